What follows belongs to an exercise in optimizing a design on an open flow for small area, a short achievable clock period and few clock cycles; a production flow would make more cautious choices. Where RTL was checked, it was by simulation tests only, not by an equivalence proof against the original. Runs are listed by start time; runs that overlapped did not see each other's results, and the first one shown may already differ from the original design. Some runs may be left out. An edit can pass the tests and still lose a function that they never use. For runs 5 to 8, 11, 14, 16, 21, 24, 25, 34 and 35, only the layout was checked, not whether the RTL still works. Power and IR drop assume default switching activity.

==> design/flow/design.v <==
module axi_stream_insert_header #(
	parameter DATA_WD 		= 32,
	parameter DATA_BYTE_WD 	= DATA_WD / 8,
	parameter BYTE_CNT_WD 	= $clog2(DATA_BYTE_WD)
) (
	input clk,
	input rst_n,
	input 							valid_in,
	input 	[DATA_WD-1 : 0] 		data_in,
	input 	[DATA_BYTE_WD-1 : 0] 	keep_in,
	input 							last_in,
	output 							ready_in,
	output 							valid_out,
	output reg	[DATA_WD-1 : 0] 	data_out,
	output reg	[DATA_BYTE_WD-1:0] 	keep_out,
	output reg						last_out,
	input 							ready_out,
	input 							valid_insert,
	input 	[DATA_WD-1 : 0] 		header_insert,
	input 	[DATA_BYTE_WD-1 : 0] 	keep_insert,
	input 	[BYTE_CNT_WD : 0] 		byte_insert_cnt,
	output 							ready_insert
);
	reg			e;			 
	reg			pend;		 
	reg			fl;			 
	reg	[1:0]	s_reg;
	reg	[31:0]	rem;
	wire		h4		= keep_insert[3];
	wire [1:0]	s_hdr	= {keep_insert[1] & ~keep_insert[3],
						   ~keep_insert[1] | (keep_insert[2] & ~keep_insert[3])};
	wire		ovf		= (s_reg == 2'd1) ? keep_in[0] : (s_reg == 2'd2) ? keep_in[1] : (s_reg == 2'd3) ? keep_in[2] : 1'b0;
	wire [1:0]	llen	= {keep_in[2] & ~keep_in[0], ~keep_in[2] | (keep_in[1] & ~keep_in[0])};
	wire [1:0]	r		= s_reg + llen;
	wire		strm	= ~e & ~pend & ~fl;
	wire		done	= fl | (strm & valid_in & last_in & ~ovf);	 
	assign valid_out	= ~e & (pend | fl | valid_in);
	assign ready_in		= ready_out & strm;
	assign ready_insert	= e | (ready_out & done);
	reg [31:0]	rot;
	always @(*) begin
		case (s_reg)
			2'd0: rot = data_in;
			2'd1: rot = {data_in[7:0], data_in[31:8]};
			2'd2: rot = {data_in[15:0], data_in[31:16]};
			default: rot = {data_in[23:0], data_in[31:24]};
		endcase
	end
	reg [31:0]	hrot;
	always @(*) begin
		case (s_hdr)
			2'd0: hrot = header_insert;
			2'd1: hrot = {header_insert[7:0], header_insert[31:8]};
			2'd2: hrot = {header_insert[15:0], header_insert[31:16]};
			default: hrot = {header_insert[23:0], header_insert[31:24]};
		endcase
	end
	wire [3:0]	therm	= {s_reg != 2'd0, s_reg[1], s_reg == 2'd3, 1'b0};
	wire [3:0]	mask	= pend ? 4'b1111 : therm;
	integer j;
	always @(*) begin
		for (j = 0; j < 4; j = j + 1)
			data_out[8*j +: 8] = mask[j] ? rem[8*j +: 8] : rot[8*j +: 8];
		if (fl) begin
			keep_out = therm;
			last_out = 1'b1;
		end else if (pend | ~last_in | ovf) begin
			keep_out = 4'b1111;
			last_out = 1'b0;
		end else begin
			keep_out = therm | (keep_in >> s_reg);
			last_out = 1'b1;
		end
	end
	wire		hs		= valid_out & ready_out;
	wire		take_h	= valid_insert & ready_insert;
	wire		take_d	= valid_in & ready_in;
	always @(posedge clk or negedge rst_n) begin
		if (!rst_n) begin
			e		<= 1'b1;
			pend	<= 1'b0;
			fl		<= 1'b0;
			s_reg	<= 2'd0;
		end else if (take_h) begin
			e		<= 1'b0;
			pend	<= h4;
			fl		<= 1'b0;
			s_reg	<= s_hdr;
		end else if (hs) begin
			if (done) begin
				e		<= 1'b1;
				fl		<= 1'b0;
			end else if (pend) begin
				pend	<= 1'b0;
			end else if (last_in & ovf) begin
				fl		<= 1'b1;
				s_reg	<= r;
			end
		end
	end
	always @(posedge clk) begin
		if (take_h)
			rem <= hrot;
		else if (take_d)
			rem[31:8] <= rot[31:8];
	end
endmodule
==> design/flow/run.sh <==
#!/bin/bash
# synth_recipe.tcl (not shown) runs the flow's synth.tcl, then flattens the netlist and writes it again
# the make line also repeats each setting of config.mk as NAME=value (left out here)
make -C /OpenROAD-flow-scripts/flow DESIGN_CONFIG=/design/flow/config.mk WORK_HOME=/design/flow/orfs CLKGATE_MAP_FILE= SYNTH_SCRIPT=/design/flow/synth_recipe.tcl finish
==> design/flow/config.mk <==
export PLATFORM = sky130hd
export DESIGN_NAME = axi_stream_insert_header
export DESIGN_NICKNAME = axi_stream_insert_header
export VERILOG_FILES = /design/flow/design.v
export SDC_FILE = /design/flow/constraint.sdc
export NUM_CORES = 4
export LEC_CHECK = 0
export CAP_MARGIN = 20
export CORE_MARGIN = 2
export CORE_UTILIZATION = 30
export SLEW_MARGIN = 20
==> design/flow/constraint.sdc <==
create_clock -name core_clock -period 5.0 [get_ports {clk}]
set_input_delay 1.0000 -clock core_clock [delete_from_list [all_inputs] [get_ports {clk}]]
set_output_delay 1.0000 -clock core_clock [all_outputs]
set_load 0.01 [all_outputs]
==> results of run 1 <==
==> Yosys cell counts, types with 2 or more instances <==
library cell and instances:
mux2_4 8, o22ai_1 49, buf_1 5, a32o_1 8, a21oi_1 21, nor2_1 37
nand2_1 64, mux2i_1 42, nand3b_1 2, a21o_1 17, inv_1 14, clkinv_1 2
edfxtp_1 32, dfrtp_1 4, buf_6 2, clkbuf_1 27, o21ai_0 44, mux2_2 36
or2_2 2, buf_2 4
==> per-layer routing <==
metal | track usage | wire [um] | vias to the layer above | share of wire
li1 | - | - | 1816 | -
met1 | 0.275 | 5940 | 1771 | 0.46
met2 | 0.304 | 5880 | 154 | 0.46
met3 | 0.0201 | 735 | 11 | 0.058
met4 | 0.0553 | 221 | 0 | 0.017
met5 | 0 | 0 | - | 0
==> through the flow <==
step / instance area, um^2 / worst slack (ps) / cells / total power [mW]
after floorplan: 3670 / 2020 / 442 / 1.50
after global placement: 4890 / 980 / 672 / 2.18
after detailed placement: 4890 / 922 / 672 / 2.19
after CTS: 5030 / 915 / 680 / 2.50
after global routing: 5030 / 815 / 680 / 2.65
final: 5030 / 900 / 680 / 2.49
==> final cells by class <==
| class | count | area [um^2] | area share |
|---|---|---|---|
| multi-input cells | 350 | 2360 | 0.469 |
| repair buffers | 121 | 1190 | 0.237 |
| flip-flops and latches | 37 | 1090 | 0.217 |
| well taps | 147 | 184 | 0.0366 |
| clock buffers | 6 | 129 | 0.0256 |
| inverters | 17 | 65.1 | 0.0129 |
| clock inverters | 2 | 10.0 | 0.00199 |
==> worst paths after layout <==
kind,startpoint,to,slack (ps)
max reg2reg,s_reg[1],s_reg[0],1820
min in group asynchronous,rst_n,pend,950
max,keep_in[2],keep_out[1],900
min,e,e,520
max in group asynchronous,rst_n,e,3780
min reg2reg,e,e,520
==> kinds of logic after synthesis <==
| group | synth area share |
|---|---|
| XOR/XNOR | 0.00239 |
| AND/OR/NAND/NOR | 0.127 |
| multiplexers | 0.258 |
| AO/OA/AOI/OAI | 0.251 |
| adder cells (fa/ha/maj) | 0.00341 |
| flip-flops | 0.296 |
| buffers and inverters | 0.0620 |
==> power by group through the flow <==
| stage | Combinational (mW) | Clock, mW | Sequential, mW |
|---|---|---|---|
| final | 1.61 | 0.305 | 0.579 |
| after global routing | 1.74 | 0.321 | 0.593 |
| after CTS | 1.62 | 0.307 | 0.577 |
| after detailed placement | 1.61 | 0 | 0.583 |
| after global placement | 1.60 | 0 | 0.579 |
| after floorplan | 1.01 | 0 | 0.487 |
==> worst max-delay path, cell delays in order <==
cell	delay, ps
clkdlybuf4s50_1	470
mux2_4	310
a21oi_1	390
a31o_2	280
o221ai_1	120
clkdlybuf4s50_1	520
==> summary.txt, run 1 <==
Critical path
  – Crit end category: output pin
  – Critical Path Source Type: input pin
  – Required time worst endpoint: 4000 ps
  – CP Max Fanout: 5
  – Crit path DAT: 3100 ps
  – WS Path Type: in -> out
  – R2R cell count: 5

STA
  – Max Slew Vio Count: 0
  – Tmin final: 4100 ps
  – Final Hold Viols: 0
  – Setup tns final: 0 ps
  – Worst-margin pin slew: 922 ps
  – Max Freq: approximately 240 MHz
  – Fin crit share: 0.820
  – Unrepaired setup endpoints after global routing: false
  – Fin Hold WS: between 500 and 600 ps
  – Final setup fails: 0
  – Rel. slew slack: 0.383
  – Clock skew: 3.76 ps

Power and ir drop
  – Clock power share: 0.122
  – Max VDD drop: between 0.15 and 0.2 mV
  – Leakage: 1.96 nW
  – Net Sw Power: 1.03 mW
  – Switching power share of the total: 0.412
  – Seq pwr share: 0.232
  – Gate power share: 0.646
  – Pwr dens: 496 nW/um^2
  – Internal power: 1.47 mW

Placed design
  – Count of input and output buffers: 116
  – GP Congestion: 0.884
  – Detailed Place HPWL: 9.50 mm

Die
  – # IOs: 121
  – Initial core utilization: 0.307
  – Die X-Extent: ~110 um
  – Core area: approximately 12000 um^2
  – Site row count: 40
  – Die area: 13100 um^2
  – Die height: 115 um

Yosys
  – Post-synth ARST share: 0.135
  – Syn. warnings: 1
  – Seq/Total Area, Yosys: 0.296
  – Synth Flop Type: edfxtp_1
  – Synth area leader: edfxtp_1
  – Mapped cell area: 3670 um^2
  – Post-synthesis area per instance: 8.31 um^2
  – Top cell type's share of synthesized area: 0.262
  – Cells after synthesis: 442
  – Yosys reg bits: 37
  – Area contributors post-synth: edfxtp_1 (26%), mux2i_1 (11%), mux2_2 (11%)
  – Number of synthesized flops with an enable pin: 32
  – Synth cell types: 42

Clock network
  – Post-CTS sizing: 0
  – Worst-Skew Late Latency: 280 ps
  – H-tree depth: 2
  – CTS root buf: clkbuf_16
  – CTS Buffer Depth: 2
  – CTS buffer count: 5
  – Post-CTS Setup Repair Bufs: 0
  – Clock transition at path regs: 60 ps
  – Sink Count: 37
  – # hold bufs at CTS: 0
  – CTS tree: done

GRT
  – Largest net degree at the start of global routing: 59
  – GRT Resource Usage Total: 0.192
  – First-pass GRT wire length: 19.4 mm
  – Initial antenna violation count: 0
  – Overflow after GRT: 0
  – Vias in the first global route: 3501

Layout
  – Most frequent cells in the layout: clkdlybuf4s50_1 (115), nand2_1 (64), o22ai_1 (49)
  – Net count, final: roughly 610
  – Max FFs per register: 32
  – Fillers: 1166
  – Layout area overhead: 37.0%
  – Utilization after layout: 0.420
  – Ant diodes: 0
  – Most common cell after layout, fill and taps aside: clkdlybuf4s50_1
  – Share of layout cells above drive strength 1: 0.122

Routing
  – Via count: 3752
  – Post-DR wirelength/cell: approximately 19 um
  – Initial DRT Pass Iterations: 5
  – Final wirelength: 12.8 mm
  – Detailed router's first-iteration violation count: 340
  – Final ANT Viol Nets: 0
  – DR vias/cell: 5.52
  – # DRC: 0

Flow run
  – Max-cap violations: 0

Hold path
  – Hold/Removal Path Class: reg -> reg
  – Hold Crit Depth: 2

Run status
  – Status: finished clean
Testbench counts, summed over its fixed seeds: cycles 1,652.
==> run 2, diff against run 1 <==
==> design/flow/design.v (replaced) <==
module axi_stream_insert_header #(
	parameter DATA_WD 		= 32,
	parameter DATA_BYTE_WD 	= DATA_WD / 8,
	parameter BYTE_CNT_WD 	= $clog2(DATA_BYTE_WD)
) (
	input clk,
	input rst_n,
	input 							valid_in,
	input 	[DATA_WD-1 : 0] 		data_in,
	input 	[DATA_BYTE_WD-1 : 0] 	keep_in,
	input 							last_in,
	output 							ready_in,
	output 							valid_out,
	output reg	[DATA_WD-1 : 0] 	data_out,
	output reg	[DATA_BYTE_WD-1:0] 	keep_out,
	output reg						last_out,
	input 							ready_out,
	input 							valid_insert,
	input 	[DATA_WD-1 : 0] 		header_insert,
	input 	[DATA_BYTE_WD-1 : 0] 	keep_insert,
	input 	[BYTE_CNT_WD : 0] 		byte_insert_cnt,
	output 							ready_insert
);
	reg			e;			 
	reg			fl;			 
	reg	[2:0]	sh;			 
	reg	[2:1]	fk;			 
	reg	[31:0]	rem;
	wire		pend	= sh[2];
	wire [4:0]	sel		= {sh == 3'd4, sh == 3'd3, sh == 3'd2, sh == 3'd1, sh == 3'd0};
	wire		ovf		= sel[1] & keep_in[0] | sel[2] & keep_in[1] | sel[3] & keep_in[2];
	wire		strm	= ~e & ~fl & ~pend;
	wire		done	= fl | (strm & valid_in & last_in & ~ovf);	 
	assign valid_out	= ~e & (pend | fl | valid_in);
	assign ready_in		= ready_out & strm;
	assign ready_insert	= e | (ready_out & done);
	wire [63:0]	win		= {rem, data_in};
	wire [3:0]	therm	= {~sel[0], sh[1], sel[3], 1'b0};
	integer j, k;
	always @(*) begin
		data_out = 32'd0;
		for (j = 0; j < 4; j = j + 1)
			for (k = 0; k < 5; k = k + 1)
				data_out[8*j +: 8] = data_out[8*j +: 8] | ({8{sel[k]}} & win[8*(j+k) +: 8]);
		if (fl) begin
			keep_out = {1'b1, fk, 1'b0};
			last_out = 1'b1;
		end else if (pend | ~last_in | ovf) begin
			keep_out = 4'b1111;
			last_out = 1'b0;
		end else begin
			keep_out = therm | (keep_in >> sh[1:0]);
			last_out = 1'b1;
		end
	end
	wire		hs		= valid_out & ready_out;
	wire		take_h	= valid_insert & ready_insert;
	wire		take_d	= valid_in & ready_in;
	always @(posedge clk or negedge rst_n) begin
		if (!rst_n) begin
			e		<= 1'b1;
			fl		<= 1'b0;
			sh		<= 3'd0;
		end else if (take_h) begin
			e		<= 1'b0;
			fl		<= 1'b0;
			sh		<= {keep_insert[3], keep_insert[1] & ~keep_insert[3],
						~keep_insert[1] | (keep_insert[2] & ~keep_insert[3])};
		end else if (hs) begin
			if (done) begin
				e		<= 1'b1;
				fl		<= 1'b0;
			end else if (pend) begin
				sh		<= 3'd0;
			end else if (last_in & ovf) begin
				fl		<= 1'b1;
			end
		end
	end
	always @(posedge clk) begin
		if (take_d)
			fk <= {sel[2] & keep_in[0] | sel[3] & keep_in[1], sel[3] & keep_in[0]};
	end
	always @(posedge clk) begin
		if (take_h)
			rem <= header_insert;
		else if (take_d)
			rem[23:0] <= data_in[23:0];
	end
endmodule
==> run 2 against run 1 <==
Net effect:
- total power shrank 17%
- setup slack better by 210 ps
- register-to-register slack about the same
- sequential power decreased by 3%
- combinational power is 19% lower
- clock-buffer cell count fell by 1
- die area is 19% lower
- largest power group unchanged
==> summary.txt, run 2 <==
Routing
  – DR vias/cell: 4.71
  – Post-DR wirelength/cell: 14.9 um
  – Detailed router's first-iteration violation count: 80
  – Final ANT Viol Nets: 0
  – # DRC: 0
  – Initial DRT Pass Iterations: 4
  – Via count: about 2600
  – Final wirelength: 8.32 mm

Placed design
  – Detailed Place HPWL: 6.07 mm
  – GP Congestion: 0.756
  – Post-placement cell area: 4220 um^2
  – Count of input and output buffers: 116

Layout
  – Ant diodes: 0
  – Share of layout cells above drive strength 1: 0.136
  – Most common cell after layout, fill and taps aside: clkdlybuf4s50_1
  – Max FFs per register: 32
  – Net count, final: approximately 510
  – Most frequent cells in the layout: clkdlybuf4s50_1 (116), nand2_1 (59), o21ai_0 (50)
  – Largest Register: rem
  – Utilization after layout: 0.447
  – Layout area overhead: 46.5%
  – Fin area: 4310 um^2

STA
  – Rel. slew slack: 0.506
  – Tmin final: 3890 ps
  – Fin crit share: 0.778
  – Worst-margin pin slew: 741 ps
  – Fin Hold WS: 712 ps
  – Setup tns final: 0 ps
  – Max Slew Vio Count: 0
  – Clock skew: 11.4 ps
  – Max Freq: 257 MHz
  – Final setup fails: 0
  – Final Hold Viols: 0
  – Unrepaired setup endpoints after global routing: false

Yosys
  – Commonest cells in the netlist: nand2_1 (59), o21ai_0 (50), mux2i_1 (36), mux2_2 (35), edfxtp_1 (34)
  – Post-synth ARST share: 0.128
  – Synth Area in XOR/XNOR: 0
  – Yosys reg bits: 39
  – Adder-cell share of the synthesized area: 0
  – Area contributors post-synth: edfxtp_1 (35%), mux2_2 (13%), mux2i_1 (12%)
  – Simple-Gate Fraction of Synth Area: 0.138
  – Compound-cell area share of the yosys netlist: 0.142
  – Synth cell types: 35
  – Number of synthesized flops with an enable pin: 34
  – Cells after synthesis: 321
  – Main combinational cell family by area after synthesis: multiplexers
  – Synth area leader: edfxtp_1
  – Synth Flop Type: edfxtp_1
  – Post-synthesis area per instance: 9.17 um^2
  – Seq/Total Area, Yosys: 0.390
  – Mapped cell area: 2940 um^2
  – Top cell type's share of synthesized area: 0.347
  – Syn. warnings: 1
  – Mux share of post-synthesis cell area: 0.283
  – Top-count cell post-synth: nand2_1

Flow run
  – Max-cap violations: 0

Run status
  – Status: finished clean

Clock network
  – CTS root buf: clkbuf_8
  – Post-CTS Setup Repair Bufs: 0
  – CTS Buffer Depth: 2
  – H-tree depth: 2
  – Post-CTS sizing: 0
  – Clock transition at path regs: around 80 ps
  – # hold bufs at CTS: 0
  – Sink Count: 39
  – CTS tree: done
  – Worst-Skew Late Latency: 300 ps
  – CTS buffer count: 5

Die
  – Site row count: 36
  – Die area: approximately 11000 um^2
  – # IOs: 121
  – Initial core utilization: 0.305
  – Die height: 103 um
  – Die X-Extent: a little over 100 um
  – Core area: 9640 um^2

Power and ir drop
  – Pwr dens: 481 nW/um^2
  – Max VDD drop: 0.188 mV
  – Total power: 2.08 mW
  – Leakage: 1.54 nW

GRT
  – Largest net degree at the start of global routing: between 40 and 50
  – Vias in the first global route: 2553
  – Initial antenna violation count: 0
  – GRT Resource Usage Total: 0.153
  – First-pass GRT wire length: ~13 mm
  – Overflow after GRT: 0

Critical path
  – Critical Path Source Type: register
  – Crit path DAT: between 2000 and 3000 ps
  – CP Max Fanout: 32
  – R2R cell count: 7
  – Crit-path max cell delay: 850 ps
  – Delay-heaviest family, CP: flip-flops
  – WS Path Type: reg -> out
  – Crit end category: output pin
  – CP Cell Sequence: buf_12 -> mux2_2 -> o21ai_0 -> o21ai_0 -> clkdlybuf4s50_1
  – Most frequent CP cell: o21ai_0
  – Crit. path cell count: 5
  – Crit-path slowest cell: dfrtp_2
  – Required time worst endpoint: roughly 4000 ps
  – Worst path bufs/invs: 2

Hold path
  – Hold Crit Depth: 2
  – Hold/Removal Path Class: reg -> reg
==> run 2: worst register-to-register path: cells and delay by family, from the launching register on <==
family / cells / cell delay (ps)
compound gates: 2 / 350
buf+inv: 3 / 970
flops: 1 / 850
mux: 2 / 750
==> run 2: final cells by class <==
| class | count | area (um^2) |
|---|---|---|
| Tap cell | 133 | 166 |
| Multi-Input combinational cell | 252 | 1660 |
| Sequential cell | 39 | 1150 |
| Inverter | 5 | 18.8 |
| Clock inverter | 3 | 20.0 |
| Fill cell | 973 | 5330 |
| Timing Repair Buffer | 123 | 1230 |
| Clock buffer | 5 | 68.8 |
==> run 2: path summary, 6_finish.rpt <==
check	from	endpoint	slack [ps]
worst max-delay path	sh[0]	data_out[24]	1110
min in group asynchronous	rst_n	sh[2]	940
max in group asynchronous	rst_n	e	3790
worst min register to register	e	fl	710
worst min-delay path	e	fl	710
worst max register to register	sh[0]	rem[23]	1830
==> run 2: kinds of logic (layout without fill, tap and decap cells) <==
kind of cell           after synthesis  after routing
buffers and inverters               30            136
and+or+nand+nor                     97             97
DFF                                 39             39
AOI/OAI and AO/OA                   77             77
muxes                               78             78
==> run 2: metal layers <==
| layer | GRT usage | up-vias | wire [um] |
|---|---|---|---|
| li1 | - | 1361 | - |
| met1 | 0.215 | 1197 | 3970 |
| met2 | 0.247 | 75 | 3860 |
| met3 | 0.0251 | 5 | 414 |
| met4 | 0.0334 | 0 | 75 |
| met5 | 0 | - | 0 |
==> run 2: metrics by stage <==
stage / std cells / setup WS [ps]
2_1_floorplan: 321 / 2250
3_3_place_gp: 552 / 1300
3_5_place_dp: 552 / 1270
4_1_cts: 560 / 1120
5_1_grt: 560 / 982
6_report: 560 / 1110
==> run 2: where the power goes <==
part	total, mW	switching (mW)	internal, mW
Clock	0.218	0.120	0.0972
Combinational	1.30	0.585	0.710
Sequential	0.562	0.132	0.430
Testbench counts for the RTL of run 2, summed over its fixed seeds: cycles 1,652.
==> run 3, diff against run 2 <==
==> design/flow/flow/run.sh (new file) <==
#!/bin/bash
# The standard layout, with the port buffers made of buf_1 cells
# (every input and output port still gets its own buffer).
set -euo pipefail
bash standard.sh "BUFFER_PORTS_ARGS=-buffer_cell sky130_fd_sc_hd__buf_1" finish > standard_flow.log 2>&1
==> design/flow/standard.sh (new file) <==
#!/bin/bash
# synth_recipe.tcl (not shown) runs the flow's synth.tcl, then flattens the netlist and writes it again
# the make line also repeats each setting of config.mk as NAME=value (left out here)
make -C /OpenROAD-flow-scripts/flow DESIGN_CONFIG=/design/flow/config.mk WORK_HOME=/design/flow/orfs CLKGATE_MAP_FILE= SYNTH_SCRIPT=/design/flow/synth_recipe.tcl "${@:-finish}"
--- a/design/flow/config.mk
+++ b/design/flow/config.mk
@@ -8,4 +8,5 @@
 export CAP_MARGIN = 20
 export CORE_MARGIN = 2
 export CORE_UTILIZATION = 30
+export SETUP_SLACK_MARGIN = 2.5
 export SLEW_MARGIN = 20
removed: design/flow/run.sh
==> run 3 against run 2 <==
Net effect:
- still clean on timing, DRC and antenna
- worst hold slack got worse by 150 ps
- total power up 7.8%
- clock-buffer cell count is 2 higher
- clock power up 4%
- synthesized area unchanged
- design area fell by 4.1%
- sequential share of layout area grew 1.3 points
- critical path type is now in -> out
- largest cell class unchanged
==> summary.txt, run 3 <==
Run status
  – Status: finished clean

Placed design
  – Detailed Place HPWL: 5.84 mm
  – GP Congestion: just under 0.8
  – Setup Slack @ Placement: 1720 ps
  – Count of input and output buffers: 116

STA
  – Final setup fails: 0
  – Clock skew: 11.4 ps
  – Worst setup margin: 2160 ps
  – Final Hold Viols: 0
  – Worst-margin pin slew: around 560 ps
  – Max Slew Vio Count: 0
  – Setup tns final: 0 ps
  – Max Freq: around 350 MHz
  – Unrepaired setup endpoints after global routing: true
  – Rel. slew slack: 0.624
  – Tmin final: 2840 ps
  – Fin crit share: 0.567

Layout
  – Most frequent cells in the layout: buf_1 (72), nand2_1 (58), o21ai_1 (40)
  – Layout area overhead: 40.5%
  – Ant diodes: 0
  – Most common cell after layout, fill and taps aside: buf_1
  – Net count, final: 530
  – Max FFs per register: 32
  – Share of layout cells above drive strength 1: 0.309
  – Fillers: 996
  – Largest Register: rem

Clock network
  – CTS buffer count: 5
  – CTS Buffer Depth: 2
  – H-tree depth: 2
  – Sink Count: 39
  – CTS root buf: clkbuf_8
  – CTS tree: done
  – Clock transition at path regs: 70 ps
  – # hold bufs at CTS: 0
  – Worst-Skew Late Latency: 290 ps

GRT
  – Largest net degree at the start of global routing: 42
  – GRT Resource Usage Total: 0.166
  – Vias in the first global route: between 2000 and 3000
  – First-pass GRT wire length: 13.5 mm
  – Initial antenna violation count: 0
  – Overflow after GRT: 0

Yosys
  – Post-synthesis area per instance: 9.17 um^2
  – Mapped cell area: 2940 um^2
  – Synth Flop Type: edfxtp_1
  – Synth cell types: 35
  – Number of synthesized flops with an enable pin: 34
  – Synth area leader: edfxtp_1
  – Area contributors post-synth: edfxtp_1 (35%), mux2_2 (13%), mux2i_1 (12%)
  – Top-count cell post-synth: nand2_1
  – Top cell type's share of synthesized area: 0.347
  – Post-synth ARST share: 0.128
  – Commonest cells in the netlist: nand2_1 (59), o21ai_0 (50), mux2i_1 (36), mux2_2 (35), edfxtp_1 (34)
  – Cells after synthesis: roughly 320
  – Syn. warnings: 1
  – Seq/Total Area, Yosys: 0.390
  – Yosys reg bits: 39

Power and ir drop
  – Internal power: between 1 and 1.5 mW
  – Total power: 2.24 mW
  – Switching power share of the total: 0.426
  – Seq pwr share: 0.225
  – Max VDD drop: 0.204 mV
  – Leakage: 1.57 nW
  – Gate power share: 0.673
  – Pwr dens: 541 nW/um^2
  – Clock power share: 0.101
  – Net Sw Power: between 0.9 and 1 mW

Critical path
  – Required time worst endpoint: 4000 ps
  – Crit end category: output pin
  – WS Path Type: in -> out
  – Critical Path Source Type: input pin
  – Crit path DAT: 1840 ps
  – CP Max Fanout: 3

Die
  – Site row count: 36
  – Core area: 9640 um^2
  – Die X-Extent: about 100 um
  – Initial core utilization: 0.305
  – # IOs: 121
  – Die height: 103 um
  – Die area: 10600 um^2

Routing
  – # DRC: 0
  – Highest Signal Layer: met4
  – Post-DR wirelength/cell: roughly 15 um
  – Metal2 WL: about 4.2 mm
  – Final wirelength: 8.97 mm
  – Detailed router's first-iteration violation count: 106
  – Initial DRT Pass Iterations: 4
  – DR vias/cell: 4.99
  – Final ANT Viol Nets: 0
  – Post-Route M1 WL: 4.17 mm
  – Via count: 2908
  – Metal3 WL: 475 um

Hold path
  – Hold/Removal Path Class: in -> async

Flow run
  – Max-cap violations: 0
run 3: cell counts after synthesis:
Identical to the previous run, type by type.
run 3: final cells by class:
cell class,count,area [um^2],area share
Clock buffer,7,86.3,0.0209
Multi-Input combinational cell,252,1780,0.431
Timing Repair Buffer,146,907,0.219
Inverter,5,31.3,0.00757
Sequential cell,39,1150,0.279
Tap cell,133,166,0.0403
Clock inverter,1,5.00,0.00121
run 3: cells by family (layout without fill, tap and decap cells):
group           count (synthesis)  in the layout  share of synthesized area
simple gates                   97             97                      0.138
mux                            78             78                      0.283
compound gates                 77             77                      0.142
flops                          39             39                      0.390
buf+inv                        30            159                     0.0472
run 3: final timing paths:
path / startpoint / endpoint / slack, ps / cells past startpoint
max: keep_in[3] / keep_out[1] / 2160 / 5
max in group asynchronous: rst_n / e / 4170 / 1
min: rst_n / sh[0] / 560 / 1
min reg2reg: e / fl / 710 / 2
min in group core_clock: e / fl / 710 / 2
max reg2reg: sh[0] / rem[20] / 2630 / 8
run 3: layer usage:
metal / GRT usage / up-vias
met1: 0.231 / 1378
met2: 0.266 / 105
met3: 0.0278 / 8
met4: 0.0435 / 0
met5: 0 / -
li1: - / 1417
run 3: worst max-delay path, cell delays in order:
cell and delay [ps]:
buf_1 110, o211ai_1 200, nand4_1 110, mux2_4 290, buf_6 120
run 3: per-stage QoR:
step | hold slack, ps | cells | utilization | cell area [um^2]
6_report | 560 | 583 | 0.429 | 4130
5_1_grt | 568 | 583 | 0.429 | 4130
4_1_cts | 555 | 579 | 0.417 | 4020
3_5_place_dp | 698 | 551 | 0.363 | 3500
3_3_place_gp | 682 | 551 | 0.363 | 3500
2_1_floorplan | 581 | 321 | - | 2960
run 3: power by group through the flow:
stage          sequential, mW  clock, mW  combinational (mW)
2_1_floorplan           0.464          0               0.832
3_3_place_gp            0.551          0                1.05
3_5_place_dp            0.555          0                1.06
4_1_cts                 0.512      0.236                1.43
5_1_grt                 0.513      0.247                1.65
6_report                0.504      0.227                1.51
run 3: what timing repair did:
action,in CTS,in global routing
setup buffers,18,4
resized for setup,89,21
hold endpoints to repair,0,0
cloned,2,0
pin swaps,7,8
setup endpoints to repair,93,64
==> run 4, diff against run 3 <==
--- a/design/flow/config.mk
+++ b/design/flow/config.mk
@@ -8,5 +8,4 @@
 export CAP_MARGIN = 20
 export CORE_MARGIN = 2
 export CORE_UTILIZATION = 30
-export SETUP_SLACK_MARGIN = 2.5
 export SLEW_MARGIN = 20
==> run 4 against run 3 <==
Net effect:
- still clean on timing, DRC and antenna
- global-route usage shrank 1.2 points
- clock skew is 7.9 ps lower
- worst hold slack got worse by 22 ps
- total power fell by 20%
- final cell count decreased by 3.8%
- critical path depth unchanged
- routed wire length down 8.7%
- synthesized cell count stayed put
- register-to-register slack got worse by 740 ps
- flip-flop and latch count is the same
- sequential power is 14% higher
- first-iteration DRC count shrank 51%
- critical path type is now reg -> out
==> summary.txt, run 4 <==
Run status
  – Status: finished clean

Die
  – # IOs: about 120
  – Die area: around 11000 um^2
  – Die height: a little over 100 um
  – Initial core utilization: 0.305
  – Site row count: 36
  – Die X-Extent: 103 um
  – Core area: 9640 um^2

Yosys
  – Yosys reg bits: 39
  – Mapped cell area: 2940 um^2
  – Area contributors post-synth: edfxtp_1 (35%), mux2_2 (13%), mux2i_1 (12%)
  – Post-synth ARST share: 0.128
  – Synth cell types: 35
  – Cells after synthesis: 321
  – Top-count cell post-synth: nand2_1
  – Post-synthesis area per instance: just over 9 um^2
  – Syn. warnings: 1
  – Commonest cells in the netlist: nand2_1 (59), o21ai_0 (50), mux2i_1 (36), mux2_2 (35), edfxtp_1 (34)
  – Synth area leader: edfxtp_1
  – Top cell type's share of synthesized area: 0.347
  – Synth Flop Type: edfxtp_1
  – Number of synthesized flops with an enable pin: 34
  – Seq/Total Area, Yosys: 0.390

GRT
  – First-pass GRT wire length: 12.5 mm
  – Initial antenna violation count: 0
  – GRT Resource Usage Total: 0.153
  – Vias in the first global route: 2426
  – Overflow after GRT: 0
  – Largest net degree at the start of global routing: 43

Critical path
  – Crit end category: output pin
  – WS Path Type: reg -> out
  – Critical Path Source Type: register
  – Required time worst endpoint: approximately 4000 ps
  – CP Cell Sequence: buf_4 -> mux2_2 -> o21ai_0 -> o21ai_0 -> buf_1
  – Most frequent CP cell: o21ai_0
  – R2R cell count: 5
  – Crit-path slowest cell: dfrtp_2
  – Crit-path max cell delay: around 1000 ps
  – Crit path DAT: 2680 ps
  – CP Max Fanout: 38

STA
  – Max Slew Vio Count: 0
  – Clock skew: 3.46 ps
  – Final setup fails: 0
  – Worst-margin pin slew: 1040 ps
  – Max Freq: around 270 MHz
  – Rel. slew slack: 0.308
  – Tmin final: 3680 ps
  – Unrepaired setup endpoints after global routing: false
  – Setup tns final: 0 ps
  – Final Hold Viols: 0
  – Fin crit share: 0.735

Clock network
  – CTS root buf: clkbuf_8
  – Worst-Skew Late Latency: 300 ps
  – CTS buffer count: 5
  – CTS tree: done
  – Post-CTS Setup Repair Bufs: 0
  – H-tree depth: 2
  – Sink Count: 39
  – CTS Buffer Depth: 2
  – # hold bufs at CTS: 0
  – Post-CTS sizing: 0
  – Clock transition at path regs: 80 ps

Placed design
  – Count of input and output buffers: 116
  – GP Congestion: 0.757
  – Detailed Place HPWL: 5.88 mm

Layout
  – Utilization after layout: 0.371
  – Most frequent cells in the layout: buf_1 (116), nand2_1 (59), o21ai_0 (50)
  – Net count, final: around 500
  – Largest Register: rem
  – Most common cell after layout, fill and taps aside: buf_1
  – Layout area overhead: 21.4%
  – Ant diodes: 0
  – Share of layout cells above drive strength 1: 0.133
  – Fillers: between 1000 and 1500
  – Max FFs per register: 32

Routing
  – Detailed router's first-iteration violation count: 52
  – # DRC: 0
  – Final wirelength: 8.19 mm
  – Initial DRT Pass Iterations: 4
  – Via count: roughly 2700
  – DR vias/cell: roughly 4.9
  – Final ANT Viol Nets: 0
  – Post-DR wirelength/cell: 14.6 um

Power and ir drop
  – Max VDD drop: ~0.19 mV
  – Pwr dens: ~500 nW/um^2
  – Leakage: 1.22 nW

Flow run
  – Max-cap violations: 0

Hold path
  – Hold/Removal Path Class: in -> async
[run 4: power breakdown]
| group | leakage (nW) | internal, mW | total (mW) | switching, mW |
|---|---|---|---|---|
| registers | 0.379 | 0.430 | 0.576 | 0.147 |
| clock network | 0.0422 | 0.0983 | 0.222 | 0.124 |
| logic | 0.803 | 0.420 | 0.984 | 0.564 |
| total | 1.22 | 0.948 | 1.78 | 0.834 |
[run 4: metal layers]
layer / track usage / up-vias / share of wire
met5: 0 / - / 0
met4: 0.0466 / 0 / 0.011
met3: 0.0298 / 9 / 0.048
met2: 0.248 / 90 / 0.47
met1: 0.207 / 1281 / 0.47
li1: - / 1368 / -
[run 4: area by class of cell]
class | instances | area (um^2) | share of cell area
Inverter | 5 | 18.8 | 0.00525
Multi-Input combinational cell | 252 | 1660 | 0.465
Timing Repair Buffer | 124 | 495 | 0.139
Clock buffer | 7 | 76.3 | 0.0214
Sequential cell | 39 | 1150 | 0.322
Clock inverter | 1 | 5.00 | 0.00140
Tap cell | 133 | 166 | 0.0466
[run 4: per-stage QoR]
stage          cells  hold slack (ps)  power (mW)  worst slack, ps  instance area, um^2
4_1_cts          561              535        1.81             1300                 3570
3_5_place_dp     553              684        1.58             1650                 3490
3_3_place_gp     553              686        1.56             1660                 3490
6_report         561              538        1.78             1320                 3570
2_1_floorplan    321              581        1.25             2250                 2940
5_1_grt          561              564        1.94             1120                 3570
[run 4: critical path, delay by kind of cell (launching register included)]
family / cells / cell delay [ps]
DFF: 1 / 1040
buffers and inverters: 2 / 510
AOI/OAI and AO/OA: 2 / 430
muxes: 1 / 370
[run 4: worst paths after layout]
path / start / endpoint / slack [ps]
worst max-delay path: sh[0] / data_out[27] / 1320
worst min-delay path: rst_n / sh[2] / 540
worst max register to register: sh[0] / rem[4] / 1890
worst min register to register: e / fl / 690
max in group asynchronous: rst_n / e / 4190
min in group core_clock: e / fl / 690
[run 4: cells by family after synthesis]
logic type	share of synthesized area
compound gates	0.142
flops	0.390
mux	0.283
buf+inv	0.0472
simple gates	0.138
==> run 5, diff against run 4 <==
--- a/design/flow/design.v
+++ b/design/flow/design.v
@@ -49,7 +49,7 @@
 			keep_out = 4'b1111;
 			last_out = 1'b0;
 		end else begin
-			keep_out = therm | (keep_in >> sh[1:0]);
+			keep_out = therm | ({1'b1, keep_in[2:0]} >> sh[1:0]);	 
 			last_out = 1'b1;
 		end
 	end
--- a/design/flow/config.mk
+++ b/design/flow/config.mk
@@ -7,5 +7,7 @@
 export LEC_CHECK = 0
 export CAP_MARGIN = 20
 export CORE_MARGIN = 2
-export CORE_UTILIZATION = 30
+export CORE_UTILIZATION = 55
+export SETUP_SLACK_MARGIN = 2.5
 export SLEW_MARGIN = 20
+export TNS_END_PERCENT = 0
==> run 5 against run 4 <==
Net effect:
- setup slack gained 650 ps
- final cell count shrank 11%
- global-route usage grew 10 points
- sequential power fell by 12%
- critical path depth is the same
- design area up 1.8%
- die area decreased by 43%
- utilization rose by 33 points
- critical path type is now in -> out
- largest cell class unchanged
==> summary.txt, run 5 <==
Routing
  – Final wirelength: 7.66 mm
  – # DRC: 0
  – Final ANT Viol Nets: 0
  – DR vias/cell: 5.55
  – Initial DRT Pass Iterations: 4
  – Detailed router's first-iteration violation count: 194
  – Post-DR wirelength/cell: 15.4 um
  – Via count: between 2000 and 3000

Critical path
  – Critical Path Source Type: input pin
  – Worst path bufs/invs: 2
  – Crit. path cell count: 5
  – Crit-path max cell delay: about 380 ps
  – Crit path DAT: ~2000 ps
  – Worst Setup SP: keep_in[0]
  – Delay-heaviest family, CP: simple AND/OR/NAND/NOR gates
  – Crit-path slowest cell: a2111oi_4
  – CP Max Fanout: 4
  – RR Endpoint: rem[23]
  – R2R cell count: 7
  – CP Cell Sequence: buf_1 -> and3b_4 -> a2111oi_4 -> or2_4 -> buf_6
  – R2R setup slack: approximately 2500 ps
  – Setup crit end: last_out
  – WS Path Type: in -> out
  – Required time worst endpoint: 4000 ps
  – Crit end category: output pin
  – RR Startpoint: sh[0]

Clock network
  – Sink Count: 39
  – CTS tree: done
  – CTS root buf: clkbuf_8
  – H-tree depth: 2
  – CTS buffer count: 5
  – # hold bufs at CTS: 0
  – Worst-Skew Late Latency: 290 ps
  – CTS Buffer Depth: 2
  – Clock transition at path regs: around 70 ps

STA
  – Final setup fails: 0
  – Setup tns final: 0 ps
  – Unrepaired setup endpoints after global routing: true
  – Max Freq: 331 MHz
  – Clock skew: 6.03 ps
  – Max Slew Vio Count: 0
  – Fin crit share: 0.605
  – Worst setup margin: roughly 2000 ps
  – Final Hold Viols: 0
  – Tmin final: 3020 ps

Hold path
  – Hold/Removal Path Class: in -> async

Yosys
  – Yosys reg bits: 39
  – Top cell type's share of synthesized area: 0.341
  – Number of synthesized flops with an enable pin: 34
  – Seq/Total Area, Yosys: 0.384
  – Post-synth ARST share: 0.128
  – Synth area leader: edfxtp_1
  – Commonest cells in the netlist: nand2_1 (54), o21ai_0 (49), mux2i_1 (35), edfxtp_1 (34), mux2_2 (25)
  – Syn. warnings: 1
  – Cells after synthesis: 318
  – Synth Flop Type: edfxtp_1
  – Post-synthesis area per instance: between 9 and 10 um^2
  – Area contributors post-synth: edfxtp_1 (34%), mux2i_1 (12%), mux2_2 (9.4%)
  – Mapped cell area: ~3000 um^2
  – Synth cell types: 36
  – Top-count cell post-synth: nand2_1

Die
  – Die area: 6040 um^2
  – Initial core utilization: 0.578
  – Die X-Extent: slightly below 80 um
  – Core area: 5170 um^2
  – # IOs: 121
  – Site row count: 26
  – Die height: roughly 78 um

Placed design
  – Count of input and output buffers: 114
  – Setup Slack @ Placement: 1450 ps
  – Detailed Place HPWL: about 5.1 mm
  – Placed insts: 479
  – GP Congestion: between 0.8 and 0.9
  – Post-placement cell area: about 3400 um^2

GRT
  – Initial antenna violation count: 0
  – GRT Resource Usage Total: 0.255
  – Largest net degree at the start of global routing: 52
  – Vias in the first global route: 2526
  – First-pass GRT wire length: 12.2 mm
  – Overflow after GRT: 0

Layout
  – Layout area overhead: 21.6%
  – Largest Register: rem
  – Fin area: 3640 um^2
  – Most frequent cells in the layout: buf_1 (110), nand2_1 (54), o21ai_0 (49)
  – Max FFs per register: 32
  – Most common cell after layout, fill and taps aside: buf_1
  – Ant diodes: 0
  – Net count, final: 507
  – Share of layout cells above drive strength 1: 0.157
  – Non-Filler Instances: slightly below 500

Power and ir drop
  – Pwr dens: 505 nW/um^2
  – Max VDD drop: between 0.2 and 0.3 mV
  – Leakage: 1.32 nW

Run status
  – Status: finished clean

Flow run
  – Max-cap violations: 0
run 5: cell count changes in the layout (fill, tap and decap cells not counted), sizes merged, moves of 2 or more:
cell   previous run  this run
a21oi            17        20
and2              0         2
buf             124       126
nand2            59        54
nand4             2         0
nor2             21        23
nor3              1         3
nor4              3         0
o21ai            51        49
run 5: cell families after synthesis:
logic type,Yosys count,share of synthesized area
buffers and inverters,30,0.0469
DFF,39,0.384
AOI/OAI and AO/OA,77,0.150
other,1,0.00125
and+or+nand+nor,95,0.135
muxes,76,0.283
run 5: area by class of cell:
class | instances | area (um^2)
repair buffers | 127 | 577
multi-input cells | 249 | 1720
flip-flops and latches | 39 | 1150
clock inverters | 2 | 7.51
clock buffers | 6 | 72.6
well taps | 70 | 87.6
inverters | 4 | 22.5
fillers | 443 | 1540
run 5: worst min-delay path by stage:
stage	slack, ps	from	to
after floorplan	660	e	fl
after global placement	700	e	fl
after detailed placement	690	e	fl
after CTS	560	rst_n	sh[2]
after global routing	550	rst_n	sh[2]
final	550	rst_n	sh[2]
run 5: worst reg2reg max path, stage by stage, from the launching register on:
cell	delay (ps)
dfrtp_4	530
buf_4	160
and3b_4	180
a2111oi_4	380
buf_4	190
a41oi_4	200
inv_8	240
mux2_2	360
run 5: through the flow:
step                hold WS (ps)  utilization  total power [mW]
global placement             699        0.659              1.52
finish                       554        0.703              1.84
CTS                          556        0.700              1.82
global route                 554        0.703              1.97
floorplan                    655            -              1.25
detailed placement           688        0.659              1.53
run 5: where the power goes:
| part | internal [mW] | total, mW | switching (mW) |
|---|---|---|---|
| clock network | 0.0954 | 0.211 | 0.115 |
| logic | 0.472 | 1.12 | 0.645 |
| registers | 0.436 | 0.507 | 0.0715 |
| total | 1.00 | 1.84 | 0.832 |
run 5: what timing repair did:
item | 4_1_cts | 5_1_grt
buffers inserted | 9 | 1
resized for setup | 14 | 3
endpoints found under the setup margin | 98 | 88
pin swaps | 3 | 2
run 5: per-layer routing:
metal	up-vias	global-route usage	part of all wire
met4	0	0.0732	0.0064
met3	4	0.0465	0.091
met5	-	0	0
met2	143	0.385	0.44
li1	1357	-	-
met1	1255	0.372	0.46
==> run 6, diff against run 5 <==
--- a/design/flow/config.mk
+++ b/design/flow/config.mk
@@ -7,7 +7,7 @@
 export LEC_CHECK = 0
 export CAP_MARGIN = 20
 export CORE_MARGIN = 2
-export CORE_UTILIZATION = 55
+export CORE_UTILIZATION = 30
 export SETUP_SLACK_MARGIN = 2.5
 export SLEW_MARGIN = 20
 export TNS_END_PERCENT = 0
==> run 6 against run 5 <==
Net effect:
- still clean
- synthesized area unchanged
- total power increased by 1.6%
- setup slack improved by 35 ps
- final cell count increased by 13%
- first-iteration DRC count decreased by 47%
- critical endpoint unchanged
==> summary.txt, run 6 <==
Run status
  – Status: finished clean

Yosys
  – Commonest cells in the netlist: nand2_1 (54), o21ai_0 (49), mux2i_1 (35), edfxtp_1 (34), mux2_2 (25)
  – Mapped cell area: 2990 um^2
  – Post-synthesis area per instance: 9.40 um^2
  – Syn. warnings: 1
  – Synth Flop Type: edfxtp_1
  – Yosys reg bits: 39
  – Post-synth ARST share: 0.128
  – Top-count cell post-synth: nand2_1
  – Cells after synthesis: 318
  – Number of synthesized flops with an enable pin: 34
  – Top cell type's share of synthesized area: 0.341
  – Synth area leader: edfxtp_1
  – Area contributors post-synth: edfxtp_1 (34%), mux2i_1 (12%), mux2_2 (9.4%)
  – Synth cell types: 36
  – Seq/Total Area, Yosys: 0.384

STA
  – Setup tns final: 0 ps
  – Unrepaired setup endpoints after global routing: true
  – Final setup fails: 0
  – Max Slew Vio Count: 0
  – Worst setup margin: 2010 ps
  – Clock skew: 9.74 ps
  – Fin crit share: 0.598
  – Tmin final: ~3000 ps
  – Final Hold Viols: 0
  – Max Freq: ~330 MHz

Die
  – Site row count: 36
  – Die X-Extent: 104 um
  – Die area: 10800 um^2
  – Core area: 9730 um^2
  – # IOs: about 120
  – Initial core utilization: 0.307
  – Die height: 104 um

Routing
  – Post-DR wirelength/cell: 15.5 um
  – Detailed router's first-iteration violation count: around 100
  – DR vias/cell: 4.85
  – Via count: approximately 2700
  – # DRC: 0
  – Final wirelength: 8.69 mm
  – Initial DRT Pass Iterations: 4
  – Final ANT Viol Nets: 0

Placed design
  – Count of input and output buffers: 114
  – Setup Slack @ Placement: 1370 ps
  – Detailed Place HPWL: 6.03 mm
  – GP Congestion: 0.815

Clock network
  – CTS Buffer Depth: 2
  – # hold bufs at CTS: 0
  – CTS buffer count: 5
  – Worst-Skew Late Latency: 300 ps
  – H-tree depth: 2
  – Sink Count: 39
  – Clock transition at path regs: 90 ps
  – CTS root buf: clkbuf_8
  – CTS tree: done

Critical path
  – WS Path Type: in -> out
  – RR Startpoint: sh[0]
  – Crit end category: output pin
  – CP Cell Sequence: buf_6 -> mux2_4 -> a2111oi_4 -> or2_4 -> buf_6
  – Critical Path Source Type: input pin
  – Crit-path max cell delay: 340 ps
  – Most frequent CP cell: buf_6
  – Required time worst endpoint: roughly 4000 ps
  – CP Max Fanout: 3
  – Crit-path slowest cell: a2111oi_4
  – Worst Setup SP: keep_in[1]
  – Crit path DAT: 1990 ps

GRT
  – Largest net degree at the start of global routing: 67
  – Vias in the first global route: 2757
  – Initial antenna violation count: 0
  – GRT Resource Usage Total: 0.162
  – First-pass GRT wire length: approximately 14 mm
  – Overflow after GRT: 0

Layout
  – Most common cell after layout, fill and taps aside: buf_1
  – Layout area overhead: 24.8%
  – Net count, final: 508
  – Ant diodes: 0
  – Largest Register: rem
  – Share of layout cells above drive strength 1: 0.173
  – Max FFs per register: 32
  – Most frequent cells in the layout: buf_1 (109), nand2_1 (54), o21ai_0 (43)

Power and ir drop
  – Max VDD drop: 0.169 mV
  – Leakage: 1.33 nW
  – Pwr dens: 500 nW/um^2

Hold path
  – Hold/Removal Path Class: in -> async

Flow run
  – Max-cap violations: 0
## run 6: changes by cell type in the layout (fill, tap and decap cells not counted), moves of 2 or more
cell	change
clkinv_2	+3
o21ai_0	-6
o21ai_1	+5
clkinv_1	-2
## run 6: final timing paths
kind,end,slack (ps),cells past startpoint
max reg2reg,rem[13],2430,7
max in group asynchronous,e,4180,1
max,last_out,2010,5
min reg2reg,fl,720,2
min,fl,550,1
min in group core_clock,fl,720,2
## run 6: report_power, final
group / switching [mW] / internal [mW]
clock: 0.122 / 0.0958
sequential: 0.0608 / 0.435
combinational: 0.677 / 0.475
## run 6: critical path, delay by kind of cell
| family | cells | cell delay (ps) |
|---|---|---|
| AND/OR/NAND/NOR | 1 | 180 |
| buffers and inverters | 2 | 180 |
| multiplexers | 1 | 280 |
| AO/OA/AOI/OAI | 1 | 340 |
## run 6: kinds of logic after synthesis
logic type	share of synthesized area
other cells	0.00125
flops	0.384
simple gates	0.135
compound gates	0.150
buf+inv	0.0469
mux	0.283
## run 6: layout make-up
cell class / instances / area, um^2
Tap cell: 133 / 166
Timing Repair Buffer: 128 / 586
Clock buffer: 5 / 68.8
Multi-Input combinational cell: 249 / 1720
Fill cell: 1024 / 6000
Clock inverter: 3 / 15.0
Inverter: 4 / 20.0
Sequential cell: 39 / 1160
## run 6: timing repair
item / CTS / global route
resized for setup: 18 / 12
buffers inserted: 6 / 4
pin swaps: 2 / 4
endpoints found under the setup margin: 98 / 98
## run 6: metrics by stage
step                cells  hold WS, ps  total power, mW  utilization  instance area, um^2
floorplan             318          655             1.25            -                 2990
global placement      543          678             1.56        0.359                 3490
detailed placement    543          694             1.58        0.359                 3490
CTS                   557          545             1.87        0.378                 3680
global route          561          549             2.02        0.383                 3730
finish                561          546             1.87        0.383                 3730
## run 6: metal layers
layer / routed length [um] / vias to the layer above / global-route usage
met5: 0 / - / 0
met4: 114 / 0 / 0.0454
met3: 394 / 9 / 0.0296
met2: 4250 / 80 / 0.276
met1: 3940 / 1284 / 0.209
li1: - / 1347 / -
==> run 7, diff against run 6 <==
==> design/flow/design.v (replaced) <==
module axi_stream_insert_header #(
	parameter DATA_WD 		= 32,
	parameter DATA_BYTE_WD 	= DATA_WD / 8,
	parameter BYTE_CNT_WD 	= $clog2(DATA_BYTE_WD)
) (
	input clk,
	input rst_n,
	input 							valid_in,
	input 	[DATA_WD-1 : 0] 		data_in,
	input 	[DATA_BYTE_WD-1 : 0] 	keep_in,
	input 							last_in,
	output 							ready_in,
	output 							valid_out,
	output reg	[DATA_WD-1 : 0] 	data_out,
	output reg	[DATA_BYTE_WD-1:0] 	keep_out,
	output reg						last_out,
	input 							ready_out,
	input 							valid_insert,
	input 	[DATA_WD-1 : 0] 		header_insert,
	input 	[DATA_BYTE_WD-1 : 0] 	keep_insert,
	input 	[BYTE_CNT_WD : 0] 		byte_insert_cnt,
	output 							ready_insert
);
	reg			e;			 
	reg			fl;			 
	reg			pend;		 
	reg	[3:0]	m;			 
	reg	[2:1]	fk;			 
	reg	[31:0]	rem;
	wire		strm	= ~e & ~fl & ~pend;
	wire		fit		= m[0] | m[1] & ~keep_in[0] | m[2] & ~keep_in[1] | m[3] & ~keep_in[2];
	wire		ovf		= m[1] & keep_in[0] | m[2] & keep_in[1] | m[3] & keep_in[2];
	assign valid_out	= pend | fl | ~e & valid_in;
	assign ready_in		= ready_out & strm;
	assign ready_insert	= e | ready_out & (fl | valid_in & last_in & fit);
	wire [63:0]	win		= {rem, data_in};
	wire [4:0]	sel		= {pend, m};
	integer j, k;
	always @(*) begin
		data_out = 32'd0;
		for (j = 0; j < 4; j = j + 1)
			for (k = 0; k < 5; k = k + 1)
				data_out[8*j +: 8] = data_out[8*j +: 8] | ({8{sel[k]}} & win[8*(j+k) +: 8]);
		keep_out[3] = 1'b1;
		keep_out[2] = fl ? fk[2] : ~(last_in & m[0] & ~keep_in[2]);
		keep_out[1] = fl ? fk[1] : ~(last_in & (m[0] & ~keep_in[1] | m[1] & ~keep_in[2]));
		keep_out[0] = ~fl & ~(last_in & (m[0] & ~keep_in[0] | m[1] & ~keep_in[1] | m[2] & ~keep_in[2]));
		last_out	= fl | last_in & fit;
	end
	wire		take_h	= valid_insert & ready_insert;
	wire		take_d	= valid_in & ready_in;
	wire		hs		= valid_out & ready_out;
	always @(posedge clk or negedge rst_n) begin
		if (!rst_n) begin
			e		<= 1'b1;
			fl		<= 1'b0;
			pend	<= 1'b0;
			m		<= 4'd0;
		end else if (take_h) begin
			e		<= 1'b0;
			fl		<= 1'b0;
			pend	<= keep_insert[3];
			m		<= {keep_insert[2] & ~keep_insert[3], keep_insert[1] & ~keep_insert[2],
						~keep_insert[1], 1'b0};
		end else if (hs) begin
			if (fl | strm & last_in & fit) begin
				e		<= 1'b1;
				fl		<= 1'b0;
			end else if (pend) begin
				pend	<= 1'b0;
				m		<= 4'b0001;
			end else if (last_in) begin
				fl		<= 1'b1;
			end
		end
	end
	always @(posedge clk) begin
		if (take_d)
			fk <= {m[2] & keep_in[0] | m[3] & keep_in[1], m[3] & keep_in[0]};
	end
	wire		hsel	= e | fl | last_in & fit;
	always @(posedge clk) begin
		if (take_h | take_d)
			rem[23:0] <= hsel ? header_insert[23:0] : data_in[23:0];
		if (take_h)
			rem[31:24] <= header_insert[31:24];
	end
endmodule
==> run 7 against run 6 <==
Net effect:
- setup slack got worse by 84 ps
- critical path depth increased by 1
- still clean
- largest power group unchanged
- design area is 5.3% lower
- highest routed layer unchanged
- sequential share of layout area is 3.0 points higher
- flip-flop and latch count rose by 2
- via count shrank 3.8%
- register-to-register slack lost 360 ps
- clock skew is essentially flat
- combinational power decreased by 4%
==> summary.txt, run 7 <==
Layout
  – Most common cell after layout, fill and taps aside: buf_1
  – Layout area overhead: 29.4%
  – Most frequent cells in the layout: buf_1 (110), nand2_1 (38), edfxtp_1 (34)
  – Register area: between 1000 and 1500 um^2
  – Net count, final: ~440
  – Ant diodes: 0
  – Share of layout cells above drive strength 1: 0.199
  – Non-Filler Instances: 470
  – Fillers: 899
  – Max FFs per register: 32
  – Largest Register: rem
  – Multi-input gate area: 1420 um^2

Yosys
  – Synth Flop Type: edfxtp_1
  – Yosys reg bits: 41
  – Area contributors post-synth: edfxtp_1 (37%), a222oi_1 (12%), mux2_4 (11%)
  – Number of synthesized flops with an enable pin: 34
  – Synth area leader: edfxtp_1
  – Post-synthesis area per instance: 11.3 um^2
  – Syn. warnings: 1
  – Top cell type's share of synthesized area: 0.374
  – Seq/Total Area, Yosys: 0.439
  – Top-count cell post-synth: nand2_1
  – Cells after synthesis: 242
  – Mapped cell area: 2730 um^2
  – Post-synth ARST share: 0.171
  – Commonest cells in the netlist: nand2_1 (38), edfxtp_1 (34), a222oi_1 (32), a22oi_1 (32), mux2_4 (20)
  – Synth cell types: between 40 and 50

Clock network
  – CTS tree: done
  – H-tree depth: 2
  – CTS root buf: clkbuf_8
  – CTS Buffer Depth: 2
  – CTS buffer count: 5
  – # hold bufs at CTS: 0
  – Worst-Skew Late Latency: 290 ps
  – Clock transition at path regs: 90 ps
  – Sink Count: 41

Critical path
  – Critical Path Source Type: input pin
  – Crit path DAT: 2070 ps
  – CP Max Fanout: 4
  – Crit-path max cell delay: between 300 and 400 ps
  – R2R cell count: 15
  – WS Path Type: in -> out
  – Crit end category: output pin
  – Delay-heaviest family, CP: simple AND/OR/NAND/NOR gates
  – Crit-path slowest cell: nor4_4
  – Required time worst endpoint: 4000 ps
  – CP Cell Sequence: buf_8 -> and2b_2 -> nor4_4 -> nor2_1 -> or2_4 -> buf_6
  – Worst path bufs/invs: 2
  – Crit. path cell count: 6

Routing
  – Initial DRT Pass Iterations: 9
  – Via count: 2617
  – Final wirelength: 7.99 mm
  – # DRC: 0
  – Post-DR wirelength/cell: 17.0 um
  – DR vias/cell: 5.57
  – Detailed router's first-iteration violation count: 216
  – Final ANT Viol Nets: 0

Placed design
  – Detailed Place HPWL: 5.50 mm
  – GP Congestion: about 0.78
  – Count of input and output buffers: 114
  – Placed insts: 445

Hold path
  – Hold/Removal Path Class: in -> async

STA
  – Tmin final: 3070 ps
  – Fin crit share: 0.615
  – Max Slew Vio Count: 0
  – Unrepaired setup endpoints after global routing: true
  – Final setup fails: 0
  – Worst-margin pin slew: about 650 ps
  – Rel. slew slack: 0.568
  – Clock skew: 9.40 ps
  – Final Hold Viols: 0
  – Setup tns final: 0 ps
  – Max Freq: 325 MHz

GRT
  – First-pass GRT wire length: 12.4 mm
  – Vias in the first global route: 2536
  – Largest net degree at the start of global routing: 38
  – Initial antenna violation count: 0
  – Overflow after GRT: 0
  – GRT Resource Usage Total: 0.156

Die
  – Die X-Extent: ~99 um
  – Die area: 9880 um^2
  – Die height: between 90 and 100 um
  – # IOs: between 100 and 150
  – Site row count: 34
  – Initial core utilization: 0.312
  – Core area: 8760 um^2

Power and ir drop
  – Leakage: between 1 and 1.5 nW
  – Total power: 1.96 mW
  – Pwr dens: 555 nW/um^2
  – Max VDD drop: between 0.2 and 0.25 mV

Flow run
  – Max-cap violations: 0

Run status
  – Status: finished clean
==> run 7: path summary, 6_finish.rpt <==
path / to / start / slack, ps
min reg2reg: pend / e / 760
min: pend / rst_n / 590
max: last_out / keep_in[0] / 1930
min in group core_clock: pend / e / 760
max reg2reg: fl / m[1] / 2070
max in group asynchronous: e / rst_n / 4090
==> run 7: where the power goes <==
part	leakage [nW]	total (mW)	switching (mW)	internal, mW
combinational	0.863	1.10	0.592	0.511
sequential	0.404	0.593	0.111	0.483
clock	0.0556	0.264	0.122	0.142
==> run 7: per-layer routing <==
metal | vias up | track usage | share of wire
li1 | 1228 | - | -
met4 | 0 | 0.0453 | 0.011
met3 | 7 | 0.0232 | 0.066
met2 | 124 | 0.281 | 0.50
met5 | - | 0 | 0
met1 | 1258 | 0.194 | 0.42
==> run 7: cells by family (layout without fill, tap and decap cells) <==
family	count (synthesis)	in the layout	synth area share
AO/OA/AOI/OAI	82	82	0.259
AND/OR/NAND/NOR	61	61	0.111
flip-flops	41	41	0.439
buffers and inverters	29	149	0.0481
multiplexers	28	28	0.142
other	1	1	0.00137
==> run 7: cell type report <==
class | count | area share
Clock buffer | 7 | 0.0305
Clock inverter | 1 | 0.00212
Tap cell | 108 | 0.0382
Multi-Input combinational cell | 172 | 0.401
Inverter | 5 | 0.00531
Sequential cell | 41 | 0.340
Timing Repair Buffer | 136 | 0.182
==> run 7: per-stage QoR <==
step	util	hold WS [ps]	worst slack (ps)	cell area (um^2)
6_report	0.403	594	1930	3530
3_3_place_gp	0.369	733	1810	3230
4_1_cts	0.398	603	1940	3490
5_1_grt	0.403	606	1910	3530
3_5_place_dp	0.369	750	1760	3230
2_1_floorplan	-	630	2220	2730
==> run 7: repair_timing <==
action / in CTS / in global routing
endpoints found under the setup margin: 86 / 78
resized for setup: 11 / 3
buffers inserted: 15 / 1
pin swaps: 3 / 3
==> run 8, diff against run 7 <==
--- a/design/flow/config.mk
+++ b/design/flow/config.mk
@@ -8,6 +8,6 @@
 export CAP_MARGIN = 20
 export CORE_MARGIN = 2
 export CORE_UTILIZATION = 30
-export SETUP_SLACK_MARGIN = 2.5
+export SETUP_SLACK_MARGIN = 2.8
 export SLEW_MARGIN = 20
 export TNS_END_PERCENT = 0
==> run 8 against run 7 <==
Net effect:
- clock skew stayed put
- utilization stayed put
- synthesized cell count did not move
- via count is the same
- register-to-register slack about the same
==> summary.txt, run 8 <==
Yosys
  – Top-count cell post-synth: nand2_1
  – Mux share of post-synthesis cell area: 0.142
  – Synth cell types: 41
  – Simple-Gate Fraction of Synth Area: 0.111
  – Commonest cells in the netlist: nand2_1 (38), edfxtp_1 (34), a222oi_1 (32), a22oi_1 (32), mux2_4 (20)
  – Synth Flop Type: edfxtp_1
  – Yosys reg bits: 41
  – Top cell type's share of synthesized area: 0.374
  – Number of synthesized flops with an enable pin: 34
  – Compound-cell area share of the yosys netlist: 0.259
  – Area contributors post-synth: edfxtp_1 (37%), a222oi_1 (12%), mux2_4 (11%)
  – Adder-cell share of the synthesized area: 0
  – Mapped cell area: 2730 um^2
  – Cells after synthesis: 242
  – Seq/Total Area, Yosys: 0.439
  – Main combinational cell family by area after synthesis: compound AO/OA/AOI/OAI gates
  – Post-synth ARST share: 0.171
  – Syn. warnings: 1
  – Synth area leader: edfxtp_1
  – Synth Area in XOR/XNOR: 0
  – Post-synthesis area per instance: 11.3 um^2

GRT
  – Largest net degree at the start of global routing: 38
  – Initial antenna violation count: 0
  – GRT Resource Usage Total: 0.156
  – Overflow after GRT: 0
  – First-pass GRT wire length: roughly 12 mm
  – Vias in the first global route: 2536

Hold path
  – Hold/Removal Path Class: in -> async

Layout
  – Max FFs per register: 32
  – Register area: approximately 1200 um^2
  – Fillers: approximately 900
  – Share of layout cells above drive strength 1: 0.199
  – Layout area overhead: 29.4%
  – Ant diodes: 0
  – Multi-input gate area: 1420 um^2
  – Most common cell after layout, fill and taps aside: buf_1
  – Most frequent cells in the layout: buf_1 (110), nand2_1 (38), edfxtp_1 (34)
  – Net count, final: 442
  – Largest Register: rem

Clock network
  – # hold bufs at CTS: 0
  – CTS Buffer Depth: 2
  – Worst-Skew Late Latency: 290 ps
  – Sink Count: 41
  – CTS root buf: clkbuf_8
  – CTS buffer count: 5
  – H-tree depth: 2
  – CTS tree: done
  – Clock transition at path regs: 90 ps

Die
  – Site row count: 34
  – Die area: 9880 um^2
  – Die X-Extent: roughly 100 um
  – Die height: about 99 um
  – # IOs: 121
  – Initial core utilization: 0.312
  – Core area: 8760 um^2

Critical path
  – RR Startpoint: m[1]
  – Crit path DAT: 2070 ps
  – Crit end category: output pin
  – R2R setup slack: 2070 ps
  – CP Max Fanout: 4
  – Worst Setup SP: keep_in[0]
  – Critical Path Source Type: input pin
  – Setup crit end: last_out
  – RR Endpoint: fl
  – R2R cell count: 15
  – Required time worst endpoint: 4000 ps
  – WS Path Type: in -> out

STA
  – Max Slew Vio Count: 0
  – Clock skew: 9.40 ps
  – Worst setup margin: roughly 1900 ps
  – Unrepaired setup endpoints after global routing: true
  – Max Freq: 325 MHz
  – Worst-margin pin slew: 648 ps
  – Setup tns final: 0 ps
  – Tmin final: 3070 ps
  – Fin crit share: 0.615
  – Final setup fails: 0
  – Final Hold Viols: 0
  – Rel. slew slack: 0.568

Routing
  – Initial DRT Pass Iterations: 9
  – Final wirelength: 7.99 mm
  – Via count: 2617
  – Final ANT Viol Nets: 0
  – # DRC: 0
  – Post-DR wirelength/cell: approximately 17 um
  – DR vias/cell: 5.57
  – Detailed router's first-iteration violation count: 216

Run status
  – Status: finished clean

Power and ir drop
  – Pwr dens: approximately 550 nW/um^2
  – Leakage: 1.32 nW
  – Max VDD drop: between 0.2 and 0.25 mV

Placed design
  – Setup Slack @ Placement: 1760 ps
  – Detailed Place HPWL: 5.50 mm
  – Count of input and output buffers: 114
  – GP Congestion: about 0.78

Flow run
  – Max-cap violations: 0
[run 8: cell counts in the layout (fill, tap and decap cells not counted)]
No cell type changed its count.
[run 8: worst min path at each step]
stage	from	endpoint	slack, ps	depth (start not counted)
after global routing	rst_n	pend	610	1
after detailed placement	e	fl	750	2
after floorplan	e	fl	630	2
after CTS	rst_n	pend	600	1
after global placement	e	pend	730	3
final	rst_n	pend	590	1
[run 8: logic make-up after synthesis]
group	Yosys count
AO/OA/AOI/OAI	82
AND/OR/NAND/NOR	61
flip-flops	41
buffers and inverters	29
multiplexers	28
other	1
[run 8: worst max-delay path, stage by stage]
cell     delay, ps
buf_8           80
and2b_2        230
nor4_4         310
nor2_1         100
or2_4          240
buf_6          120
[run 8: power by group]
group	internal, mW	total (mW)	switching [mW]
Sequential	0.483	0.593	0.111
Combinational	0.511	1.10	0.592
Clock	0.142	0.264	0.122
Total	1.14	1.96	0.824
[run 8: per-layer routing]
metal / share of wire / global-route usage / wire (um)
met1: 0.42 / 0.194 / 3360
met5: 0 / 0 / 0
met3: 0.066 / 0.0232 / 528
met2: 0.50 / 0.281 / 4020
met4: 0.011 / 0.0453 / 89
[run 8: layout make-up]
class / count / area share
clock buffer: 7 / 0.0305
clock inverter: 1 / 0.00212
multi-input combinational: 172 / 0.401
timing repair buffer: 136 / 0.182
tap: 108 / 0.0382
inverter: 5 / 0.00531
sequential: 41 / 0.340
[run 8: what timing repair did]
action,in CTS,in global routing
gates resized for setup,11,3
setup endpoints to repair,100,88
buffers inserted,15,1
pin swaps,3,3
[run 8: stage by stage]
stage	power [mW]	std cells	cell area (um^2)	hold WS, ps	util
after CTS	1.94	468	3490	603	0.398
final	1.96	470	3530	594	0.403
after global placement	1.60	445	3230	733	0.369
after detailed placement	1.61	445	3230	750	0.369
after floorplan	1.30	242	2730	630	-
after global routing	2.10	470	3530	606	0.403
==> run 9, diff against run 8 <==
--- a/design/flow/design.v
+++ b/design/flow/design.v
@@ -28,8 +28,8 @@
 	reg	[2:1]	fk;			 
 	reg	[31:0]	rem;
 	wire		strm	= ~e & ~fl & ~pend;
-	wire		fit		= m[0] | m[1] & ~keep_in[0] | m[2] & ~keep_in[1] | m[3] & ~keep_in[2];
 	wire		ovf		= m[1] & keep_in[0] | m[2] & keep_in[1] | m[3] & keep_in[2];
+	wire		fit		= ~pend & ~ovf;
 	assign valid_out	= pend | fl | ~e & valid_in;
 	assign ready_in		= ready_out & strm;
 	assign ready_insert	= e | ready_out & (fl | valid_in & last_in & fit);
@@ -78,11 +78,12 @@
 		if (take_d)
 			fk <= {m[2] & keep_in[0] | m[3] & keep_in[1], m[3] & keep_in[0]};
 	end
+	wire		en		= e | ready_out & (fl | pend | valid_in);
 	wire		hsel	= e | fl | last_in & fit;
 	always @(posedge clk) begin
-		if (take_h | take_d)
-			rem[23:0] <= hsel ? header_insert[23:0] : data_in[23:0];
-		if (take_h)
-			rem[31:24] <= header_insert[31:24];
+		if (en) begin
+			rem[23:0]	<= hsel ? header_insert[23:0] : data_in[23:0];
+			rem[31:24]	<= header_insert[31:24];
+		end
 	end
 endmodule
--- a/design/flow/config.mk
+++ b/design/flow/config.mk
@@ -7,7 +7,7 @@
 export LEC_CHECK = 0
 export CAP_MARGIN = 20
 export CORE_MARGIN = 2
-export CORE_UTILIZATION = 30
-export SETUP_SLACK_MARGIN = 2.8
+export CORE_UTILIZATION = 50
+export SETUP_SLACK_MARGIN = 2.7
 export SLEW_MARGIN = 20
 export TNS_END_PERCENT = 0
==> run 9 against run 8 <==
Net effect:
- register-to-register slack better by 670 ps
- critical path depth down 1
- flip-flop and latch count unchanged
- combinational power down 13%
- clock skew up 1.2 ps
- die area down 41%
- final cell count down 12%
- setup slack better by 340 ps
- sequential power up 8.9%
- maximum frequency up 12%
==> summary.txt, run 9 <==
Critical path
  – Worst path bufs/invs: 2
  – CP Cell Sequence: buf_8 -> nor2b_4 -> a311oi_4 -> nor2_4 -> buf_6
  – R2R setup slack: roughly 2700 ps
  – CP Max Fanout: 2
  – Delay-heaviest family, CP: compound AO/OA/AOI/OAI gates
  – Crit path DAT: 1740 ps
  – Crit end category: output pin
  – WS Path Type: in -> out
  – Crit-path max cell delay: 330 ps
  – Crit-path slowest cell: a311oi_4
  – Required time worst endpoint: 4000 ps
  – Critical Path Source Type: input pin

Yosys
  – Post-synth ARST share: 0.171
  – Post-synthesis area per instance: between 10 and 15 um^2
  – Cells after synthesis: 234
  – Area contributors post-synth: edfxtp_1 (39%), a222oi_1 (12%), a22oi_1 (9.1%)
  – Commonest cells in the netlist: nand2_1 (38), edfxtp_1 (34), a222oi_1 (32), a22oi_1 (32), clkbuf_1 (14)
  – Mux share of post-synthesis cell area: 0.136
  – Simple-Gate Fraction of Synth Area: 0.0994
  – Synth Flop Type: edfxtp_1
  – Adder-cell share of the synthesized area: 0
  – Synth cell types: 37
  – Seq/Total Area, Yosys: 0.455
  – Yosys reg bits: 41
  – Syn. warnings: 1
  – Top-count cell post-synth: nand2_1
  – Top cell type's share of synthesized area: 0.388
  – Number of synthesized flops with an enable pin: 34
  – Mapped cell area: 2630 um^2
  – Compound-cell area share of the yosys netlist: 0.255
  – Synth area leader: edfxtp_1
  – Main combinational cell family by area after synthesis: compound AO/OA/AOI/OAI gates
  – Synth Area in XOR/XNOR: 0

GRT
  – Vias in the first global route: 2347
  – First-pass GRT wire length: 10.9 mm
  – Overflow after GRT: 0
  – Initial antenna violation count: 0
  – Largest net degree at the start of global routing: 39
  – GRT Resource Usage Total: 0.234

STA
  – Worst-margin pin slew: 953 ps
  – Fin Hold WS: approximately 570 ps
  – Unrepaired setup endpoints after global routing: true
  – Tmin final: 2740 ps
  – Max Freq: roughly 370 MHz
  – Worst setup margin: 2260 ps
  – Final setup fails: 0
  – Rel. slew slack: 0.363
  – Max Slew Vio Count: 0
  – Setup tns final: 0 ps
  – Final Hold Viols: 0
  – Fin crit share: 0.547
  – Clock skew: 10.6 ps

Layout
  – Most common cell after layout, fill and taps aside: buf_1
  – Share of layout cells above drive strength 1: 0.189
  – Ant diodes: 0
  – Largest Register: rem
  – Max FFs per register: 32
  – Net count, final: 424
  – Fillers: between 400 and 500
  – Most frequent cells in the layout: buf_1 (99), nand2_1 (38), edfxtp_1 (34)
  – Utilization after layout: 0.660
  – Layout area overhead: 28.1%

Die
  – Die X-Extent: 76.5 um
  – Site row count: 26
  – # IOs: 121
  – Core area: 5110 um^2
  – Die area: ~5900 um^2
  – Initial core utilization: 0.515
  – Die height: 76.5 um

Flow run
  – Max-cap violations: 0

Routing
  – DR vias/cell: 6.16
  – Post-DR wirelength/cell: 17.6 um
  – # DRC: 0
  – Via count: around 2500
  – Final wirelength: 7.27 mm
  – Final ANT Viol Nets: 0
  – Detailed router's first-iteration violation count: 316
  – Initial DRT Pass Iterations: 5

Clock network
  – Sink Count: ~40
  – # hold bufs at CTS: 0
  – CTS root buf: clkbuf_8
  – CTS Buffer Depth: 2
  – CTS tree: done
  – H-tree depth: 2
  – Worst-Skew Late Latency: 300 ps
  – CTS buffer count: 5
  – Clock transition at path regs: 70 ps

Power and ir drop
  – Internal power: 1.12 mW
  – Leakage: 1.26 nW
  – Gate power share: 0.497
  – Seq pwr share: 0.337
  – Pwr dens: roughly 570 nW/um^2
  – Net Sw Power: ~0.80 mW
  – Switching power share of the total: 0.416
  – Max VDD drop: approximately 0.26 mV
  – Clock power share: 0.166

Placed design
  – Detailed Place HPWL: 4.56 mm
  – Count of input and output buffers: 114
  – GP Congestion: 0.798
  – Setup Slack @ Placement: around 2100 ps

Hold path
  – Hold/Removal Path Class: in -> async

Run status
  – Status: finished clean
-- run 9: final timing paths --
check | start | end | cells after the start
worst max-delay path | last_in | ready_insert | 5
worst min-delay path | rst_n | m[2] | 1
worst max register to register | m[2] | rem[23] | 4
worst min register to register | e | e | 2
max in group asynchronous | rst_n | e | 1
min in group core_clock | e | e | 2
-- run 9: cells by family (layout without fill, tap and decap cells) --
logic type | after synthesis | after routing
other cells | 1 | 1
simple gates | 56 | 56
buf+inv | 30 | 140
compound gates | 77 | 77
flops | 41 | 41
mux | 29 | 29
-- run 9: timing repair --
| action | CTS | global route |
|---|---|---|
| resized for setup | 21 | 22 |
| setup endpoints to repair | 70 | 66 |
| endpoints found under the hold margin | 0 | 0 |
| setup buffers | 1 | 8 |
| pin swaps | 4 | 13 |
-- run 9: area by class of cell --
type | instances | area, um^2 | share of cell area
multi-input combinational | 163 | 1330 | 0.393
sequential | 41 | 1210 | 0.360
timing repair buffer | 126 | 588 | 0.175
tap | 70 | 87.6 | 0.0260
clock buffer | 5 | 68.8 | 0.0204
clock inverter | 3 | 65.1 | 0.0193
inverter | 6 | 22.5 | 0.00668
-- run 9: per-layer routing --
layer | track usage | vias to the layer above | wire length (um) | part of all wire
li1 | - | 1182 | - | -
met1 | 0.293 | 1214 | 2980 | 0.41
met2 | 0.402 | 147 | 3580 | 0.49
met3 | 0.0533 | 6 | 645 | 0.089
met4 | 0.0709 | 0 | 64 | 0.0088
met5 | 0 | - | 0 | 0
-- run 9: metrics by stage --
stage,area (um^2),power (mW),std cells
3_3_place_gp,3080,1.52,397
5_1_grt,3370,2.03,414
4_1_cts,3270,1.86,406
3_5_place_dp,3080,1.52,397
2_1_floorplan,2650,1.25,234
6_report,3370,1.92,414
-- run 9: worst register-to-register path: stages, from the launching register on --
cell and delay [ps]:
dfrtp_4 680, a22oi_2 190, a311oi_4 290, buf_4 460
mux2_2 400
-- run 9: power by group through the flow --
stage          combinational [mW]  sequential [mW]  clock, mW
6_report                    0.954            0.646      0.319
5_1_grt                      1.04            0.659      0.339
4_1_cts                     0.874            0.661      0.323
3_5_place_dp                0.866            0.658          0
3_3_place_gp                0.861            0.658          0
2_1_floorplan               0.748            0.505          0
Testbench counts for the RTL of run 9, summed over its fixed seeds: cycles 1,652.
==> run 10, diff against run 9 <==
--- a/design/flow/config.mk
+++ b/design/flow/config.mk
@@ -7,7 +7,7 @@
 export LEC_CHECK = 0
 export CAP_MARGIN = 20
 export CORE_MARGIN = 2
-export CORE_UTILIZATION = 50
-export SETUP_SLACK_MARGIN = 2.7
+export CORE_UTILIZATION = 30
+export SETUP_SLACK_MARGIN = 2.5
 export SLEW_MARGIN = 20
 export TNS_END_PERCENT = 0
==> run 10 against run 9 <==
Net effect:
- still clean on timing, DRC and antenna
- utilization decreased by 27 points
- global-route usage fell by 7.7 points
- sequential share of layout area is 0.29 points higher
- routed wire length up 6.4%
- setup slack better by 1.1 ps
- critical endpoint unchanged
- largest power group unchanged
- highest routed layer unchanged
==> summary.txt, run 10 <==
Layout
  – Max FFs per register: 32
  – Most frequent cells in the layout: buf_1 (109), nand2_1 (38), edfxtp_1 (34)
  – Multi-input gate area: 1320 um^2
  – Register area: about 1200 um^2
  – Utilization after layout: 0.389
  – Fillers: just under 900
  – Net count, final: 422
  – Largest Register: rem
  – Most common cell after layout, fill and taps aside: buf_1
  – Ant diodes: 0
  – Share of layout cells above drive strength 1: 0.155
  – Layout area overhead: 27.2%

Yosys
  – Mapped cell area: 2630 um^2
  – Top-count cell post-synth: nand2_1
  – Synth Flop Type: edfxtp_1
  – Area contributors post-synth: edfxtp_1 (39%), a222oi_1 (12%), a22oi_1 (9.1%)
  – Top cell type's share of synthesized area: 0.388
  – Number of synthesized flops with an enable pin: 34
  – Post-synth ARST share: 0.171
  – Yosys reg bits: between 40 and 50
  – Cells after synthesis: 234
  – Post-synthesis area per instance: 11.2 um^2
  – Commonest cells in the netlist: nand2_1 (38), edfxtp_1 (34), a222oi_1 (32), a22oi_1 (32), clkbuf_1 (14)
  – Syn. warnings: 1
  – Seq/Total Area, Yosys: 0.455
  – Synth cell types: 37
  – Synth area leader: edfxtp_1

GRT
  – Overflow after GRT: 0
  – Initial antenna violation count: 0
  – Met2 usage: 0.268
  – First-pass GRT wire length: 12.1 mm
  – Grt peak-use layer: met2
  – Grt met3 use: 0.0317
  – Met1 GRT Util: 0.197
  – Largest net degree at the start of global routing: 37
  – Vias in the first global route: approximately 2500
  – GRT Resource Usage Total: 0.157

Routing
  – # DRC: 0
  – DR vias/cell: 5.62
  – Detailed router's first-iteration violation count: approximately 260
  – Via count: roughly 2500
  – Post-DR wirelength/cell: 17.2 um
  – Final ANT Viol Nets: 0
  – Final wirelength: 7.73 mm
  – Initial DRT Pass Iterations: 6

STA
  – Fin crit share: 0.547
  – Final setup fails: 0
  – Final Hold Viols: 0
  – Max Freq: 366 MHz
  – Tmin final: around 2700 ps
  – Max Slew Vio Count: 0
  – Clock skew: 10.6 ps
  – Rel. slew slack: 0.355
  – Worst-margin pin slew: 966 ps
  – Unrepaired setup endpoints after global routing: true
  – Fin Hold WS: between 500 and 600 ps
  – Worst setup margin: between 2000 and 2500 ps
  – Setup tns final: 0 ps

Die
  – Die X-Extent: between 90 and 100 um
  – # IOs: 121
  – Site row count: 34
  – Initial core utilization: 0.306
  – Die height: 97.7 um
  – Core area: 8590 um^2
  – Die area: 9540 um^2

Hold path
  – Hold/Removal Path Class: in -> async

Clock network
  – CTS buffer count: 5
  – Worst-Skew Late Latency: 300 ps
  – # hold bufs at CTS: 0
  – CTS tree: done
  – Clock transition at path regs: 90 ps
  – CTS root buf: clkbuf_8
  – H-tree depth: 2
  – Sink Count: a little over 40
  – CTS Buffer Depth: 2

Power and ir drop
  – Leakage: 1.21 nW
  – Pwr dens: approximately 560 nW/um^2
  – Max VDD drop: 0.196 mV

Critical path
  – RR Endpoint: rem[20]
  – Required time worst endpoint: 4000 ps
  – Worst Setup SP: keep_in[1]
  – RR Startpoint: m[3]
  – Setup crit end: ready_insert
  – CP Max Fanout: 4
  – WS Path Type: in -> out
  – R2R setup slack: 2790 ps
  – R2R cell count: 4
  – Crit path DAT: 1730 ps
  – Crit end category: output pin
  – Critical Path Source Type: input pin

Placed design
  – GP Congestion: slightly below 0.8
  – Setup Slack @ Placement: around 2100 ps
  – Count of input and output buffers: 114
  – Detailed Place HPWL: 5.25 mm

Flow run
  – Max-cap violations: 0

Run status
  – Status: finished clean
run 10: cell counts after synthesis:
Identical to the previous run, type by type.
run 10: worst min path at each step:
stage          start  endpoint  slack, ps  depth (start not counted)
2_1_floorplan   m[0]      m[0]        670                          3
3_3_place_gp       e         e        730                          2
3_5_place_dp       e         e        740                          2
4_1_cts        rst_n      m[1]        580                          1
5_1_grt        rst_n      pend        610                          1
6_report       rst_n      m[1]        580                          1
run 10: stage by stage:
step | total power [mW] | cell area (um^2) | cells
after global placement | 1.53 | 3120 | 436
after global routing | 2.01 | 3350 | 450
after CTS | 1.85 | 3290 | 445
after floorplan | 1.25 | 2640 | 234
after detailed placement | 1.55 | 3120 | 436
final | 1.87 | 3350 | 450
run 10: kinds of logic (layout without fill, tap and decap cells):
kind of cell           count (synthesis)  in the layout  synth area share
AOI/OAI and AO/OA                     77             77             0.255
buffers and inverters                 30            138            0.0523
DFF                                   41             41             0.455
muxes                                 29             29             0.136
other                                  1              1           0.00143
and+or+nand+nor                       56             56            0.0994
run 10: area by class of cell:
| type | instances | share of cell area |
|---|---|---|
| clock buffer | 7 | 0.0355 |
| timing repair buffer | 124 | 0.159 |
| multi-input combinational | 163 | 0.394 |
| inverter | 6 | 0.00673 |
| sequential | 41 | 0.363 |
| tap | 108 | 0.0404 |
| clock inverter | 1 | 0.00150 |
run 10: routing by layer:
metal / share of wire / vias to the layer above
met5: 0 / -
met4: 0.015 / 0
met3: 0.070 / 10
met2: 0.49 / 122
met1: 0.42 / 1225
li1: - / 1173
run 10: report_power, final:
group / internal (mW) / total [mW] / leakage (nW) / switching, mW
Combinational: 0.425 / 0.970 / 0.735 / 0.546
Clock: 0.158 / 0.282 / 0.0645 / 0.124
Sequential: 0.478 / 0.618 / 0.406 / 0.140
run 10: worst max-delay path: stages:
cell,delay [ps]
buf_2,120
a22oi_2,220
a311oi_4,140
nor2_1,110
buf_2,140
run 10: what timing repair did:
| action | in CTS | in global routing |
|---|---|---|
| gates cloned | 0 | 0 |
| pin swaps | 2 | 3 |
| gates resized for setup | 18 | 3 |
| setup buffers | 1 | 5 |
| endpoints found under the setup margin | 69 | 39 |
==> run 11, diff against run 10 <==
--- a/design/flow/design.v
+++ b/design/flow/design.v
@@ -80,10 +80,11 @@
 	end
 	wire		en		= e | ready_out & (fl | pend | valid_in);
 	wire		hsel	= e | fl | last_in & fit;
+	wire		ld_h	= en & hsel;
+	wire		ld_d	= en & ~hsel;
 	always @(posedge clk) begin
-		if (en) begin
-			rem[23:0]	<= hsel ? header_insert[23:0] : data_in[23:0];
+		rem[23:0]	<= {24{ld_h}} & header_insert[23:0] | {24{ld_d}} & data_in[23:0] | {24{~en}} & rem[23:0];
+		if (en)
 			rem[31:24]	<= header_insert[31:24];
-		end
 	end
 endmodule
==> run 11 against run 10 <==
Net effect:
- utilization increased by 0.73 points
- sequential power about the same
- final cell count increased by 6.9%
- maximum frequency decreased by 6.7%
- largest cell class unchanged
- highest routed layer unchanged
==> summary.txt, run 11 <==
Yosys
  – Number of synthesized flops with an enable pin: 10
  – Post-synthesis area per instance: 9.70 um^2
  – Commonest cells in the netlist: nand2_1 (41), a222oi_1 (32), a22oi_1 (32), dfxtp_1 (24), a221o_1 (20)
  – Synth cell types: 41
  – Synth Flop Type: dfxtp_1
  – Top cell type's share of synthesized area: 0.186
  – Syn. warnings: 1
  – Post-synth ARST share: 0.171
  – Area contributors post-synth: dfxtp_1 (19%), a222oi_1 (12%), edfxtp_1 (12%)
  – Top-count cell post-synth: nand2_1
  – Seq/Total Area, Yosys: 0.371
  – Cells after synthesis: about 270
  – Mapped cell area: 2580 um^2
  – Synth area leader: dfxtp_1
  – Yosys reg bits: 41

Routing
  – Final wirelength: between 8 and 9 mm
  – Post-DR wirelength/cell: 18.5 um
  – DR vias/cell: 5.78
  – Via count: 2782
  – Detailed router's first-iteration violation count: 460
  – Final ANT Viol Nets: 0
  – # DRC: 0
  – Initial DRT Pass Iterations: 7

Critical path
  – CP Max Fanout: 3
  – WS Path Type: in -> out
  – Crit end category: output pin
  – Delay-heaviest family, CP: simple AND/OR/NAND/NOR gates
  – Worst path bufs/invs: 3
  – Crit-path max cell delay: ~380 ps
  – Required time worst endpoint: 4000 ps
  – Critical Path Source Type: input pin
  – CP Cell Sequence: buf_6 -> or3_4 -> a21oi_4 -> buf_12 -> nor2_4 -> buf_6
  – Crit-path slowest cell: or3_4
  – Crit path DAT: 1930 ps
  – Most frequent CP cell: buf_6

GRT
  – Met1 GRT Util: 0.271
  – GRT Resource Usage Total: 0.191
  – Met2 usage: 0.299
  – Grt peak-use layer: met2
  – Vias in the first global route: 2760
  – Largest net degree at the start of global routing: just over 40
  – First-pass GRT wire length: 14.6 mm
  – Overflow after GRT: 0
  – Grt met3 use: 0.0347
  – Initial antenna violation count: 0

STA
  – Final setup fails: 0
  – Rel. slew slack: 0.504
  – Max Freq: 341 MHz
  – Setup tns final: 0 ps
  – Final Hold Viols: 0
  – Unrepaired setup endpoints after global routing: true
  – Tmin final: 2930 ps
  – Fin Hold WS: 582 ps
  – Fin crit share: 0.586
  – Worst-margin pin slew: between 700 and 800 ps
  – Max Slew Vio Count: 0
  – Clock skew: 5.91 ps

Die
  – Core area: 8260 um^2
  – Site row count: 33
  – Die X-Extent: between 90 and 100 um
  – Die area: 9360 um^2
  – # IOs: 121
  – Die height: 96.7 um
  – Initial core utilization: 0.312

Layout
  – Ant diodes: 0
  – Layout area overhead: 27.0%
  – Net count, final: 456
  – Most frequent cells in the layout: buf_1 (112), nand2_1 (41), a222oi_1 (32), a22oi_1 (32), dfxtp_1 (24)
  – Max FFs per register: 32
  – Largest Register: rem
  – Most common cell after layout, fill and taps aside: buf_1
  – Share of layout cells above drive strength 1: 0.125
  – Fillers: between 800 and 900

Clock network
  – CTS Buffer Depth: 2
  – H-tree depth: 2
  – CTS tree: done
  – Worst-Skew Late Latency: 290 ps
  – Sink Count: 41
  – CTS root buf: clkbuf_8
  – Clock transition at path regs: 80 ps
  – CTS buffer count: 5

Hold path
  – Hold/Removal Path Class: in -> async

Power and ir drop
  – Leakage: between 1 and 1.5 nW
  – Pwr dens: 592 nW/um^2
  – Max VDD drop: 0.177 mV
  – Total power: 1.94 mW

Placed design
  – Count of input and output buffers: 114
  – Detailed Place HPWL: 5.75 mm
  – GP Congestion: 0.791

Run status
  – Status: finished clean

Flow run
  – Max-cap violations: 0
==> run 11: cell types whose count changed after synthesis, moves of 3 or more <==
cell      change
and2_2        +6
edfxtp_1     -24
mux2_1        -8
a221o_1      +20
mux2_2        -6
nand2_1       +3
and2_1       +17
a221o_2       +4
dfxtp_1      +24
mux2_4       -10
==> run 11: per-layer routing <==
| layer | share of wire | vias to the layer above |
|---|---|---|
| met4 | 0.010 | 0 |
| met5 | 0 | - |
| met1 | 0.46 | 1319 |
| met3 | 0.088 | 10 |
| li1 | - | 1301 |
| met2 | 0.44 | 152 |
==> run 11: worst register-to-register path: cells and delay by family (launching register included) <==
kind                   cells  cell delay (ps)
buffers and inverters      3              700
and+or+nand+nor            2              830
AOI/OAI and AO/OA          2              330
DFF                        1              340
==> run 11: kinds of logic after synthesis <==
| logic type | synth area share |
|---|---|
| buffers and inverters | 0.0660 |
| AOI/OAI and AO/OA | 0.358 |
| muxes | 0.0199 |
| other | 0.00145 |
| and+or+nand+nor | 0.183 |
| DFF | 0.371 |
==> run 11: area by class of cell <==
cell class,instances,area [um^2],area share
Inverter,6,22.5,0.00688
Multi-Input combinational cell,192,1460,0.445
Clock inverter,2,38.8,0.0118
Tap cell,105,131,0.0401
Clock buffer,6,72.6,0.0222
Sequential cell,41,958,0.293
Timing Repair Buffer,129,593,0.181
==> run 11: worst paths after layout <==
path                           from           end  slack (ps)  cells after the start
max                        valid_in  ready_insert        2070                      6
min                           rst_n          m[3]         580                      1
max reg2reg                    pend       rem[19]        2750                      7
min reg2reg                 rem[16]       rem[16]         600                      2
max in group asynchronous     rst_n             e        4110                      1
min in group core_clock     rem[16]       rem[16]         600                      2
==> run 11: timing repair <==
item                       in CTS  in global routing
pin swaps                       2                  4
cloned                          2                  0
gates resized for setup         5                  3
setup buffers                   3                  4
hold endpoints to repair        0                  0
setup endpoints to repair      39                 39
hold buffers                    0                  0
==> run 11: report_power, final <==
part	internal, mW	leakage, nW	switching, mW
clock network	0.150	0.0554	0.124
registers	0.475	0.384	0.140
logic	0.455	0.817	0.595
total	1.08	1.26	0.859
==> run 11: per-stage QoR <==
| step | utilization | setup slack, ps | instance area [um^2] | instances |
|---|---|---|---|---|
| floorplan | - | 2190 | 2580 | 266 |
| global placement | 0.369 | 1630 | 3040 | 464 |
| detailed placement | 0.369 | 1610 | 3040 | 464 |
| CTS | 0.392 | 2040 | 3240 | 477 |
| global route | 0.397 | 2040 | 3280 | 481 |
| finish | 0.397 | 2070 | 3280 | 481 |
==> run 12, diff against run 11 <==
--- a/design/flow/design.v
+++ b/design/flow/design.v
@@ -80,11 +80,10 @@
 	end
 	wire		en		= e | ready_out & (fl | pend | valid_in);
 	wire		hsel	= e | fl | last_in & fit;
-	wire		ld_h	= en & hsel;
-	wire		ld_d	= en & ~hsel;
 	always @(posedge clk) begin
-		rem[23:0]	<= {24{ld_h}} & header_insert[23:0] | {24{ld_d}} & data_in[23:0] | {24{~en}} & rem[23:0];
-		if (en)
+		if (en) begin
+			rem[23:0]	<= hsel ? header_insert[23:0] : data_in[23:0];
 			rem[31:24]	<= header_insert[31:24];
+		end
 	end
 endmodule
==> design/flow/flow/run.sh (replaced) <==
#!/bin/bash
# The standard layout, with the port buffers made of buf_1 cells
# (every input and output port still gets its own buffer) and a small clock
# tree: large sink clusters, no dummy balancing loads.
set -euo pipefail
bash standard.sh "BUFFER_PORTS_ARGS=-buffer_cell sky130_fd_sc_hd__buf_1" \
  "CTS_ARGS=-sink_clustering_enable -repair_clock_nets -dont_use_dummy_load -sink_clustering_size 50 -sink_clustering_max_diameter 400 -buf_list sky130_fd_sc_hd__clkbuf_8 -root_buf sky130_fd_sc_hd__clkbuf_8" \
  finish > standard_flow.log 2>&1
==> run 12 against run 11 <==
Net effect:
- largest cell class unchanged
- utilization decreased by 1.3 points
- via count down 8.7%
- still clean
- highest routed layer unchanged
- routed wire length decreased by 13%
==> summary.txt, run 12 <==
Run status
  – Status: finished clean

Clock network
  – H-tree depth: 2
  – CTS buffer count: 5
  – Sink Count: 41
  – Clock transition at path regs: approximately 90 ps
  – Worst-Skew Late Latency: 300 ps
  – CTS Buffer Depth: 2
  – CTS root buf: clkbuf_8
  – CTS tree: done

Yosys
  – Mapped cell area: approximately 2600 um^2
  – Cells after synthesis: 234
  – Synth area leader: edfxtp_1
  – Seq/Total Area, Yosys: 0.455
  – Area contributors post-synth: edfxtp_1 (39%), a222oi_1 (12%), a22oi_1 (9.1%)
  – Synth Flop Type: edfxtp_1
  – Post-synthesis area per instance: roughly 11 um^2
  – Yosys reg bits: a little over 40
  – Number of synthesized flops with an enable pin: 34
  – Syn. warnings: 1
  – Top cell type's share of synthesized area: 0.388
  – Top-count cell post-synth: nand2_1
  – Post-synth ARST share: 0.171
  – Synth cell types: 37
  – Commonest cells in the netlist: nand2_1 (38), edfxtp_1 (34), a222oi_1 (32), a22oi_1 (32), clkbuf_1 (14)

Routing
  – Post-DR wirelength/cell: 17.3 um
  – Final ANT Viol Nets: 0
  – Final wirelength: just under 8 mm
  – Via count: between 2000 and 3000
  – Initial DRT Pass Iterations: 5
  – # DRC: 0
  – Detailed router's first-iteration violation count: 264
  – DR vias/cell: 5.67

STA
  – Worst setup margin: between 2000 and 2500 ps
  – Setup tns final: 0 ps
  – Unrepaired setup endpoints after global routing: true
  – Worst-margin pin slew: 971 ps
  – Clock skew: 19.0 ps
  – Fin crit share: 0.546
  – Final setup fails: 0
  – Fin Hold WS: 576 ps
  – Max Freq: roughly 370 MHz
  – Max Slew Vio Count: 0
  – Rel. slew slack: 0.351
  – Final Hold Viols: 0
  – Tmin final: 2730 ps

Critical path
  – CP Max Fanout: 4
  – Crit-path max cell delay: 220 ps
  – Required time worst endpoint: 4000 ps
  – WS Path Type: in -> out
  – Crit-path slowest cell: a22oi_2
  – CP Cell Sequence: buf_2 -> a22oi_2 -> a311oi_4 -> nor2_1 -> buf_2
  – Crit path DAT: 1730 ps
  – Most frequent CP cell: buf_2
  – Crit end category: output pin
  – Critical Path Source Type: input pin

Placed design
  – Detailed Place HPWL: 5.25 mm
  – Count of input and output buffers: 114
  – Post-placement cell area: 3120 um^2
  – GP Congestion: about 0.79
  – Setup Slack @ Placement: 2100 ps

Layout
  – Largest Register: rem
  – Ant diodes: 0
  – Max FFs per register: 32
  – Net count, final: 423
  – Share of layout cells above drive strength 1: 0.150
  – Multi-input gate area: approximately 1300 um^2
  – Most common cell after layout, fill and taps aside: buf_1
  – Register area: roughly 1200 um^2
  – Fin area: about 3300 um^2
  – Most frequent cells in the layout: buf_1 (109), nand2_1 (38), edfxtp_1 (34)
  – Fillers: 876
  – Layout area overhead: 25.3%

Die
  – # IOs: ~120
  – Die X-Extent: 97.7 um
  – Initial core utilization: 0.306
  – Die area: approximately 9500 um^2
  – Site row count: 34
  – Die height: 97.7 um
  – Core area: 8590 um^2

Hold path
  – Hold/Removal Path Class: in -> async

Power and ir drop
  – Total power: 1.79 mW
  – Leakage: 1.18 nW
  – Max VDD drop: 0.183 mV
  – Pwr dens: roughly 540 nW/um^2

Flow run
  – Max-cap violations: 0

GRT
  – Overflow after GRT: 0
  – Initial antenna violation count: 0
  – GRT Resource Usage Total: 0.157
  – Largest net degree at the start of global routing: 37
  – Vias in the first global route: 2471
  – First-pass GRT wire length: 12.1 mm
-- run 12: cell types whose count changed in the layout (fill, tap and decap cells not counted), moves of 4 or more --
| cell | delta |
|---|---|
| dfrtp_1 | -4 |
| a221o_2 | -4 |
| a221o_1 | -20 |
| dfrtp_4 | +4 |
| mux2_4 | +10 |
| mux2_2 | +6 |
| and2_1 | -17 |
| mux2_1 | +8 |
| edfxtp_1 | +24 |
| and2_2 | -6 |
| dfxtp_1 | -24 |
-- run 12: worst paths after layout --
check,startpoint,end,slack (ps),depth (start not counted)
min reg2reg,e,e,680,2
max reg2reg,m[3],rem[20],2790,4
min,rst_n,m[1],580,1
max,keep_in[1],ready_insert,2270,5
max in group asynchronous,rst_n,m[3],4100,1
min in group core_clock,e,e,680,2
-- run 12: logic make-up after synthesis --
| logic type | after synthesis | synth area share |
|---|---|---|
| simple gates | 56 | 0.0994 |
| mux | 29 | 0.136 |
| flops | 41 | 0.455 |
| compound gates | 77 | 0.255 |
| buf+inv | 30 | 0.0523 |
| other cells | 1 | 0.00143 |
-- run 12: area by class of cell --
type,count,area share
flip-flops and latches,41,0.368
inverters,6,0.00683
multi-input cells,163,0.399
repair buffers,125,0.164
well taps,108,0.0410
clock buffers,5,0.0209
-- run 12: worst max-delay path: cells and delay by family --
kind / cells / cell delay, ps
AO/OA/AOI/OAI: 2 / 360
buffers and inverters: 2 / 260
AND/OR/NAND/NOR: 1 / 110
-- run 12: power breakdown --
part / internal (mW) / switching, mW / leakage [nW]
Sequential: 0.478 / 0.141 / 0.406
Combinational: 0.426 / 0.543 / 0.741
Clock: 0.0902 / 0.111 / 0.0359
-- run 12: metrics by stage --
stage	cells	util
detailed placement	436	0.363
finish	448	0.384
CTS	442	0.377
global placement	436	0.363
floorplan	234	-
global route	448	0.384
-- run 12: layer usage --
metal	global-route usage	part of all wire	vias to the layer above	wire (um)
met5	0	0	-	0
met4	0.0524	0.013	0	101
met3	0.0317	0.078	8	600
met2	0.266	0.49	127	3760
met1	0.200	0.42	1232	3270
li1	-	-	1172	-
-- run 12: what timing repair did --
item | in CTS | in global routing
resized for setup | 18 | 3
gates cloned | 0 | 0
setup endpoints to repair | 68 | 39
buffers inserted | 1 | 6
pin swaps | 2 | 3
hold buffers | 0 | 0
Testbench counts for the RTL of run 12, summed over its fixed seeds: cycles 1,652.
==> run 13, diff against run 12 <==
==> design/flow/flow/run.sh (replaced) <==
#!/bin/bash
# The standard layout, with the port buffers made of buf_1 cells
# (every input and output port still gets its own buffer) and a clock tree
# without dummy balancing loads.
set -euo pipefail
bash standard.sh "BUFFER_PORTS_ARGS=-buffer_cell sky130_fd_sc_hd__buf_1" \
  "CTS_ARGS=-sink_clustering_enable -repair_clock_nets -dont_use_dummy_load" \
  finish > standard_flow.log 2>&1
==> run 13 against run 12 <==
Net effect:
- non-clock buffer count unchanged
- die area unchanged
- critical path depth unchanged
- worst hold slack unchanged
- register-to-register slack about the same
- utilization unchanged
- via count unchanged
- first-iteration DRC count unchanged
- highest routed layer unchanged
==> summary.txt, run 13 <==
Layout
  – Largest Register: rem
  – Ant diodes: 0
  – Max FFs per register: 32
  – Most common cell after layout, fill and taps aside: buf_1
  – Multi-input gate area: between 1000 and 1500 um^2
  – Register area: 1210 um^2
  – Fin area: between 3000 and 4000 um^2
  – Net count, final: 423
  – Fillers: 876
  – Share of layout cells above drive strength 1: 0.150
  – Non-Filler Instances: 448
  – Most frequent cells in the layout: buf_1 (109), nand2_1 (38), edfxtp_1 (34)
  – Utilization after layout: 0.384
  – Layout area overhead: 25.3%

Power and ir drop
  – Total power: 1.79 mW
  – Pwr dens: between 500 and 600 nW/um^2
  – Leakage: 1.18 nW
  – Max VDD drop: between 0.15 and 0.2 mV

Yosys
  – Simple-Gate Fraction of Synth Area: 0.0994
  – Top cell type's share of synthesized area: 0.388
  – Compound-cell area share of the yosys netlist: 0.255
  – Synth area leader: edfxtp_1
  – Syn. warnings: 1
  – Number of synthesized flops with an enable pin: 34
  – Mux share of post-synthesis cell area: 0.136
  – Commonest cells in the netlist: nand2_1 (38), edfxtp_1 (34), a222oi_1 (32), a22oi_1 (32), clkbuf_1 (14)
  – Area contributors post-synth: edfxtp_1 (39%), a222oi_1 (12%), a22oi_1 (9.1%)
  – Synth Flop Type: edfxtp_1
  – Adder-cell share of the synthesized area: 0
  – Main combinational cell family by area after synthesis: compound AO/OA/AOI/OAI gates
  – Mapped cell area: 2630 um^2
  – Post-synthesis area per instance: between 10 and 15 um^2
  – Synth cell types: 37
  – Post-synth ARST share: 0.171
  – Top-count cell post-synth: nand2_1
  – Seq/Total Area, Yosys: 0.455
  – Synth Area in XOR/XNOR: 0
  – Yosys reg bits: 41
  – Cells after synthesis: 234

Critical path
  – Crit end category: output pin
  – R2R setup slack: 2790 ps
  – Crit path DAT: 1730 ps
  – WS Path Type: in -> out
  – RR Startpoint: m[3]
  – Setup crit end: ready_insert
  – CP Cell Sequence: buf_2 -> a22oi_2 -> a311oi_4 -> nor2_1 -> buf_2
  – RR Endpoint: rem[20]
  – Crit-path max cell delay: 220 ps
  – Worst Setup SP: keep_in[1]
  – Crit-path slowest cell: a22oi_2
  – Required time worst endpoint: 4000 ps
  – Most frequent CP cell: buf_2
  – Critical Path Source Type: input pin
  – R2R cell count: 4
  – CP Max Fanout: 4

Clock network
  – CTS buffer count: 5
  – Worst-Skew Late Latency: 300 ps
  – Sink Count: 41
  – CTS Buffer Depth: 2
  – Clock transition at path regs: 90 ps
  – # hold bufs at CTS: 0
  – CTS tree: done
  – H-tree depth: 2
  – CTS root buf: clkbuf_8

Routing
  – DR vias/cell: 5.67
  – Final ANT Viol Nets: 0
  – Detailed router's first-iteration violation count: ~260
  – Final wirelength: between 7 and 8 mm
  – # DRC: 0
  – Initial DRT Pass Iterations: 5
  – Post-DR wirelength/cell: ~17 um
  – Via count: 2539

STA
  – Fin Hold WS: 576 ps
  – Final Hold Viols: 0
  – Worst setup margin: 2270 ps
  – Fin crit share: 0.546
  – Clock skew: about 19 ps
  – Tmin final: between 2000 and 3000 ps
  – Max Slew Vio Count: 0
  – Setup tns final: 0 ps
  – Final setup fails: 0
  – Unrepaired setup endpoints after global routing: true
  – Worst-margin pin slew: 971 ps
  – Max Freq: 366 MHz
  – Rel. slew slack: 0.351

Flow run
  – Max-cap violations: 0

Placed design
  – Detailed Place HPWL: 5.25 mm
  – Post-placement cell area: approximately 3100 um^2
  – Count of input and output buffers: 114
  – Setup Slack @ Placement: between 2000 and 2500 ps
  – Placed insts: 436
  – GP Congestion: 0.794

Die
  – Die area: between 9000 and 10000 um^2
  – Die X-Extent: 97.7 um
  – Core area: 8590 um^2
  – Initial core utilization: 0.306
  – # IOs: 121
  – Die height: around 100 um
  – Site row count: 34

GRT
  – Largest net degree at the start of global routing: 37
  – GRT Resource Usage Total: 0.157
  – Initial antenna violation count: 0
  – Overflow after GRT: 0
  – Vias in the first global route: 2471
  – First-pass GRT wire length: approximately 12 mm

Run status
  – Status: finished clean

Hold path
  – Hold/Removal Path Class: in -> async
run 13: cell counts in the layout (fill, tap and decap cells not counted):
No cell type changed its count.
run 13: worst min path at each step:
stage | from | to | slack [ps] | cells past startpoint
floorplan | m[0] | m[0] | 670 | 3
global placement | e | e | 730 | 2
detailed placement | e | e | 740 | 2
CTS | rst_n | m[1] | 580 | 1
global route | rst_n | pend | 610 | 1
finish | rst_n | m[1] | 580 | 1
run 13: area by class of cell:
class                      count  area share
multi-input combinational    163       0.399
inverter                       6     0.00683
clock buffer                   5      0.0209
tap                          108      0.0410
timing repair buffer         125       0.164
sequential                    41       0.368
run 13: worst max-delay path: cells and delay by family:
kind	cells	cell delay, ps
AOI/OAI and AO/OA	2	360
buffers and inverters	2	260
and+or+nand+nor	1	110
run 13: layer usage:
| metal | track usage | routed length, um | up-vias | part of all wire |
|---|---|---|---|---|
| met5 | 0 | 0 | - | 0 |
| met1 | 0.200 | 3270 | 1232 | 0.42 |
| met3 | 0.0317 | 600 | 8 | 0.078 |
| li1 | - | - | 1172 | - |
| met4 | 0.0524 | 101 | 0 | 0.013 |
| met2 | 0.266 | 3760 | 127 | 0.49 |
run 13: cells by family after synthesis:
group | Yosys count
AO/OA/AOI/OAI | 77
buffers and inverters | 30
flip-flops | 41
multiplexers | 29
other | 1
AND/OR/NAND/NOR | 56
run 13: where the power goes:
part / total, mW / internal, mW / switching [mW]
clock: 0.201 / 0.0902 / 0.111
combinational: 0.969 / 0.426 / 0.543
sequential: 0.619 / 0.478 / 0.141
total: 1.79 / 0.994 / 0.794
run 13: repair_timing:
item / in CTS / in global routing
setup buffers: 1 / 6
setup endpoints to repair: 68 / 39
gates resized for setup: 18 / 3
pin swaps: 2 / 3
==> run 14, diff against run 13 <==
--- a/design/flow/design.v
+++ b/design/flow/design.v
@@ -12,8 +12,8 @@
 	output 							ready_in,
 	output 							valid_out,
 	output reg	[DATA_WD-1 : 0] 	data_out,
-	output reg	[DATA_BYTE_WD-1:0] 	keep_out,
-	output reg						last_out,
+	output 	[DATA_BYTE_WD-1:0] 		keep_out,
+	output 							last_out,
 	input 							ready_out,
 	input 							valid_insert,
 	input 	[DATA_WD-1 : 0] 		header_insert,
@@ -32,7 +32,8 @@
 	wire		fit		= ~pend & ~ovf;
 	assign valid_out	= pend | fl | ~e & valid_in;
 	assign ready_in		= ready_out & strm;
-	assign ready_insert	= e | ready_out & (fl | valid_in & last_in & fit);
+	ahi_rins u_rins (.e(e), .fl(fl), .pend(pend), .m(m[3:1]), .ready_out(ready_out), .valid_in(valid_in),
+					 .last_in(last_in), .keep_in(keep_in[2:0]), .ready_insert(ready_insert));
 	wire [63:0]	win		= {rem, data_in};
 	wire [4:0]	sel		= {pend, m};
 	integer j, k;
@@ -41,12 +42,10 @@
 		for (j = 0; j < 4; j = j + 1)
 			for (k = 0; k < 5; k = k + 1)
 				data_out[8*j +: 8] = data_out[8*j +: 8] | ({8{sel[k]}} & win[8*(j+k) +: 8]);
-		keep_out[3] = 1'b1;
-		keep_out[2] = fl ? fk[2] : ~(last_in & m[0] & ~keep_in[2]);
-		keep_out[1] = fl ? fk[1] : ~(last_in & (m[0] & ~keep_in[1] | m[1] & ~keep_in[2]));
-		keep_out[0] = ~fl & ~(last_in & (m[0] & ~keep_in[0] | m[1] & ~keep_in[1] | m[2] & ~keep_in[2]));
-		last_out	= fl | last_in & fit;
 	end
+	assign keep_out[3] = 1'b1;
+	ahi_keep u_keep (.fl(fl), .fk(fk), .m(m[2:0]), .last_in(last_in), .keep_in(keep_in[2:0]), .keep_out(keep_out[2:0]));
+	ahi_last u_last (.fl(fl), .pend(pend), .m(m[3:1]), .last_in(last_in), .keep_in(keep_in[2:0]), .last_out(last_out));
 	wire		take_h	= valid_insert & ready_insert;
 	wire		take_d	= valid_in & ready_in;
 	wire		hs		= valid_out & ready_out;
@@ -87,3 +86,40 @@
 		end
 	end
 endmodule
+module ahi_rins (
+	input			e,
+	input			fl,
+	input			pend,
+	input	[3:1]	m,
+	input			ready_out,
+	input			valid_in,
+	input			last_in,
+	input	[2:0]	keep_in,
+	output			ready_insert
+);
+	wire ovf = m[1] & keep_in[0] | m[2] & keep_in[1] | m[3] & keep_in[2];
+	assign ready_insert = e | ready_out & (fl | valid_in & last_in & ~pend & ~ovf);
+endmodule
+module ahi_last (
+	input			fl,
+	input			pend,
+	input	[3:1]	m,
+	input			last_in,
+	input	[2:0]	keep_in,
+	output			last_out
+);
+	wire ovf = m[1] & keep_in[0] | m[2] & keep_in[1] | m[3] & keep_in[2];
+	assign last_out = fl | last_in & ~pend & ~ovf;
+endmodule
+module ahi_keep (
+	input			fl,
+	input	[2:1]	fk,
+	input	[2:0]	m,
+	input			last_in,
+	input	[2:0]	keep_in,
+	output	[2:0]	keep_out
+);
+	assign keep_out[2] = fl ? fk[2] : ~(last_in & m[0] & ~keep_in[2]);
+	assign keep_out[1] = fl ? fk[1] : ~(last_in & (m[0] & ~keep_in[1] | m[1] & ~keep_in[2]));
+	assign keep_out[0] = ~fl & ~(last_in & (m[0] & ~keep_in[0] | m[1] & ~keep_in[1] | m[2] & ~keep_in[2]));
+endmodule
--- a/design/flow/config.mk
+++ b/design/flow/config.mk
@@ -10,4 +10,6 @@
 export CORE_UTILIZATION = 30
 export SETUP_SLACK_MARGIN = 2.5
 export SLEW_MARGIN = 20
+export SYNTH_HIERARCHICAL = 1
+export SYNTH_MINIMUM_KEEP_SIZE = 0
 export TNS_END_PERCENT = 0
==> run 14 against run 13 <==
Net effect:
- highest routed layer unchanged
- global-route usage rose by 0.92 points
- routed wire length is 3.1% higher
- clock skew rose by 4.5 ps
- final cell count is 1.1% higher
- design area hardly changed
- utilization shrank 0.22 points
==> summary.txt, run 14 <==
Run status
  – Status: finished clean

Routing
  – Detailed router's first-iteration violation count: 253
  – Via count: 2639
  – # DRC: 0
  – DR vias/cell: 5.83
  – Initial DRT Pass Iterations: 7
  – Post-DR wirelength/cell: 17.6 um
  – Final ANT Viol Nets: 0
  – Final wirelength: around 8.0 mm

Die
  – Die height: about 98 um
  – Die area: 9570 um^2
  – Site row count: 34
  – Core area: about 8600 um^2
  – # IOs: 121
  – Initial core utilization: 0.306
  – Die X-Extent: between 90 and 100 um

Yosys
  – Synth Flop Type: edfxtp_1
  – Synth Area in XOR/XNOR: 0
  – Compound-cell area share of the yosys netlist: 0.291
  – Main combinational cell family by area after synthesis: compound AO/OA/AOI/OAI gates
  – Yosys reg bits: 41
  – Top-count cell post-synth: nand2_1
  – Top cell type's share of synthesized area: 0.387
  – Area contributors post-synth: edfxtp_1 (39%), a222oi_1 (13%), mux2_2 (9.8%)
  – Mapped cell area: 2640 um^2
  – Syn. warnings: 7
  – Cells after synthesis: 239
  – Synth cell types: between 40 and 50
  – Number of synthesized flops with an enable pin: 34
  – Commonest cells in the netlist: nand2_1 (38), edfxtp_1 (34), a222oi_1 (33), a22oi_1 (33), mux2_2 (23)
  – Simple-Gate Fraction of Synth Area: 0.100
  – Synth area leader: edfxtp_1
  – Post-synth ARST share: 0.171
  – Post-synthesis area per instance: roughly 11 um^2
  – Seq/Total Area, Yosys: 0.453
  – Mux share of post-synthesis cell area: 0.102
  – Adder-cell share of the synthesized area: 0

Critical path
  – Required time worst endpoint: 4000 ps
  – RR Endpoint: rem[9]
  – RR Startpoint: m[2]
  – R2R cell count: 5
  – WS Path Type: in -> out
  – Crit path DAT: 1790 ps
  – CP Max Fanout: 8
  – R2R setup slack: between 2000 and 3000 ps
  – Crit end category: output pin
  – Critical Path Source Type: input pin

Power and ir drop
  – Seq pwr share: 0.327
  – Gate power share: 0.580
  – Total power: roughly 2.1 mW
  – Internal power: 1.14 mW
  – Leakage: around 1.2 nW
  – Switching power share of the total: 0.451
  – Max VDD drop: 0.266 mV
  – Net Sw Power: about 0.94 mW
  – Clock power share: 0.093
  – Pwr dens: approximately 630 nW/um^2

GRT
  – GRT Resource Usage Total: 0.166
  – Largest net degree at the start of global routing: 39
  – Initial antenna violation count: 0
  – First-pass GRT wire length: roughly 13 mm
  – Vias in the first global route: 2625
  – Overflow after GRT: 0

Layout
  – Fillers: roughly 910
  – Share of layout cells above drive strength 1: 0.174
  – Max FFs per register: 32
  – Layout area overhead: 24.8%
  – Ant diodes: 0
  – Most common cell after layout, fill and taps aside: buf_1
  – Most frequent cells in the layout: buf_1 (104), nand2_1 (38), edfxtp_1 (34)
  – Largest Register: rem
  – Net count, final: 428

Hold path
  – Min-delay src: e
  – Hold Crit Depth: 2
  – Hold/Removal Path Class: reg -> reg
  – Hold path endpoint: e

Clock network
  – Clock transition at path regs: 90 ps
  – Worst-Skew Late Latency: 300 ps
  – CTS buffer count: 5
  – CTS Buffer Depth: 2
  – CTS tree: done
  – Sink Count: slightly above 40
  – H-tree depth: 2
  – CTS root buf: clkbuf_8
  – # hold bufs at CTS: 0

Placed design
  – Setup Slack @ Placement: 2020 ps
  – Count of input and output buffers: 114
  – Detailed Place HPWL: 5.40 mm
  – GP Congestion: between 0.7 and 0.8

STA
  – Final setup fails: 0
  – Final Hold Viols: 0
  – Worst setup margin: between 2000 and 2500 ps
  – Fin crit share: 0.557
  – Rel. slew slack: 0.434
  – Tmin final: 2790 ps
  – Unrepaired setup endpoints after global routing: true
  – Max Slew Vio Count: 0
  – Max Freq: 359 MHz
  – Setup tns final: 0 ps
  – Worst-margin pin slew: 849 ps
  – Clock skew: 23.5 ps

Flow run
  – Max-cap violations: 0
-- run 14: worst max-delay path by stage --
stage                     from  slack [ps]      endpoint
finish               ready_out        2210      ready_in
detailed placement   ready_out        2020      ready_in
global placement     ready_out        2020      ready_in
global route        keep_in[0]        2180  ready_insert
CTS                 keep_in[0]        2220  ready_insert
floorplan           keep_in[0]        2450  ready_insert
-- run 14: stage by stage --
stage / instance area, um^2 / hold slack (ps) / util / instances
after floorplan: 2640 / 496 / - / 239
after CTS: 3270 / 559 / 0.379 / 451
after global routing: 3300 / 580 / 0.382 / 453
after global placement: 3130 / 532 / 0.362 / 442
final: 3300 / 563 / 0.382 / 453
after detailed placement: 3130 / 544 / 0.362 / 442
-- run 14: logic make-up (layout without fill, tap and decap cells) --
kind of cell / after synthesis / count (layout)
buf+inv: 30 / 136
mux: 24 / 24
simple gates: 56 / 56
other cells: 1 / 1
compound gates: 87 / 87
flops: 41 / 41
-- run 14: critical path: stages --
cell    delay (ps)
buf_4          120
or4b_4         470
inv_2           60
buf_2          130
-- run 14: repair_timing --
item / 4_1_cts / 5_1_grt
cloned: 0 / 0
endpoints found under the hold margin: 0 / 0
pin swaps: 2 / 4
setup buffers: 4 / 2
gates resized for setup: 21 / 5
endpoints found under the setup margin: 63 / 39
-- run 14: layout make-up --
class	instances	area, um^2	share of cell area
repair buffers	125	548	0.166
clock buffers	5	68.8	0.0209
flip-flops and latches	41	1210	0.367
multi-input cells	168	1310	0.398
well taps	108	135	0.0410
inverters	6	22.5	0.00683
-- run 14: Yosys stat by module (local to each module, per instance) --
| module | area (um^2) | flops+latches | copies in the design | cells |
|---|---|---|---|---|
| ahi_last | 25.0 | 0 | 1 | 4 |
| ahi_keep | 75.1 | 0 | 1 | 12 |
| axi_stream_insert_header | 2510 | 41 | 1 | 220 |
| ahi_rins | 30.0 | 0 | 1 | 3 |
-- run 14: routing by layer --
metal	vias to the layer above	wire, um	part of all wire	GRT usage
li1	1212	-	-	-
met1	1291	3440	0.43	0.217
met2	124	3850	0.48	0.274
met3	12	572	0.072	0.0365
met4	0	111	0.014	0.0545
met5	-	0	0	0
-- run 14: power groups by stage --
| stage | clock [mW] | sequential (mW) | combinational, mW |
|---|---|---|---|
| 3_3_place_gp | 0 | 0.704 | 1.13 |
| 6_report | 0.194 | 0.680 | 1.20 |
| 3_5_place_dp | 0 | 0.705 | 1.14 |
| 4_1_cts | 0.208 | 0.682 | 1.19 |
| 2_1_floorplan | 0 | 0.611 | 0.868 |
| 5_1_grt | 0.223 | 0.701 | 1.33 |
==> run 15, diff against run 14 <==
==> design/flow/design.v: back to that of run 9 <==
--- a/design/flow/config.mk
+++ b/design/flow/config.mk
@@ -8,8 +8,7 @@
 export CAP_MARGIN = 20
 export CORE_MARGIN = 2
 export CORE_UTILIZATION = 30
+export PLACE_DENSITY = 0.7
 export SETUP_SLACK_MARGIN = 2.5
 export SLEW_MARGIN = 20
-export SYNTH_HIERARCHICAL = 1
-export SYNTH_MINIMUM_KEEP_SIZE = 0
 export TNS_END_PERCENT = 0
==> run 15 against run 14 <==
Net effect:
- still clean
- clock power about the same
- total power is 14% lower
- final cell count down 1.3%
- die area is 0.36% lower
- via count fell by 5.7%
- first-iteration DRC count up 21%
- largest power group unchanged
- highest routed layer unchanged
==> summary.txt, run 15 <==
Routing
  – Final ANT Viol Nets: 0
  – Post-DR wirelength/cell: 17.3 um
  – Detailed router's first-iteration violation count: about 310
  – Final wirelength: just under 8 mm
  – Via count: 2488
  – Initial DRT Pass Iterations: 7
  – DR vias/cell: 5.57
  – # DRC: 0

Layout
  – Most frequent cells in the layout: buf_1 (109), nand2_1 (38), edfxtp_1 (34)
  – Ant diodes: 0
  – Most common cell after layout, fill and taps aside: buf_1
  – Net count, final: 422
  – Max FFs per register: 32
  – Register area: 1200 um^2
  – Share of layout cells above drive strength 1: 0.145
  – Largest Register: rem
  – Utilization after layout: 0.385
  – Multi-input gate area: between 1000 and 1500 um^2
  – Fillers: 861
  – Layout area overhead: 25.6%

STA
  – Final setup fails: 0
  – Rel. slew slack: 0.353
  – Final Hold Viols: 0
  – Tmin final: 2770 ps
  – Fin crit share: 0.555
  – Setup tns final: 0 ps
  – Max Slew Vio Count: 0
  – Worst-margin pin slew: 967 ps
  – Clock skew: about 8.4 ps
  – Unrepaired setup endpoints after global routing: true
  – Max Freq: 360 MHz

Yosys
  – Number of synthesized flops with an enable pin: 34
  – Post-synthesis area per instance: 11.2 um^2
  – Yosys reg bits: 41
  – Synth cell types: 37
  – Synth Flop Type: edfxtp_1
  – Area contributors post-synth: edfxtp_1 (39%), a222oi_1 (12%), a22oi_1 (9.1%)
  – Commonest cells in the netlist: nand2_1 (38), edfxtp_1 (34), a222oi_1 (32), a22oi_1 (32), clkbuf_1 (14)
  – Syn. warnings: 1
  – Cells after synthesis: between 200 and 250
  – Synth area leader: edfxtp_1
  – Post-synth ARST share: 0.171
  – Top-count cell post-synth: nand2_1
  – Seq/Total Area, Yosys: 0.455
  – Mapped cell area: 2630 um^2
  – Top cell type's share of synthesized area: 0.388

Placed design
  – GP Congestion: 0.785
  – Count of input and output buffers: 114
  – Detailed Place HPWL: 5.20 mm

Power and ir drop
  – Max VDD drop: between 0.2 and 0.25 mV
  – Gate power share: 0.564
  – Net Sw Power: between 0.7 and 0.8 mW
  – Switching power share of the total: 0.442
  – Internal power: 1.00 mW
  – Pwr dens: 543 nW/um^2
  – Leakage: 1.19 nW
  – Clock power share: 0.107
  – Seq pwr share: 0.328

GRT
  – Overflow after GRT: 0
  – GRT Resource Usage Total: 0.153
  – Vias in the first global route: 2468
  – Initial antenna violation count: 0
  – Largest net degree at the start of global routing: 39
  – First-pass GRT wire length: between 10 and 15 mm

Flow run
  – Max-cap violations: 0

Critical path
  – RR Endpoint: rem[21]
  – R2R cell count: 5
  – R2R setup slack: about 2700 ps
  – WS Path Type: in -> out
  – Crit path DAT: roughly 1800 ps
  – Required time worst endpoint: approximately 4000 ps
  – CP Max Fanout: 2
  – Crit end category: output pin
  – Critical Path Source Type: input pin
  – RR Startpoint: pend

Die
  – # IOs: 121
  – Die area: 9540 um^2
  – Die height: 97.7 um
  – Core area: 8590 um^2
  – Initial core utilization: 0.306
  – Site row count: 34
  – Die X-Extent: approximately 98 um

Clock network
  – CTS buffer count: 5
  – H-tree depth: 2
  – CTS root buf: clkbuf_8
  – Worst-Skew Late Latency: ~280 ps
  – CTS tree: done
  – CTS Buffer Depth: 2
  – Sink Count: slightly above 40
  – Clock transition at path regs: roughly 70 ps

Hold path
  – Hold/Removal Path Class: in -> async

Run status
  – Status: finished clean
==> run 15: cell types whose count changed after synthesis, moves of 2 or more <==
cell       delta
nor2b_1       -2
a31oi_1       -2
mux2_2       -16
nor3_1        +3
mux2_4       +10
mux2_1        +7
mux2i_1       +4
nor2_1        +3
o2bb2ai_1     -2
==> run 15: layout make-up <==
cell class	count	share of cell area
clock buffers	5	0.0208
repair buffers	124	0.168
multi-input cells	163	0.399
flip-flops and latches	41	0.364
inverters	6	0.00681
well taps	108	0.0409
==> run 15: cells by family after synthesis <==
family / count (synthesis) / synth area share
other: 1 / 0.00143
DFF: 41 / 0.455
and+or+nand+nor: 56 / 0.0994
AOI/OAI and AO/OA: 77 / 0.255
buffers and inverters: 30 / 0.0523
muxes: 29 / 0.136
==> run 15: power groups by stage <==
stage | clock (mW) | combinational (mW) | sequential, mW
floorplan | 0 | 0.744 | 0.505
global placement | 0 | 0.889 | 0.638
detailed placement | 0 | 0.938 | 0.619
CTS | 0.203 | 0.969 | 0.599
global route | 0.216 | 1.12 | 0.603
finish | 0.193 | 1.01 | 0.589
==> run 15: repair_timing <==
item	4_1_cts	5_1_grt
gates resized for setup	12	7
gates cloned	0	0
setup buffers	2	3
setup endpoints to repair	39	39
hold buffers	0	0
pin swaps	2	5
==> run 15: layer usage <==
metal	GRT usage	vias up	share of wire
li1	-	1173	-
met1	0.200	1186	0.41
met2	0.264	124	0.51
met3	0.0259	5	0.073
met4	0.0406	0	0.0059
met5	0	-	0
==> run 15: worst max path at each step <==
| stage | start | end | slack [ps] | cells past startpoint |
|---|---|---|---|---|
| detailed placement | last_in | ready_insert | 2120 | 5 |
| global route | keep_in[1] | ready_insert | 2180 | 5 |
| global placement | m[1] | keep_out[1] | 2060 | 5 |
| CTS | last_in | ready_insert | 2240 | 5 |
| finish | last_in | ready_insert | 2230 | 5 |
| floorplan | last_in | ready_insert | 2060 | 4 |
==> run 15: worst max-delay path, cell delays in order <==
cell      delay (ps)
buf_8            100
nor2b_4          120
a311oi_4         330
nor2_1            80
buf_2            140
==> run 15: through the flow <==
step | setup WS (ps) | hold slack [ps] | std cells | power [mW] | area [um^2]
after floorplan | 2060 | 672 | 234 | 1.25 | 2640
after global placement | 2060 | 724 | 436 | 1.53 | 3120
after detailed placement | 2120 | 765 | 437 | 1.56 | 3140
after CTS | 2240 | 592 | 444 | 1.77 | 3250
after global routing | 2180 | 607 | 447 | 1.94 | 3310
final | 2230 | 593 | 447 | 1.79 | 3310
Testbench counts for the RTL of run 15, summed over its fixed seeds: cycles 1,652.
==> run 16, diff against run 15 <==
--- a/design/flow/design.v
+++ b/design/flow/design.v
@@ -12,8 +12,8 @@
 	output 							ready_in,
 	output 							valid_out,
 	output reg	[DATA_WD-1 : 0] 	data_out,
-	output reg	[DATA_BYTE_WD-1:0] 	keep_out,
-	output reg						last_out,
+	output 	[DATA_BYTE_WD-1:0] 		keep_out,
+	output 							last_out,
 	input 							ready_out,
 	input 							valid_insert,
 	input 	[DATA_WD-1 : 0] 		header_insert,
@@ -28,11 +28,25 @@
 	reg	[2:1]	fk;			 
 	reg	[31:0]	rem;
 	wire		strm	= ~e & ~fl & ~pend;
-	wire		ovf		= m[1] & keep_in[0] | m[2] & keep_in[1] | m[3] & keep_in[2];
-	wire		fit		= ~pend & ~ovf;
-	assign valid_out	= pend | fl | ~e & valid_in;
-	assign ready_in		= ready_out & strm;
-	assign ready_insert	= e | ready_out & (fl | valid_in & last_in & fit);
+	wire		npend	= ~pend;
+	wire		owed	= pend | fl;
+	wire		novf_r, novf_l, novf_s;
+	ahi_novf u_novf_r (.m(m[3:1]), .keep_in(keep_in[2:0]), .novf(novf_r));
+	ahi_novf u_novf_l (.m(m[3:1]), .keep_in(keep_in[2:0]), .novf(novf_l));
+	ahi_novf u_novf_s (.m(m[3:1]), .keep_in(keep_in[2:0]), .novf(novf_s));
+	wire		fit		= npend & novf_s;
+	ahi_and2 u_rin (.a(ready_out), .b(strm), .y(ready_in));
+	ahi_ao21 u_vout (.a(valid_in), .b(~e), .c(owed), .y(valid_out));
+	ahi_rins u_rins (.e(e), .fl(fl), .npend(npend), .novf(novf_r), .ready_out(ready_out),
+					 .valid_in(valid_in), .last_in(last_in), .ready_insert(ready_insert));
+	ahi_ao31 u_last (.a(last_in), .b(npend), .c(novf_l), .d(fl), .y(last_out));
+	assign keep_out[3] = 1'b1;
+	ahi_keep u_keep2 (.f(fl & fk[2]), .nf(~fl), .last_in(last_in), .m(m[0]), .nk(~keep_in[2]),
+					  .m2(1'b0), .nk2(1'b0), .m3(1'b0), .nk3(1'b0), .y(keep_out[2]));
+	ahi_keep u_keep1 (.f(fl & fk[1]), .nf(~fl), .last_in(last_in), .m(m[0]), .nk(~keep_in[1]),
+					  .m2(m[1]), .nk2(~keep_in[2]), .m3(1'b0), .nk3(1'b0), .y(keep_out[1]));
+	ahi_keep u_keep0 (.f(1'b0), .nf(~fl), .last_in(last_in), .m(m[0]), .nk(~keep_in[0]),
+					  .m2(m[1]), .nk2(~keep_in[1]), .m3(m[2]), .nk3(~keep_in[2]), .y(keep_out[0]));
 	wire [63:0]	win		= {rem, data_in};
 	wire [4:0]	sel		= {pend, m};
 	integer j, k;
@@ -41,11 +55,6 @@
 		for (j = 0; j < 4; j = j + 1)
 			for (k = 0; k < 5; k = k + 1)
 				data_out[8*j +: 8] = data_out[8*j +: 8] | ({8{sel[k]}} & win[8*(j+k) +: 8]);
-		keep_out[3] = 1'b1;
-		keep_out[2] = fl ? fk[2] : ~(last_in & m[0] & ~keep_in[2]);
-		keep_out[1] = fl ? fk[1] : ~(last_in & (m[0] & ~keep_in[1] | m[1] & ~keep_in[2]));
-		keep_out[0] = ~fl & ~(last_in & (m[0] & ~keep_in[0] | m[1] & ~keep_in[1] | m[2] & ~keep_in[2]));
-		last_out	= fl | last_in & fit;
 	end
 	wire		take_h	= valid_insert & ready_insert;
 	wire		take_d	= valid_in & ready_in;
@@ -87,3 +96,45 @@
 		end
 	end
 endmodule
+module ahi_novf (
+	input	[3:1]	m,
+	input	[2:0]	keep_in,
+	output			novf
+);
+	assign novf = ~(m[1] & keep_in[0] | m[2] & keep_in[1] | m[3] & keep_in[2]);
+endmodule
+module ahi_and2 (input a, input b, output y);
+	assign y = a & b;
+endmodule
+module ahi_ao21 (input a, input b, input c, output y);
+	assign y = a & b | c;
+endmodule
+module ahi_ao31 (input a, input b, input c, input d, output y);
+	assign y = a & b & c | d;
+endmodule
+module ahi_rins (
+	input			e,
+	input			fl,
+	input			npend,
+	input			novf,
+	input			ready_out,
+	input			valid_in,
+	input			last_in,
+	output			ready_insert
+);
+	assign ready_insert = e | ready_out & (fl | valid_in & last_in & npend & novf);
+endmodule
+module ahi_keep (
+	input			f,
+	input			nf,
+	input			last_in,
+	input			m,
+	input			nk,
+	input			m2,
+	input			nk2,
+	input			m3,
+	input			nk3,
+	output			y
+);
+	assign y = f | nf & ~(last_in & (m & nk | m2 & nk2 | m3 & nk3));
+endmodule
--- a/design/flow/config.mk
+++ b/design/flow/config.mk
@@ -8,7 +8,8 @@
 export CAP_MARGIN = 20
 export CORE_MARGIN = 2
 export CORE_UTILIZATION = 30
-export PLACE_DENSITY = 0.7
 export SETUP_SLACK_MARGIN = 2.5
 export SLEW_MARGIN = 20
+export SYNTH_HIERARCHICAL = 1
+export SYNTH_MINIMUM_KEEP_SIZE = 0
 export TNS_END_PERCENT = 0
==> run 16 against run 15 <==
Net effect:
- still clean
- utilization is 0.15 points lower
- die area is 3.3% higher
- setup slack got worse by 140 ps
- synthesized area grew 3.4%
- maximum frequency decreased by 4.8%
- clock-buffer cell count unchanged
- design area increased by 1.6%
- routed wire length up 3.2%
- clock power is 4% higher
- first-iteration DRC count is 2.0% higher
- combinational power increased by 34%
- flip-flop and latch count is the same
==> summary.txt, run 16 <==
Layout
  – Most common cell after layout, fill and taps aside: buf_1
  – Max FFs per register: 32
  – Net count, final: 438
  – Ant diodes: 0
  – Fillers: 900
  – Utilization after layout: 0.383
  – Most frequent cells in the layout: buf_1 (111), nand2_1 (41), a222oi_1 (35), a22oi_1 (35), edfxtp_1 (34)
  – Fin area: 3360 um^2
  – Share of layout cells above drive strength 1: 0.132
  – Largest Register: rem
  – Layout area overhead: 23.4%
  – Non-Filler Instances: around 460

STA
  – Unrepaired setup endpoints after global routing: true
  – Worst-margin pin slew: 690 ps
  – Final Hold Viols: 0
  – Rel. slew slack: 0.540
  – Tmin final: 2920 ps
  – Setup tns final: 0 ps
  – Fin Hold WS: ~590 ps
  – Final setup fails: 0
  – Fin crit share: 0.583
  – Max Slew Vio Count: 0
  – Max Freq: 343 MHz
  – Clock skew: 13.8 ps

Routing
  – Initial DRT Pass Iterations: 6
  – Final ANT Viol Nets: 0
  – Final wirelength: 7.98 mm
  – Via count: 2641
  – # DRC: 0
  – Post-DR wirelength/cell: 17.2 um
  – DR vias/cell: 5.70
  – Detailed router's first-iteration violation count: roughly 310

Clock network
  – CTS root buf: clkbuf_8
  – H-tree depth: 2
  – Sink Count: 41
  – CTS tree: done
  – Worst-Skew Late Latency: 290 ps
  – Clock transition at path regs: 80 ps
  – CTS buffer count: 5
  – CTS Buffer Depth: 2

Yosys
  – Number of synthesized flops with an enable pin: 34
  – Cells after synthesis: 244
  – Synth area leader: edfxtp_1
  – Post-synth ARST share: 0.171
  – Synth Flop Type: edfxtp_1
  – Seq/Total Area, Yosys: 0.440
  – Mapped cell area: 2720 um^2
  – Commonest cells in the netlist: nand2_1 (41), a222oi_1 (35), a22oi_1 (35), edfxtp_1 (34), clkbuf_1 (20)
  – Synth cell types: 33
  – Top cell type's share of synthesized area: 0.375
  – Area contributors post-synth: edfxtp_1 (38%), a222oi_1 (13%), mux2_4 (10%)
  – Yosys reg bits: 41
  – Syn. warnings: 7
  – Top-count cell post-synth: nand2_1
  – Post-synthesis area per instance: 11.2 um^2

Placed design
  – GP Congestion: 0.805
  – Post-placement cell area: 3240 um^2
  – Detailed Place HPWL: ~5.4 mm
  – Count of input and output buffers: 114
  – Placed insts: roughly 450

Critical path
  – Worst path bufs/invs: 2
  – CP Cell Sequence: buf_8 -> a222oi_1 -> a41o_1 -> a21o_1 -> buf_2
  – Critical Path Source Type: input pin
  – Delay-heaviest family, CP: compound AO/OA/AOI/OAI gates
  – Required time worst endpoint: roughly 4000 ps
  – Crit-path max cell delay: around 330 ps
  – CP Max Fanout: 5
  – Crit-path slowest cell: a222oi_1
  – Crit end category: output pin
  – WS Path Type: in -> out
  – Crit path DAT: 1920 ps

GRT
  – Initial antenna violation count: 1
  – Overflow after GRT: 0
  – Vias in the first global route: 2461
  – Largest net degree at the start of global routing: 39
  – GRT Resource Usage Total: 0.154
  – First-pass GRT wire length: ~12 mm

Die
  – Core area: 8760 um^2
  – # IOs: about 120
  – Site row count: 34
  – Die X-Extent: 99.2 um
  – Die height: between 90 and 100 um
  – Die area: 9850 um^2
  – Initial core utilization: 0.311

Power and ir drop
  – Max VDD drop: just over 0.2 mV
  – Leakage: 1.30 nW
  – Pwr dens: 675 nW/um^2

Hold path
  – Hold/Removal Path Class: in -> async

Flow run
  – Max-cap violations: 0

Run status
  – Status: finished clean
## run 16: changes by cell type after synthesis, moves of 3 or more
cell	delta
mux2_1	-3
mux2_2	-7
buf_1	-4
clkbuf_1	+6
a22oi_1	+3
a222oi_1	+3
nor2b_4	+3
nand2_1	+3
mux2_4	+9
a311o_1	+3
nor3_1	-3
and2_1	+4
mux2i_1	-4
## run 16: power breakdown
group / switching (mW) / leakage (nW) / internal [mW]
Sequential: 0.160 / 0.412 / 0.559
Combinational: 0.747 / 0.851 / 0.601
Clock: 0.111 / 0.0359 / 0.0903
## run 16: cell families after synthesis
| group | count (synthesis) | synth area share |
|---|---|---|
| other | 2 | 0.00276 |
| multiplexers | 24 | 0.126 |
| AND/OR/NAND/NOR | 58 | 0.103 |
| AO/OA/AOI/OAI | 87 | 0.275 |
| flip-flops | 41 | 0.440 |
| buffers and inverters | 32 | 0.0538 |
## run 16: what timing repair did
action                                  4_1_cts  5_1_grt
endpoints found under the setup margin       63       63
hold endpoints to repair                      0        0
gates resized for setup                       8        3
pin swaps                                     3        3
hold buffers                                  0        0
setup buffers                                 2        2
## run 16: area by class of cell
type	instances	area [um^2]	share of cell area
Sequential cell	41	1200	0.358
Clock buffer	5	68.8	0.0205
Tap cell	108	135	0.0402
Inverter	8	30.0	0.00894
Timing Repair Buffer	124	520	0.155
Multi-Input combinational cell	177	1400	0.417
## run 16: worst paths after layout
path,from,endpoint,slack [ps],depth (start not counted)
setup / recovery,keep_in[0],ready_insert,2080,5
hold / removal,rst_n,pend,590,1
setup reg to reg,m[1],rem[22],2490,5
hold reg to reg,fl,fl,650,2
max in group asynchronous,rst_n,e,4100,1
min in group core_clock,fl,fl,650,2
## run 16: per-stage QoR
step,power (mW),setup slack [ps]
6_report,2.27,2080
5_1_grt,2.43,2020
3_3_place_gp,2.03,1810
4_1_cts,2.27,2060
3_5_place_dp,2.04,1770
2_1_floorplan,1.67,2370
## run 16: per-module statistics from Yosys (local to each module, per instance)
| module | area (um^2) | flip-flops and latches | cells |
|---|---|---|---|
| axi_stream_insert_header | 2550 | 41 | 224 |
| ahi_keep | 35.0 | 0 | 4 |
| ahi_rins | 17.5 | 0 | 2 |
| ahi_novf | 10.0 | 0 | 1 |
| ahi_ao31 | 8.76 | 0 | 1 |
| ahi_ao21 | 7.51 | 0 | 1 |
| ahi_and2 | 6.26 | 0 | 1 |
## run 16: per-layer routing
layer,global-route usage,part of all wire
met4,0.0495,0.0093
met3,0.0309,0.097
met1,0.202,0.41
met2,0.255,0.48
met5,0,0.0020
==> run 17, diff against run 16 <==
==> design/flow/design.v (replaced) <==
module axi_stream_insert_header #(
	parameter DATA_WD 		= 32,
	parameter DATA_BYTE_WD 	= DATA_WD / 8,
	parameter BYTE_CNT_WD 	= $clog2(DATA_BYTE_WD)
) (
	input clk,
	input rst_n,
	input 							valid_in,
	input 	[DATA_WD-1 : 0] 		data_in,
	input 	[DATA_BYTE_WD-1 : 0] 	keep_in,
	input 							last_in,
	output 							ready_in,
	output 							valid_out,
	output 	[DATA_WD-1 : 0] 		data_out,
	output 	[DATA_BYTE_WD-1:0] 		keep_out,
	output 							last_out,
	input 							ready_out,
	input 							valid_insert,
	input 	[DATA_WD-1 : 0] 		header_insert,
	input 	[DATA_BYTE_WD-1 : 0] 	keep_insert,
	input 	[BYTE_CNT_WD : 0] 		byte_insert_cnt,
	output 							ready_insert
);
	reg			e;			 
	reg			fl;			 
	reg			pend;		 
	reg	[3:0]	m;			 
	reg	[2:1]	fk;			 
	reg	[31:0]	rem;
	wire		ne		= ~e;
	wire		nfl		= ~fl;
	wire		strm	= ~e & ~fl & ~pend;
	wire		owed	= pend | fl;
	wire [2:0]	nq		= ~(m[2:0] & {nfl, nfl, 1'b1});	 
	wire		np1		= fl & ~fk[1];
	wire		np2		= fl & ~fk[2];
	wire [2:0]	nv;
	ahi_a21oi u_nv0 (.a1(m[1]), .a2(keep_in[0]), .b1(pend), .y(nv[0]));
	ahi_nand2 u_nv1 (.a(m[2]), .b(keep_in[1]), .y(nv[1]));
	ahi_nand2 u_nv2 (.a(m[3]), .b(keep_in[2]), .y(nv[2]));
	wire		ri_x, ri_y, ri_b;
	ahi_nand4 u_ri_x (.a(nv[0]), .b(nv[1]), .c(nv[2]), .d(valid_in), .y(ri_x));
	ahi_nand2 u_ri_y (.a(ready_out), .b(last_in), .y(ri_y));
	ahi_nand2 u_ri_b (.a(ready_out), .b(fl), .y(ri_b));
	ahi_o211ai u_ri (.a1(ri_x), .a2(ri_y), .b1(ne), .c1(ri_b), .y(ready_insert));
	wire		lz;
	ahi_nand4 u_lz (.a(nv[0]), .b(nv[1]), .c(nv[2]), .d(last_in), .y(lz));
	ahi_nand2 u_last (.a(nfl), .b(lz), .y(last_out));
	ahi_and2 u_rin (.a(ready_out), .b(strm), .y(ready_in));
	ahi_a21o u_vout (.a1(valid_in), .a2(ne), .b1(owed), .y(valid_out));
	assign keep_out[3] = 1'b1;
	wire [2:0]	kt;
	ahi_nor2 u_kt2 (.a(nq[0]), .b(keep_in[2]), .y(kt[2]));
	ahi_o22ai u_kt1 (.a1(nq[0]), .a2(keep_in[1]), .b1(nq[1]), .b2(keep_in[2]), .y(kt[1]));
	ahi_o222ai u_kt0 (.a1(nq[0]), .a2(keep_in[0]), .b1(nq[1]), .b2(keep_in[1]), .c1(nq[2]), .c2(keep_in[2]), .y(kt[0]));
	ahi_a21oi u_k2 (.a1(last_in), .a2(kt[2]), .b1(np2), .y(keep_out[2]));
	ahi_a21oi u_k1 (.a1(last_in), .a2(kt[1]), .b1(np1), .y(keep_out[1]));
	ahi_a21oi u_k0 (.a1(last_in), .a2(kt[0]), .b1(fl), .y(keep_out[0]));
	wire [63:0]	win		= {rem, data_in};
	wire [4:0]	sel		= {pend, m};
	genvar gj;
	generate
		for (gj = 0; gj < 32; gj = gj + 1) begin : g_out
			wire t01, t23, t4;
			ahi_a22oi u_t01 (.a1(sel[0]), .a2(win[gj]), .b1(sel[1]), .b2(win[gj + 8]), .y(t01));
			ahi_a22oi u_t23 (.a1(sel[2]), .a2(win[gj + 16]), .b1(sel[3]), .b2(win[gj + 24]), .y(t23));
			ahi_nand2 u_t4 (.a(sel[4]), .b(win[gj + 32]), .y(t4));
			ahi_nand3 u_o (.a(t01), .b(t23), .c(t4), .y(data_out[gj]));
		end
	endgenerate
	wire		take_h	= valid_insert & ready_insert;
	wire		take_d	= valid_in & ready_in;
	wire		hs		= valid_out & ready_out;
	always @(posedge clk or negedge rst_n) begin
		if (!rst_n) begin
			e		<= 1'b1;
			fl		<= 1'b0;
			pend	<= 1'b0;
			m		<= 4'd0;
		end else if (take_h) begin
			e		<= 1'b0;
			fl		<= 1'b0;
			pend	<= keep_insert[3];
			m		<= {keep_insert[2] & ~keep_insert[3], keep_insert[1] & ~keep_insert[2],
						~keep_insert[1], 1'b0};
		end else if (hs) begin
			if (fl | strm & ~lz) begin
				e		<= 1'b1;
				fl		<= 1'b0;
			end else if (pend) begin
				pend	<= 1'b0;
				m		<= 4'b0001;
			end else if (last_in) begin
				fl		<= 1'b1;
			end
		end
	end
	always @(posedge clk) begin
		if (take_d)
			fk <= {m[2] & keep_in[0] | m[3] & keep_in[1], m[3] & keep_in[0]};
	end
	wire		en		= e | ready_out & (fl | pend | valid_in);
	wire		hsel	= e | fl | ~lz;
	always @(posedge clk) begin
		if (en) begin
			rem[23:0]	<= hsel ? header_insert[23:0] : data_in[23:0];
			rem[31:24]	<= header_insert[31:24];
		end
	end
endmodule
module ahi_nand2 (input a, input b, output y);
	assign y = ~(a & b);
endmodule
module ahi_nand3 (input a, input b, input c, output y);
	assign y = ~(a & b & c);
endmodule
module ahi_nand4 (input a, input b, input c, input d, output y);
	assign y = ~(a & b & c & d);
endmodule
module ahi_nor2 (input a, input b, output y);
	assign y = ~(a | b);
endmodule
module ahi_and2 (input a, input b, output y);
	assign y = a & b;
endmodule
module ahi_a21o (input a1, input a2, input b1, output y);
	assign y = a1 & a2 | b1;
endmodule
module ahi_a21oi (input a1, input a2, input b1, output y);
	assign y = ~(a1 & a2 | b1);
endmodule
module ahi_a22oi (input a1, input a2, input b1, input b2, output y);
	assign y = ~(a1 & a2 | b1 & b2);
endmodule
module ahi_o211ai (input a1, input a2, input b1, input c1, output y);
	assign y = ~((a1 | a2) & b1 & c1);
endmodule
module ahi_o22ai (input a1, input a2, input b1, input b2, output y);
	assign y = ~((a1 | a2) & (b1 | b2));
endmodule
module ahi_o222ai (input a1, input a2, input b1, input b2, input c1, input c2, output y);
	assign y = ~((a1 | a2) & (b1 | b2) & (c1 | c2));
endmodule
==> run 17 against run 16 <==
Net effect:
- clock skew grew 3.2 ps
- global-route usage rose by 0.57 points
- synthesized area is 10% higher
- routed wire length is 10% higher
- critical path type unchanged
- largest power group unchanged
==> summary.txt, run 17 <==
STA
  – Clock skew: 17.0 ps
  – Max Freq: 377 MHz
  – Final setup fails: 0
  – Rel. slew slack: 0.589
  – Worst-margin pin slew: 615 ps
  – Max Slew Vio Count: 0
  – Tmin final: roughly 2700 ps
  – Fin crit share: 0.531
  – Final Hold Viols: 0
  – Setup tns final: 0 ps
  – Unrepaired setup endpoints after global routing: true

Hold path
  – Hold/Removal Path Class: in -> async

GRT
  – Initial antenna violation count: 0
  – Overflow after GRT: 0
  – Met2 usage: 0.289
  – GRT Resource Usage Total: 0.160
  – Vias in the first global route: 2622
  – Met1 GRT Util: 0.201
  – First-pass GRT wire length: 13.7 mm
  – Largest net degree at the start of global routing: 37
  – Grt peak-use layer: met2
  – Grt met3 use: 0.0269

Clock network
  – Clock transition at path regs: 70 ps
  – Worst-Skew Late Latency: 290 ps
  – # hold bufs at CTS: 0
  – CTS Buffer Depth: 2
  – H-tree depth: 2
  – CTS tree: done
  – CTS buffer count: 5
  – CTS root buf: clkbuf_8
  – Sink Count: between 40 and 50

Layout
  – Net count, final: 460
  – Max FFs per register: 32
  – Most frequent cells in the layout: buf_1 (109), a22oi_2 (64), nand2_1 (43)
  – Layout area overhead: 25.6%
  – Most common cell after layout, fill and taps aside: buf_1
  – Share of layout cells above drive strength 1: 0.326
  – Ant diodes: 0
  – Largest Register: rem
  – Utilization after layout: 0.388

Routing
  – Detailed router's first-iteration violation count: 91
  – Final wirelength: 8.80 mm
  – DR vias/cell: 5.22
  – Via count: 2660
  – Post-DR wirelength/cell: 17.3 um
  – # DRC: 0
  – Initial DRT Pass Iterations: 4
  – Final ANT Viol Nets: 0

Die
  – Core area: 9730 um^2
  – Site row count: 36
  – Die height: 104 um
  – Initial core utilization: 0.309
  – # IOs: about 120
  – Die X-Extent: 104 um
  – Die area: 10800 um^2

Yosys
  – Post-synthesis area per instance: 11.8 um^2
  – Mapped cell area: 3010 um^2
  – Adder-cell share of the synthesized area: 0
  – Compound-cell area share of the yosys netlist: 0.318
  – Commonest cells in the netlist: a22oi_2 (64), nand2_1 (43), edfxtp_1 (34), nand3_1 (32), mux2_4 (20)
  – Post-synth ARST share: 0.171
  – Main combinational cell family by area after synthesis: compound AO/OA/AOI/OAI gates
  – Area contributors post-synth: edfxtp_1 (34%), a22oi_2 (27%), mux2_4 (10%)
  – Number of synthesized flops with an enable pin: 34
  – Synth cell types: 33
  – Cells after synthesis: 254
  – Seq/Total Area, Yosys: 0.398
  – Synth Flop Type: edfxtp_1
  – Top-count cell post-synth: a22oi_2
  – Mux share of post-synthesis cell area: 0.115
  – Syn. warnings: 7
  – Synth area leader: edfxtp_1
  – Top cell type's share of synthesized area: 0.340
  – Simple-Gate Fraction of Synth Area: 0.139
  – Synth Area in XOR/XNOR: 0
  – Yosys reg bits: 41

Power and ir drop
  – Total power: 2.48 mW
  – Pwr dens: 658 nW/um^2
  – Max VDD drop: 0.275 mV
  – Leakage: 1.27 nW

Flow run
  – Max-cap violations: 0

Critical path
  – CP Max Fanout: 2
  – WS Path Type: in -> out
  – Crit end category: output pin
  – Crit path DAT: 1650 ps
  – Critical Path Source Type: input pin
  – Required time worst endpoint: 4000 ps

Placed design
  – GP Congestion: around 0.75
  – Count of input and output buffers: 114
  – Detailed Place HPWL: around 5.6 mm

Run status
  – Status: finished clean
## run 17: final timing paths
check / cells past startpoint / from / endpoint / slack, ps
max in group asynchronous: 1 / rst_n / e / 4070
max reg2reg: 5 / m[3] / rem[20] / 2760
max: 5 / keep_in[0] / ready_insert / 2350
min: 1 / rst_n / m[1] / 610
min reg2reg: 2 / e / e / 610
min in group core_clock: 2 / e / e / 610
## run 17: logic make-up after synthesis
family                 count (synthesis)
AOI/OAI and AO/OA                     84
buffers and inverters                 11
DFF                                   41
muxes                                 24
other                                  1
and+or+nand+nor                       93
## run 17: metal layers
layer  up-vias  wire length (um)
li1       1259                 -
met1      1310              3760
met5         -                 0
met3         7               390
met2        84              4590
met4         0                63
## run 17: report_power, final
| part | switching (mW) | internal (mW) |
|---|---|---|
| Clock | 0.105 | 0.0901 |
| Sequential | 0.270 | 0.575 |
| Combinational | 0.772 | 0.672 |
## run 17: layout make-up
cell class              count  area (um^2)
repair buffers            123          569
well taps                 133          166
fillers                  1024         5950
inverters                   6         22.5
multi-input cells         202         1740
flip-flops and latches     41         1210
clock buffers               5         68.8
## run 17: through the flow
step	cells	setup WS [ps]	cell area, um^2	hold slack (ps)
2_1_floorplan	254	2290	3010	537
3_3_place_gp	498	2070	3560	575
3_5_place_dp	498	2050	3560	594
4_1_cts	507	2300	3730	603
5_1_grt	510	2290	3780	610
6_report	510	2350	3780	607
## run 17: worst max-delay path, cell delays in order
cell,delay (ps)
buf_8,100
a21oi_4,110
nand4_1,130
o211ai_2,160
buf_2,150
## run 17: timing repair
action,4_1_cts,5_1_grt
endpoints found under the setup margin,63,63
gates resized for setup,11,4
pin swaps,3,4
setup buffers,4,3
## run 17: Yosys stat by module, one instance, submodules excluded, excerpt
module / cells / area, um^2 / times used
ahi_nand2: 1 / 3.75 / 37
ahi_o222ai: 2 / 17.5 / 1
ahi_o22ai: 1 / 6.26 / 1
ahi_nand4: 1 / 6.26 / 2
axi_stream_insert_header: 108 / 1800 / 1
ahi_a21o: 1 / 7.51 / 1
ahi_a22oi: 1 / 12.5 / 64
ahi_nand3: 1 / 5.00 / 32
ahi_and2: 1 / 6.26 / 1
ahi_o211ai: 1 / 12.5 / 1
ahi_nor2: 1 / 3.75 / 1
Testbench counts for the RTL of run 17, summed over its fixed seeds: cycles 1,652.
==> run 18, diff against run 17 <==
==> design/flow/design.v: back to that of run 9 <==
==> design/flow/flow/run.sh (replaced) <==
#!/bin/bash
# The standard layout (standard.sh), with three changes:
# - the port buffers are buf_1 cells (every input and output port still gets
#   its own buffer);
# - the clock tree has no dummy balancing loads;
# - after the standard synthesis, every cell is set to its smallest drive
#   strength (flow/downsize.tcl); repair during placement sizes up again.
# Each tool's output goes to a log file of its own in this folder.
set -euo pipefail
ARGS=("BUFFER_PORTS_ARGS=-buffer_cell sky130_fd_sc_hd__buf_1"
      "CTS_ARGS=-sink_clustering_enable -repair_clock_nets -dont_use_dummy_load")
bash standard.sh "${ARGS[@]}" synth > synth.log 2>&1
R=orfs/results/${FLOW_PLATFORM:-sky130hd}/axi_stream_insert_header/base
cp $R/1_synth.odb $R/1_synth_standard.odb
DS_IN=$R/1_synth_standard.odb DS_OUT=$R/1_synth.odb openroad -no_init -exit flow/downsize.tcl > downsize.log 2>&1
bash standard.sh "${ARGS[@]}" finish > layout.log 2>&1
==> design/flow/flow/downsize.tcl (new file) <==
# Swap every cell of the synthesized netlist to the smallest drive strength
# of the same cell (same function and pins); placement and timing repair
# size them up again where needed. Registers keep their cell type.
read_db $::env(DS_IN)
set db [ord::get_db]
set best [dict create]
foreach lib [$db getLibs] {
  foreach m [$lib getMasters] {
    set n [$m getName]
    if {[regexp {^(sky130_fd_sc_hd__[a-z0-9]+)_(\d+)$} $n -> base sz]} {
      set a [expr {[$m getWidth] * [$m getHeight]}]
      if {![dict exists $best $base] || $a < [lindex [dict get $best $base] 1]} {
        dict set best $base [list $m $a]
      }
    }
  }
}
set n 0
foreach inst [[ord::get_db_block] getInsts] {
  set m [$inst getMaster]
  if {[regexp {^(sky130_fd_sc_hd__[a-z0-9]+)_(\d+)$} [$m getName] -> base sz]} {
    set b [lindex [dict get $best $base] 0]
    if {[$b getName] ne [$m getName]} {
      $inst swapMaster $b
      incr n
    }
  }
}
puts "downsized $n cells"
write_db $::env(DS_OUT)
--- a/design/flow/config.mk
+++ b/design/flow/config.mk
@@ -10,6 +10,4 @@
 export CORE_UTILIZATION = 30
 export SETUP_SLACK_MARGIN = 2.5
 export SLEW_MARGIN = 20
-export SYNTH_HIERARCHICAL = 1
-export SYNTH_MINIMUM_KEEP_SIZE = 0
 export TNS_END_PERCENT = 0
==> run 18 against run 17 <==
Net effect:
- synthesized cell count shrank 7.9%
- critical path type unchanged
- die area is 15% lower
- clock-buffer cell count unchanged
- worst hold slack worse by 9.1 ps
- register-to-register slack got worse by 50 ps
- synthesized area shrank 16%
- combinational power is 32% lower
- utilization increased by 0.43 points
- flip-flop and latch count did not move
- design area decreased by 15%
- critical endpoint unchanged
- first-iteration DRC count rose to 3.0 times the previous value
==> summary.txt, run 18 <==
Die
  – Site row count: 33
  – Initial core utilization: 0.309
  – Die area: 9170 um^2
  – # IOs: between 100 and 150
  – Die X-Extent: 95.8 um
  – Core area: 8180 um^2
  – Die height: 95.8 um

Critical path
  – Crit end category: output pin
  – Crit-path max cell delay: 340 ps
  – Critical Path Source Type: input pin
  – CP Max Fanout: 3
  – Crit path DAT: 1770 ps
  – R2R setup slack: about 2700 ps
  – Required time worst endpoint: 4000 ps
  – WS Path Type: in -> out
  – CP Cell Sequence: buf_8 -> nor2b_4 -> a311oi_4 -> nor2_1 -> buf_2
  – Crit-path slowest cell: a311oi_4
  – RR Endpoint: rem[11]
  – RR Startpoint: pend
  – R2R cell count: 5

Hold path
  – Hold/Removal Path Class: in -> async

Clock network
  – CTS root buf: clkbuf_8
  – Sink Count: 41
  – Clock transition at path regs: 70 ps
  – CTS buffer count: 5
  – # hold bufs at CTS: 0
  – H-tree depth: 2
  – CTS tree: done
  – Worst-Skew Late Latency: 290 ps
  – CTS Buffer Depth: 2

Placed design
  – Count of input and output buffers: 114
  – Setup Slack @ Placement: 1990 ps
  – GP Congestion: 0.760
  – Detailed Place HPWL: 5.18 mm
  – Placed insts: 434

STA
  – Setup tns final: 0 ps
  – Max Freq: between 300 and 400 MHz
  – Max Slew Vio Count: 0
  – Final Hold Viols: 0
  – Unrepaired setup endpoints after global routing: true
  – Worst-margin pin slew: 957 ps
  – Final setup fails: 0
  – Rel. slew slack: 0.360
  – Tmin final: 2770 ps
  – Worst setup margin: ~2200 ps
  – Fin crit share: 0.555
  – Clock skew: approximately 10 ps

Routing
  – Final ANT Viol Nets: 0
  – Final wirelength: around 7.7 mm
  – Via count: about 2500
  – Post-DR wirelength/cell: roughly 17 um
  – Detailed router's first-iteration violation count: 276
  – Initial DRT Pass Iterations: 8
  – DR vias/cell: 5.73
  – # DRC: 0

Power and ir drop
  – Total power: 1.73 mW
  – Pwr dens: 541 nW/um^2
  – Leakage: 1.11 nW
  – Max VDD drop: 0.178 mV

Yosys
  – Post-synthesis area per instance: 10.8 um^2
  – Mapped cell area: 2530 um^2
  – Syn. warnings: 1
  – Cells after synthesis: about 230

Flow run
  – Max-cap violations: 0

GRT
  – Overflow after GRT: 0
  – First-pass GRT wire length: 11.3 mm
  – Vias in the first global route: ~2300
  – Initial antenna violation count: 0
  – GRT Resource Usage Total: 0.160
  – Largest net degree at the start of global routing: 37

Run status
  – Status: finished clean

Layout
  – Non-Filler Instances: 441
  – Share of layout cells above drive strength 1: 0.0744
  – Most frequent cells in the layout: buf_1 (108), nand2_1 (38), edfxtp_1 (34)
  – Largest Register: rem
  – Most common cell after layout, fill and taps aside: buf_1
  – Max FFs per register: 32
  – Ant diodes: 0
  – Net count, final: 419
  – Layout area overhead: 26.9%
==> run 18: cell count changes in the layout (fill, tap and decap cells not counted), sizes merged, moves of 3 or more <==
cell,before,now
a21oi,6,3
a222oi,0,32
a22oi,64,33
mux2i,0,4
nand2,43,39
nand2b,0,3
nand3,32,1
nor2,8,4
nor3,0,3
o21ai,5,2
==> run 18: stage by stage <==
stage | hold WS [ps] | cell area, um^2 | util
5_1_grt | 612 | 3210 | 0.392
3_5_place_dp | 715 | 3060 | 0.375
6_report | 598 | 3210 | 0.392
2_1_floorplan | 624 | 2550 | -
3_3_place_gp | 692 | 3060 | 0.375
4_1_cts | 596 | 3180 | 0.389
==> run 18: repair_timing <==
item / CTS / global route
pin swaps: 2 / 3
resized for setup: 15 / 6
hold endpoints to repair: 0 / 0
endpoints found under the setup margin: 63 / 39
setup buffers: 1 / 1
==> run 18: worst max path at each step <==
stage / start / end / slack (ps) / depth (start not counted)
after detailed placement: m[1] / ready_insert / 1990 / 4
after CTS: last_in / ready_insert / 2220 / 5
after global routing: last_in / ready_insert / 2190 / 5
final: last_in / ready_insert / 2230 / 5
after global placement: m[1] / ready_insert / 2060 / 4
after floorplan: last_in / ready_insert / 2040 / 4
==> run 18: where the power goes <==
| part | switching [mW] | internal, mW | leakage [nW] |
|---|---|---|---|
| Combinational | 0.594 | 0.391 | 0.668 |
| Clock | 0.105 | 0.0901 | 0.0359 |
| Sequential | 0.0811 | 0.472 | 0.410 |
| Total | 0.781 | 0.953 | 1.11 |
==> run 18: critical path: cells and delay by family <==
family | cells | cell delay (ps)
simple gates | 2 | 200
buf+inv | 2 | 230
compound gates | 1 | 340
==> run 18: layer usage <==
metal | share of wire | vias up | routed length, um | GRT usage
met5 | 0 | - | 0 | 0
met2 | 0.47 | 154 | 3590 | 0.260
met1 | 0.43 | 1204 | 3280 | 0.211
li1 | - | 1162 | - | -
met4 | 0.011 | 0 | 85 | 0.0464
met3 | 0.097 | 8 | 744 | 0.0392
==> run 18: layout make-up <==
class                   count  area [um^2]
repair buffers            121          519
multi-input cells         163         1260
clock buffers               5         68.8
inverters                   6         22.5
fillers                   880         4970
flip-flops and latches     41         1200
well taps                 105          131
Testbench counts for the RTL of run 18, summed over its fixed seeds: cycles 1,652.
==> run 19, diff against run 18 <==
==> design/flow/design.v: back to that of run 17 <==
--- a/design/flow/config.mk
+++ b/design/flow/config.mk
@@ -10,4 +10,6 @@
 export CORE_UTILIZATION = 30
 export SETUP_SLACK_MARGIN = 2.5
 export SLEW_MARGIN = 20
+export SYNTH_HIERARCHICAL = 1
+export SYNTH_MINIMUM_KEEP_SIZE = 0
 export TNS_END_PERCENT = 0
==> run 19 against run 18 <==
Net effect:
- still clean
- register-to-register slack improved by 110 ps
- setup slack improved by 59 ps
- via count rose by 4.8%
- synthesized cell count rose by 8.5%
- clock power fell by 2%
- maximum frequency rose by 2.2%
- routed wire length rose by 1.0%
- first-iteration DRC count fell by 43%
- clock skew rose by 11 ps
- highest routed layer unchanged
==> summary.txt, run 19 <==
GRT
  – Vias in the first global route: 2528
  – Largest net degree at the start of global routing: 37
  – GRT Resource Usage Total: 0.168
  – Overflow after GRT: 0
  – First-pass GRT wire length: 12.0 mm
  – Initial antenna violation count: 0

STA
  – Max Freq: 368 MHz
  – Tmin final: 2710 ps
  – Final setup fails: 0
  – Unrepaired setup endpoints after global routing: true
  – Max Slew Vio Count: 0
  – Fin crit share: 0.543
  – Fin Hold WS: 597 ps
  – Final Hold Viols: 0
  – Clock skew: about 21 ps
  – Setup tns final: 0 ps

Clock network
  – CTS Buffer Depth: 2
  – CTS tree: done
  – Worst-Skew Late Latency: about 290 ps
  – # hold bufs at CTS: 0
  – H-tree depth: 2
  – CTS buffer count: 5
  – Clock transition at path regs: 90 ps
  – CTS root buf: clkbuf_8
  – Sink Count: roughly 40

Routing
  – # DRC: 0
  – Final wirelength: 7.78 mm
  – Via count: 2650
  – Initial DRT Pass Iterations: 5
  – DR vias/cell: ~5.5
  – Final ANT Viol Nets: 0
  – Detailed router's first-iteration violation count: roughly 160
  – Post-DR wirelength/cell: 16.2 um

Power and ir drop
  – Total power: 2.09 mW
  – Max VDD drop: 0.475 mV
  – Leakage: approximately 1.1 nW
  – Pwr dens: 645 nW/um^2

Layout
  – Register area: about 1200 um^2
  – Share of layout cells above drive strength 1: 0.0535
  – Most common cell after layout, fill and taps aside: buf_1
  – Layout area overhead: 27.7%
  – Net count, final: 457
  – Largest Register: rem
  – Multi-input gate area: 1310 um^2
  – Fillers: 848
  – Most frequent cells in the layout: buf_1 (111), a22oi_1 (64), nand2_1 (43)
  – Max FFs per register: 32
  – Ant diodes: 0

Yosys
  – Post-synthesis area per instance: around 10 um^2
  – Mapped cell area: 2540 um^2
  – Cells after synthesis: 254
  – Syn. warnings: 7

Run status
  – Status: finished clean

Critical path
  – Worst Setup SP: keep_in[1]
  – Critical Path Source Type: input pin
  – RR Startpoint: m[3]
  – WS Path Type: in -> out
  – R2R cell count: 5
  – Crit end category: output pin
  – Crit path DAT: 1710 ps
  – Required time worst endpoint: around 4000 ps
  – RR Endpoint: rem[17]
  – Setup crit end: keep_out[0]
  – CP Max Fanout: 4
  – R2R setup slack: 2820 ps

Die
  – Die height: about 96 um
  – Die X-Extent: about 96 um
  – Initial core utilization: 0.309
  – Core area: 8220 um^2
  – # IOs: 121
  – Site row count: 33
  – Die area: 9220 um^2

Placed design
  – Detailed Place HPWL: 5.33 mm
  – Count of input and output buffers: around 110
  – GP Congestion: 0.809

Flow run
  – Max-cap violations: 0

Hold path
  – Hold/Removal Path Class: in -> async
==> run 19: changes by cell type in the layout (fill, tap and decap cells not counted), sizes merged, moves of 2 or more <==
cell	delta
a21oi	+3
a222oi	-32
a22oi	+31
a32o	+2
and2	+2
mux2i	-4
nand2	+4
nand2b	-3
nand3	+31
nand4	+2
nor2	+4
nor3	-3
o21ai	+3
==> run 19: per-layer routing <==
layer  vias to the layer above  global-route usage  part of all wire
li1                       1249                   -                 -
met1                      1277               0.217              0.41
met2                       120               0.289              0.50
met3                         4              0.0305             0.075
met4                         0              0.0440            0.0072
met5                         -                   0                 0
==> run 19: layout make-up <==
class                   count  area share
clock buffers               5      0.0212
repair buffers            120       0.153
inverters                   6     0.00694
multi-input cells         202       0.405
well taps                 105      0.0405
flip-flops and latches     41       0.373
==> run 19: where the power goes <==
group | switching, mW | internal (mW) | total (mW)
Combinational | 0.660 | 0.456 | 1.12
Sequential | 0.215 | 0.572 | 0.787
Clock | 0.101 | 0.0900 | 0.191
==> run 19: worst max-delay path: stages <==
cell,delay (ps)
buf_1,160
o22a_1,160
o21ai_0,80
a21oi_1,140
buf_1,170
==> run 19: repair_timing <==
item	4_1_cts	5_1_grt
pin swaps	3	3
endpoints found under the setup margin	39	39
gates resized for setup	11	3
buffers inserted	1	1
==> run 19: per-stage QoR <==
step	worst slack [ps]	std cells	instance area, um^2	util
detailed placement	2200	472	3120	0.379
global route	2230	479	3250	0.395
global placement	2200	472	3110	0.379
finish	2290	479	3250	0.395
floorplan	2430	254	2540	-
CTS	2270	478	3230	0.393
==> run 19: worst min-delay path by stage <==
stage	from	slack [ps]	end
6_report	rst_n	600	m[2]
2_1_floorplan	e	530	e
4_1_cts	rst_n	600	m[2]
5_1_grt	rst_n	610	m[2]
3_3_place_gp	e	590	e
3_5_place_dp	e	590	e
Testbench counts for the RTL of run 19, summed over its fixed seeds: cycles 1,652.
==> run 20, diff against run 19 <==
--- a/design/flow/config.mk
+++ b/design/flow/config.mk
@@ -12,4 +12,4 @@
 export SLEW_MARGIN = 20
 export SYNTH_HIERARCHICAL = 1
 export SYNTH_MINIMUM_KEEP_SIZE = 0
-export TNS_END_PERCENT = 0
+export TNS_END_PERCENT = 100
==> run 20 against run 19 <==
Net effect:
- worst hold slack gained 4.7 ps
- design area grew 25%
- final cell count grew 3.3%
- die area is the same
- highest routed layer unchanged
- utilization grew 9.9 points
==> summary.txt, run 20 <==
Clock network
  – CTS Buffer Depth: 2
  – CTS buffer count: 5
  – CTS tree: done
  – Sink Count: 41
  – Clock transition at path regs: about 70 ps
  – CTS root buf: clkbuf_8
  – Worst-Skew Late Latency: 290 ps
  – H-tree depth: 2

Routing
  – Initial DRT Pass Iterations: 4
  – Final wirelength: 8.96 mm
  – DR vias/cell: 5.47
  – # DRC: 0
  – Final ANT Viol Nets: 0
  – Detailed router's first-iteration violation count: 210
  – Post-DR wirelength/cell: 18.1 um
  – Via count: 2710

Yosys
  – Post-synthesis area per instance: 10.0 um^2
  – Mapped cell area: 2540 um^2
  – Syn. warnings: 7
  – Cells after synthesis: approximately 250

Flow run
  – Max-cap violations: 0

Layout
  – Max FFs per register: 32
  – Multi-input gate area: between 1500 and 2000 um^2
  – Layout area overhead: 59.6%
  – Net count, final: 473
  – Ant diodes: 0
  – Share of layout cells above drive strength 1: 0.408
  – Fillers: about 770
  – Largest Register: rem
  – Most frequent cells in the layout: a22oi_2 (46), nand2_1 (41), buf_1 (41)
  – Non-Filler Instances: 495
  – Register area: 1210 um^2
  – Most common cell after layout, fill and taps aside: a22oi_2

GRT
  – Vias in the first global route: around 2600
  – Overflow after GRT: 0
  – First-pass GRT wire length: 12.8 mm
  – Initial antenna violation count: 0
  – Largest net degree at the start of global routing: 37
  – GRT Resource Usage Total: 0.184

Die
  – Site row count: 33
  – Initial core utilization: 0.309
  – Die height: 96.0 um
  – # IOs: between 100 and 150
  – Die X-Extent: around 96 um
  – Die area: 9220 um^2
  – Core area: 8220 um^2

Critical path
  – CP Max Fanout: 2
  – Crit path DAT: 1690 ps
  – RR Endpoint: rem[22]
  – WS Path Type: in -> out
  – RR Startpoint: m[1]
  – R2R cell count: 7
  – Crit end category: output pin
  – Required time worst endpoint: 4000 ps
  – Critical Path Source Type: input pin
  – R2R setup slack: 2870 ps

Power and ir drop
  – Pwr dens: 623 nW/um^2
  – Max VDD drop: 0.363 mV
  – Total power: 2.52 mW
  – Leakage: 1.54 nW

Run status
  – Status: finished clean

STA
  – Rel. slew slack: 0.611
  – Clock skew: 11.2 ps
  – Final Hold Viols: 0
  – Worst setup margin: 2310 ps
  – Final setup fails: 0
  – Fin crit share: 0.539
  – Max Freq: 371 MHz
  – Tmin final: 2690 ps
  – Worst-margin pin slew: 582 ps
  – Setup tns final: 0 ps
  – Unrepaired setup endpoints after global routing: true
  – Max Slew Vio Count: 0
  – Fin Hold WS: 601 ps

Placed design
  – Setup Slack @ Placement: 2210 ps
  – Placed insts: 473
  – Detailed Place HPWL: approximately 5.5 mm
  – GP Congestion: just under 0.8
  – Count of input and output buffers: 114

Hold path
  – Hold/Removal Path Class: in -> async
-- run 20: how the worst max path moves through the flow --
stage / from / end / slack, ps / depth (start not counted)
2_1_floorplan: keep_in[0] / ready_insert / 2510 / 3
3_3_place_gp: keep_in[0] / ready_insert / 2210 / 5
3_5_place_dp: m[2] / keep_out[0] / 2210 / 5
4_1_cts: keep_in[0] / ready_insert / 2290 / 5
5_1_grt: keep_in[0] / ready_insert / 2250 / 5
6_report: keep_in[0] / ready_insert / 2310 / 5
-- run 20: per-layer routing --
metal | up-vias | GRT usage | part of all wire | routed length (um)
met5 | - | 0 | 0 | 0
li1 | 1283 | - | - | -
met1 | 1333 | 0.229 | 0.41 | 3640
met3 | 4 | 0.0329 | 0.063 | 564
met2 | 90 | 0.326 | 0.52 | 4710
met4 | 0 | 0.0452 | 0.0054 | 48
-- run 20: through the flow --
| step | utilization | instance area [um^2] |
|---|---|---|
| after floorplan | - | 2550 |
| after global placement | 0.381 | 3130 |
| after detailed placement | 0.381 | 3130 |
| after CTS | 0.463 | 3800 |
| after global routing | 0.494 | 4060 |
| final | 0.494 | 4060 |
-- run 20: power breakdown --
part / internal (mW) / switching, mW / total [mW]
sequential: 0.574 / 0.127 / 0.701
clock: 0.0902 / 0.109 / 0.199
combinational: 0.754 / 0.870 / 1.62
total: 1.42 / 1.11 / 2.52
-- run 20: what timing repair did --
item / 4_1_cts / 5_1_grt
gates cloned: 1 / 0
endpoints found under the setup margin: 83 / 39
gates resized for setup: 160 / 64
buffers inserted: 11 / 5
pin swaps: 51 / 53
hold buffers: 0 / 0
-- run 20: cell type report --
cell class | count | share of cell area
Timing Repair Buffer | 136 | 0.259
Tap cell | 105 | 0.0324
Clock buffer | 5 | 0.0170
Inverter | 6 | 0.00555
Sequential cell | 41 | 0.299
Multi-Input combinational cell | 202 | 0.386
-- run 20: worst max-delay path: stages --
cell and delay [ps]:
buf_8 100, a21oi_4 110, nand4_1 90, o211ai_1 230
buf_2 170
==> run 21, diff against run 20 <==
--- a/design/flow/design.v
+++ b/design/flow/design.v
@@ -68,9 +68,11 @@
 			ahi_nand3 u_o (.a(t01), .b(t23), .c(t4), .y(data_out[gj]));
 		end
 	endgenerate
-	wire		take_h	= valid_insert & ready_insert;
-	wire		take_d	= valid_in & ready_in;
-	wire		hs		= valid_out & ready_out;
+	wire		fit_i	= ~pend & ~(m[1] & keep_in[0] | m[2] & keep_in[1] | m[3] & keep_in[2]);
+	wire		lf		= last_in & fit_i;
+	wire		take_h	= valid_insert & (e | ready_out & (fl | valid_in & lf));
+	wire		take_d	= valid_in & ready_out & strm;
+	wire		hs		= ready_out & (owed | ~e & valid_in);
 	always @(posedge clk or negedge rst_n) begin
 		if (!rst_n) begin
 			e		<= 1'b1;
@@ -84,7 +86,7 @@
 			m		<= {keep_insert[2] & ~keep_insert[3], keep_insert[1] & ~keep_insert[2],
 						~keep_insert[1], 1'b0};
 		end else if (hs) begin
-			if (fl | strm & ~lz) begin
+			if (fl | strm & lf) begin
 				e		<= 1'b1;
 				fl		<= 1'b0;
 			end else if (pend) begin
@@ -100,12 +102,21 @@
 			fk <= {m[2] & keep_in[0] | m[3] & keep_in[1], m[3] & keep_in[0]};
 	end
 	wire		en		= e | ready_out & (fl | pend | valid_in);
-	wire		hsel	= e | fl | ~lz;
+	wire		hsel	= e | fl | lf;
+	wire		ld_h	= en & hsel;
+	wire		ld_d	= en & ~hsel;
+	wire		hold	= ~en;
+	wire [23:0]	rn;
+	generate
+		for (gj = 0; gj < 24; gj = gj + 1) begin : g_rem
+			ahi_a222oi u_rn (.a1(ld_h), .a2(header_insert[gj]), .b1(ld_d), .b2(data_in[gj]),
+							 .c1(hold), .c2(rem[gj]), .y(rn[gj]));
+		end
+	endgenerate
 	always @(posedge clk) begin
-		if (en) begin
-			rem[23:0]	<= hsel ? header_insert[23:0] : data_in[23:0];
+		rem[23:0]	<= ~rn;
+		if (en)
 			rem[31:24]	<= header_insert[31:24];
-		end
 	end
 endmodule
 module ahi_nand2 (input a, input b, output y);
@@ -141,3 +152,6 @@
 module ahi_o222ai (input a1, input a2, input b1, input b2, input c1, input c2, output y);
 	assign y = ~((a1 | a2) & (b1 | b2) & (c1 | c2));
 endmodule
+module ahi_a222oi (input a1, input a2, input b1, input b2, input c1, input c2, output y);
+	assign y = ~(a1 & a2 | b1 & b2 | c1 & c2);
+endmodule
--- a/design/flow/config.mk
+++ b/design/flow/config.mk
@@ -12,4 +12,4 @@
 export SLEW_MARGIN = 20
 export SYNTH_HIERARCHICAL = 1
 export SYNTH_MINIMUM_KEEP_SIZE = 0
-export TNS_END_PERCENT = 100
+export TNS_END_PERCENT = 0
==> run 21 against run 20 <==
Net effect:
- sequential power fell by 7.3%
- largest cell class unchanged
- still clean on timing, DRC and antenna
- highest routed layer unchanged
- largest power group unchanged
- design area shrank 20%
- register-to-register slack about the same
==> summary.txt, run 21 <==
GRT
  – First-pass GRT wire length: about 14 mm
  – Vias in the first global route: 2680
  – GRT Resource Usage Total: 0.197
  – Initial antenna violation count: 0
  – Overflow after GRT: 0
  – Largest net degree at the start of global routing: 38

Hold path
  – Hold/Removal Path Class: reg -> reg

Power and ir drop
  – Clock power share: 0.089
  – Seq pwr share: 0.294
  – Net Sw Power: around 1.1 mW
  – Pwr dens: 677 nW/um^2
  – Switching power share of the total: 0.500
  – Total power: approximately 2.2 mW
  – Internal power: ~1.1 mW
  – Leakage: about 1.3 nW
  – Max VDD drop: 0.217 mV
  – Gate power share: 0.617

Die
  – Core area: a little over 8000 um^2
  – Initial core utilization: 0.304
  – Die X-Extent: 94.6 um
  – # IOs: 121
  – Die height: roughly 95 um
  – Site row count: 33
  – Die area: 8940 um^2

Layout
  – Non-Filler Instances: 520
  – Layout area overhead: 32.7%
  – Fillers: about 880
  – Most common cell after layout, fill and taps aside: buf_1
  – Largest Register: rem
  – Register area: 960 um^2
  – Most frequent cells in the layout: buf_1 (104), a22oi_1 (63), nand2_1 (38)
  – Multi-input gate area: 1450 um^2
  – Share of layout cells above drive strength 1: 0.0892
  – Ant diodes: 0
  – Max FFs per register: 32
  – Net count, final: 498

Flow run
  – Max-cap violations: 0

Critical path
  – Crit end category: output pin
  – RR Startpoint: e
  – CP Cell Sequence: clkbuf_2 -> a22oi_1 -> nand3_1 -> buf_1
  – Setup crit end: data_out[17]
  – Crit path DAT: 1640 ps
  – Worst Setup SP: data_in[17]
  – R2R setup slack: roughly 2900 ps
  – Critical Path Source Type: input pin
  – CP Max Fanout: 4
  – RR Endpoint: rem[14]
  – WS Path Type: in -> out
  – Crit-path max cell delay: 200 ps
  – R2R cell count: 5
  – Crit-path slowest cell: a22oi_1
  – Required time worst endpoint: 4000 ps

Placed design
  – Detailed Place HPWL: 5.79 mm
  – Setup Slack @ Placement: 1800 ps
  – Count of input and output buffers: between 100 and 150
  – Placed insts: 508
  – GP Congestion: 0.774

Routing
  – # DRC: 0
  – Final ANT Viol Nets: 0
  – Detailed router's first-iteration violation count: 323
  – Via count: roughly 3000
  – Final wirelength: ~9.3 mm
  – Initial DRT Pass Iterations: 5
  – Post-DR wirelength/cell: 18.0 um
  – DR vias/cell: just under 6

STA
  – Worst setup margin: 2360 ps
  – Unrepaired setup endpoints after global routing: true
  – Tmin final: 2640 ps
  – Setup tns final: 0 ps
  – Worst-margin pin slew: 835 ps
  – Final Hold Viols: 0
  – Max Slew Vio Count: 0
  – Rel. slew slack: 0.437
  – Clock skew: 14.0 ps
  – Fin crit share: 0.528
  – Max Freq: around 380 MHz
  – Final setup fails: 0

Clock network
  – H-tree depth: 2
  – Sink Count: a little over 40
  – Worst-Skew Late Latency: roughly 290 ps
  – Clock transition at path regs: ~60 ps
  – CTS buffer count: 5
  – CTS Buffer Depth: 2
  – CTS root buf: clkbuf_8
  – CTS tree: done

Yosys
  – Cells after synthesis: between 200 and 300
  – Syn. warnings: 7
  – Post-synthesis area per instance: around 8.6 um^2
  – Mapped cell area: 2460 um^2

Run status
  – Status: finished clean
==> run 21: area by class of cell <==
| cell class | instances | area share |
|---|---|---|
| multi-input combinational | 217 | 0.445 |
| clock buffer | 5 | 0.0211 |
| sequential | 41 | 0.294 |
| inverter | 28 | 0.0334 |
| tap | 105 | 0.0403 |
| timing repair buffer | 124 | 0.166 |
==> run 21: worst max-delay path: cells and delay by family <==
kind | cells | cell delay, ps
compound gates | 1 | 200
buf+inv | 2 | 280
simple gates | 1 | 150
==> run 21: power by group through the flow <==
stage | registers (mW) | clock network, mW | logic (mW)
final | 0.650 | 0.196 | 1.36
after CTS | 0.640 | 0.205 | 1.31
after global routing | 0.672 | 0.220 | 1.50
after floorplan | 0.704 | 0 | 0.748
after global placement | 0.655 | 0 | 1.23
after detailed placement | 0.644 | 0 | 1.27
==> run 21: repair_timing <==
item	CTS	global route
cloned	1	1
endpoints found under the setup margin	70	63
hold buffers	0	0
gates resized for setup	11	16
pin swaps	4	3
buffers inserted	5	0
==> run 21: worst min path at each step <==
stage / cells past startpoint / to / slack [ps] / start
after floorplan: 2 / rem[16] / 470 / rem[16]
after global placement: 2 / rem[18] / 490 / rem[18]
after detailed placement: 2 / rem[20] / 500 / rem[20]
after CTS: 2 / rem[22] / 520 / rem[22]
after global routing: 2 / rem[18] / 550 / rem[18]
final: 2 / rem[22] / 510 / rem[22]
==> run 21: routing by layer <==
layer / GRT usage / wire length (um) / up-vias
met2: 0.334 / 4510 / 160
li1: - / - / 1425
met3: 0.0391 / 807 / 10
met1: 0.251 / 3910 / 1468
met4: 0.0616 / 103 / 0
met5: 0 / 0 / -
==> run 21: stage by stage <==
stage               area (um^2)  hold WS, ps  utilization
CTS                        3210          517        0.397
detailed placement         3070          497        0.380
finish                     3260          513        0.403
floorplan                  2480          471            -
global placement           3060          491        0.378
global route               3260          552        0.403
==> run 22, diff against run 21 <==
--- a/design/flow/design.v
+++ b/design/flow/design.v
@@ -68,11 +68,9 @@
 			ahi_nand3 u_o (.a(t01), .b(t23), .c(t4), .y(data_out[gj]));
 		end
 	endgenerate
-	wire		fit_i	= ~pend & ~(m[1] & keep_in[0] | m[2] & keep_in[1] | m[3] & keep_in[2]);
-	wire		lf		= last_in & fit_i;
-	wire		take_h	= valid_insert & (e | ready_out & (fl | valid_in & lf));
-	wire		take_d	= valid_in & ready_out & strm;
-	wire		hs		= ready_out & (owed | ~e & valid_in);
+	wire		take_h	= valid_insert & ready_insert;
+	wire		take_d	= valid_in & ready_in;
+	wire		hs		= valid_out & ready_out;
 	always @(posedge clk or negedge rst_n) begin
 		if (!rst_n) begin
 			e		<= 1'b1;
@@ -86,7 +84,7 @@
 			m		<= {keep_insert[2] & ~keep_insert[3], keep_insert[1] & ~keep_insert[2],
 						~keep_insert[1], 1'b0};
 		end else if (hs) begin
-			if (fl | strm & lf) begin
+			if (fl | strm & ~lz) begin
 				e		<= 1'b1;
 				fl		<= 1'b0;
 			end else if (pend) begin
@@ -102,7 +100,7 @@
 			fk <= {m[2] & keep_in[0] | m[3] & keep_in[1], m[3] & keep_in[0]};
 	end
 	wire		en		= e | ready_out & (fl | pend | valid_in);
-	wire		hsel	= e | fl | lf;
+	wire		hsel	= e | fl | ~lz;
 	wire		ld_h	= en & hsel;
 	wire		ld_d	= en & ~hsel;
 	wire		hold	= ~en;
==> run 22 against run 21 <==
Net effect:
- register-to-register slack lost 330 ps
- critical path type unchanged
- critical path depth grew 1
- clock skew shrank 2.6 ps
- total power shrank 3.1%
- final cell count shrank 2.1%
- utilization grew 0.24 points
- still clean on timing, DRC and antenna
- clock power is essentially flat
- first-iteration DRC count shrank 23%
- largest cell class unchanged
- largest power group unchanged
- combinational power shrank about 10%
- via count shrank 5.5%
- flip-flop and latch count is the same
- clock-buffer cell count is the same
==> summary.txt, run 22 <==
Run status
  – Status: finished clean

STA
  – Max Freq: between 300 and 400 MHz
  – Clock skew: about 11 ps
  – Final setup fails: 0
  – Setup tns final: 0 ps
  – Rel. slew slack: 0.353
  – Tmin final: 2730 ps
  – Fin crit share: 0.545
  – Final Hold Viols: 0
  – Worst setup margin: 2270 ps
  – Worst-margin pin slew: 970 ps
  – Unrepaired setup endpoints after global routing: true
  – Max Slew Vio Count: 0

Clock network
  – CTS tree: done
  – Worst-Skew Late Latency: 290 ps
  – Sink Count: 41
  – CTS buffer count: 5
  – CTS root buf: clkbuf_8
  – H-tree depth: 2
  – CTS Buffer Depth: 2
  – Clock transition at path regs: ~70 ps
  – # hold bufs at CTS: 0

GRT
  – Largest net degree at the start of global routing: 37
  – Initial antenna violation count: 0
  – Vias in the first global route: 2746
  – GRT Resource Usage Total: 0.190
  – First-pass GRT wire length: 13.1 mm
  – Overflow after GRT: 0

Critical path
  – Critical Path Source Type: input pin
  – Crit path DAT: 1730 ps
  – Delay-heaviest family, CP: compound AO/OA/AOI/OAI gates
  – CP Max Fanout: 2
  – Crit end category: output pin
  – Crit-path max cell delay: about 230 ps
  – Worst path bufs/invs: 2
  – Required time worst endpoint: 4000 ps
  – Crit-path slowest cell: o211ai_1
  – CP Cell Sequence: buf_8 -> a21oi_4 -> nand4_1 -> o211ai_1 -> buf_2
  – WS Path Type: in -> out

Routing
  – Final ANT Viol Nets: 0
  – Final wirelength: 8.36 mm
  – Detailed router's first-iteration violation count: approximately 250
  – # DRC: 0
  – DR vias/cell: 5.69
  – Via count: 2895
  – Post-DR wirelength/cell: 16.4 um
  – Initial DRT Pass Iterations: 6

Yosys
  – Mapped cell area: 2380 um^2
  – Post-synthesis area per instance: 8.51 um^2
  – Cells after synthesis: 280
  – Syn. warnings: 7

Layout
  – Fin area: 3130 um^2
  – Fillers: 814
  – Largest Register: rem
  – Ant diodes: 0
  – Net count, final: slightly below 500
  – Layout area overhead: 31.5%
  – Utilization after layout: 0.406
  – Most common cell after layout, fill and taps aside: buf_1
  – Most frequent cells in the layout: buf_1 (108), a22oi_1 (64), nand2_1 (42)
  – Share of layout cells above drive strength 1: 0.0713
  – Max FFs per register: 32

Die
  – Die area: 8670 um^2
  – Site row count: 32
  – Core area: between 7000 and 8000 um^2
  – Die X-Extent: about 93 um
  – # IOs: roughly 120
  – Die height: 93.1 um
  – Initial core utilization: 0.308

Placed design
  – Count of input and output buffers: 114
  – Post-placement cell area: 2990 um^2
  – Setup Slack @ Placement: 2120 ps
  – GP Congestion: 0.816
  – Detailed Place HPWL: 5.70 mm

Power and ir drop
  – Total power: 2.14 mW
  – Leakage: 1.23 nW
  – Max VDD drop: 0.325 mV
  – Pwr dens: 683 nW/um^2

Hold path
  – Hold/Removal Path Class: reg -> reg

Flow run
  – Max-cap violations: 0
[run 22: power breakdown]
part | internal, mW | switching (mW)
sequential | 0.502 | 0.226
clock | 0.0901 | 0.107
combinational | 0.495 | 0.721
[run 22: path summary, 6_finish.rpt]
check	to	from	cells past startpoint	slack (ps)
max	ready_insert	keep_in[0]	5	2270
min in group asynchronous	m[0]	rst_n	1	620
max in group asynchronous	m[0]	rst_n	1	4050
min	rem[17]	rem[17]	2	510
min reg2reg	rem[17]	rem[17]	2	510
max reg2reg	rem[22]	m[3]	6	2540
[run 22: repair_timing]
action	in CTS	in global routing
setup buffers	2	3
resized for setup	8	9
setup endpoints to repair	63	63
pin swaps	3	4
[run 22: stage by stage]
| stage | std cells | hold slack [ps] |
|---|---|---|
| finish | 509 | 511 |
| global route | 509 | 541 |
| CTS | 506 | 515 |
| detailed placement | 499 | 498 |
| global placement | 499 | 491 |
| floorplan | 280 | 471 |
[run 22: layer usage]
| metal | GRT usage | vias up | share of wire |
|---|---|---|---|
| li1 | - | 1373 | - |
| met1 | 0.253 | 1381 | 0.44 |
| met2 | 0.312 | 135 | 0.48 |
| met3 | 0.0322 | 6 | 0.073 |
| met4 | 0.0650 | 0 | 0.0069 |
| met5 | 0 | - | 0 |
[run 22: final cells by class]
type / instances / area (um^2) / share of cell area
Multi-Input combinational cell: 207 / 1340 / 0.426
Clock buffer: 5 / 68.8 / 0.0220
Inverter: 30 / 113 / 0.0359
Tap cell: 102 / 128 / 0.0407
Timing Repair Buffer: 124 / 524 / 0.167
Sequential cell: 41 / 966 / 0.308
[run 22: worst register-to-register path, cell delays in order, from the launching register on]
cell and delay (ps):
dfrtp_2 820, nand2_2 130, nand4_1 180, o21ai_0 110, a21o_1 540, a222oi_1 500, inv_1 80
Testbench counts for the RTL of run 22, summed over its fixed seeds: cycles 1,652.
==> run 23, diff against run 22 <==
--- a/design/flow/config.mk
+++ b/design/flow/config.mk
@@ -7,7 +7,7 @@
 export LEC_CHECK = 0
 export CAP_MARGIN = 20
 export CORE_MARGIN = 2
-export CORE_UTILIZATION = 30
+export CORE_UTILIZATION = 50
 export SETUP_SLACK_MARGIN = 2.5
 export SLEW_MARGIN = 20
 export SYNTH_HIERARCHICAL = 1
==> run 23 against run 22 <==
Net effect:
- still clean on timing, DRC and antenna
- flip-flop and latch count unchanged
- synthesized cell count unchanged
- global-route usage increased by 8.1 points
- via count increased by 0.52%
- non-clock buffer count decreased by 1
- maximum frequency decreased by 1.1%
- routed wire length decreased by 12%
- setup slack got worse by 30 ps
- combinational power about the same
- final cell count decreased by 9.6%
- register-to-register slack improved by 50 ps
==> summary.txt, run 23 <==
GRT
  – Overflow after GRT: 0
  – Largest net degree at the start of global routing: 35
  – Initial antenna violation count: 0
  – GRT Resource Usage Total: 0.270
  – Vias in the first global route: 2414
  – First-pass GRT wire length: 11.2 mm

Power and ir drop
  – Clock power share: 0.090
  – Seq pwr share: 0.335
  – Total power: 2.10 mW
  – Max VDD drop: 0.536 mV
  – Gate power share: 0.575
  – Leakage: 1.24 nW
  – Pwr dens: 687 nW/um^2
  – Net Sw Power: between 1 and 1.5 mW
  – Internal power: 1.08 mW
  – Switching power share of the total: 0.486

STA
  – Max Freq: 363 MHz
  – Final setup fails: 0
  – Worst setup margin: 2240 ps
  – Max Slew Vio Count: 0
  – Tmin final: 2760 ps
  – Final Hold Viols: 0
  – Rel. slew slack: 0.405
  – Clock skew: 20.7 ps
  – Unrepaired setup endpoints after global routing: true
  – Fin crit share: 0.551
  – Setup tns final: 0 ps
  – Worst-margin pin slew: 892 ps

Flow run
  – Max-cap violations: 0

Placed design
  – Setup Slack @ Placement: 2130 ps
  – GP Congestion: 0.842
  – Placed insts: around 450
  – Count of input and output buffers: 114
  – Detailed Place HPWL: ~4.9 mm

Die
  – Die area: 5340 um^2
  – Initial core utilization: 0.511
  – Die height: 73.0 um
  – Core area: around 4700 um^2
  – Site row count: 25
  – # IOs: ~120
  – Die X-Extent: 73.0 um

Critical path
  – Crit end category: output pin
  – CP Max Fanout: 2
  – R2R cell count: 7
  – Crit path DAT: ~1800 ps
  – Required time worst endpoint: roughly 4000 ps
  – WS Path Type: in -> out
  – Critical Path Source Type: input pin

Routing
  – # DRC: 0
  – Via count: between 2000 and 3000
  – Detailed router's first-iteration violation count: 303
  – Initial DRT Pass Iterations: 6
  – Post-DR wirelength/cell: between 15 and 20 um
  – DR vias/cell: 6.33
  – Final ANT Viol Nets: 0
  – Final wirelength: around 7.4 mm

Layout
  – Most frequent cells in the layout: buf_1 (107), a22oi_1 (64), nand2_1 (43)
  – Largest Register: rem
  – Non-Filler Instances: 460
  – Max FFs per register: 32
  – Net count, final: 489
  – Multi-input gate area: 1330 um^2
  – Fillers: 455
  – Share of layout cells above drive strength 1: 0.0640
  – Register area: just under 1000 um^2
  – Ant diodes: 0
  – Most common cell after layout, fill and taps aside: buf_1
  – Layout area overhead: 28.5%

Hold path
  – Hold Crit Depth: 2
  – Hold/Removal Path Class: reg -> reg

Yosys
  – Post-synthesis area per instance: 8.51 um^2
  – Mapped cell area: 2380 um^2
  – Cells after synthesis: 280
  – Syn. warnings: 7

Clock network
  – CTS buffer count: 5
  – Clock transition at path regs: 80 ps
  – # hold bufs at CTS: 0
  – CTS Buffer Depth: 2
  – H-tree depth: 2
  – CTS root buf: clkbuf_8
  – Worst-Skew Late Latency: 290 ps
  – Sink Count: 41
  – CTS tree: done

Run status
  – Status: finished clean
-- run 23: routing by layer --
layer  wire length [um]  GRT usage  vias up
met5                  0          0        -
met2               3630      0.456      161
met1               2980      0.351     1368
li1                   -          -     1373
met3                738     0.0622        8
met4                 50     0.0617        0
-- run 23: repair_timing --
action | CTS | global route
setup buffers | 1 | 2
gates cloned | 0 | 0
endpoints found under the setup margin | 63 | 63
pin swaps | 3 | 4
resized for setup | 7 | 10
-- run 23: cell type report --
cell class	count	share of cell area
clock buffers	5	0.0225
multi-input cells	207	0.435
well taps	54	0.0221
flip-flops and latches	41	0.315
inverters	30	0.0368
repair buffers	123	0.169
-- run 23: critical path, cell delays in order --
cell	delay (ps)
buf_8	100
a21oi_4	110
nand4_1	110
o211ai_1	250
buf_2	180
-- run 23: path summary, 6_finish.rpt --
check | startpoint | endpoint | slack, ps
worst max-delay path | keep_in[0] | ready_insert | 2240
worst min-delay path | rem[17] | rem[17] | 510
worst max register to register | m[1] | rem[13] | 2590
worst min register to register | rem[17] | rem[17] | 510
max in group asynchronous | rst_n | e | 4050
min in group asynchronous | rst_n | m[2] | 610
-- run 23: per-stage QoR --
step                 util  hold slack (ps)  instance area (um^2)
finish              0.657              512                  3060
global route        0.657              551                  3060
CTS                 0.649              512                  3030
detailed placement  0.629              497                  2930
global placement    0.629              491                  2930
floorplan               -              471                  2400
-- run 23: power groups by stage --
stage	Combinational, mW	Sequential [mW]	Clock (mW)
after floorplan	0.741	0.703	0
after global placement	1.17	0.696	0
after detailed placement	1.18	0.700	0
after CTS	1.18	0.694	0.198
after global routing	1.34	0.730	0.209
final	1.21	0.705	0.190
==> run 24, diff against run 23 <==
--- a/design/flow/design.v
+++ b/design/flow/design.v
@@ -60,12 +60,26 @@
 	wire [4:0]	sel		= {pend, m};
 	genvar gj;
 	generate
-		for (gj = 0; gj < 32; gj = gj + 1) begin : g_out
+		for (gj = 0; gj < 16; gj = gj + 1) begin : g_lo
 			wire t01, t23, t4;
 			ahi_a22oi u_t01 (.a1(sel[0]), .a2(win[gj]), .b1(sel[1]), .b2(win[gj + 8]), .y(t01));
 			ahi_a22oi u_t23 (.a1(sel[2]), .a2(win[gj + 16]), .b1(sel[3]), .b2(win[gj + 24]), .y(t23));
 			ahi_nand2 u_t4 (.a(sel[4]), .b(win[gj + 32]), .y(t4));
 			ahi_nand3 u_o (.a(t01), .b(t23), .c(t4), .y(data_out[gj]));
+		end
+		for (gj = 16; gj < 24; gj = gj + 1) begin : g_l2
+			wire td, tr;
+			ahi_a22oi u_td (.a1(sel[0]), .a2(win[gj]), .b1(sel[1]), .b2(win[gj + 8]), .y(td));
+			ahi_a222oi u_tr (.a1(sel[2]), .a2(win[gj + 16]), .b1(sel[3]), .b2(win[gj + 24]),
+							 .c1(sel[4]), .c2(win[gj + 32]), .y(tr));
+			ahi_nand2 u_o (.a(td), .b(tr), .y(data_out[gj]));
+		end
+		for (gj = 24; gj < 32; gj = gj + 1) begin : g_l3
+			wire td, tr;
+			ahi_a22oi u_td (.a1(sel[0]), .a2(win[gj]), .b1(sel[4]), .b2(win[gj + 32]), .y(td));
+			ahi_a222oi u_tr (.a1(sel[1]), .a2(win[gj + 8]), .b1(sel[2]), .b2(win[gj + 16]),
+							 .c1(sel[3]), .c2(win[gj + 24]), .y(tr));
+			ahi_nand2 u_o (.a(td), .b(tr), .y(data_out[gj]));
 		end
 	endgenerate
 	wire		take_h	= valid_insert & ready_insert;
@@ -101,14 +115,15 @@
 	end
 	wire		en		= e | ready_out & (fl | pend | valid_in);
 	wire		hsel	= e | fl | ~lz;
+	genvar gr;
 	wire		ld_h	= en & hsel;
 	wire		ld_d	= en & ~hsel;
 	wire		hold	= ~en;
 	wire [23:0]	rn;
 	generate
-		for (gj = 0; gj < 24; gj = gj + 1) begin : g_rem
-			ahi_a222oi u_rn (.a1(ld_h), .a2(header_insert[gj]), .b1(ld_d), .b2(data_in[gj]),
-							 .c1(hold), .c2(rem[gj]), .y(rn[gj]));
+		for (gr = 0; gr < 24; gr = gr + 1) begin : g_rem
+			ahi_a222oi u_rn (.a1(ld_h), .a2(header_insert[gr]), .b1(ld_d), .b2(data_in[gr]),
+							 .c1(hold), .c2(rem[gr]), .y(rn[gr]));
 		end
 	endgenerate
 	always @(posedge clk) begin
--- a/design/flow/config.mk
+++ b/design/flow/config.mk
@@ -7,7 +7,7 @@
 export LEC_CHECK = 0
 export CAP_MARGIN = 20
 export CORE_MARGIN = 2
-export CORE_UTILIZATION = 50
+export CORE_UTILIZATION = 30
 export SETUP_SLACK_MARGIN = 2.5
 export SLEW_MARGIN = 20
 export SYNTH_HIERARCHICAL = 1
==> run 24 against run 23 <==
Net effect:
- critical path depth is the same
- synthesized cell count shrank 5.7%
- global-route usage shrank 8.3 points
- final cell count grew 8.0%
- register-to-register slack lost 200 ps
- total power grew 3.5%
- maximum frequency shrank 0.89%
- utilization shrank 25 points
==> summary.txt, run 24 <==
Clock network
  – CTS tree: done
  – CTS root buf: clkbuf_8
  – CTS Buffer Depth: 2
  – H-tree depth: 2
  – Clock transition at path regs: 80 ps
  – CTS buffer count: 5
  – Worst-Skew Late Latency: 290 ps
  – Sink Count: 41

Placed design
  – Count of input and output buffers: 114
  – GP Congestion: about 0.8
  – Detailed Place HPWL: 5.67 mm
  – Setup Slack @ Placement: a little over 2000 ps

STA
  – Clock skew: 6.83 ps
  – Unrepaired setup endpoints after global routing: true
  – Final Hold Viols: 0
  – Rel. slew slack: 0.354
  – Final setup fails: 0
  – Max Slew Vio Count: 0
  – Fin crit share: 0.556
  – Setup tns final: 0 ps
  – Max Freq: 360 MHz
  – Worst-margin pin slew: 969 ps
  – Tmin final: 2780 ps
  – Worst setup margin: ~2200 ps

Die
  – Initial core utilization: 0.306
  – Die X-Extent: 92.4 um
  – Die height: 92.4 um
  – # IOs: around 120
  – Core area: roughly 7600 um^2
  – Site row count: 32
  – Die area: 8530 um^2

Yosys
  – Mapped cell area: 2340 um^2
  – Syn. warnings: 7
  – Cells after synthesis: 264
  – Post-synthesis area per instance: around 8.9 um^2

GRT
  – GRT Resource Usage Total: 0.188
  – Vias in the first global route: 2599
  – Largest net degree at the start of global routing: 37
  – Initial antenna violation count: 0
  – Overflow after GRT: 0
  – First-pass GRT wire length: around 13 mm

Layout
  – Share of layout cells above drive strength 1: 0.0759
  – Largest Register: rem
  – Register area: a little under 1000 um^2
  – Most common cell after layout, fill and taps aside: buf_1
  – Ant diodes: 0
  – Layout area overhead: 33.2%
  – Most frequent cells in the layout: buf_1 (110), a22oi_1 (48), nand2_1 (43)
  – Utilization after layout: 0.408
  – Multi-input gate area: 1290 um^2
  – Max FFs per register: 32
  – Fillers: 805
  – Net count, final: 478

Critical path
  – R2R cell count: 8
  – Required time worst endpoint: 4000 ps
  – Crit path DAT: 1780 ps
  – CP Max Fanout: 2
  – RR Endpoint: rem[18]
  – Crit end category: output pin
  – WS Path Type: in -> out
  – Critical Path Source Type: input pin
  – R2R setup slack: 2390 ps
  – RR Startpoint: pend

Hold path
  – Hold path endpoint: rem[20]
  – Min-delay src: rem[20]
  – Hold/Removal Path Class: reg -> reg
  – Hold Crit Depth: 2

Run status
  – Status: finished clean

Routing
  – Post-DR wirelength/cell: around 17 um
  – Final wirelength: 8.38 mm
  – DR vias/cell: approximately 5.8
  – Via count: ~2900
  – Final ANT Viol Nets: 0
  – Initial DRT Pass Iterations: 6
  – Detailed router's first-iteration violation count: 347
  – # DRC: 0

Power and ir drop
  – Max VDD drop: 0.394 mV
  – Pwr dens: ~700 nW/um^2
  – Leakage: ~1.2 nW

Flow run
  – Max-cap violations: 0
-- run 24: worst max-delay path, stage by stage --
cell and delay [ps]:
buf_8 100, a21oi_4 120, nand4_1 100, o211ai_1 270, buf_2 190
-- run 24: through the flow --
| stage | instances | hold WS, ps | area, um^2 | power (mW) |
|---|---|---|---|---|
| global placement | 484 | 493 | 2950 | 1.89 |
| detailed placement | 484 | 500 | 2950 | 1.91 |
| finish | 497 | 521 | 3120 | 2.18 |
| CTS | 492 | 521 | 3060 | 2.13 |
| floorplan | 264 | 470 | 2360 | 1.45 |
| global route | 497 | 548 | 3120 | 2.36 |
-- run 24: routing by layer --
metal  track usage  vias up  wire, um
li1              -     1349         -
met1         0.255     1371      3690
met4        0.0473        0        76
met2         0.308      158      3880
met5             0        -         0
met3        0.0342        8       739
-- run 24: cell type report --
class	instances	area share
multi-input cells	191	0.414
flip-flops and latches	41	0.310
repair buffers	128	0.177
well taps	102	0.0409
inverters	30	0.0361
clock buffers	5	0.0220
-- run 24: power breakdown --
group,switching (mW),internal (mW),total [mW]
Clock,0.109,0.0901,0.200
Sequential,0.197,0.505,0.702
Combinational,0.754,0.520,1.27
Total,1.06,1.12,2.18
-- run 24: what timing repair did --
action / in CTS / in global routing
setup buffers: 3 / 5
pin swaps: 3 / 3
hold buffers: 0 / 0
setup endpoints to repair: 63 / 63
gates resized for setup: 9 / 8
-- run 24: how the worst max path moves through the flow --
stage	startpoint	endpoint	slack (ps)	cells after the start
2_1_floorplan	keep_in[0]	ready_insert	2450	3
3_3_place_gp	keep_in[0]	ready_insert	2120	5
3_5_place_dp	keep_in[0]	rem[18]	2080	7
4_1_cts	keep_in[0]	ready_insert	2160	5
5_1_grt	keep_in[0]	last_out	2170	6
6_report	keep_in[0]	ready_insert	2220	5
==> run 25, diff against run 24 <==
--- a/design/flow/design.v
+++ b/design/flow/design.v
@@ -25,13 +25,13 @@
 	reg			fl;			 
 	reg			pend;		 
 	reg	[3:0]	m;			 
-	reg	[2:1]	fk;			 
 	reg	[31:0]	rem;
 	wire		ne		= ~e;
 	wire		nfl		= ~fl;
 	wire		strm	= ~e & ~fl & ~pend;
 	wire		owed	= pend | fl;
 	wire [2:0]	nq		= ~(m[2:0] & {nfl, nfl, 1'b1});	 
+	wire [2:1]	fk		= rem[25:24];	 
 	wire		np1		= fl & ~fk[1];
 	wire		np2		= fl & ~fk[2];
 	wire [2:0]	nv;
@@ -109,10 +109,6 @@
 			end
 		end
 	end
-	always @(posedge clk) begin
-		if (take_d)
-			fk <= {m[2] & keep_in[0] | m[3] & keep_in[1], m[3] & keep_in[0]};
-	end
 	wire		en		= e | ready_out & (fl | pend | valid_in);
 	wire		hsel	= e | fl | ~lz;
 	genvar gr;
@@ -126,10 +122,13 @@
 							 .c1(hold), .c2(rem[gr]), .y(rn[gr]));
 		end
 	endgenerate
+	wire [2:1]	fk_new	= {m[2] & keep_in[0] | m[3] & keep_in[1], m[3] & keep_in[0]};
 	always @(posedge clk) begin
 		rem[23:0]	<= ~rn;
-		if (en)
-			rem[31:24]	<= header_insert[31:24];
+		if (en) begin
+			rem[31:26]	<= header_insert[31:26];
+			rem[25:24]	<= hsel ? header_insert[25:24] : fk_new;
+		end
 	end
 endmodule
 module ahi_nand2 (input a, input b, output y);
==> run 25 against run 24 <==
Net effect:
- die area decreased by 2.4%
- sequential share of layout area decreased by 1.5 points
- flip-flop and latch count decreased by 2
- combinational power about the same
- setup slack improved by 41 ps
- maximum frequency increased by 1.5%
==> summary.txt, run 25 <==
STA
  – Unrepaired setup endpoints after global routing: true
  – Worst setup margin: 2260 ps
  – Tmin final: 2740 ps
  – Final Hold Viols: 0
  – Clock skew: 10.7 ps
  – Worst-margin pin slew: ~800 ps
  – Final setup fails: 0
  – Max Freq: 365 MHz
  – Max Slew Vio Count: 0
  – Rel. slew slack: 0.468
  – Setup tns final: 0 ps
  – Fin crit share: 0.548

Layout
  – Net count, final: 474
  – Most frequent cells in the layout: buf_1 (108), a22oi_1 (49), nand2_1 (42)
  – Share of layout cells above drive strength 1: 0.0818
  – Utilization after layout: 0.417
  – Most common cell after layout, fill and taps aside: buf_1
  – Non-Filler Instances: 490
  – Layout area overhead: 34.0%
  – Ant diodes: 0
  – Max FFs per register: 32
  – Largest Register: rem
  – Fin area: 3060 um^2

GRT
  – Overflow after GRT: 0
  – Vias in the first global route: 2489
  – GRT Resource Usage Total: 0.187
  – First-pass GRT wire length: 12.7 mm
  – Initial antenna violation count: 0
  – Largest net degree at the start of global routing: 35

Placed design
  – Placed insts: ~480
  – Post-placement cell area: 2900 um^2
  – Count of input and output buffers: 114
  – Detailed Place HPWL: ~5.5 mm
  – Setup Slack @ Placement: between 1500 and 2000 ps
  – GP Congestion: roughly 0.83

Die
  – Die area: 8330 um^2
  – Die X-Extent: 91.3 um
  – Die height: 91.3 um
  – # IOs: 121
  – Site row count: 31
  – Initial core utilization: 0.312
  – Core area: 7330 um^2

Routing
  – Initial DRT Pass Iterations: 5
  – Final ANT Viol Nets: 0
  – Detailed router's first-iteration violation count: 350
  – # DRC: 0
  – Via count: 2871
  – Post-DR wirelength/cell: between 15 and 20 um
  – Final wirelength: 8.50 mm
  – DR vias/cell: 5.86

Flow run
  – Max-cap violations: 0

Critical path
  – Crit-path slowest cell: o211ai_1
  – Delay-heaviest family, CP: compound AO/OA/AOI/OAI gates
  – CP Cell Sequence: buf_8 -> a21oi_4 -> nand4_1 -> o211ai_1 -> buf_2
  – Crit path DAT: 1740 ps
  – Required time worst endpoint: about 4000 ps
  – CP Max Fanout: 2
  – WS Path Type: in -> out
  – Crit-path max cell delay: 220 ps
  – Worst path bufs/invs: 2
  – Crit end category: output pin
  – Critical Path Source Type: input pin

Hold path
  – Hold/Removal Path Class: reg -> reg

Clock network
  – H-tree depth: 2
  – Clock transition at path regs: 80 ps
  – CTS tree: done
  – Sink Count: 39
  – CTS buffer count: 5
  – # hold bufs at CTS: 0
  – CTS root buf: clkbuf_8
  – CTS Buffer Depth: 2
  – Worst-Skew Late Latency: 280 ps

Yosys
  – Cells after synthesis: 264
  – Mapped cell area: 2280 um^2
  – Syn. warnings: 7
  – Post-synthesis area per instance: 8.65 um^2

Run status
  – Status: finished clean

Power and ir drop
  – Max VDD drop: around 0.32 mV
  – Leakage: 1.24 nW
  – Pwr dens: roughly 700 nW/um^2
run 25: through the flow:
stage / power [mW] / hold slack, ps
global placement: 1.89 / 492
global route: 2.32 / 539
finish: 2.14 / 521
floorplan: 1.43 / 470
CTS: 2.13 / 517
detailed placement: 1.90 / 501
run 25: final cells by class:
class	count	area (um^2)
Inverter	32	120
Tap cell	99	124
Clock buffer	5	68.8
Multi-Input combinational cell	191	1310
Fill cell	780	4270
Timing Repair Buffer	124	532
Sequential cell	39	902
run 25: worst paths after layout:
path                             from      endpoint  slack, ps  cells past startpoint
setup / recovery           keep_in[0]  ready_insert       2260                      5
hold / removal                rem[17]       rem[17]        520                      2
setup reg to reg                 m[3]       rem[21]       2460                      9
hold reg to reg               rem[17]       rem[17]        520                      2
max in group asynchronous       rst_n             e       4090                      1
min in group asynchronous       rst_n          m[2]        600                      1
run 25: metal layers:
layer | vias to the layer above | share of wire | GRT usage
li1 | 1344 | - | -
met1 | 1361 | 0.45 | 0.260
met2 | 161 | 0.45 | 0.311
met3 | 5 | 0.093 | 0.0299
met4 | 0 | 0.0042 | 0.0316
met5 | - | 0 | 0
run 25: what timing repair did:
| item | CTS | global route |
|---|---|---|
| setup buffers | 3 | 0 |
| gates cloned | 0 | 1 |
| setup endpoints to repair | 61 | 63 |
| pin swaps | 4 | 4 |
| gates resized for setup | 11 | 9 |
run 25: worst register-to-register path: cells and delay by family (launching register included):
| family | cells | cell delay, ps |
|---|---|---|
| AND/OR/NAND/NOR | 4 | 810 |
| buffers and inverters | 4 | 770 |
| flip-flops | 1 | 510 |
| AO/OA/AOI/OAI | 1 | 330 |
run 25: power by group:
group | switching (mW) | total, mW | leakage (nW) | internal (mW)
sequential | 0.177 | 0.659 | 0.364 | 0.482
combinational | 0.780 | 1.29 | 0.842 | 0.514
clock | 0.101 | 0.191 | 0.0359 | 0.0900
total | 1.06 | 2.14 | 1.24 | 1.09
==> run 26, diff against run 25 <==
--- a/design/flow/design.v
+++ b/design/flow/design.v
@@ -82,9 +82,10 @@
 			ahi_nand2 u_o (.a(td), .b(tr), .y(data_out[gj]));
 		end
 	endgenerate
-	wire		take_h	= valid_insert & ready_insert;
-	wire		take_d	= valid_in & ready_in;
-	wire		hs		= valid_out & ready_out;
+	wire		fit_i	= ~pend & ~(m[1] & keep_in[0] | m[2] & keep_in[1] | m[3] & keep_in[2]);
+	wire		lf		= last_in & fit_i;
+	wire		take_h	= valid_insert & (e | ready_out & (fl | valid_in & lf));
+	wire		hs		= ready_out & (owed | ~e & valid_in);
 	always @(posedge clk or negedge rst_n) begin
 		if (!rst_n) begin
 			e		<= 1'b1;
@@ -98,7 +99,7 @@
 			m		<= {keep_insert[2] & ~keep_insert[3], keep_insert[1] & ~keep_insert[2],
 						~keep_insert[1], 1'b0};
 		end else if (hs) begin
-			if (fl | strm & ~lz) begin
+			if (fl | strm & lf) begin
 				e		<= 1'b1;
 				fl		<= 1'b0;
 			end else if (pend) begin
@@ -110,7 +111,7 @@
 		end
 	end
 	wire		en		= e | ready_out & (fl | pend | valid_in);
-	wire		hsel	= e | fl | ~lz;
+	wire		hsel	= e | fl | lf;
 	genvar gr;
 	wire		ld_h	= en & hsel;
 	wire		ld_d	= en & ~hsel;
==> run 26 against run 25 <==
Net effect:
- still clean
- flip-flop and latch count stayed put
- clock power hardly changed
- non-clock buffer count stayed put
- global-route usage is 0.87 points higher
- die area is 3.8% higher
- critical path depth stayed put
- first-iteration DRC count is 15% higher
- synthesized area is 3.9% higher
- critical path type unchanged
- critical endpoint unchanged
==> summary.txt, run 26 <==
Critical path
  – Crit path DAT: 1650 ps
  – RR Endpoint: rem[12]
  – WS Path Type: in -> out
  – Required time worst endpoint: 4000 ps
  – RR Startpoint: m[2]
  – Critical Path Source Type: input pin
  – R2R setup slack: 2630 ps
  – R2R cell count: 6
  – CP Max Fanout: 2
  – Crit end category: output pin

Hold path
  – Hold Crit Depth: 2
  – Hold/Removal Path Class: reg -> reg
  – Min-delay src: rem[21]
  – Hold path endpoint: rem[21]

STA
  – Final Hold Viols: 0
  – Final setup fails: 0
  – Tmin final: approximately 2700 ps
  – Max Slew Vio Count: 0
  – Clock skew: between 20 and 25 ps
  – Fin crit share: 0.530
  – Fin Hold WS: 529 ps
  – Setup tns final: 0 ps
  – Worst-margin pin slew: between 800 and 900 ps
  – Rel. slew slack: 0.427
  – Worst setup margin: 2350 ps
  – Max Freq: 377 MHz
  – Unrepaired setup endpoints after global routing: true

Layout
  – Register area: between 900 and 1000 um^2
  – Net count, final: 484
  – Max FFs per register: 32
  – Ant diodes: 0
  – Non-Filler Instances: roughly 500
  – Largest Register: rem
  – Fillers: 853
  – Layout area overhead: 31.8%
  – Multi-input gate area: 1400 um^2
  – Share of layout cells above drive strength 1: 0.0798
  – Most common cell after layout, fill and taps aside: buf_1
  – Most frequent cells in the layout: buf_1 (107), a22oi_1 (49), nand2_1 (42)

Power and ir drop
  – Switching power share of the total: 0.499
  – Seq pwr share: 0.287
  – Leakage: 1.25 nW
  – Gate power share: 0.628
  – Pwr dens: just over 700 nW/um^2
  – Internal power: 1.12 mW
  – Total power: 2.24 mW
  – Net Sw Power: 1.12 mW
  – Max VDD drop: 0.321 mV
  – Clock power share: 0.085

Clock network
  – CTS buffer count: 5
  – CTS tree: done
  – H-tree depth: 2
  – CTS Buffer Depth: 2
  – CTS root buf: clkbuf_8
  – Worst-Skew Late Latency: 290 ps
  – Clock transition at path regs: 60 ps
  – Sink Count: 39

Routing
  – Via count: 2987
  – Post-DR wirelength/cell: around 17 um
  – Detailed router's first-iteration violation count: 401
  – Final ANT Viol Nets: 0
  – # DRC: 0
  – DR vias/cell: 5.94
  – Final wirelength: 8.67 mm
  – Initial DRT Pass Iterations: 9

GRT
  – Initial antenna violation count: 0
  – Largest net degree at the start of global routing: 38
  – GRT Resource Usage Total: 0.196
  – Met1 GRT Util: 0.252
  – Met2 usage: 0.330
  – Overflow after GRT: 0
  – Grt met3 use: 0.0355
  – First-pass GRT wire length: 13.7 mm
  – Vias in the first global route: 2803
  – Grt peak-use layer: met2

Placed design
  – Detailed Place HPWL: 5.84 mm
  – Count of input and output buffers: 114
  – Setup Slack @ Placement: 1670 ps
  – Placed insts: 494
  – GP Congestion: around 0.84

Flow run
  – Max-cap violations: 0

Yosys
  – Cells after synthesis: 274
  – Syn. warnings: 7
  – Post-synthesis area per instance: approximately 8.7 um^2
  – Mapped cell area: 2370 um^2

Die
  – Die area: 8640 um^2
  – # IOs: ~120
  – Die X-Extent: 93.0 um
  – Initial core utilization: 0.309
  – Core area: 7690 um^2
  – Site row count: 32
  – Die height: 93.0 um

Run status
  – Status: finished clean
==> run 26: layout make-up <==
cell class,count,area share
Multi-Input combinational cell,205,0.446
Sequential cell,39,0.288
Timing Repair Buffer,124,0.169
Tap cell,102,0.0408
Inverter,28,0.0340
Clock buffer,5,0.0220
==> run 26: power groups by stage <==
stage | logic (mW) | clock network, mW | registers, mW
3_5_place_dp | 1.32 | 0 | 0.673
5_1_grt | 1.55 | 0.215 | 0.662
2_1_floorplan | 0.808 | 0 | 0.703
4_1_cts | 1.37 | 0.200 | 0.652
3_3_place_gp | 1.31 | 0 | 0.667
6_report | 1.41 | 0.190 | 0.643
==> run 26: timing repair <==
action	in CTS	in global routing
endpoints found under the setup margin	70	64
setup buffers	2	2
hold buffers	0	0
pin swaps	3	3
gates resized for setup	16	5
endpoints found under the hold margin	0	0
cloned	0	0
==> run 26: worst max-delay path by stage <==
stage,from,endpoint,slack (ps),cells past startpoint
floorplan,keep_in[0],ready_insert,2500,3
global placement,ready_out,rem[4],1700,6
detailed placement,ready_out,rem[20],1670,6
CTS,keep_in[0],ready_insert,2340,5
global route,keep_in[0],ready_insert,2280,5
finish,keep_in[0],ready_insert,2350,5
==> run 26: worst max-delay path, cell delays in order <==
cell and delay (ps):
buf_8 100, a21oi_4 110, nand4_1 100, o211ai_1 180
buf_2 160
==> run 26: routing by layer <==
metal | vias to the layer above | part of all wire
li1 | 1395 | -
met1 | 1402 | 0.40
met2 | 175 | 0.48
met3 | 15 | 0.093
met4 | 0 | 0.019
met5 | - | 0
==> run 26: per-stage QoR <==
stage	area [um^2]	utilization
final	3130	0.407
after global routing	3130	0.407
after CTS	3100	0.403
after detailed placement	2980	0.388
after global placement	2980	0.388
after floorplan	2390	-
Testbench counts for the RTL of run 26, summed over its fixed seeds: cycles 1,652.
==> run 27, diff against run 26 <==
--- a/design/flow/config.mk
+++ b/design/flow/config.mk
@@ -8,7 +8,7 @@
 export CAP_MARGIN = 20
 export CORE_MARGIN = 2
 export CORE_UTILIZATION = 30
-export SETUP_SLACK_MARGIN = 2.5
+export SETUP_SLACK_MARGIN = 2.6
 export SLEW_MARGIN = 20
 export SYNTH_HIERARCHICAL = 1
 export SYNTH_MINIMUM_KEEP_SIZE = 0
==> run 27 against run 26 <==
Net effect:
- still clean on timing, DRC and antenna
- worst hold slack lost 18 ps
- synthesized cell count is the same
- combinational power is essentially flat
- design area grew 1.6%
- sequential share of layout area shrank 0.23 points
- via count grew 0.40%
- flip-flop and latch count is the same
- clock skew shrank 2.6 ps
- clock power grew 2%
- sequential power grew 4.0%
- global-route usage shrank 0.079 points
- critical path type unchanged
- largest cell class unchanged
==> summary.txt, run 27 <==
Yosys
  – Cells after synthesis: 274
  – Post-synthesis area per instance: 8.67 um^2
  – Syn. warnings: 7
  – Mapped cell area: 2370 um^2

Run status
  – Status: finished clean

Clock network
  – Clock transition at path regs: 50 ps
  – CTS Buffer Depth: 2
  – CTS buffer count: 5
  – H-tree depth: 2
  – CTS tree: done
  – CTS root buf: clkbuf_8
  – Sink Count: 39
  – Worst-Skew Late Latency: 290 ps

STA
  – Fin crit share: 0.529
  – Worst-margin pin slew: 871 ps
  – Rel. slew slack: 0.413
  – Unrepaired setup endpoints after global routing: true
  – Setup tns final: 0 ps
  – Max Slew Vio Count: 0
  – Clock skew: 18.0 ps
  – Final setup fails: 0
  – Max Freq: 378 MHz
  – Tmin final: 2640 ps
  – Final Hold Viols: 0

Critical path
  – Setup crit end: ready_insert
  – CP Max Fanout: 2
  – Crit-path slowest cell: o211ai_1
  – Worst path bufs/invs: 2
  – R2R setup slack: 2750 ps
  – Crit path DAT: 1640 ps
  – WS Path Type: in -> out
  – RR Endpoint: rem[0]
  – Crit. path cell count: 5
  – CP Cell Sequence: buf_8 -> a21oi_4 -> nand4_1 -> o211ai_1 -> buf_2
  – R2R cell count: 6
  – Crit end category: output pin
  – Critical Path Source Type: input pin
  – Delay-heaviest family, CP: compound AO/OA/AOI/OAI gates
  – Crit-path max cell delay: 180 ps
  – Worst Setup SP: keep_in[0]
  – Required time worst endpoint: around 4000 ps
  – RR Startpoint: m[3]

GRT
  – Overflow after GRT: 0
  – Initial antenna violation count: 0
  – GRT Resource Usage Total: 0.195
  – Vias in the first global route: 2718
  – First-pass GRT wire length: 13.4 mm
  – Largest net degree at the start of global routing: 38

Power and ir drop
  – Clock power share: 0.084
  – Total power: 2.30 mW
  – Seq pwr share: 0.291
  – Gate power share: 0.624
  – Internal power: 1.15 mW
  – Pwr dens: slightly above 700 nW/um^2
  – Max VDD drop: 0.289 mV
  – Net Sw Power: roughly 1.1 mW
  – Switching power share of the total: 0.500
  – Leakage: 1.26 nW

Layout
  – Most common cell after layout, fill and taps aside: buf_1
  – Ant diodes: 0
  – Share of layout cells above drive strength 1: 0.0945
  – Non-Filler Instances: about 500
  – Fin area: 3180 um^2
  – Net count, final: ~490
  – Largest Register: rem
  – Most frequent cells in the layout: buf_1 (106), a22oi_1 (49), nand2_1 (41)
  – Max FFs per register: 32
  – Layout area overhead: 34.0%

Die
  – Die height: 93.0 um
  – Die X-Extent: 93.0 um
  – Die area: 8640 um^2
  – # IOs: 121
  – Site row count: 32
  – Initial core utilization: 0.309
  – Core area: 7690 um^2

Placed design
  – Detailed Place HPWL: 5.68 mm
  – Count of input and output buffers: 114
  – Post-placement cell area: 2980 um^2
  – GP Congestion: 0.786
  – Placed insts: 492

Hold path
  – Hold/Removal Path Class: reg -> reg

Routing
  – Final wirelength: between 8 and 9 mm
  – Via count: roughly 3000
  – Final ANT Viol Nets: 0
  – Initial DRT Pass Iterations: 7
  – DR vias/cell: 5.95
  – Post-DR wirelength/cell: 17.8 um
  – # DRC: 0
  – Detailed router's first-iteration violation count: 429

Flow run
  – Max-cap violations: 0
-- run 27: worst min-delay path, stage by stage (launching register included) --
cell and delay (ps):
dfxtp_1 340, a222oi_1 90, inv_1 50
-- run 27: layer usage --
metal  wire length (um)  global-route usage  part of all wire
met1               3820               0.268              0.42
met2               4190               0.321              0.47
met3                926              0.0322              0.10
met4                 52              0.0466            0.0058
met5                  0                   0                 0
-- run 27: layout make-up --
type,count,area [um^2]
multi-input combinational,206,1430
inverter,28,106
tap,102,128
timing repair buffer,124,542
clock buffer,5,68.8
fill,812,4510
sequential,39,908
-- run 27: timing repair --
action | 4_1_cts | 5_1_grt
hold buffers | 0 | 0
resized for setup | 17 | 11
pin swaps | 3 | 6
setup endpoints to repair | 72 | 73
buffers inserted | 5 | 1
gates cloned | 0 | 1
-- run 27: worst min path at each step --
stage / cells after the start / to / startpoint / slack, ps
final: 2 / rem[20] / rem[20] / 510
after global routing: 2 / rem[20] / rem[20] / 540
after CTS: 2 / rem[20] / rem[20] / 510
after detailed placement: 2 / rem[20] / rem[20] / 500
after global placement: 2 / rem[20] / rem[20] / 480
after floorplan: 2 / rem[16] / rem[16] / 470
-- run 27: power groups by stage --
stage	clock, mW	combinational (mW)	sequential [mW]
floorplan	0	0.811	0.707
global placement	0	1.26	0.708
detailed placement	0	1.27	0.712
CTS	0.202	1.36	0.672
global route	0.214	1.58	0.694
finish	0.194	1.43	0.669
-- run 27: metrics by stage --
step	hold slack, ps	util	setup WS [ps]
finish	511	0.414	2360
floorplan	470	-	2530
CTS	512	0.406	2340
global placement	485	0.387	1700
detailed placement	498	0.387	1720
global route	540	0.414	2240
==> run 28, diff against run 27 <==
--- a/design/flow/config.mk
+++ b/design/flow/config.mk
@@ -7,8 +7,8 @@
 export LEC_CHECK = 0
 export CAP_MARGIN = 20
 export CORE_MARGIN = 2
-export CORE_UTILIZATION = 30
-export SETUP_SLACK_MARGIN = 2.6
+export CORE_UTILIZATION = 40
+export SETUP_SLACK_MARGIN = 2.5
 export SLEW_MARGIN = 20
 export SYNTH_HIERARCHICAL = 1
 export SYNTH_MINIMUM_KEEP_SIZE = 0
==> run 28 against run 27 <==
Net effect:
- clock skew fell by 9.7 ps
- non-clock buffer count increased by 1
- global-route usage is 4.8 points higher
- sequential power rose by 3.4%
- first-iteration DRC count is 7.7% lower
- maximum frequency is 0.45% higher
- sequential share of layout area rose by 0.60 points
- flip-flop and latch count unchanged
- clock power fell by 3%
- total power fell by 2.5%
- combinational power shrank 5%
- final cell count fell by 5.4%
- critical path type unchanged
- critical endpoint unchanged
- largest cell class unchanged
==> summary.txt, run 28 <==
Routing
  – Final wirelength: 8.21 mm
  – # DRC: 0
  – Final ANT Viol Nets: 0
  – DR vias/cell: 6.30
  – Detailed router's first-iteration violation count: 396
  – Via count: ~3000
  – Post-DR wirelength/cell: between 15 and 20 um
  – Initial DRT Pass Iterations: 8

GRT
  – GRT Resource Usage Total: 0.243
  – Initial antenna violation count: 0
  – Grt peak-use layer: met2
  – Vias in the first global route: approximately 2500
  – Met1 GRT Util: 0.317
  – Overflow after GRT: 0
  – First-pass GRT wire length: 12.4 mm
  – Grt met3 use: 0.0478
  – Met2 usage: 0.416
  – Largest net degree at the start of global routing: 38

Layout
  – Largest Register: rem
  – Most frequent cells in the layout: buf_1 (107), a22oi_1 (49), nand2_1 (43)
  – Net count, final: slightly below 500
  – Fin area: 3120 um^2
  – Most common cell after layout, fill and taps aside: buf_1
  – Utilization after layout: 0.536
  – Max FFs per register: 32
  – Share of layout cells above drive strength 1: 0.0846
  – Layout area overhead: 31.2%
  – Ant diodes: 0
  – Non-Filler Instances: 477

STA
  – Max Slew Vio Count: 0
  – Fin Hold WS: 518 ps
  – Worst setup margin: 2370 ps
  – Tmin final: around 2600 ps
  – Max Freq: 380 MHz
  – Final setup fails: 0
  – Fin crit share: 0.526
  – Setup tns final: 0 ps
  – Final Hold Viols: 0
  – Worst-margin pin slew: 951 ps
  – Unrepaired setup endpoints after global routing: true
  – Clock skew: ~8.4 ps
  – Rel. slew slack: 0.359

Critical path
  – Crit-path slowest cell: o211ai_1
  – Required time worst endpoint: 4000 ps
  – Crit end category: output pin
  – CP Max Fanout: 2
  – Critical Path Source Type: input pin
  – WS Path Type: in -> out
  – Crit path DAT: 1630 ps
  – Crit-path max cell delay: 160 ps
  – CP Cell Sequence: buf_8 -> a21oi_4 -> nand4_1 -> o211ai_1 -> buf_2

Placed design
  – Setup Slack @ Placement: 1690 ps
  – Post-placement cell area: 2950 um^2
  – Detailed Place HPWL: roughly 5.5 mm
  – Count of input and output buffers: 114
  – Placed insts: between 400 and 500
  – GP Congestion: 0.876

Clock network
  – Sink Count: 39
  – Clock transition at path regs: 70 ps
  – CTS root buf: clkbuf_8
  – H-tree depth: 2
  – CTS Buffer Depth: 2
  – CTS tree: done
  – # hold bufs at CTS: 0
  – CTS buffer count: 5
  – Worst-Skew Late Latency: a little under 300 ps

Die
  – Site row count: 28
  – Die height: 81.1 um
  – Initial core utilization: 0.408
  – Die area: between 6000 and 7000 um^2
  – Die X-Extent: 81.1 um
  – # IOs: 121
  – Core area: 5820 um^2

Run status
  – Status: finished clean

Power and ir drop
  – Net Sw Power: 1.10 mW
  – Leakage: 1.25 nW
  – Seq pwr share: 0.309
  – Clock power share: 0.084
  – Switching power share of the total: 0.493
  – Total power: between 2 and 2.5 mW
  – Internal power: 1.14 mW
  – Pwr dens: 718 nW/um^2
  – Max VDD drop: 0.467 mV
  – Gate power share: 0.607

Hold path
  – Hold/Removal Path Class: reg -> reg

Yosys
  – Syn. warnings: 7
  – Cells after synthesis: 274
  – Post-synthesis area per instance: 8.67 um^2
  – Mapped cell area: 2370 um^2

Flow run
  – Max-cap violations: 0
-- run 28: cell type report --
class	count	area [um^2]
multi-input cells	205	1400
repair buffers	125	544
flip-flops and latches	39	908
well taps	75	93.8
inverters	28	106
fillers	618	2700
clock buffers	5	68.8
-- run 28: worst max-delay path, delay by kind of cell --
| family | cells | cell delay [ps] |
|---|---|---|
| and+or+nand+nor | 1 | 100 |
| AOI/OAI and AO/OA | 2 | 270 |
| buffers and inverters | 2 | 260 |
-- run 28: repair_timing --
action | 4_1_cts | 5_1_grt
buffers inserted | 1 | 5
resized for setup | 17 | 7
endpoints found under the setup margin | 63 | 72
pin swaps | 3 | 4
hold endpoints to repair | 0 | 0
-- run 28: power by group through the flow --
stage | logic, mW | clock network (mW) | registers, mW
5_1_grt | 1.51 | 0.211 | 0.712
2_1_floorplan | 0.808 | 0 | 0.703
3_5_place_dp | 1.27 | 0 | 0.704
4_1_cts | 1.29 | 0.196 | 0.705
3_3_place_gp | 1.25 | 0 | 0.700
6_report | 1.36 | 0.188 | 0.692
-- run 28: worst paths after layout --
kind                                endpoint  startpoint  slack [ps]  cells after the start
worst max register to register        rem[8]        m[3]        2710                      6
worst min register to register       rem[23]     rem[23]         520                      2
min in group asynchronous                 fl       rst_n         610                      1
worst max-delay path            ready_insert  keep_in[0]        2370                      5
worst min-delay path                 rem[23]     rem[23]         520                      2
max in group asynchronous               m[0]       rst_n        4080                      1
-- run 28: metal layers --
metal,vias to the layer above,share of wire
li1,1396,-
met1,1465,0.43
met2,134,0.48
met3,10,0.082
met4,0,0.012
met5,-,0
==> run 29, diff against run 28 <==
--- a/design/flow/config.mk
+++ b/design/flow/config.mk
@@ -7,8 +7,8 @@
 export LEC_CHECK = 0
 export CAP_MARGIN = 20
 export CORE_MARGIN = 2
-export CORE_UTILIZATION = 40
-export SETUP_SLACK_MARGIN = 2.5
+export CORE_UTILIZATION = 30
+export SETUP_SLACK_MARGIN = 0.0
 export SLEW_MARGIN = 20
 export SYNTH_HIERARCHICAL = 1
 export SYNTH_MINIMUM_KEEP_SIZE = 0
==> run 29 against run 28 <==
Net effect:
- clock-buffer cell count is the same
- register-to-register slack lost 450 ps
- still clean on timing, DRC and antenna
- largest power group unchanged
- clock skew grew 6.3 ps
- global-route usage shrank 5.2 points
==> summary.txt, run 29 <==
Run status
  – Status: finished clean

Yosys
  – Syn. warnings: 7
  – Post-synthesis area per instance: between 8 and 9 um^2
  – Cells after synthesis: 274
  – Mapped cell area: 2370 um^2

Layout
  – Share of layout cells above drive strength 1: 0.0377
  – Ant diodes: 0
  – Max FFs per register: 32
  – Largest Register: rem
  – Utilization after layout: 0.398
  – Non-Filler Instances: 500
  – Layout area overhead: 29.0%
  – Net count, final: 481
  – Most common cell after layout, fill and taps aside: buf_1
  – Most frequent cells in the layout: buf_1 (114), a22oi_1 (49), nand2_1 (43)

Power and ir drop
  – Total power: ~2.2 mW
  – Gate power share: 0.591
  – Switching power share of the total: 0.499
  – Net Sw Power: about 1.1 mW
  – Seq pwr share: 0.324
  – Max VDD drop: 0.407 mV
  – Clock power share: 0.086
  – Internal power: ~1.1 mW
  – Leakage: 1.20 nW
  – Pwr dens: 715 nW/um^2

STA
  – Max Slew Vio Count: 0
  – Unrepaired setup endpoints after global routing: false
  – Setup tns final: 0 ps
  – Worst-margin pin slew: 888 ps
  – Max Freq: between 300 and 400 MHz
  – Final Hold Viols: 0
  – Fin crit share: 0.584
  – Tmin final: between 2000 and 3000 ps
  – Worst setup margin: around 2100 ps
  – Clock skew: 14.6 ps
  – Rel. slew slack: 0.401
  – Final setup fails: 0

Routing
  – Via count: 2981
  – Detailed router's first-iteration violation count: approximately 350
  – # DRC: 0
  – Post-DR wirelength/cell: 16.9 um
  – Final ANT Viol Nets: 0
  – Initial DRT Pass Iterations: 6
  – Final wirelength: 8.46 mm
  – DR vias/cell: 5.96

Clock network
  – Post-CTS Setup Repair Bufs: 0
  – Post-CTS sizing: 0
  – H-tree depth: 2
  – Worst-Skew Late Latency: 290 ps
  – CTS buffer count: 5
  – CTS Buffer Depth: 2
  – Clock transition at path regs: 70 ps
  – CTS root buf: clkbuf_8
  – # hold bufs at CTS: 0
  – CTS tree: done
  – Sink Count: 39

Critical path
  – Crit end category: output pin
  – RR Endpoint: rem[20]
  – Critical Path Source Type: register
  – R2R setup slack: 2260 ps
  – Worst Setup SP: m[2]
  – R2R cell count: 7
  – Setup crit end: keep_out[0]
  – CP Max Fanout: 24
  – RR Startpoint: m[2]
  – WS Path Type: reg -> out
  – Required time worst endpoint: ~4000 ps
  – Crit path DAT: 1920 ps

Placed design
  – Count of input and output buffers: 114
  – Placed insts: 495
  – Setup Slack @ Placement: 2150 ps
  – GP Congestion: 0.841
  – Detailed Place HPWL: slightly below 6 mm

Die
  – Die height: just over 90 um
  – Die X-Extent: 93.0 um
  – Site row count: 32
  – # IOs: 121
  – Initial core utilization: 0.309
  – Die area: 8640 um^2
  – Core area: 7690 um^2

GRT
  – Initial antenna violation count: 0
  – Largest net degree at the start of global routing: 37
  – Vias in the first global route: about 2600
  – Overflow after GRT: 0
  – First-pass GRT wire length: 13.2 mm
  – GRT Resource Usage Total: 0.191

Hold path
  – Min-delay src: rem[17]
  – Hold/Removal Path Class: reg -> reg

Flow run
  – Max-cap violations: 0
run 29: worst min path at each step:
stage,endpoint,slack (ps),cells past startpoint
global route,rem[17],540,2
finish,rem[17],520,2
detailed placement,rem[17],500,2
global placement,rem[22],490,2
floorplan,rem[16],470,2
CTS,rem[22],520,2
run 29: area by class of cell:
type / count / area (um^2)
well taps: 102 / 128
inverters: 28 / 105
repair buffers: 121 / 488
clock buffers: 5 / 68.8
flip-flops and latches: 39 / 898
fillers: 865 / 4620
multi-input cells: 205 / 1380
run 29: through the flow:
stage | hold WS [ps] | area (um^2)
final | 517 | 3060
after global routing | 544 | 3060
after CTS | 515 | 3060
after detailed placement | 497 | 2990
after global placement | 489 | 2970
after floorplan | 470 | 2370
run 29: metal layers:
layer	wire, um	part of all wire	vias up	GRT usage
met2	4020	0.48	179	0.315
met4	53	0.0063	0	0.0392
met1	3560	0.42	1405	0.265
li1	-	-	1392	-
met5	0	0	-	0
met3	819	0.097	5	0.0298
run 29: worst max-delay path, stage by stage (launching register included):
cell     delay [ps]
dfrtp_1         670
buf_4           390
nand2_1          90
o22a_1          190
o21ai_0          70
a21oi_1          80
buf_1           140
run 29: power by group through the flow:
stage	combinational, mW	clock [mW]	sequential [mW]
floorplan	0.798	0	0.702
finish	1.29	0.187	0.709
global placement	1.27	0	0.706
global route	1.43	0.206	0.736
detailed placement	1.29	0	0.712
CTS	1.30	0.197	0.705
==> run 30, diff against run 29 <==
--- a/design/flow/config.mk
+++ b/design/flow/config.mk
@@ -8,7 +8,7 @@
 export CAP_MARGIN = 20
 export CORE_MARGIN = 2
 export CORE_UTILIZATION = 30
-export SETUP_SLACK_MARGIN = 0.0
+export SETUP_SLACK_MARGIN = 2.2
 export SLEW_MARGIN = 20
 export SYNTH_HIERARCHICAL = 1
 export SYNTH_MINIMUM_KEEP_SIZE = 0
==> run 30 against run 29 <==
Net effect:
- routed wire length increased by 0.26%
- total power increased by 0.15%
- largest cell class unchanged
- clock skew is 2.3 ps lower
- highest routed layer unchanged
- still clean
- flip-flop and latch count did not move
- worst hold slack got worse by 0.66 ps
- final cell count shrank 0.20%
- setup slack improved by 120 ps
- register-to-register slack better by 400 ps
==> summary.txt, run 30 <==
Routing
  – DR vias/cell: 5.99
  – Post-DR wirelength/cell: 17.0 um
  – Final ANT Viol Nets: 0
  – Detailed router's first-iteration violation count: 330
  – Final wirelength: around 8.5 mm
  – Initial DRT Pass Iterations: 6
  – Via count: about 3000
  – # DRC: 0

Placed design
  – Count of input and output buffers: 114
  – Placed insts: 494
  – Detailed Place HPWL: 5.65 mm
  – GP Congestion: about 0.86

STA
  – Unrepaired setup endpoints after global routing: true
  – Final setup fails: 0
  – Tmin final: 2800 ps
  – Max Freq: 358 MHz
  – Clock skew: 12.3 ps
  – Final Hold Viols: 0
  – Rel. slew slack: 0.374
  – Setup tns final: 0 ps
  – Worst-margin pin slew: 930 ps
  – Fin crit share: 0.559
  – Max Slew Vio Count: 0

Critical path
  – Crit-path max cell delay: 200 ps
  – RR Endpoint: rem[22]
  – R2R cell count: 6
  – Crit end category: output pin
  – R2R setup slack: 2660 ps
  – Setup crit end: ready_insert
  – Crit-path slowest cell: a21oi_1
  – CP Max Fanout: 5
  – WS Path Type: in -> out
  – Critical Path Source Type: input pin
  – Worst Setup SP: keep_in[0]
  – Required time worst endpoint: roughly 4000 ps
  – RR Startpoint: m[1]
  – Most frequent CP cell: buf_1
  – Crit path DAT: 1800 ps
  – CP Cell Sequence: buf_1 -> a21oi_1 -> nand4_1 -> o211ai_1 -> buf_1

Die
  – Die area: 8640 um^2
  – Die height: 93.0 um
  – Initial core utilization: 0.309
  – Die X-Extent: about 93 um
  – Core area: between 7000 and 8000 um^2
  – Site row count: 32
  – # IOs: 121

Clock network
  – Sink Count: 39
  – # hold bufs at CTS: 0
  – Clock transition at path regs: 80 ps
  – CTS tree: done
  – CTS root buf: clkbuf_8
  – Post-CTS Setup Repair Bufs: 0
  – CTS Buffer Depth: 2
  – Worst-Skew Late Latency: 280 ps
  – H-tree depth: 2
  – CTS buffer count: 5

Layout
  – Register area: approximately 900 um^2
  – Share of layout cells above drive strength 1: 0.0378
  – Non-Filler Instances: 499
  – Fillers: around 860
  – Max FFs per register: 32
  – Most frequent cells in the layout: buf_1 (114), a22oi_1 (49), nand2_1 (43)
  – Ant diodes: 0
  – Largest Register: rem
  – Most common cell after layout, fill and taps aside: buf_1
  – Net count, final: 480
  – Multi-input gate area: between 1000 and 1500 um^2
  – Layout area overhead: 28.7%

GRT
  – Initial antenna violation count: 0
  – Largest net degree at the start of global routing: 38
  – GRT Resource Usage Total: 0.184
  – Vias in the first global route: 2697
  – First-pass GRT wire length: 12.9 mm
  – Overflow after GRT: 0

Power and ir drop
  – Pwr dens: about 720 nW/um^2
  – Internal power: 1.09 mW
  – Leakage: ~1.2 nW
  – Gate power share: 0.605
  – Seq pwr share: 0.309
  – Switching power share of the total: 0.501
  – Clock power share: 0.086
  – Max VDD drop: 0.372 mV
  – Net Sw Power: 1.10 mW

Yosys
  – Post-synthesis area per instance: 8.67 um^2
  – Cells after synthesis: ~270
  – Mapped cell area: 2370 um^2
  – Syn. warnings: 7

Hold path
  – Hold/Removal Path Class: reg -> reg

Run status
  – Status: finished clean

Flow run
  – Max-cap violations: 0
run 30: what timing repair did:
action | CTS | global route
pin swaps | 0 | 0
endpoints found under the setup margin | 26 | 3
hold endpoints to repair | 0 | 0
resized for setup | 2 | 1
run 30: cell type report:
class / count / area share
tap: 102 / 0.0418
clock buffer: 5 / 0.0225
multi-input combinational: 205 / 0.451
timing repair buffer: 120 / 0.155
sequential: 39 / 0.295
inverter: 28 / 0.0344
run 30: critical path: cells and delay by family:
kind | cells | cell delay, ps
and+or+nand+nor | 1 | 120
buffers and inverters | 2 | 310
AOI/OAI and AO/OA | 2 | 370
run 30: per-stage QoR:
| stage | worst slack (ps) | instance area (um^2) | util | hold slack [ps] | power, mW |
|---|---|---|---|---|---|
| global placement | 1780 | 2970 | 0.387 | 486 | 1.96 |
| global route | 2140 | 3060 | 0.398 | 530 | 2.37 |
| CTS | 2190 | 3050 | 0.397 | 519 | 2.18 |
| floorplan | 2250 | 2370 | - | 470 | 1.50 |
| detailed placement | 1750 | 2970 | 0.387 | 499 | 1.98 |
| finish | 2200 | 3060 | 0.398 | 516 | 2.19 |
run 30: worst min-delay path by stage:
stage | cells past startpoint | slack (ps) | start | end
2_1_floorplan | 2 | 470 | rem[16] | rem[16]
4_1_cts | 2 | 520 | rem[21] | rem[21]
3_5_place_dp | 2 | 500 | rem[21] | rem[21]
6_report | 2 | 520 | rem[21] | rem[21]
3_3_place_gp | 2 | 490 | rem[19] | rem[19]
5_1_grt | 2 | 530 | rem[19] | rem[19]
run 30: power groups by stage:
stage / Combinational (mW) / Clock (mW) / Sequential, mW
floorplan: 0.798 / 0 / 0.702
global placement: 1.29 / 0 / 0.672
detailed placement: 1.30 / 0 / 0.677
CTS: 1.31 / 0.199 / 0.673
global route: 1.46 / 0.213 / 0.704
finish: 1.33 / 0.189 / 0.678
run 30: layer usage:
layer,track usage,up-vias,part of all wire
met5,0,-,0
met4,0.0466,0,0.0078
met3,0.0298,7,0.081
met2,0.312,161,0.47
met1,0.243,1434,0.44
li1,-,1389,-
==> run 31, diff against run 30 <==
--- a/design/flow/config.mk
+++ b/design/flow/config.mk
@@ -8,8 +8,8 @@
 export CAP_MARGIN = 20
 export CORE_MARGIN = 2
 export CORE_UTILIZATION = 30
-export SETUP_SLACK_MARGIN = 2.2
+export SETUP_SLACK_MARGIN = 2.5
 export SLEW_MARGIN = 20
 export SYNTH_HIERARCHICAL = 1
 export SYNTH_MINIMUM_KEEP_SIZE = 0
-export TNS_END_PERCENT = 0
+export TNS_END_PERCENT = 3
==> run 31 against run 30 <==
Net effect:
- routed wire length rose by 2.0%
- maximum frequency rose by 5.1%
- global-route usage rose by 1.3 points
- synthesized area did not move
- clock-buffer cell count did not move
- setup slack improved by 140 ps
- register-to-register slack got worse by 20 ps
- design area rose by 2.9%
- critical endpoint unchanged
- largest cell class unchanged
==> summary.txt, run 31 <==
Clock network
  – Clock transition at path regs: 80 ps
  – Worst-Skew Late Latency: about 290 ps
  – H-tree depth: 2
  – # hold bufs at CTS: 0
  – CTS Buffer Depth: 2
  – CTS root buf: clkbuf_8
  – CTS buffer count: 5
  – Sink Count: 39
  – CTS tree: done

Layout
  – Largest Register: rem
  – Net count, final: between 400 and 500
  – Most common cell after layout, fill and taps aside: buf_1
  – Share of layout cells above drive strength 1: 0.0848
  – Utilization after layout: 0.409
  – Most frequent cells in the layout: buf_1 (107), a22oi_1 (49), nand2_1 (42)
  – Layout area overhead: 32.5%
  – Ant diodes: 0
  – Max FFs per register: 32

STA
  – Final Hold Viols: 0
  – Rel. slew slack: 0.425
  – Final setup fails: 0
  – Unrepaired setup endpoints after global routing: true
  – Setup tns final: 0 ps
  – Worst-margin pin slew: between 800 and 900 ps
  – Tmin final: between 2000 and 3000 ps
  – Fin crit share: 0.532
  – Max Slew Vio Count: 0
  – Max Freq: 376 MHz
  – Clock skew: slightly below 20 ps

Power and ir drop
  – Max VDD drop: 0.323 mV
  – Seq pwr share: 0.287
  – Pwr dens: between 700 and 800 nW/um^2
  – Net Sw Power: 1.13 mW
  – Leakage: 1.25 nW
  – Gate power share: 0.628
  – Switching power share of the total: 0.500
  – Internal power: around 1.1 mW
  – Clock power share: 0.085

Placed design
  – Detailed Place HPWL: about 5.8 mm
  – Count of input and output buffers: ~110
  – GP Congestion: around 0.84

Critical path
  – Crit path DAT: 1660 ps
  – Critical Path Source Type: input pin
  – Crit end category: output pin
  – CP Max Fanout: 2
  – CP Cell Sequence: buf_8 -> a21oi_4 -> nand4_1 -> o211ai_1 -> buf_2
  – Crit-path slowest cell: o211ai_1
  – Required time worst endpoint: 4000 ps
  – Crit-path max cell delay: around 180 ps
  – WS Path Type: in -> out

GRT
  – First-pass GRT wire length: 13.7 mm
  – Initial antenna violation count: 0
  – Vias in the first global route: 2808
  – Largest net degree at the start of global routing: 38
  – GRT Resource Usage Total: 0.196
  – Overflow after GRT: 0

Routing
  – Final wirelength: approximately 8.6 mm
  – Detailed router's first-iteration violation count: 429
  – # DRC: 0
  – Initial DRT Pass Iterations: 8
  – Final ANT Viol Nets: 0
  – DR vias/cell: 5.95
  – Post-DR wirelength/cell: 17.2 um
  – Via count: 2991

Die
  – # IOs: 121
  – Site row count: 32
  – Initial core utilization: 0.309
  – Core area: slightly below 8000 um^2
  – Die height: 93.0 um
  – Die X-Extent: 93.0 um
  – Die area: about 8600 um^2

Yosys
  – Syn. warnings: 7
  – Mapped cell area: 2370 um^2
  – Cells after synthesis: approximately 270
  – Post-synthesis area per instance: 8.67 um^2

Flow run
  – Max-cap violations: 0

Hold path
  – Hold/Removal Path Class: reg -> reg

Run status
  – Status: finished clean
run 31: per-layer routing:
metal,track usage,up-vias,part of all wire
met5,0,-,0
met4,0.0686,0,0.019
met3,0.0355,14,0.083
met1,0.253,1418,0.42
met2,0.330,163,0.48
li1,-,1396,-
run 31: per-stage QoR:
stage | setup slack (ps) | area [um^2] | hold slack (ps) | std cells | power (mW)
after global routing | 2280 | 3150 | 547 | 503 | 2.44
after CTS | 2340 | 3110 | 516 | 501 | 2.23
after floorplan | 2500 | 2390 | 470 | 274 | 1.51
after detailed placement | 1670 | 2980 | 498 | 494 | 2.00
final | 2340 | 3150 | 526 | 503 | 2.25
after global placement | 1700 | 2980 | 487 | 494 | 1.97
run 31: worst paths after layout:
check / startpoint / to / slack [ps] / cells past startpoint
max: keep_in[0] / ready_insert / 2340 / 5
min: rem[22] / rem[22] / 530 / 2
max reg2reg: m[2] / rem[18] / 2640 / 7
min reg2reg: rem[22] / rem[22] / 530 / 2
max in group asynchronous: rst_n / e / 4080 / 1
min in group asynchronous: rst_n / m[3] / 590 / 1
run 31: repair_timing:
item                       CTS  global route
pin swaps                    4             3
setup endpoints to repair   70            64
setup buffers                2             2
resized for setup           17             7
run 31: worst max-delay path, delay by kind of cell:
| family | cells | cell delay (ps) |
|---|---|---|
| AOI/OAI and AO/OA | 2 | 290 |
| and+or+nand+nor | 1 | 100 |
| buffers and inverters | 2 | 270 |
run 31: cell type report:
type	count	area, um^2
fillers	856	4540
multi-input cells	205	1410
flip-flops and latches	39	902
repair buffers	124	529
well taps	102	128
inverters	28	106
clock buffers	5	68.8
run 31: power by group through the flow:
| stage | clock network, mW | logic, mW | registers (mW) |
|---|---|---|---|
| after floorplan | 0 | 0.808 | 0.703 |
| after global placement | 0 | 1.31 | 0.667 |
| after detailed placement | 0 | 1.32 | 0.673 |
| after CTS | 0.200 | 1.38 | 0.654 |
| after global routing | 0.215 | 1.56 | 0.666 |
| final | 0.192 | 1.41 | 0.648 |
==> run 32, diff against run 31 <==
--- a/design/flow/config.mk
+++ b/design/flow/config.mk
@@ -12,4 +12,4 @@
 export SLEW_MARGIN = 20
 export SYNTH_HIERARCHICAL = 1
 export SYNTH_MINIMUM_KEEP_SIZE = 0
-export TNS_END_PERCENT = 3
+export TNS_END_PERCENT = 10
==> run 32 against run 31 <==
Net effect:
- still clean on timing, DRC and antenna
- sequential power grew 0.6%
- clock-buffer cell count unchanged
- utilization rose by 3.0 points
- final cell count rose by 2.0%
- clock skew grew 3.4 ps
- flip-flop and latch count stayed put
- critical path type unchanged
- largest cell class unchanged
==> summary.txt, run 32 <==
Run status
  – Status: finished clean

Routing
  – Final ANT Viol Nets: 0
  – # DRC: 0
  – Post-DR wirelength/cell: about 18 um
  – Final wirelength: 9.27 mm
  – Via count: 3042
  – Post-Route M1 WL: 3.73 mm
  – DR vias/cell: 5.93
  – Metal3 WL: 949 um
  – Detailed router's first-iteration violation count: just under 500
  – Initial DRT Pass Iterations: 10
  – Highest Signal Layer: met4
  – Metal2 WL: 4.40 mm

Die
  – Core area: 7690 um^2
  – Die height: between 90 and 100 um
  – Die X-Extent: 93.0 um
  – Site row count: 32
  – # IOs: 121
  – Initial core utilization: 0.309
  – Die area: 8640 um^2

Clock network
  – CTS tree: done
  – Worst-Skew Late Latency: 300 ps
  – CTS buffer count: 5
  – CTS Buffer Depth: 2
  – CTS root buf: clkbuf_8
  – # hold bufs at CTS: 0
  – Sink Count: 39
  – H-tree depth: 2
  – Clock transition at path regs: ~60 ps

STA
  – Worst setup margin: 2340 ps
  – Max Slew Vio Count: 0
  – Rel. slew slack: 0.410
  – Clock skew: 22.9 ps
  – Max Freq: 376 MHz
  – Worst-margin pin slew: ~900 ps
  – Unrepaired setup endpoints after global routing: true
  – Tmin final: about 2700 ps
  – Final setup fails: 0
  – Setup tns final: 0 ps
  – Final Hold Viols: 0
  – Fin crit share: 0.532

Layout
  – Max FFs per register: 32
  – Layout area overhead: 42.3%
  – Utilization after layout: 0.440
  – Largest Register: rem
  – Share of layout cells above drive strength 1: 0.131
  – Most common cell after layout, fill and taps aside: buf_1
  – Fillers: between 800 and 900
  – Register area: 902 um^2
  – Most frequent cells in the layout: buf_1 (100), a22oi_1 (46), nand2_1 (42)
  – Net count, final: 494
  – Multi-input gate area: ~1400 um^2
  – Ant diodes: 0

GRT
  – First-pass GRT wire length: about 14 mm
  – Overflow after GRT: 0
  – Largest net degree at the start of global routing: 38
  – Initial antenna violation count: 0
  – Vias in the first global route: 2808
  – GRT Resource Usage Total: 0.196

Yosys
  – Cells after synthesis: about 270
  – Post-synthesis area per instance: 8.67 um^2
  – Mapped cell area: 2370 um^2
  – Syn. warnings: 7

Power and ir drop
  – Max VDD drop: 0.322 mV
  – Pwr dens: between 700 and 800 nW/um^2
  – Total power: 2.44 mW
  – Leakage: around 1.4 nW

Placed design
  – Detailed Place HPWL: about 5.8 mm
  – GP Congestion: 0.844
  – Count of input and output buffers: 114
  – Setup Slack @ Placement: 1670 ps

Critical path
  – WS Path Type: in -> out
  – Critical Path Source Type: input pin
  – Crit path DAT: 1660 ps
  – CP Cell Sequence: buf_8 -> a21oi_4 -> nand4_1 -> o211ai_1 -> buf_2
  – Required time worst endpoint: 4000 ps
  – Crit-path slowest cell: o211ai_1
  – CP Max Fanout: 2
  – Crit end category: output pin
  – Crit-path max cell delay: 180 ps

Hold path
  – Hold/Removal Path Class: reg -> reg

Flow run
  – Max-cap violations: 0
run 32: worst paths after layout:
kind                             from            to  slack, ps  depth (start not counted)
setup / recovery           keep_in[0]  ready_insert       2340                          5
hold / removal                rem[19]       rem[19]        520                          2
setup reg to reg                 pend       rem[12]       2630                          6
hold reg to reg               rem[19]       rem[19]        520                          2
max in group asynchronous       rst_n             e       4070                          1
min in group asynchronous       rst_n          m[3]        600                          1
run 32: final cells by class:
class | count | share of cell area
Tap cell | 102 | 0.0378
Multi-Input combinational cell | 205 | 0.422
Timing Repair Buffer | 134 | 0.221
Sequential cell | 39 | 0.267
Inverter | 28 | 0.0315
Clock buffer | 5 | 0.0204
run 32: critical path: cells and delay by family:
kind	cells	cell delay (ps)
AO/OA/AOI/OAI	2	290
buffers and inverters	2	270
AND/OR/NAND/NOR	1	100
run 32: through the flow:
| step | hold slack, ps | instance area [um^2] | cells |
|---|---|---|---|
| after global placement | 487 | 2980 | 494 |
| after detailed placement | 498 | 2980 | 494 |
| after CTS | 516 | 3110 | 501 |
| final | 520 | 3380 | 513 |
| after global routing | 547 | 3380 | 513 |
| after floorplan | 470 | 2390 | 274 |
run 32: what timing repair did:
| action | in CTS | in global routing |
|---|---|---|
| setup buffers | 2 | 9 |
| resized for setup | 17 | 45 |
| gates cloned | 0 | 3 |
| endpoints found under the setup margin | 70 | 64 |
| pin swaps | 4 | 13 |
run 32: layer usage:
layer / vias to the layer above / global-route usage
li1: 1426 / -
met1: 1419 / 0.253
met2: 177 / 0.330
met3: 20 / 0.0355
met4: 0 / 0.0686
met5: - / 0
run 32: report_power, final:
part	switching [mW]	leakage, nW	internal [mW]
registers	0.163	0.358	0.489
logic	0.910	0.977	0.682
clock network	0.103	0.0359	0.0900
total	1.18	1.37	1.26
==> run 33, diff against run 32 <==
==> design/flow/flow/run.sh (replaced) <==
#!/bin/bash
# The standard layout, with the port buffers made of buf_1 cells
# (every input and output port still gets its own buffer) and a clock tree
# without dummy balancing loads.
set -euo pipefail
bash standard.sh "BUFFER_PORTS_ARGS=-buffer_cell sky130_fd_sc_hd__buf_1" \
  "CTS_ARGS=-sink_clustering_enable -repair_clock_nets -dont_use_dummy_load" \
  finish > standard_flow.log 2>&1
--- a/design/flow/config.mk
+++ b/design/flow/config.mk
@@ -12,4 +12,4 @@
 export SLEW_MARGIN = 20
 export SYNTH_HIERARCHICAL = 1
 export SYNTH_MINIMUM_KEEP_SIZE = 0
-export TNS_END_PERCENT = 10
+export TNS_END_PERCENT = 0
removed: design/flow/flow/downsize.tcl
==> run 33 against run 32 <==
Net effect:
- via count grew 3.5%
- worst hold slack gained 5.7 ps
- design area grew 7.0%
- setup slack gained 35 ps
- routed wire length grew 12%
- sequential share of layout area shrank 1.4 points
- clock skew shrank 6.9 ps
- global-route usage shrank 0.13 points
- maximum frequency grew 1.3%
- total power grew 8.2%
- clock-buffer cell count is the same
- register-to-register slack lost 30 ps
- largest cell class unchanged
==> summary.txt, run 33 <==
Run status
  – Status: finished clean

Critical path
  – CP Max Fanout: 2
  – R2R cell count: 7
  – R2R setup slack: 2600 ps
  – Setup crit end: ready_insert
  – RR Startpoint: m[3]
  – Crit end category: output pin
  – WS Path Type: in -> out
  – RR Endpoint: rem[23]
  – Required time worst endpoint: about 4000 ps
  – Worst Setup SP: keep_in[0]
  – Crit path DAT: 1630 ps
  – Critical Path Source Type: input pin

Placed design
  – Count of input and output buffers: about 110
  – Setup Slack @ Placement: approximately 2000 ps
  – GP Congestion: between 0.8 and 0.9
  – Detailed Place HPWL: 6.15 mm

Routing
  – Initial DRT Pass Iterations: 8
  – Via count: 3147
  – # DRC: 0
  – Post-DR wirelength/cell: 19.8 um
  – Final ANT Viol Nets: 0
  – DR vias/cell: 6.03
  – Final wirelength: 10.4 mm
  – Detailed router's first-iteration violation count: 352

Clock network
  – CTS buffer count: 5
  – CTS root buf: clkbuf_8
  – CTS tree: done
  – CTS Buffer Depth: 2
  – Clock transition at path regs: 60 ps
  – # hold bufs at CTS: 0
  – Worst-Skew Late Latency: 300 ps
  – Sink Count: 39
  – H-tree depth: 2

Yosys
  – Top-count cell post-synth: a22oi_2
  – Yosys reg bits: 39
  – Mapped cell area: around 2700 um^2
  – Post-synth ARST share: 0.179
  – Seq/Total Area, Yosys: 0.334
  – Synth area leader: a22oi_2
  – Syn. warnings: 7
  – Top cell type's share of synthesized area: 0.229
  – Cells after synthesis: 274
  – Area contributors post-synth: a22oi_2 (23%), dfxtp_1 (18%), a222oi_1 (15%)
  – Synth Flop Type: dfxtp_1
  – Number of synthesized flops with an enable pin: 8
  – Commonest cells in the netlist: a22oi_2 (49), nand2_1 (43), a222oi_1 (40), inv_1 (27), dfxtp_1 (24)
  – Synth cell types: 42
  – Post-synthesis area per instance: 9.79 um^2

GRT
  – GRT Resource Usage Total: 0.195
  – Vias in the first global route: 2927
  – Largest net degree at the start of global routing: 27
  – Initial antenna violation count: 0
  – Overflow after GRT: 0
  – First-pass GRT wire length: around 15 mm

Die
  – Die X-Extent: between 90 and 100 um
  – Initial core utilization: 0.309
  – Site row count: 34
  – Die height: 98.6 um
  – Die area: 9710 um^2
  – Core area: 8680 um^2
  – # IOs: 121

STA
  – Final Hold Viols: 0
  – Max Slew Vio Count: 0
  – Worst-margin pin slew: 725 ps
  – Tmin final: 2630 ps
  – Setup tns final: 0 ps
  – Clock skew: 16.0 ps
  – Rel. slew slack: 0.515
  – Unrepaired setup endpoints after global routing: true
  – Max Freq: 381 MHz
  – Final setup fails: 0
  – Fin crit share: 0.525
  – Worst setup margin: 2370 ps

Hold path
  – Hold/Removal Path Class: reg -> reg
  – Hold Crit Depth: 2

Layout
  – Layout area overhead: 34.8%
  – Most frequent cells in the layout: buf_1 (102), a22oi_2 (49), nand2_1 (43)
  – Largest Register: rem
  – Most common cell after layout, fill and taps aside: buf_1
  – Net count, final: 497
  – Ant diodes: 0
  – Share of layout cells above drive strength 1: 0.273
  – Max FFs per register: 32

Power and ir drop
  – Total power: 2.64 mW
  – Max VDD drop: 0.448 mV
  – Leakage: 1.38 nW
  – Pwr dens: 730 nW/um^2

Flow run
  – Max-cap violations: 0
-- run 33: cells by family after synthesis --
kind of cell,after synthesis,synth area share
AO/OA/AOI/OAI,118,0.471
buffers and inverters,30,0.0462
flip-flops,39,0.334
multiplexers,1,0.00373
other,1,0.00140
AND/OR/NAND/NOR,85,0.144
-- run 33: per-module statistics from Yosys, one instance, submodules excluded, excerpt --
module | flops+latches | cells inside | area, um^2 | copies in the design
ahi_o211ai | 0 | 1 | 12.5 | 1
ahi_and2 | 0 | 1 | 6.26 | 1
ahi_a21o | 0 | 1 | 7.51 | 1
ahi_o22ai | 0 | 1 | 6.26 | 1
ahi_nand2 | 0 | 1 | 3.75 | 37
ahi_nand4 | 0 | 1 | 6.26 | 2
axi_stream_insert_header | 39 | 120 | 1360 | 1
-- run 33: critical path: stages --
cell and delay, ps:
buf_8 100, a21oi_4 110, nand4_1 130, o211ai_2 140, buf_2 140
-- run 33: per-stage QoR --
| step | instances | area [um^2] | util | hold WS [ps] |
|---|---|---|---|---|
| global route | 522 | 3620 | 0.417 | 546 |
| detailed placement | 498 | 3270 | 0.377 | 498 |
| global placement | 498 | 3270 | 0.376 | 486 |
| finish | 522 | 3620 | 0.417 | 525 |
| floorplan | 274 | 2690 | - | 470 |
| CTS | 514 | 3510 | 0.404 | 516 |
-- run 33: worst min path at each step --
stage	from	end	slack (ps)
floorplan	rem[16]	rem[16]	470
global placement	rem[22]	rem[22]	490
detailed placement	rem[20]	rem[20]	500
CTS	rem[20]	rem[20]	520
global route	rem[17]	rem[17]	550
finish	rem[19]	rem[19]	530
-- run 33: routing by layer --
metal	part of all wire	GRT usage	vias to the layer above	wire [um]
li1	-	-	1427	-
met5	0	0	-	0
met2	0.48	0.313	170	4940
met3	0.10	0.0411	16	1040
met4	0.014	0.0706	0	144
met1	0.41	0.260	1534	4230
-- run 33: area by class of cell --
class / count / area (um^2)
multi-input cells: 205 / 1690
repair buffers: 137 / 702
well taps: 108 / 135
fillers: 924 / 5060
clock buffers: 5 / 68.8
inverters: 28 / 106
flip-flops and latches: 39 / 915
-- run 33: what timing repair did --
action	in CTS	in global routing
buffers inserted	11	8
pin swaps	4	9
endpoints found under the setup margin	63	63
resized for setup	17	12
-- run 33: report_power, final --
group          internal (mW)  leakage (nW)  switching (mW)  total [mW]
clock                 0.0901        0.0359           0.107       0.198
sequential             0.500         0.356           0.205       0.705
combinational          0.737         0.984           0.999        1.74
total                   1.33          1.38            1.31        2.64
==> run 34, diff against run 33 <==
--- a/design/flow/design.v
+++ b/design/flow/design.v
@@ -28,9 +28,10 @@
 	reg	[31:0]	rem;
 	wire		ne		= ~e;
 	wire		nfl		= ~fl;
+	wire		npend	= ~pend;
 	wire		strm	= ~e & ~fl & ~pend;
 	wire		owed	= pend | fl;
-	wire [2:0]	nq		= ~(m[2:0] & {nfl, nfl, 1'b1});	 
+	wire [2:0]	nq		= ~(m[2:0] & {nfl, nfl, npend});	 
 	wire [2:1]	fk		= rem[25:24];	 
 	wire		np1		= fl & ~fk[1];
 	wire		np2		= fl & ~fk[2];
@@ -57,7 +58,7 @@
 	ahi_a21oi u_k1 (.a1(last_in), .a2(kt[1]), .b1(np1), .y(keep_out[1]));
 	ahi_a21oi u_k0 (.a1(last_in), .a2(kt[0]), .b1(fl), .y(keep_out[0]));
 	wire [63:0]	win		= {rem, data_in};
-	wire [4:0]	sel		= {pend, m};
+	wire [4:0]	sel		= {pend, m[3:1], m[0] & npend};
 	genvar gj;
 	generate
 		for (gj = 0; gj < 16; gj = gj + 1) begin : g_lo
@@ -97,14 +98,13 @@
 			fl		<= 1'b0;
 			pend	<= keep_insert[3];
 			m		<= {keep_insert[2] & ~keep_insert[3], keep_insert[1] & ~keep_insert[2],
-						~keep_insert[1], 1'b0};
+						~keep_insert[1], keep_insert[3]};
 		end else if (hs) begin
 			if (fl | strm & lf) begin
 				e		<= 1'b1;
 				fl		<= 1'b0;
 			end else if (pend) begin
 				pend	<= 1'b0;
-				m		<= 4'b0001;
 			end else if (last_in) begin
 				fl		<= 1'b1;
 			end
==> design/flow/flow/run.sh (replaced) <==
#!/bin/bash
# The standard layout (standard.sh), with three changes:
# - the port buffers are buf_1 cells (every input and output port still gets
#   its own buffer);
# - the clock tree has no dummy balancing loads;
# - after the standard synthesis, every cell is set to its smallest drive
#   strength (flow/downsize.tcl); repair during placement sizes up again.
# Each tool's output goes to a log file of its own in this folder.
set -euo pipefail
ARGS=("BUFFER_PORTS_ARGS=-buffer_cell sky130_fd_sc_hd__buf_1"
      "CTS_ARGS=-sink_clustering_enable -repair_clock_nets -dont_use_dummy_load")
bash standard.sh "${ARGS[@]}" synth > synth.log 2>&1
R=orfs/results/${FLOW_PLATFORM:-sky130hd}/axi_stream_insert_header/base
cp $R/1_synth.odb $R/1_synth_standard.odb
DS_IN=$R/1_synth_standard.odb DS_OUT=$R/1_synth.odb openroad -no_init -exit flow/downsize.tcl > downsize.log 2>&1
bash standard.sh "${ARGS[@]}" finish > layout.log 2>&1
==> design/flow/flow/downsize.tcl (new file) <==
# Swap every cell of the synthesized netlist to the smallest drive strength
# of the same cell (same function and pins); placement and timing repair
# size them up again where needed. Registers keep their cell type.
read_db $::env(DS_IN)
set db [ord::get_db]
set best [dict create]
foreach lib [$db getLibs] {
  foreach m [$lib getMasters] {
    set n [$m getName]
    if {[regexp {^(sky130_fd_sc_hd__[a-z0-9]+)_(\d+)$} $n -> base sz]} {
      set a [expr {[$m getWidth] * [$m getHeight]}]
      if {![dict exists $best $base] || $a < [lindex [dict get $best $base] 1]} {
        dict set best $base [list $m $a]
      }
    }
  }
}
set n 0
foreach inst [[ord::get_db_block] getInsts] {
  set m [$inst getMaster]
  if {[regexp {^(sky130_fd_sc_hd__[a-z0-9]+)_(\d+)$} [$m getName] -> base sz]} {
    set b [lindex [dict get $best $base] 0]
    if {[$b getName] ne [$m getName]} {
      $inst swapMaster $b
      incr n
    }
  }
}
puts "downsized $n cells"
write_db $::env(DS_OUT)
==> run 34 against run 33 <==
Net effect:
- sequential power down 17%
- clock power fell by 3%
- die area shrank 14%
- flip-flop and latch count stayed put
- setup slack worse by 57 ps
- non-clock buffer count is the same
- critical path depth did not move
- register-to-register slack hardly changed
- critical endpoint unchanged
==> summary.txt, run 34 <==
Layout
  – Most common cell after layout, fill and taps aside: buf_1
  – Max FFs per register: 32
  – Share of layout cells above drive strength 1: 0.138
  – Ant diodes: 0
  – Utilization after layout: 0.444
  – Fillers: roughly 750
  – Net count, final: 488
  – Most frequent cells in the layout: buf_1 (106), a22oi_1 (44), nand2_1 (40), a222oi_1 (40), inv_1 (30)
  – Layout area overhead: 41.5%
  – Largest Register: rem

Yosys
  – Syn. warnings: 7
  – Cells after synthesis: 262
  – Post-synthesis area per instance: 8.78 um^2
  – Mapped cell area: roughly 2300 um^2

Clock network
  – Sink Count: 39
  – CTS root buf: clkbuf_8
  – # hold bufs at CTS: 0
  – CTS Buffer Depth: 2
  – Clock transition at path regs: 60 ps
  – CTS buffer count: 5
  – Worst-Skew Late Latency: about 290 ps
  – CTS tree: done
  – H-tree depth: 2

Die
  – Core area: around 7300 um^2
  – Initial core utilization: 0.314
  – Die height: 91.6 um
  – Die area: 8380 um^2
  – Die X-Extent: 91.6 um
  – # IOs: 121
  – Site row count: 31

GRT
  – Overflow after GRT: 0
  – Initial antenna violation count: 0
  – Largest net degree at the start of global routing: 37
  – Vias in the first global route: 2769
  – GRT Resource Usage Total: 0.209
  – First-pass GRT wire length: 13.9 mm

Critical path
  – Critical Path Source Type: input pin
  – Crit end category: output pin
  – Crit. path cell count: 5
  – CP Max Fanout: 5
  – Worst path bufs/invs: 2
  – Delay-heaviest family, CP: compound AO/OA/AOI/OAI gates
  – CP Cell Sequence: buf_8 -> a21oi_4 -> nand4_1 -> o211ai_1 -> buf_2
  – Required time worst endpoint: 4000 ps
  – R2R cell count: 6
  – WS Path Type: in -> out
  – Crit-path max cell delay: ~170 ps
  – Crit path DAT: approximately 1700 ps
  – Crit-path slowest cell: o211ai_1

Power and ir drop
  – Max VDD drop: 0.243 mV
  – Switching power share of the total: 0.470
  – Net Sw Power: 0.943 mW
  – Gate power share: 0.611
  – Clock power share: 0.096
  – Seq pwr share: 0.293
  – Pwr dens: roughly 620 nW/um^2
  – Internal power: about 1.1 mW
  – Leakage: ~1.3 nW

STA
  – Clock skew: between 20 and 25 ps
  – Tmin final: 2680 ps
  – Max Slew Vio Count: 0
  – Setup tns final: 0 ps
  – Final setup fails: 0
  – Fin crit share: 0.537
  – Worst-margin pin slew: 843 ps
  – Max Freq: 373 MHz
  – Worst setup margin: 2320 ps
  – Unrepaired setup endpoints after global routing: true
  – Final Hold Viols: 0
  – Rel. slew slack: 0.438

Routing
  – Detailed router's first-iteration violation count: 437
  – Metal2 WL: between 4 and 5 mm
  – Initial DRT Pass Iterations: 9
  – Final ANT Viol Nets: 0
  – Post-Route M1 WL: between 3 and 4 mm
  – Post-DR wirelength/cell: between 15 and 20 um
  – Highest Signal Layer: met4
  – # DRC: 0
  – Final wirelength: 9.06 mm
  – Metal3 WL: around 850 um
  – Via count: approximately 3000
  – DR vias/cell: 5.91

Placed design
  – Count of input and output buffers: 114
  – Detailed Place HPWL: around 5.5 mm
  – GP Congestion: 0.813
  – Setup Slack @ Placement: 1840 ps

Run status
  – Status: finished clean

Hold path
  – Hold Crit Depth: 2
  – Hold/Removal Path Class: reg -> reg

Flow run
  – Max-cap violations: 0
run 34: layout make-up:
type | count | area (um^2) | area share
well taps | 99 | 124 | 0.0381
repair buffers | 137 | 648 | 0.199
flip-flops and latches | 39 | 903 | 0.278
multi-input cells | 192 | 1380 | 0.425
inverters | 31 | 120 | 0.0369
clock buffers | 5 | 68.8 | 0.0211
repair inverters | 1 | 7.51 | 0.00231
run 34: worst register-to-register path: cells and delay by family, from the launching register on:
family                 cells  cell delay, ps
AOI/OAI and AO/OA          2            1040
buffers and inverters      2             480
and+or+nand+nor            2             410
DFF                        1             330
run 34: path summary, 6_finish.rpt:
kind                            start           end  slack, ps
setup / recovery           keep_in[0]  ready_insert       2320
hold reg to reg               rem[16]       rem[16]        520
max in group asynchronous       rst_n          pend       4080
hold / removal                rem[16]       rem[16]        520
min in group asynchronous       rst_n          m[0]        600
setup reg to reg                 m[1]        rem[0]       2600
run 34: per-stage QoR:
| stage | hold slack (ps) | cell area (um^2) | total power [mW] | instances |
|---|---|---|---|---|
| floorplan | 470 | 2360 | 1.27 | 262 |
| CTS | 519 | 3170 | 1.95 | 498 |
| finish | 517 | 3250 | 2.01 | 504 |
| detailed placement | 501 | 2930 | 1.64 | 477 |
| global route | 554 | 3250 | 2.16 | 504 |
| global placement | 489 | 2930 | 1.63 | 477 |
run 34: metal layers:
metal | vias up | global-route usage
met4 | 0 | 0.102
met2 | 186 | 0.346
met5 | - | 0
met1 | 1403 | 0.263
met3 | 19 | 0.0357
li1 | 1371 | -
run 34: what timing repair did:
item / 4_1_cts / 5_1_grt
resized for setup: 14 / 11
cloned: 2 / 0
setup buffers: 14 / 6
endpoints found under the setup margin: 75 / 65
pin swaps: 4 / 1
run 34: power groups by stage:
stage / clock network (mW) / logic, mW / registers, mW
6_report: 0.193 / 1.22 / 0.588
5_1_grt: 0.213 / 1.34 / 0.604
4_1_cts: 0.200 / 1.16 / 0.588
3_5_place_dp: 0 / 1.02 / 0.620
3_3_place_gp: 0 / 1.01 / 0.618
2_1_floorplan: 0 / 0.639 / 0.629
==> run 35, diff against run 34 <==
--- a/design/flow/design.v
+++ b/design/flow/design.v
@@ -28,10 +28,9 @@
 	reg	[31:0]	rem;
 	wire		ne		= ~e;
 	wire		nfl		= ~fl;
-	wire		npend	= ~pend;
 	wire		strm	= ~e & ~fl & ~pend;
 	wire		owed	= pend | fl;
-	wire [2:0]	nq		= ~(m[2:0] & {nfl, nfl, npend});	 
+	wire [2:0]	nq		= ~(m[2:0] & {nfl, nfl, 1'b1});	 
 	wire [2:1]	fk		= rem[25:24];	 
 	wire		np1		= fl & ~fk[1];
 	wire		np2		= fl & ~fk[2];
@@ -40,8 +39,8 @@
 	ahi_nand2 u_nv1 (.a(m[2]), .b(keep_in[1]), .y(nv[1]));
 	ahi_nand2 u_nv2 (.a(m[3]), .b(keep_in[2]), .y(nv[2]));
 	wire		ri_x, ri_y, ri_b;
-	ahi_nand4 u_ri_x (.a(nv[0]), .b(nv[1]), .c(nv[2]), .d(valid_in), .y(ri_x));
-	ahi_nand2 u_ri_y (.a(ready_out), .b(last_in), .y(ri_y));
+	ahi_nand3 u_ri_x (.a(nv[0]), .b(nv[1]), .c(nv[2]), .y(ri_x));
+	ahi_nand3 u_ri_y (.a(ready_out), .b(last_in), .c(valid_in), .y(ri_y));
 	ahi_nand2 u_ri_b (.a(ready_out), .b(fl), .y(ri_b));
 	ahi_o211ai u_ri (.a1(ri_x), .a2(ri_y), .b1(ne), .c1(ri_b), .y(ready_insert));
 	wire		lz;
@@ -58,7 +57,7 @@
 	ahi_a21oi u_k1 (.a1(last_in), .a2(kt[1]), .b1(np1), .y(keep_out[1]));
 	ahi_a21oi u_k0 (.a1(last_in), .a2(kt[0]), .b1(fl), .y(keep_out[0]));
 	wire [63:0]	win		= {rem, data_in};
-	wire [4:0]	sel		= {pend, m[3:1], m[0] & npend};
+	wire [4:0]	sel		= {pend, m};
 	genvar gj;
 	generate
 		for (gj = 0; gj < 16; gj = gj + 1) begin : g_lo
@@ -98,13 +97,14 @@
 			fl		<= 1'b0;
 			pend	<= keep_insert[3];
 			m		<= {keep_insert[2] & ~keep_insert[3], keep_insert[1] & ~keep_insert[2],
-						~keep_insert[1], keep_insert[3]};
+						~keep_insert[1], 1'b0};
 		end else if (hs) begin
 			if (fl | strm & lf) begin
 				e		<= 1'b1;
 				fl		<= 1'b0;
 			end else if (pend) begin
 				pend	<= 1'b0;
+				m		<= 4'b0001;
 			end else if (last_in) begin
 				fl		<= 1'b1;
 			end
==> run 35 against run 34 <==
Net effect:
- clock skew down 9.6 ps
- utilization down 3.2 points
- final cell count down 0.60%
- design area down 2.7%
- total power up 13%
- first-iteration DRC count down 22%
==> summary.txt, run 35 <==
Run status
  – Status: finished clean

Routing
  – Detailed router's first-iteration violation count: about 340
  – Final ANT Viol Nets: 0
  – Final wirelength: 8.69 mm
  – Via count: 2978
  – DR vias/cell: about 5.9
  – # DRC: 0
  – Post-DR wirelength/cell: 17.3 um
  – Initial DRT Pass Iterations: 10

Critical path
  – Crit-path max cell delay: approximately 170 ps
  – WS Path Type: in -> out
  – Worst path bufs/invs: 2
  – R2R setup slack: 2820 ps
  – Delay-heaviest family, CP: compound AO/OA/AOI/OAI gates
  – Critical Path Source Type: input pin
  – Required time worst endpoint: 4000 ps
  – Crit end category: output pin
  – CP Cell Sequence: buf_8 -> a21oi_4 -> nand3_2 -> o211ai_1 -> buf_2
  – CP Max Fanout: 2
  – Crit path DAT: 1620 ps
  – Crit-path slowest cell: o211ai_1

Power and ir drop
  – Leakage: 1.25 nW
  – Pwr dens: approximately 720 nW/um^2
  – Net Sw Power: between 1 and 1.5 mW
  – Total power: 2.26 mW
  – Gate power share: 0.619
  – Switching power share of the total: 0.502
  – Internal power: around 1.1 mW
  – Max VDD drop: 0.370 mV
  – Seq pwr share: 0.296
  – Clock power share: 0.086

GRT
  – Overflow after GRT: 0
  – Vias in the first global route: 2596
  – First-pass GRT wire length: 12.9 mm
  – Largest net degree at the start of global routing: 38
  – GRT Resource Usage Total: 0.187
  – Initial antenna violation count: 0

Yosys
  – Post-synthesis area per instance: 8.67 um^2
  – Mapped cell area: approximately 2400 um^2
  – Syn. warnings: 7
  – Cells after synthesis: 274

Layout
  – Net count, final: 482
  – Non-Filler Instances: between 500 and 600
  – Largest Register: rem
  – Layout area overhead: 33.3%
  – Ant diodes: 0
  – Fillers: 822
  – Max FFs per register: 32
  – Most frequent cells in the layout: buf_1 (106), a22oi_1 (49), nand2_1 (42)
  – Register area: between 900 and 1000 um^2
  – Most common cell after layout, fill and taps aside: buf_1
  – Share of layout cells above drive strength 1: 0.0802
  – Multi-input gate area: 1430 um^2

STA
  – Setup tns final: 0 ps
  – Final setup fails: 0
  – Unrepaired setup endpoints after global routing: true
  – Tmin final: 2620 ps
  – Final Hold Viols: 0
  – Rel. slew slack: 0.415
  – Worst-margin pin slew: 868 ps
  – Clock skew: 13.5 ps
  – Max Slew Vio Count: 0
  – Fin crit share: 0.524
  – Max Freq: 382 MHz

Placed design
  – Detailed Place HPWL: 5.47 mm
  – Count of input and output buffers: between 100 and 150
  – Placed insts: 492
  – GP Congestion: 0.845

Clock network
  – CTS tree: done
  – Sink Count: 39
  – Worst-Skew Late Latency: 290 ps
  – CTS buffer count: 5
  – Clock transition at path regs: roughly 70 ps
  – CTS Buffer Depth: 2
  – H-tree depth: 2
  – CTS root buf: clkbuf_8

Die
  – Initial core utilization: 0.309
  – Die X-Extent: 93.0 um
  – Die area: 8640 um^2
  – # IOs: 121
  – Die height: around 93 um
  – Site row count: 32
  – Core area: 7690 um^2

Flow run
  – Max-cap violations: 0

Hold path
  – Hold/Removal Path Class: reg -> reg
run 35: cell types whose count changed in the layout (fill, tap and decap cells not counted), sizes merged, moves of 3 or more:
cell / before / now
buf: 135 / 120
a311o: 0 / 3
and2: 1 / 4
inv: 30 / 27
mux2: 3 / 0
o211ai: 1 / 4
o21ai: 3 / 6
run 35: stage by stage:
| step | hold slack, ps | util | setup slack, ps | instance area [um^2] |
|---|---|---|---|---|
| 2_1_floorplan | 470 | - | 2520 | 2390 |
| 3_3_place_gp | 494 | 0.386 | 1660 | 2970 |
| 3_5_place_dp | 496 | 0.387 | 1940 | 2980 |
| 4_1_cts | 518 | 0.401 | 2350 | 3080 |
| 5_1_grt | 559 | 0.412 | 2330 | 3170 |
| 6_report | 520 | 0.412 | 2380 | 3170 |
run 35: metal layers:
metal  vias to the layer above  GRT usage  wire, um
met5                         -          0         0
met4                         0     0.0613       115
met3                        11     0.0467       952
met2                       197      0.295      4050
met1                      1379      0.250      3570
li1                       1391          -         -
run 35: tightest hold or removal path: stages, from the launching register on:
cell and delay (ps):
dfxtp_1 350, a222oi_1 90, inv_1 50
run 35: path summary, 6_finish.rpt:
check,start,endpoint,depth (start not counted)
worst max-delay path,keep_in[0],ready_insert,5
worst min-delay path,rem[22],rem[22],2
worst max register to register,m[1],rem[0],6
worst min register to register,rem[22],rem[22],2
max in group asynchronous,rst_n,m[0],1
min in group asynchronous,rst_n,pend,1
run 35: power by group through the flow:
stage / combinational (mW) / clock, mW / sequential [mW]
finish: 1.40 / 0.194 / 0.670
global route: 1.54 / 0.221 / 0.691
CTS: 1.34 / 0.206 / 0.663
detailed placement: 1.32 / 0 / 0.666
global placement: 1.31 / 0 / 0.661
floorplan: 0.809 / 0 / 0.703
run 35: what timing repair did:
action	CTS	global route
hold buffers	0	0
cloned	0	1
pin swaps	3	8
setup endpoints to repair	71	63
setup buffers	1	2
resized for setup	15	17
run 35: area by class of cell:
class	instances	area share
multi-input combinational	206	0.451
sequential	39	0.285
timing repair buffer	121	0.168
tap	102	0.0403
inverter	28	0.0336
clock buffer	5	0.0217

[what the ideal ports hide]
In the flow no input, the clock included, has a driving cell. The finished layouts below were timed again as built, in two steps.
Step 1 (the two cells are an assumption about what drives the block):
set clk [get_ports {clk}]
set_driving_cell -lib_cell sky130_fd_sc_hd__clkbuf_16 $clk
set_driving_cell -lib_cell sky130_fd_sc_hd__buf_2 [delete_from_list [all_inputs] $clk]
Step 2, shift: input delay + t, output delay - t, t = (earliest + latest rising clock arrival at the registers) / 2. This alone moves slack from input paths to output paths.
Three values: ideal, step 1, step 2; two values: the first two.
run | shift t [ns] | setup slack, ns | worst hold slack (ns) | clock arrival spread, ns | worst data-port slew with drivers (ns)
run 1 | 0.316 | 0.900 / 0.874 / 0.874 | 0.525 / 0.525 / 0.525 | 0.004 / 0.003 | 0.05
run 2 | 0.324 | 1.112 / 1.080 / 1.219 | 0.712 / 0.712 / 0.712 | 0.012 / 0.011 | 0.06
run 3 | 0.315 | 2.164 / 2.144 / 2.144 | 0.560 / 0.558 / 0.707 | 0.012 / 0.012 | 0.05
run 4 | 0.328 | 1.323 / 1.293 / 1.620 | 0.538 / 0.536 / 0.692 | 0.004 / 0.005 | 0.05
run 5 | 0.318 | 1.976 / 1.947 / 1.947 | 0.554 / 0.549 / 0.707 | 0.006 / 0.006 | 0.05
run 6 | 0.324 | 2.011 / 1.971 / 1.971 | 0.546 / 0.535 / 0.716 | 0.010 / 0.010 | 0.05
run 7 | 0.319 | 1.927 / 1.869 / 1.665 | 0.594 / 0.584 / 0.762 | 0.010 / 0.010 | 0.06
run 8 | 0.319 | 1.927 / 1.869 / 1.665 | 0.594 / 0.584 / 0.762 | 0.010 / 0.010 | 0.06
run 9 | 0.327 | 2.264 / 2.220 / 2.220 | 0.572 / 0.565 / 0.754 | 0.011 / 0.011 | 0.06
run 10 | 0.322 | 2.265 / 2.230 / 2.230 | 0.578 / 0.571 / 0.678 | 0.011 / 0.011 | 0.05
run 11 | 0.323 | 2.068 / 2.036 / 2.036 | 0.582 / 0.572 / 0.603 | 0.010 / 0.010 | 0.04
run 12 | 0.318 | 2.268 / 2.236 / 2.236 | 0.576 / 0.569 / 0.679 | 0.019 / 0.019 | 0.05
run 13 | 0.318 | 2.268 / 2.236 / 2.236 | 0.576 / 0.569 / 0.679 | 0.019 / 0.019 | 0.05
run 14 | 0.315 | 2.213 / 2.179 / 2.179 | 0.563 / 0.563 / 0.563 | 0.024 / 0.023 | 0.05
run 15 | 0.305 | 2.225 / 2.175 / 2.175 | 0.593 / 0.587 / 0.716 | 0.011 / 0.011 | 0.06
run 16 | 0.312 | 2.084 / 2.044 / 1.964 | 0.589 / 0.588 / 0.650 | 0.014 / 0.014 | 0.06
run 17 | 0.307 | 2.347 / 2.308 / 2.275 | 0.607 / 0.602 / 0.607 | 0.017 / 0.017 | 0.05
run 18 | 0.314 | 2.226 / 2.186 / 2.186 | 0.598 / 0.596 / 0.724 | 0.011 / 0.012 | 0.05
run 19 | 0.309 | 2.286 / 2.265 / 2.265 | 0.597 / 0.590 / 0.612 | 0.021 / 0.021 | 0.05
run 20 | 0.312 | 2.307 / 2.268 / 2.268 | 0.601 / 0.598 / 0.640 | 0.011 / 0.011 | 0.06
run 21 | 0.311 | 2.362 / 2.332 / 2.129 | 0.513 / 0.513 / 0.513 | 0.014 / 0.014 | 0.06
run 22 | 0.311 | 2.274 / 2.237 / 2.153 | 0.511 / 0.511 / 0.511 | 0.014 / 0.014 | 0.05
run 23 | 0.308 | 2.244 / 2.196 / 2.196 | 0.512 / 0.512 / 0.512 | 0.021 / 0.021 | 0.06
run 24 | 0.319 | 2.219 / 2.171 / 2.000 | 0.521 / 0.521 / 0.521 | 0.007 / 0.007 | 0.06
run 25 | 0.307 | 2.260 / 2.214 / 2.104 | 0.521 / 0.521 / 0.521 | 0.013 / 0.012 | 0.06
run 26 | 0.312 | 2.348 / 2.309 / 2.149 | 0.529 / 0.529 / 0.529 | 0.021 / 0.020 | 0.05
run 27 | 0.309 | 2.356 / 2.316 / 2.226 | 0.511 / 0.511 / 0.511 | 0.029 / 0.029 | 0.05
run 28 | 0.317 | 2.368 / 2.326 / 2.124 | 0.518 / 0.518 / 0.518 | 0.008 / 0.009 | 0.05
run 29 | 0.306 | 2.081 / 2.053 / 2.119 | 0.517 / 0.517 / 0.517 | 0.015 / 0.015 | 0.05
run 30 | 0.304 | 2.204 / 2.181 / 2.089 | 0.516 / 0.516 / 0.516 | 0.012 / 0.012 | 0.05
run 31 | 0.314 | 2.340 / 2.300 / 2.173 | 0.526 / 0.526 / 0.526 | 0.020 / 0.020 | 0.05
run 32 | 0.316 | 2.339 / 2.299 / 2.153 | 0.520 / 0.520 / 0.520 | 0.023 / 0.023 | 0.06
run 33 | 0.314 | 2.373 / 2.332 / 2.203 | 0.525 / 0.525 / 0.525 | 0.016 / 0.016 | 0.05
run 34 | 0.310 | 2.316 / 2.279 / 2.205 | 0.517 / 0.517 / 0.517 | 0.023 / 0.023 | 0.06
run 35 | 0.312 | 2.380 / 2.337 / 2.211 | 0.520 / 0.520 / 0.520 | 0.014 / 0.013 | 0.06
After both steps every run listed still meets setup and hold.
